Background: an optimization exercise with open tools, aiming at small area. Do not read the settings as production practice.
In this exercise RTL edits were held to simulation tests only and were not proved equivalent to the original.
Order is by start time. A run may have started before the one above it ended, and the first run may already hold edits.
Not every run is shown, and edits may drop behaviour that the tests do not exercise.
Power figures rest on the tool's default switching activity, not on a simulated workload.

$ cat flow/flow/run.sh
#!/bin/bash
# Own layout flow: the standard flow (standard.sh) with three changes that
# only cut cell area:
#  - synthesis maps the logic with an area-oriented ABC script (flow/area.abc)
#    and without Yosys's full-adder extraction; the registers are mapped before
#    either step, so they are the standard synthesis's (checked below, falling
#    back to the standard netlist if they are not);
#  - ports are buffered with buf_1 instead of a delay buffer;
#  - CTS adds no dummy loads.
# Each step's full output goes to a log file in this folder.
set -euo pipefail
W=$PWD
R=orfs/results/sky130hd/flappybird_top/base
mkdir -p own

# 1. the standard synthesis, kept for reference
bash standard.sh synth > 1_synth_standard.log 2>&1
cp $R/1_2_yosys.v own/standard_1_2_yosys.v

# 2. own synthesis: synth.tcl with the ABC script swapped and no extract_fa
sed -e 's#^\( *\)log_cmd abc {\*}\$abc_args#\1lset abc_args 1 '"$W"'/flow/area.abc\n&#' \
    -e 's#^\( *\)extract_fa {\*}\[dont_use_extract_fa_args\]#\1\# extract_fa left out#' \
    "$FLOW_HOME/scripts/synth.tcl" > own/synth.tcl
grep -q "flow/area.abc" own/synth.tcl
grep -q "extract_fa left out" own/synth.tcl
sed -e 's#\$::env(SCRIPTS_DIR)/synth.tcl#'"$W"'/own/synth.tcl#' synth_recipe.tcl > own/synth_recipe.tcl
grep -q "own/synth.tcl" own/synth_recipe.tcl
rm -f $R/1_2_yosys.v $R/1_synth.odb $R/1_synth.sdc
if bash standard.sh "SYNTH_SCRIPT=$W/own/synth_recipe.tcl" synth > 1_synth_own.log 2>&1 &&
   python3 flow/regs.py own/standard_1_2_yosys.v $R/1_2_yosys.v > regs.log 2>&1; then
  echo "own synthesis used" >> regs.log
else
  echo "own synthesis not used: back to the standard netlist" >> regs.log
  rm -f $R/1_synth.odb $R/1_synth.sdc
  cp own/standard_1_2_yosys.v $R/1_2_yosys.v
  touch $R/1_2_yosys.v
  bash standard.sh synth > 1_synth_fallback.log 2>&1
fi

# 3. floorplan to final layout
bash standard.sh \
  "BUFFER_PORTS_ARGS=-buffer_cell sky130_fd_sc_hd__buf_1" \
  "CTS_ARGS=-sink_clustering_enable -repair_clock_nets -dont_use_dummy_load" \
  finish > 2_finish.log 2>&1
test -s out/final.def
$ cat flow/flow/area.abc
strash
dc2
balance; resub -K 6; rewrite; resub -K 6 -N 2; refactor; resub -K 8; balance; resub -K 8 -N 2; rewrite; resub -K 10; rewrite -z; resub -K 10 -N 2; balance; resub -K 12; refactor -z; resub -K 12 -N 2; rewrite -z; balance
dch
amap
topo
$ cat flow/flow/regs.py
#!/usr/bin/env python3
"""regs.py A.v B.v: exit 0 if the two netlists hold the same flip-flops: the same
instance names, each with the same cell type (drive strength aside)."""
import re
import sys


def regs(path):
    text = open(path).read()
    out = {}
    for m in re.finditer(r"^\s*(sky130_fd_sc_hd__(?:df|edf|sdf|dl)\w*?)(?:_\d+)?\s+(\\\S+|\S+)\s*\(", text, re.M):
        out[m.group(2)] = m.group(1)
    return out


a, b = regs(sys.argv[1]), regs(sys.argv[2])
print(f"{len(a)} registers in {sys.argv[1]}, {len(b)} in {sys.argv[2]}")
if not a or a != b:
    for k in sorted(set(a) | set(b)):
        if a.get(k) != b.get(k):
            print("differs:", k, a.get(k), b.get(k))
    sys.exit(1)
$ cat flow/standard.sh
#!/bin/bash
# synth_recipe.tcl (not shown) runs the flow's synth.tcl, then flattens the netlist and writes it again
# the make line also repeats each setting of config.mk as NAME=value (left out here)
make -C /OpenROAD-flow-scripts/flow DESIGN_CONFIG=/design/flow/config.mk WORK_HOME=/design/flow/orfs CLKGATE_MAP_FILE= SYNTH_SCRIPT=/design/flow/synth_recipe.tcl "${@:-finish}"
$ cat flow/config.mk
export PLATFORM = sky130hd
export DESIGN_NAME = flappybird_top
export DESIGN_NICKNAME = flappybird_top
export VERILOG_FILES = /design/flow/design.v
export SDC_FILE = /design/flow/constraint.sdc
export NUM_CORES = 4
export LEC_CHECK = 0
export CAP_MARGIN = 20
export CORE_MARGIN = 2
export CORE_UTILIZATION = 30
export GPL_TIMING_DRIVEN = 0
export PLACE_DENSITY = 0.4
export SLEW_MARGIN = 20
$ cat flow/constraint.sdc
create_clock -name core_clock -period 10.0 [get_ports {ClkPort}]
set_input_delay 2.0000 -clock core_clock [delete_from_list [all_inputs] [get_ports {ClkPort}]]
set_output_delay 2.0000 -clock core_clock [all_outputs]
set_load 0.01 [all_outputs]
$ cat flow/design.v
module flappy30by30_12_bit_rom(input wire [4:0] row, input wire [4:0] col, output wire [11:0] color_data);
  wire [9:0] a = {row, col};
  wire new_n23, new_n24, new_n25, new_n26, new_n27, new_n28, new_n29,
    new_n30, new_n31, new_n32, new_n33, new_n34, new_n35, new_n36, new_n37,
    new_n38, new_n39, new_n40, new_n41, new_n42, new_n43, new_n44, new_n45,
    new_n46, new_n47, new_n48, new_n49, new_n50, new_n51, new_n52, new_n53,
    new_n54, new_n55, new_n56, new_n57, new_n58, new_n59, new_n60, new_n61,
    new_n62, new_n63, new_n64, new_n65, new_n66, new_n67, new_n68, new_n69,
    new_n70, new_n71, new_n72, new_n73, new_n74, new_n75, new_n76, new_n77,
    new_n78, new_n79, new_n80, new_n81, new_n82, new_n83, new_n84, new_n85,
    new_n86, new_n87, new_n88, new_n89, new_n90, new_n91, new_n92, new_n93,
    new_n94, new_n95, new_n96, new_n97, new_n98, new_n99, new_n100,
    new_n101, new_n102, new_n103, new_n104, new_n105, new_n106, new_n107,
    new_n108, new_n109, new_n110, new_n111, new_n112, new_n113, new_n114,
    new_n115, new_n116, new_n117, new_n118, new_n119, new_n120, new_n121,
    new_n122, new_n123, new_n124, new_n125, new_n126, new_n127, new_n128,
    new_n129, new_n130, new_n131, new_n132, new_n133, new_n134, new_n135,
    new_n136, new_n137, new_n138, new_n139, new_n140, new_n141, new_n142,
    new_n143, new_n144, new_n145, new_n146, new_n147, new_n148, new_n149,
    new_n150, new_n151, new_n152, new_n153, new_n154, new_n155, new_n156,
    new_n157, new_n158, new_n159, new_n160, new_n161, new_n162, new_n163,
    new_n164, new_n165, new_n166, new_n167, new_n168, new_n169, new_n170,
    new_n171, new_n172, new_n173, new_n174, new_n175, new_n176, new_n177,
    new_n178, new_n179, new_n180, new_n181, new_n182, new_n183, new_n184,
    new_n185, new_n186, new_n187, new_n188, new_n189, new_n190, new_n191,
    new_n192, new_n193, new_n194, new_n195, new_n196, new_n197, new_n198,
    new_n199, new_n200, new_n201, new_n202, new_n203, new_n204, new_n205,
    new_n206, new_n207, new_n208, new_n209, new_n210, new_n212, new_n213,
    new_n214, new_n215, new_n216, new_n217, new_n218, new_n219, new_n220,
    new_n221, new_n222, new_n223, new_n224, new_n225, new_n226, new_n227,
    new_n228, new_n229, new_n230, new_n231, new_n232, new_n233, new_n234,
    new_n235, new_n236, new_n237, new_n238, new_n240, new_n241, new_n242,
    new_n243, new_n244, new_n245, new_n246, new_n247, new_n248, new_n249,
    new_n250, new_n251, new_n252, new_n253, new_n254, new_n256, new_n257,
    new_n258, new_n259, new_n260, new_n261, new_n262, new_n263, new_n264,
    new_n265, new_n266, new_n267, new_n268, new_n269, new_n270, new_n271,
    new_n272, new_n273, new_n274, new_n275, new_n276, new_n277, new_n278,
    new_n279, new_n280, new_n281, new_n282, new_n283, new_n284, new_n285,
    new_n286, new_n287, new_n288, new_n289, new_n290, new_n291, new_n292,
    new_n293, new_n294, new_n295, new_n296, new_n297, new_n298, new_n299,
    new_n300, new_n301, new_n302, new_n303, new_n304, new_n305, new_n306,
    new_n307, new_n308, new_n309, new_n310, new_n311, new_n312, new_n313,
    new_n314, new_n315, new_n316, new_n317, new_n318, new_n319, new_n320,
    new_n321, new_n322, new_n323, new_n324, new_n325, new_n326, new_n327,
    new_n328, new_n329, new_n330, new_n331, new_n332, new_n333, new_n334,
    new_n335, new_n337, new_n338, new_n339, new_n340, new_n341, new_n342,
    new_n343, new_n344, new_n345, new_n346, new_n347, new_n348, new_n349,
    new_n350, new_n351, new_n352, new_n353, new_n354, new_n355, new_n356,
    new_n357, new_n358, new_n359, new_n360, new_n361, new_n362, new_n363,
    new_n364, new_n365, new_n366, new_n367, new_n368, new_n369, new_n370,
    new_n371, new_n372, new_n373, new_n374, new_n375, new_n376, new_n377,
    new_n378, new_n379, new_n380, new_n381, new_n382, new_n383, new_n384,
    new_n385, new_n386, new_n387, new_n388, new_n389, new_n390, new_n391,
    new_n392, new_n393, new_n394, new_n395, new_n396, new_n397, new_n398,
    new_n399, new_n400, new_n401, new_n402, new_n403, new_n404, new_n405,
    new_n406, new_n407, new_n408, new_n409, new_n410, new_n411, new_n412,
    new_n413, new_n414, new_n415, new_n416, new_n417, new_n418, new_n419,
    new_n420, new_n421, new_n422, new_n423, new_n424, new_n425, new_n427,
    new_n428, new_n429, new_n430, new_n431, new_n432, new_n433, new_n434,
    new_n435, new_n436, new_n437, new_n438, new_n439, new_n440, new_n441,
    new_n442, new_n443, new_n444, new_n445, new_n446, new_n447, new_n448,
    new_n449, new_n450, new_n451, new_n452, new_n453, new_n454, new_n455,
    new_n456, new_n457, new_n458, new_n459, new_n460, new_n461, new_n462,
    new_n463, new_n464, new_n465, new_n466, new_n467, new_n468, new_n469,
    new_n470, new_n471, new_n472, new_n473, new_n474, new_n475, new_n477,
    new_n478, new_n479, new_n480, new_n481, new_n482, new_n483, new_n484,
    new_n485, new_n486, new_n487, new_n488, new_n489, new_n490, new_n491,
    new_n492, new_n493, new_n494, new_n495, new_n496, new_n497, new_n498,
    new_n499, new_n500, new_n501, new_n502, new_n503, new_n504, new_n505,
    new_n506, new_n507, new_n508, new_n509, new_n510, new_n511, new_n512,
    new_n513, new_n514, new_n515, new_n516, new_n517, new_n519, new_n520,
    new_n521, new_n522, new_n523, new_n524, new_n525, new_n526, new_n527,
    new_n528, new_n529, new_n530, new_n531, new_n532, new_n533, new_n534,
    new_n535, new_n536, new_n537, new_n538, new_n539, new_n540, new_n541,
    new_n542, new_n543, new_n544, new_n545, new_n546, new_n547, new_n548,
    new_n549, new_n550, new_n551, new_n552, new_n553, new_n554, new_n555,
    new_n557, new_n558, new_n559, new_n560, new_n561, new_n562, new_n563,
    new_n564, new_n565, new_n566, new_n567, new_n568, new_n569, new_n570,
    new_n571, new_n572, new_n573, new_n575, new_n576, new_n577, new_n578,
    new_n579, new_n580, new_n581, new_n582, new_n583, new_n584, new_n585,
    new_n586, new_n587, new_n588, new_n589, new_n590, new_n591, new_n592,
    new_n593, new_n594, new_n595, new_n596, new_n597, new_n598, new_n599,
    new_n600, new_n601, new_n602, new_n603, new_n604, new_n605, new_n606,
    new_n607, new_n608, new_n609, new_n610, new_n611, new_n612, new_n613,
    new_n614, new_n615, new_n616, new_n617, new_n618, new_n619, new_n620,
    new_n621, new_n622, new_n623, new_n624, new_n625, new_n626, new_n627,
    new_n628, new_n629, new_n630, new_n631, new_n632, new_n633, new_n634,
    new_n635, new_n636, new_n637, new_n638, new_n639, new_n640, new_n641,
    new_n642, new_n643, new_n644, new_n645, new_n646, new_n647, new_n648,
    new_n649, new_n651, new_n652, new_n653, new_n654, new_n655, new_n656,
    new_n657, new_n658, new_n659, new_n660, new_n661, new_n662, new_n663,
    new_n664, new_n665, new_n666, new_n667, new_n668, new_n669, new_n670,
    new_n671, new_n672, new_n673, new_n674, new_n675, new_n676, new_n677,
    new_n678, new_n679, new_n680, new_n681, new_n682, new_n683, new_n684,
    new_n685, new_n686, new_n687, new_n688, new_n689, new_n690, new_n691,
    new_n692, new_n693, new_n694, new_n696, new_n697, new_n698, new_n699,
    new_n700, new_n701, new_n702, new_n703, new_n704, new_n705, new_n706,
    new_n707, new_n708, new_n709, new_n710, new_n711, new_n712, new_n713,
    new_n714, new_n715, new_n716, new_n717, new_n718, new_n719, new_n720,
    new_n721, new_n722, new_n723, new_n724, new_n725, new_n726, new_n727,
    new_n728, new_n729, new_n730, new_n731, new_n732;
  assign new_n23 = a[6] & a[1];
  assign new_n24 = ~a[9] & a[8];
  assign new_n25 = a[7] & new_n24;
  assign new_n26 = ~a[4] & new_n25;
  assign new_n27 = a[6] & ~a[1];
  assign new_n28 = ~a[2] & new_n27;
  assign new_n29 = a[5] & a[0];
  assign new_n30 = ~a[6] & ~a[3];
  assign new_n31 = a[6] & a[3];
  assign new_n32 = ~new_n30 & ~new_n31;
  assign new_n33 = new_n29 & ~new_n32;
  assign new_n34 = ~new_n28 & ~new_n33;
  assign new_n35 = new_n26 & ~new_n34;
  assign new_n36 = a[4] & ~a[3];
  assign new_n37 = a[9] & ~a[8];
  assign new_n38 = ~a[7] & new_n37;
  assign new_n39 = new_n36 & new_n38;
  assign new_n40 = a[1] & ~a[0];
  assign new_n41 = a[6] & a[2];
  assign new_n42 = ~new_n40 & ~new_n41;
  assign new_n43 = new_n39 & new_n42;
  assign new_n44 = ~new_n35 & ~new_n43;
  assign new_n45 = new_n23 & ~new_n44;
  assign new_n46 = ~a[6] & ~a[5];
  assign new_n47 = a[1] & new_n46;
  assign new_n48 = ~a[6] & a[0];
  assign new_n49 = ~new_n47 & ~new_n48;
  assign new_n50 = a[1] & a[0];
  assign new_n51 = ~a[5] & new_n50;
  assign new_n52 = a[5] & ~a[2];
  assign new_n53 = ~new_n50 & new_n52;
  assign new_n54 = ~new_n51 & ~new_n53;
  assign new_n55 = new_n49 & new_n54;
  assign new_n56 = ~a[1] & ~a[0];
  assign new_n57 = a[2] & ~new_n56;
  assign new_n58 = new_n39 & ~new_n57;
  assign new_n59 = new_n55 & new_n58;
  assign new_n60 = a[6] & ~a[5];
  assign new_n61 = ~a[5] & a[2];
  assign new_n62 = a[3] & new_n50;
  assign new_n63 = ~new_n61 & new_n62;
  assign new_n64 = ~new_n60 & new_n63;
  assign new_n65 = new_n41 & ~new_n56;
  assign new_n66 = ~a[6] & ~a[2];
  assign new_n67 = a[5] & new_n66;
  assign new_n68 = a[3] & ~a[1];
  assign new_n69 = ~new_n67 & new_n68;
  assign new_n70 = ~new_n65 & ~new_n69;
  assign new_n71 = ~new_n64 & new_n70;
  assign new_n72 = ~a[1] & a[0];
  assign new_n73 = ~a[5] & new_n72;
  assign new_n74 = a[2] & new_n73;
  assign new_n75 = new_n38 & new_n74;
  assign new_n76 = new_n71 & new_n75;
  assign new_n77 = ~new_n36 & new_n76;
  assign new_n78 = ~new_n59 & ~new_n77;
  assign new_n79 = a[1] & ~new_n24;
  assign new_n80 = a[4] & new_n30;
  assign new_n81 = ~a[0] & new_n80;
  assign new_n82 = ~a[4] & a[3];
  assign new_n83 = a[6] & new_n82;
  assign new_n84 = ~a[7] & new_n83;
  assign new_n85 = ~new_n81 & ~new_n84;
  assign new_n86 = ~new_n79 & ~new_n85;
  assign new_n87 = ~new_n55 & new_n86;
  assign new_n88 = ~a[3] & ~a[2];
  assign new_n89 = a[4] & new_n88;
  assign new_n90 = new_n25 & new_n89;
  assign new_n91 = ~new_n87 & ~new_n90;
  assign new_n92 = a[6] & a[5];
  assign new_n93 = ~new_n46 & ~new_n92;
  assign new_n94 = a[0] & new_n93;
  assign new_n95 = ~new_n91 & new_n94;
  assign new_n96 = ~a[4] & new_n37;
  assign new_n97 = a[2] & new_n96;
  assign new_n98 = ~a[6] & new_n97;
  assign new_n99 = new_n24 & new_n89;
  assign new_n100 = ~new_n98 & ~new_n99;
  assign new_n101 = ~new_n25 & ~new_n100;
  assign new_n102 = a[7] & new_n82;
  assign new_n103 = ~a[5] & new_n36;
  assign new_n104 = ~new_n102 & ~new_n103;
  assign new_n105 = new_n56 & ~new_n104;
  assign new_n106 = ~new_n63 & ~new_n105;
  assign new_n107 = ~new_n30 & ~new_n106;
  assign new_n108 = new_n101 & new_n107;
  assign new_n109 = ~new_n95 & ~new_n108;
  assign new_n110 = new_n78 & new_n109;
  assign new_n111 = ~a[2] & new_n82;
  assign new_n112 = ~a[5] & new_n37;
  assign new_n113 = ~new_n25 & ~new_n38;
  assign new_n114 = new_n82 & ~new_n113;
  assign new_n115 = ~a[6] & new_n114;
  assign new_n116 = ~new_n112 & new_n115;
  assign new_n117 = new_n111 & new_n116;
  assign new_n118 = a[7] & a[1];
  assign new_n119 = ~a[7] & ~a[1];
  assign new_n120 = ~new_n118 & ~new_n119;
  assign new_n121 = ~new_n50 & new_n120;
  assign new_n122 = new_n117 & new_n121;
  assign new_n123 = ~new_n41 & ~new_n66;
  assign new_n124 = new_n37 & new_n123;
  assign new_n125 = new_n80 & new_n124;
  assign new_n126 = ~a[2] & new_n83;
  assign new_n127 = a[6] & ~a[2];
  assign new_n128 = ~new_n37 & ~new_n127;
  assign new_n129 = ~a[3] & ~a[1];
  assign new_n130 = a[4] & new_n129;
  assign new_n131 = ~new_n128 & new_n130;
  assign new_n132 = ~new_n126 & ~new_n131;
  assign new_n133 = ~new_n125 & new_n132;
  assign new_n134 = ~new_n40 & ~new_n72;
  assign new_n135 = a[5] & new_n24;
  assign new_n136 = ~new_n134 & new_n135;
  assign new_n137 = ~new_n133 & new_n136;
  assign new_n138 = ~a[7] & new_n137;
  assign new_n139 = ~new_n50 & new_n57;
  assign new_n140 = new_n26 & new_n139;
  assign new_n141 = ~a[3] & a[2];
  assign new_n142 = new_n25 & new_n141;
  assign new_n143 = a[6] & new_n142;
  assign new_n144 = new_n140 & new_n143;
  assign new_n145 = ~new_n138 & ~new_n144;
  assign new_n146 = ~new_n122 & new_n145;
  assign new_n147 = new_n110 & new_n146;
  assign new_n148 = ~new_n45 & new_n147;
  assign new_n149 = a[7] & ~a[2];
  assign new_n150 = ~a[6] & new_n82;
  assign new_n151 = new_n112 & new_n150;
  assign new_n152 = new_n149 & new_n151;
  assign new_n153 = ~a[6] & a[5];
  assign new_n154 = ~a[4] & new_n141;
  assign new_n155 = a[1] & new_n25;
  assign new_n156 = new_n154 & new_n155;
  assign new_n157 = new_n153 & new_n156;
  assign new_n158 = ~new_n152 & ~new_n157;
  assign new_n159 = a[1] & ~new_n158;
  assign new_n160 = a[7] & new_n37;
  assign new_n161 = new_n153 & new_n160;
  assign new_n162 = ~new_n66 & new_n82;
  assign new_n163 = new_n161 & new_n162;
  assign new_n164 = ~a[2] & new_n80;
  assign new_n165 = ~new_n56 & new_n112;
  assign new_n166 = new_n164 & new_n165;
  assign new_n167 = ~new_n163 & ~new_n166;
  assign new_n168 = ~new_n159 & new_n167;
  assign new_n169 = ~new_n92 & new_n162;
  assign new_n170 = a[5] & ~a[1];
  assign new_n171 = ~a[5] & a[1];
  assign new_n172 = ~new_n170 & ~new_n171;
  assign new_n173 = ~a[2] & ~new_n172;
  assign new_n174 = new_n81 & new_n173;
  assign new_n175 = ~new_n169 & ~new_n174;
  assign new_n176 = new_n40 & ~new_n175;
  assign new_n177 = new_n25 & new_n176;
  assign new_n178 = new_n168 & ~new_n177;
  assign new_n179 = new_n24 & new_n82;
  assign new_n180 = a[2] & new_n179;
  assign new_n181 = ~new_n112 & ~new_n180;
  assign new_n182 = new_n86 & ~new_n181;
  assign new_n183 = new_n111 & new_n112;
  assign new_n184 = a[6] & new_n180;
  assign new_n185 = ~new_n183 & ~new_n184;
  assign new_n186 = ~new_n93 & ~new_n185;
  assign new_n187 = ~new_n97 & ~new_n186;
  assign new_n188 = new_n182 & new_n187;
  assign new_n189 = new_n50 & new_n90;
  assign new_n190 = a[5] & new_n189;
  assign new_n191 = new_n30 & new_n40;
  assign new_n192 = new_n97 & new_n191;
  assign new_n193 = ~a[7] & new_n192;
  assign new_n194 = ~new_n190 & ~new_n193;
  assign new_n195 = ~new_n188 & new_n194;
  assign new_n196 = new_n178 & new_n195;
  assign new_n197 = new_n38 & new_n150;
  assign new_n198 = new_n38 & new_n93;
  assign new_n199 = new_n141 & new_n198;
  assign new_n200 = ~new_n197 & ~new_n199;
  assign new_n201 = new_n154 & ~new_n200;
  assign new_n202 = ~new_n186 & ~new_n201;
  assign new_n203 = new_n50 & ~new_n202;
  assign new_n204 = ~a[1] & new_n29;
  assign new_n205 = ~new_n80 & ~new_n111;
  assign new_n206 = new_n204 & ~new_n205;
  assign new_n207 = new_n124 & new_n206;
  assign new_n208 = ~a[7] & new_n207;
  assign new_n209 = ~new_n203 & ~new_n208;
  assign new_n210 = new_n196 & new_n209;
  assign color_data[11] = new_n148 & new_n210;
  assign new_n212 = ~a[7] & ~new_n96;
  assign new_n213 = a[3] & new_n119;
  assign new_n214 = new_n210 & ~new_n213;
  assign new_n215 = a[2] & ~new_n214;
  assign new_n216 = ~a[7] & new_n97;
  assign new_n217 = new_n31 & new_n216;
  assign new_n218 = ~new_n29 & new_n217;
  assign new_n219 = a[5] & new_n218;
  assign new_n220 = ~new_n215 & ~new_n219;
  assign new_n221 = ~new_n212 & ~new_n220;
  assign new_n222 = new_n56 & new_n90;
  assign new_n223 = ~new_n137 & ~new_n222;
  assign new_n224 = new_n26 & ~new_n71;
  assign new_n225 = new_n38 & new_n50;
  assign new_n226 = ~new_n111 & ~new_n154;
  assign new_n227 = new_n225 & ~new_n226;
  assign new_n228 = new_n71 & new_n227;
  assign new_n229 = ~new_n208 & ~new_n228;
  assign new_n230 = ~new_n224 & new_n229;
  assign new_n231 = new_n223 & new_n230;
  assign new_n232 = new_n178 & new_n231;
  assign new_n233 = ~new_n221 & new_n232;
  assign new_n234 = ~a[5] & ~a[0];
  assign new_n235 = ~new_n111 & ~new_n234;
  assign new_n236 = ~new_n29 & new_n197;
  assign new_n237 = ~new_n235 & new_n236;
  assign new_n238 = new_n110 & ~new_n237;
  assign color_data[10] = ~new_n233 | ~new_n238;
  assign new_n240 = new_n24 & new_n50;
  assign new_n241 = new_n83 & new_n240;
  assign new_n242 = ~new_n115 & ~new_n241;
  assign new_n243 = a[6] & new_n36;
  assign new_n244 = ~a[2] & new_n24;
  assign new_n245 = ~new_n72 & ~new_n120;
  assign new_n246 = new_n244 & new_n245;
  assign new_n247 = new_n243 & new_n246;
  assign new_n248 = ~a[6] & new_n90;
  assign new_n249 = ~new_n40 & ~new_n73;
  assign new_n250 = new_n248 & ~new_n249;
  assign new_n251 = ~new_n247 & ~new_n250;
  assign new_n252 = ~new_n182 & new_n251;
  assign new_n253 = new_n242 & new_n252;
  assign new_n254 = new_n233 & new_n253;
  assign color_data[7] = color_data[11] & ~new_n254;
  assign new_n256 = new_n217 & ~color_data[7];
  assign new_n257 = ~a[5] & new_n127;
  assign new_n258 = ~a[1] & new_n257;
  assign new_n259 = color_data[7] & new_n258;
  assign new_n260 = ~a[7] & new_n24;
  assign new_n261 = ~a[5] & new_n260;
  assign new_n262 = new_n83 & new_n261;
  assign new_n263 = ~a[6] & ~new_n200;
  assign new_n264 = ~new_n262 & ~new_n263;
  assign new_n265 = new_n56 & ~new_n264;
  assign new_n266 = ~new_n112 & ~new_n265;
  assign new_n267 = new_n139 & new_n150;
  assign new_n268 = a[2] & new_n243;
  assign new_n269 = new_n134 & new_n268;
  assign new_n270 = ~new_n267 & ~new_n269;
  assign new_n271 = ~new_n266 & new_n270;
  assign new_n272 = ~a[7] & a[5];
  assign new_n273 = ~new_n242 & new_n272;
  assign new_n274 = ~a[7] & ~a[0];
  assign new_n275 = ~new_n24 & ~new_n37;
  assign new_n276 = new_n274 & ~new_n275;
  assign new_n277 = ~new_n112 & ~new_n276;
  assign new_n278 = ~new_n273 & new_n277;
  assign new_n279 = ~new_n271 & ~new_n278;
  assign new_n280 = a[7] & ~a[5];
  assign new_n281 = ~a[0] & ~new_n280;
  assign new_n282 = new_n164 & new_n281;
  assign new_n283 = ~new_n279 & ~new_n282;
  assign new_n284 = ~new_n133 & ~new_n283;
  assign new_n285 = new_n61 & new_n160;
  assign new_n286 = new_n243 & new_n285;
  assign new_n287 = ~a[6] & ~new_n226;
  assign new_n288 = ~new_n243 & ~new_n287;
  assign new_n289 = new_n73 & ~new_n288;
  assign new_n290 = new_n260 & new_n289;
  assign new_n291 = ~new_n286 & ~new_n290;
  assign new_n292 = ~a[0] & new_n37;
  assign new_n293 = new_n118 & new_n292;
  assign new_n294 = new_n183 & new_n293;
  assign new_n295 = new_n291 & ~new_n294;
  assign new_n296 = new_n127 & ~new_n295;
  assign new_n297 = new_n39 & new_n73;
  assign new_n298 = ~a[0] & new_n23;
  assign new_n299 = new_n89 & new_n298;
  assign new_n300 = new_n135 & new_n299;
  assign new_n301 = ~new_n297 & ~new_n300;
  assign new_n302 = ~new_n296 & new_n301;
  assign new_n303 = new_n56 & new_n117;
  assign new_n304 = new_n113 & ~new_n244;
  assign new_n305 = ~new_n52 & ~new_n61;
  assign new_n306 = ~new_n304 & ~new_n305;
  assign new_n307 = new_n265 & new_n306;
  assign new_n308 = ~new_n303 & ~new_n307;
  assign new_n309 = new_n302 & new_n308;
  assign new_n310 = new_n185 & ~new_n248;
  assign new_n311 = new_n200 & new_n310;
  assign new_n312 = ~new_n96 & ~new_n311;
  assign new_n313 = ~new_n36 & ~new_n150;
  assign new_n314 = ~new_n41 & new_n160;
  assign new_n315 = ~new_n313 & new_n314;
  assign new_n316 = ~new_n312 & ~new_n315;
  assign new_n317 = new_n51 & ~new_n316;
  assign new_n318 = new_n60 & new_n97;
  assign new_n319 = ~new_n186 & ~new_n318;
  assign new_n320 = new_n78 & new_n319;
  assign new_n321 = ~new_n119 & new_n281;
  assign new_n322 = ~new_n320 & new_n321;
  assign new_n323 = ~a[1] & new_n201;
  assign new_n324 = ~new_n90 & ~new_n156;
  assign new_n325 = ~new_n323 & new_n324;
  assign new_n326 = ~new_n55 & ~new_n325;
  assign new_n327 = a[5] & ~new_n270;
  assign new_n328 = new_n25 & new_n327;
  assign new_n329 = new_n167 & ~new_n328;
  assign new_n330 = ~new_n326 & new_n329;
  assign new_n331 = ~new_n322 & new_n330;
  assign new_n332 = ~new_n317 & new_n331;
  assign new_n333 = new_n309 & new_n332;
  assign new_n334 = ~new_n284 & new_n333;
  assign new_n335 = ~new_n259 & new_n334;
  assign color_data[9] = ~new_n256 & new_n335;
  assign new_n337 = ~new_n82 & ~new_n243;
  assign new_n338 = a[1] & ~new_n337;
  assign new_n339 = ~a[6] & new_n280;
  assign new_n340 = new_n36 & new_n339;
  assign new_n341 = ~new_n338 & ~new_n340;
  assign new_n342 = new_n225 & ~new_n341;
  assign new_n343 = ~new_n317 & ~new_n342;
  assign new_n344 = new_n257 & new_n343;
  assign new_n345 = a[1] & ~new_n257;
  assign new_n346 = ~new_n108 & new_n345;
  assign new_n347 = ~new_n344 & ~new_n346;
  assign new_n348 = ~a[0] & ~new_n264;
  assign new_n349 = new_n46 & new_n90;
  assign new_n350 = ~new_n348 & ~new_n349;
  assign new_n351 = ~new_n347 & new_n350;
  assign new_n352 = ~a[1] & ~new_n286;
  assign new_n353 = new_n114 & new_n272;
  assign new_n354 = ~new_n161 & ~new_n292;
  assign new_n355 = ~new_n115 & new_n354;
  assign new_n356 = ~new_n353 & new_n355;
  assign new_n357 = a[7] & a[5];
  assign new_n358 = new_n83 & new_n357;
  assign new_n359 = ~new_n89 & ~new_n358;
  assign new_n360 = ~new_n354 & new_n359;
  assign new_n361 = ~new_n356 & ~new_n360;
  assign new_n362 = ~new_n352 & ~new_n361;
  assign new_n363 = new_n352 & new_n361;
  assign new_n364 = ~new_n362 & ~new_n363;
  assign new_n365 = ~new_n351 & ~new_n364;
  assign new_n366 = new_n141 & ~new_n343;
  assign new_n367 = ~new_n29 & ~new_n119;
  assign new_n368 = new_n184 & ~new_n367;
  assign new_n369 = a[3] & new_n26;
  assign new_n370 = new_n204 & new_n369;
  assign new_n371 = ~new_n368 & ~new_n370;
  assign new_n372 = ~a[7] & a[6];
  assign new_n373 = ~new_n339 & ~new_n372;
  assign new_n374 = ~new_n242 & ~new_n373;
  assign new_n375 = new_n31 & new_n56;
  assign new_n376 = ~a[4] & new_n375;
  assign new_n377 = ~new_n156 & ~new_n376;
  assign new_n378 = ~new_n374 & new_n377;
  assign new_n379 = new_n306 & ~new_n378;
  assign new_n380 = new_n371 & ~new_n379;
  assign new_n381 = ~new_n39 & ~new_n114;
  assign new_n382 = ~a[2] & ~new_n381;
  assign new_n383 = ~new_n52 & new_n134;
  assign new_n384 = ~new_n127 & ~new_n383;
  assign new_n385 = new_n369 & new_n384;
  assign new_n386 = new_n116 & ~new_n385;
  assign new_n387 = ~new_n382 & ~new_n386;
  assign new_n388 = ~new_n46 & ~new_n280;
  assign new_n389 = new_n382 & new_n388;
  assign new_n390 = ~new_n50 & ~new_n389;
  assign new_n391 = ~new_n387 & new_n390;
  assign new_n392 = ~new_n76 & new_n194;
  assign new_n393 = ~a[7] & ~new_n72;
  assign new_n394 = new_n135 & ~new_n393;
  assign new_n395 = ~new_n225 & ~new_n293;
  assign new_n396 = ~new_n394 & new_n395;
  assign new_n397 = new_n93 & new_n111;
  assign new_n398 = ~new_n396 & new_n397;
  assign new_n399 = new_n94 & new_n129;
  assign new_n400 = a[5] & ~a[3];
  assign new_n401 = new_n23 & new_n400;
  assign new_n402 = new_n24 & new_n127;
  assign new_n403 = ~new_n375 & ~new_n402;
  assign new_n404 = ~new_n401 & new_n403;
  assign new_n405 = ~new_n399 & new_n404;
  assign new_n406 = new_n143 & ~new_n405;
  assign new_n407 = ~new_n398 & ~new_n406;
  assign new_n408 = new_n392 & new_n407;
  assign new_n409 = new_n80 & ~new_n234;
  assign new_n410 = new_n29 & new_n30;
  assign new_n411 = ~new_n409 & ~new_n410;
  assign new_n412 = a[7] & ~a[1];
  assign new_n413 = new_n244 & new_n412;
  assign new_n414 = new_n200 & ~new_n413;
  assign new_n415 = ~new_n411 & ~new_n414;
  assign new_n416 = ~new_n105 & ~new_n298;
  assign new_n417 = new_n101 & ~new_n416;
  assign new_n418 = ~new_n56 & new_n201;
  assign new_n419 = ~new_n417 & ~new_n418;
  assign new_n420 = ~new_n415 & new_n419;
  assign new_n421 = new_n408 & new_n420;
  assign new_n422 = ~new_n391 & new_n421;
  assign new_n423 = new_n380 & new_n422;
  assign new_n424 = new_n302 & new_n423;
  assign new_n425 = ~new_n366 & new_n424;
  assign color_data[8] = new_n365 | ~new_n425;
  assign new_n427 = ~color_data[10] & ~new_n242;
  assign new_n428 = new_n201 & new_n365;
  assign new_n429 = a[0] & ~new_n145;
  assign new_n430 = new_n246 & new_n410;
  assign new_n431 = ~a[5] & ~a[2];
  assign new_n432 = new_n241 & new_n431;
  assign new_n433 = ~new_n207 & ~new_n432;
  assign new_n434 = ~new_n430 & new_n433;
  assign new_n435 = ~new_n76 & new_n434;
  assign new_n436 = ~new_n219 & new_n435;
  assign new_n437 = ~new_n429 & new_n436;
  assign new_n438 = ~new_n428 & new_n437;
  assign new_n439 = new_n37 & new_n327;
  assign new_n440 = new_n46 & new_n142;
  assign new_n441 = ~new_n186 & ~new_n440;
  assign new_n442 = new_n226 & ~new_n441;
  assign new_n443 = ~new_n439 & ~new_n442;
  assign new_n444 = new_n56 & ~new_n443;
  assign new_n445 = new_n58 & ~new_n206;
  assign new_n446 = new_n168 & ~new_n445;
  assign new_n447 = new_n272 & new_n292;
  assign new_n448 = new_n243 & new_n447;
  assign new_n449 = ~a[6] & ~new_n172;
  assign new_n450 = new_n135 & new_n449;
  assign new_n451 = new_n111 & new_n274;
  assign new_n452 = a[7] & a[0];
  assign new_n453 = new_n36 & new_n452;
  assign new_n454 = ~new_n451 & ~new_n453;
  assign new_n455 = new_n450 & ~new_n454;
  assign new_n456 = ~new_n88 & new_n455;
  assign new_n457 = ~new_n448 & ~new_n456;
  assign new_n458 = new_n225 & new_n318;
  assign new_n459 = new_n252 & ~new_n458;
  assign new_n460 = new_n457 & new_n459;
  assign new_n461 = ~a[7] & new_n135;
  assign new_n462 = ~a[0] & ~new_n461;
  assign new_n463 = new_n123 & ~new_n462;
  assign new_n464 = a[1] & ~new_n431;
  assign new_n465 = ~new_n113 & ~new_n464;
  assign new_n466 = ~new_n463 & ~new_n465;
  assign new_n467 = a[0] & ~new_n197;
  assign new_n468 = ~new_n341 & ~new_n467;
  assign new_n469 = ~new_n466 & new_n468;
  assign new_n470 = a[5] & new_n469;
  assign new_n471 = ~new_n303 & ~new_n470;
  assign new_n472 = new_n460 & new_n471;
  assign new_n473 = new_n446 & new_n472;
  assign new_n474 = ~new_n444 & new_n473;
  assign new_n475 = new_n438 & new_n474;
  assign color_data[6] = ~new_n427 & new_n475;
  assign new_n477 = ~new_n149 & ~new_n412;
  assign new_n478 = ~new_n327 & new_n477;
  assign new_n479 = ~new_n374 & new_n478;
  assign new_n480 = ~a[0] & new_n82;
  assign new_n481 = new_n36 & new_n431;
  assign new_n482 = ~new_n480 & ~new_n481;
  assign new_n483 = new_n24 & ~new_n482;
  assign new_n484 = ~new_n479 & new_n483;
  assign new_n485 = ~new_n444 & ~new_n484;
  assign new_n486 = new_n335 & ~new_n485;
  assign new_n487 = new_n444 & new_n484;
  assign new_n488 = new_n99 & new_n469;
  assign new_n489 = a[5] & new_n156;
  assign new_n490 = ~new_n43 & ~new_n489;
  assign new_n491 = ~new_n48 & ~new_n490;
  assign new_n492 = ~new_n488 & ~new_n491;
  assign new_n493 = ~new_n72 & ~new_n492;
  assign new_n494 = ~a[5] & new_n100;
  assign new_n495 = a[0] & ~new_n32;
  assign new_n496 = new_n96 & new_n495;
  assign new_n497 = new_n494 & new_n496;
  assign new_n498 = ~new_n227 & ~new_n497;
  assign new_n499 = new_n306 & ~new_n498;
  assign new_n500 = new_n182 & new_n292;
  assign new_n501 = ~new_n108 & ~new_n386;
  assign new_n502 = ~new_n500 & new_n501;
  assign new_n503 = ~new_n31 & ~new_n60;
  assign new_n504 = ~new_n449 & new_n503;
  assign new_n505 = ~new_n176 & ~new_n504;
  assign new_n506 = new_n382 & ~new_n505;
  assign new_n507 = ~new_n118 & ~new_n139;
  assign new_n508 = ~new_n151 & ~new_n448;
  assign new_n509 = ~new_n507 & ~new_n508;
  assign new_n510 = new_n371 & ~new_n455;
  assign new_n511 = ~new_n509 & new_n510;
  assign new_n512 = ~new_n506 & new_n511;
  assign new_n513 = new_n502 & new_n512;
  assign new_n514 = ~new_n499 & new_n513;
  assign new_n515 = ~new_n493 & new_n514;
  assign new_n516 = ~new_n487 & new_n515;
  assign new_n517 = new_n438 & new_n516;
  assign color_data[5] = new_n486 | ~new_n517;
  assign new_n519 = new_n196 & ~new_n353;
  assign new_n520 = a[6] & ~new_n519;
  assign new_n521 = a[1] & ~new_n520;
  assign new_n522 = ~new_n169 & new_n373;
  assign new_n523 = new_n114 & new_n522;
  assign new_n524 = ~new_n349 & new_n352;
  assign new_n525 = ~new_n523 & new_n524;
  assign new_n526 = ~new_n521 & ~new_n525;
  assign new_n527 = ~new_n168 & new_n445;
  assign new_n528 = new_n164 & ~new_n446;
  assign new_n529 = ~new_n527 & new_n528;
  assign new_n530 = ~new_n40 & new_n374;
  assign new_n531 = new_n93 & new_n225;
  assign new_n532 = new_n96 & new_n531;
  assign new_n533 = ~new_n530 & ~new_n532;
  assign new_n534 = a[2] & ~new_n533;
  assign new_n535 = ~new_n206 & new_n270;
  assign new_n536 = new_n160 & ~new_n535;
  assign new_n537 = ~new_n189 & ~new_n297;
  assign new_n538 = ~new_n536 & new_n537;
  assign new_n539 = new_n123 & ~new_n538;
  assign new_n540 = new_n35 & ~new_n129;
  assign new_n541 = ~new_n29 & ~new_n93;
  assign new_n542 = new_n156 & ~new_n541;
  assign new_n543 = ~new_n193 & ~new_n542;
  assign new_n544 = ~new_n218 & new_n543;
  assign new_n545 = ~new_n540 & new_n544;
  assign new_n546 = ~new_n37 & ~new_n261;
  assign new_n547 = new_n268 & ~new_n546;
  assign new_n548 = ~new_n248 & ~new_n547;
  assign new_n549 = new_n56 & ~new_n548;
  assign new_n550 = new_n457 & ~new_n469;
  assign new_n551 = ~new_n549 & new_n550;
  assign new_n552 = new_n545 & new_n551;
  assign new_n553 = ~new_n539 & new_n552;
  assign new_n554 = ~new_n534 & new_n553;
  assign new_n555 = ~new_n529 & new_n554;
  assign color_data[4] = new_n526 | ~new_n555;
  assign new_n557 = ~new_n74 & ~color_data[11];
  assign new_n558 = ~new_n38 & ~new_n98;
  assign new_n559 = ~new_n82 & new_n382;
  assign new_n560 = a[1] & new_n111;
  assign new_n561 = a[2] & ~new_n93;
  assign new_n562 = ~new_n198 & ~new_n561;
  assign new_n563 = new_n82 & ~new_n562;
  assign new_n564 = ~new_n560 & ~new_n563;
  assign new_n565 = ~new_n559 & new_n564;
  assign new_n566 = ~new_n558 & ~new_n565;
  assign new_n567 = new_n184 & ~new_n241;
  assign new_n568 = ~a[1] & ~new_n180;
  assign new_n569 = a[1] & new_n180;
  assign new_n570 = ~new_n568 & ~new_n569;
  assign new_n571 = ~new_n242 & new_n570;
  assign new_n572 = ~new_n567 & ~new_n571;
  assign new_n573 = ~new_n566 & new_n572;
  assign color_data[3] = ~new_n557 & new_n573;
  assign new_n575 = ~color_data[7] & new_n265;
  assign new_n576 = color_data[11] & ~new_n252;
  assign new_n577 = new_n141 & new_n450;
  assign new_n578 = ~new_n23 & ~new_n172;
  assign new_n579 = new_n180 & new_n578;
  assign new_n580 = ~new_n577 & ~new_n579;
  assign new_n581 = ~new_n278 & ~new_n580;
  assign new_n582 = new_n36 & ~new_n93;
  assign new_n583 = a[2] & new_n240;
  assign new_n584 = new_n582 & new_n583;
  assign new_n585 = ~new_n40 & ~new_n149;
  assign new_n586 = ~a[4] & ~new_n585;
  assign new_n587 = ~new_n546 & new_n586;
  assign new_n588 = ~new_n405 & new_n587;
  assign new_n589 = ~new_n584 & ~new_n588;
  assign new_n590 = new_n291 & new_n589;
  assign new_n591 = ~new_n581 & new_n590;
  assign new_n592 = a[0] & ~new_n118;
  assign new_n593 = ~new_n179 & new_n592;
  assign new_n594 = new_n158 & new_n593;
  assign new_n595 = a[6] & new_n201;
  assign new_n596 = ~new_n27 & ~new_n47;
  assign new_n597 = ~new_n142 & ~new_n180;
  assign new_n598 = ~new_n596 & ~new_n597;
  assign new_n599 = ~new_n289 & ~new_n598;
  assign new_n600 = ~new_n497 & new_n599;
  assign new_n601 = ~new_n595 & new_n600;
  assign new_n602 = ~new_n594 & ~new_n601;
  assign new_n603 = new_n591 & ~new_n602;
  assign new_n604 = new_n301 & ~new_n342;
  assign new_n605 = new_n174 & new_n260;
  assign new_n606 = ~new_n385 & ~new_n605;
  assign new_n607 = new_n88 & new_n531;
  assign new_n608 = new_n94 & new_n140;
  assign new_n609 = new_n48 & new_n216;
  assign new_n610 = ~new_n608 & ~new_n609;
  assign new_n611 = ~new_n607 & new_n610;
  assign new_n612 = new_n606 & new_n611;
  assign new_n613 = new_n604 & new_n612;
  assign new_n614 = ~new_n272 & ~new_n280;
  assign new_n615 = new_n164 & ~new_n614;
  assign new_n616 = ~new_n382 & ~new_n615;
  assign new_n617 = new_n240 & ~new_n616;
  assign new_n618 = new_n48 & new_n246;
  assign new_n619 = ~a[0] & new_n171;
  assign new_n620 = ~new_n618 & ~new_n619;
  assign new_n621 = ~new_n494 & ~new_n620;
  assign new_n622 = ~a[4] & new_n621;
  assign new_n623 = ~new_n617 & ~new_n622;
  assign new_n624 = new_n613 & new_n623;
  assign new_n625 = new_n37 & ~new_n357;
  assign new_n626 = ~new_n186 & new_n625;
  assign new_n627 = ~new_n461 & ~new_n626;
  assign new_n628 = ~new_n565 & ~new_n627;
  assign new_n629 = a[2] & new_n497;
  assign new_n630 = new_n73 & new_n88;
  assign new_n631 = new_n26 & new_n630;
  assign new_n632 = new_n37 & new_n174;
  assign new_n633 = ~new_n631 & ~new_n632;
  assign new_n634 = ~new_n629 & new_n633;
  assign new_n635 = new_n98 & new_n134;
  assign new_n636 = ~new_n140 & ~new_n635;
  assign new_n637 = new_n400 & ~new_n636;
  assign new_n638 = ~a[7] & a[1];
  assign new_n639 = new_n480 & ~new_n638;
  assign new_n640 = ~new_n156 & ~new_n639;
  assign new_n641 = new_n60 & ~new_n304;
  assign new_n642 = ~new_n640 & new_n641;
  assign new_n643 = ~new_n637 & ~new_n642;
  assign new_n644 = new_n97 & ~new_n643;
  assign new_n645 = new_n634 & ~new_n644;
  assign new_n646 = ~new_n628 & new_n645;
  assign new_n647 = new_n624 & new_n646;
  assign new_n648 = new_n603 & new_n647;
  assign new_n649 = ~new_n576 & new_n648;
  assign color_data[2] = ~new_n575 & new_n649;
  assign new_n651 = ~new_n133 & ~new_n148;
  assign new_n652 = new_n492 & new_n634;
  assign new_n653 = ~new_n651 & new_n652;
  assign new_n654 = a[7] & ~new_n653;
  assign new_n655 = ~a[1] & new_n147;
  assign new_n656 = a[5] & ~new_n147;
  assign new_n657 = new_n115 & ~new_n656;
  assign new_n658 = ~new_n655 & new_n657;
  assign new_n659 = ~a[5] & new_n380;
  assign new_n660 = ~new_n99 & ~new_n143;
  assign new_n661 = new_n56 & ~new_n582;
  assign new_n662 = ~new_n660 & new_n661;
  assign new_n663 = a[9] & new_n206;
  assign new_n664 = ~new_n299 & ~new_n663;
  assign new_n665 = ~new_n137 & new_n664;
  assign new_n666 = ~new_n662 & new_n665;
  assign new_n667 = ~a[7] & ~new_n275;
  assign new_n668 = ~new_n666 & new_n667;
  assign new_n669 = ~new_n140 & ~new_n668;
  assign new_n670 = ~new_n659 & ~new_n669;
  assign new_n671 = new_n260 & new_n560;
  assign new_n672 = ~new_n285 & ~new_n671;
  assign new_n673 = ~a[5] & ~new_n86;
  assign new_n674 = ~new_n672 & ~new_n673;
  assign new_n675 = ~new_n617 & ~new_n674;
  assign new_n676 = new_n357 & new_n635;
  assign new_n677 = ~new_n294 & ~new_n676;
  assign new_n678 = ~new_n265 & new_n677;
  assign new_n679 = new_n30 & new_n621;
  assign new_n680 = new_n141 & ~new_n604;
  assign new_n681 = ~new_n679 & ~new_n680;
  assign new_n682 = new_n678 & new_n681;
  assign new_n683 = new_n675 & new_n682;
  assign new_n684 = new_n603 & new_n683;
  assign new_n685 = a[5] & new_n120;
  assign new_n686 = ~new_n380 & new_n685;
  assign new_n687 = ~new_n98 & ~new_n500;
  assign new_n688 = ~new_n311 & ~new_n687;
  assign new_n689 = ~new_n532 & ~new_n688;
  assign new_n690 = new_n604 & ~new_n689;
  assign new_n691 = ~new_n686 & ~new_n690;
  assign new_n692 = new_n684 & new_n691;
  assign new_n693 = ~new_n670 & new_n692;
  assign new_n694 = ~new_n658 & new_n693;
  assign color_data[1] = new_n654 | ~new_n694;
  assign new_n696 = a[1] & new_n160;
  assign new_n697 = ~new_n260 & ~new_n696;
  assign new_n698 = new_n29 & ~new_n697;
  assign new_n699 = ~new_n180 & ~new_n447;
  assign new_n700 = ~new_n698 & new_n699;
  assign new_n701 = ~new_n81 & ~new_n150;
  assign new_n702 = ~a[2] & ~new_n701;
  assign new_n703 = a[0] & new_n46;
  assign new_n704 = ~new_n702 & ~new_n703;
  assign new_n705 = ~new_n700 & ~new_n704;
  assign new_n706 = ~new_n215 & new_n705;
  assign new_n707 = ~new_n309 & new_n357;
  assign new_n708 = ~new_n441 & ~new_n614;
  assign new_n709 = new_n101 & new_n614;
  assign new_n710 = ~a[0] & ~new_n709;
  assign new_n711 = ~new_n708 & new_n710;
  assign new_n712 = ~new_n72 & ~new_n108;
  assign new_n713 = ~new_n311 & ~new_n712;
  assign new_n714 = ~new_n40 & ~new_n631;
  assign new_n715 = ~new_n439 & new_n714;
  assign new_n716 = ~new_n713 & new_n715;
  assign new_n717 = ~new_n711 & ~new_n716;
  assign new_n718 = ~new_n192 & ~new_n632;
  assign new_n719 = ~new_n607 & new_n718;
  assign new_n720 = ~new_n201 & ~new_n540;
  assign new_n721 = ~new_n662 & new_n720;
  assign new_n722 = new_n719 & new_n721;
  assign new_n723 = ~a[7] & ~new_n111;
  assign new_n724 = new_n497 & ~new_n723;
  assign new_n725 = new_n643 & ~new_n724;
  assign new_n726 = new_n722 & new_n725;
  assign new_n727 = new_n43 & new_n506;
  assign new_n728 = new_n675 & ~new_n727;
  assign new_n729 = new_n726 & new_n728;
  assign new_n730 = new_n591 & new_n729;
  assign new_n731 = ~new_n717 & new_n730;
  assign new_n732 = ~new_n707 & new_n731;
  assign color_data[0] = new_n706 | ~new_n732;
endmodule
`timescale 1ns / 1ps
module flappybird_top (
    input        ClkPort,
    input        BtnC,
    input        BtnL,
    input        BtnU,
    output       Hsync,
    output       Vsync,
    output [3:0] vgaRed,
    output [3:0] vgaGreen,
    output [3:0] vgaBlue
);
    function automatic ge10(input [9:0] x, input [9:0] k);
        integer i;
        reg r;
        begin
            r = 1'b1;
            for (i = 0; i < 10; i = i + 1)
                r = k[i] ? (x[i] & r) : (x[i] | r);
            ge10 = r;
        end
    endfunction
    function automatic [11:0] inc12(input [11:0] a);
        integer i;
        reg c;
        begin
            c = 1'b1;
            for (i = 0; i < 12; i = i + 1) begin
                inc12[i] = a[i] ^ c;
                c = a[i] & c;
            end
        end
    endfunction
    function automatic [9:0] sub10(input [9:0] a, input [9:0] b);
        integer i;
        reg br;
        begin
            br = 1'b0;
            for (i = 0; i < 10; i = i + 1) begin
                sub10[i] = a[i] ^ b[i] ^ br;
                br = (~a[i] & b[i]) | (~(a[i] ^ b[i]) & br);
            end
        end
    endfunction
    function automatic [9:0] add10(input [9:0] a, input [9:0] b, input c);
        integer i;
        reg cy;
        begin
            cy = c;
            for (i = 0; i < 10; i = i + 1) begin
                add10[i] = a[i] ^ b[i] ^ cy;
                cy = (a[i] & b[i]) | ((a[i] ^ b[i]) & cy);
            end
        end
    endfunction
    reg [11:0] t;
    reg [4:0]  hs;
    reg [9:0]  vCount;
    wire [9:0] hCount = {hs, t[6:2]};
    wire [11:0] t_inc  = inc12(t);
    wire [11:0] hs_inc = inc12({7'd0, hs});
    wire [11:0] v_inc  = inc12({2'd0, vCount});
    wire line_end  = &t[6:0];
    wire hs_last   = hs[4] & hs[3];                       
    wire v_last    = vCount[9] & vCount[3] & vCount[2];   
    always @(posedge ClkPort or posedge BtnC) begin
        if (BtnC) begin
            t <= 12'd0;
            hs <= 5'd0;
            vCount <= 10'd0;
        end else begin
            t <= t_inc;
            if (line_end) begin
                if (hs_last) begin
                    hs <= 5'd0;
                    vCount <= v_last ? 10'd0 : v_inc[9:0];
                end else begin
                    hs <= hs_inc[4:0];
                end
            end
        end
    end
    wire tick = ~|t;
    assign Hsync = hs[4] | hs[3] | hs[2] | (hs[1] & hs[0]);    
    assign Vsync = |vCount[9:1];                              
    wire bright = ge10(hCount, 10'd145) & ~(hs_last & ge10({5'd0, t[6:2]}, 10'd17)) &
                  ge10(vCount, 10'd35) & ~ge10(vCount, 10'd516);
    localparam [1:0] S_I = 2'd0, S_FLAP = 2'd1, S_HITREST = 2'd2, S_HIT = 2'd3;
    reg [1:0] st;
    reg       hit;
    reg [9:0] bird_y;
    reg [8:0] px;                   
    wire [9:0] px10 = {1'b0, px};
    wire p1_col = ge10(px10, 10'd140) & ~ge10(px10, 10'd171);
    wire p2_col = ge10(px10, 10'd502) | ~ge10(px10, 10'd21);
    wire hit1 = p1_col & ~(ge10(bird_y, 10'd150) & ~ge10(bird_y, 10'd251));
    wire hit2 = p2_col & ~(ge10(bird_y, 10'd180) & ~ge10(bird_y, 10'd281));
    wire ground = ge10(bird_y, 10'd440);
    wire s_flap = (st == S_FLAP);
    wire s_hr   = (st == S_HITREST);
    wire up     = s_flap & BtnU;
    wire [9:0] by_step = add10(bird_y, {up, up, up, up, up, 1'b0, up, up, ~up, 1'b0}, s_hr);
    wire [11:0] px_dec = inc12({3'd0, ~px});    
    always @(posedge ClkPort or posedge BtnC) begin
        if (BtnC) begin
            st <= S_I;
            hit <= 1'b0;
            bird_y <= 10'd240;
            px <= 9'd250;
        end else if (tick) begin
            hit <= s_flap & (hit1 | hit2 | ground);
            case (st)
                S_I: begin
                    if (BtnL) st <= S_FLAP;
                end
                S_FLAP: begin
                    bird_y <= by_step;
                    px <= ~px_dec[8:0];
                    if (hit) st <= S_HITREST;
                end
                S_HITREST: begin
                    if (ground) begin
                        bird_y <= 10'd440;
                        st <= S_HIT;
                    end else begin
                        bird_y <= by_step;
                    end
                end
                S_HIT: begin
                    if (BtnL) begin
                        st <= S_I;
                        bird_y <= 10'd240;
                        px <= 9'd250;
                    end
                end
            endcase
        end
    end
    wire [9:0] dy = sub10(vCount, bird_y);
    wire [9:0] tm1 = sub10({3'd0, t[6:0]}, 10'd1);
    wire [4:0] col = tm1[6:2];
    wire [4:0] row = dy[4:0];
    wire in_rows = ~|dy[9:5] & ~&dy[4:1];                        
    wire in_cols = ~hs[0] & hs[1] & ~hs[2] & hs[3] & ~&t[6:3];    
    wire bird_region = in_rows & in_cols;
    reg c0_b, c0_r;
    always @(posedge ClkPort) begin
        c0_b <= (row == 5'd9) || (row == 5'd15) || (row == 5'd17) ||
                (row == 5'd18) || (row == 5'd21);
        c0_r <= (row == 5'd16);
    end
    wire [11:0] rom_color;
    flappy30by30_12_bit_rom bird_rom (.row(row), .col(col), .color_data(rom_color));
    wire col0 = ~|col;
    wire [11:0] bird_color = col0 ? {3'b101, c0_r, 4'h4, 1'b1, ~c0_b, c0_b, c0_b} : rom_color;
    wire [9:0] e_hi = sub10({1'b0, hCount[9:1]}, px10);
    wire [9:0] e = {e_hi[8:0], hCount[0]};
    wire horiz1 = ~ge10(e, 10'd40);
    wire horiz2 = ge10(e, 10'd300) & ~ge10(e, 10'd340);
    wire pipe1 = horiz1 & (~ge10(vCount, 10'd150) | ge10(vCount, 10'd270));
    wire pipe2 = horiz2 & (~ge10(vCount, 10'd180) | ge10(vCount, 10'd300));
    reg [11:0] rgb;
    always @* begin
        if (!bright)
            rgb = 12'h000;
        else if (bird_region)
            rgb = bird_color;
        else if (pipe1 | pipe2)
            rgb = 12'h0f0;
        else if (ge10(vCount, 10'd460))
            rgb = 12'h840;
        else
            rgb = 12'h2cf;
    end
    assign vgaRed   = rgb[11:8];
    assign vgaGreen = rgb[7:4];
    assign vgaBlue  = rgb[3:0];
endmodule
==> results of run 1 <==
-- layer usage --
layer | track usage (%) | part of all wire [%] | up-vias
met3 | 9.388 | 9.7 | 159
li1 | - | - | 3522
met2 | 54.38 | 45 | 504
met4 | 20.22 | 7.6 | 0
met1 | 39.33 | 38 | 3571
met5 | 0 | 0 | -
-- cell families after synthesis --
| family | count (synthesis) | share of synthesized area (%) |
|---|---|---|
| DFF | 51 | 22.23 |
| buffers and inverters | 139 | 9.069 |
| and+or+nand+nor | 467 | 34.25 |
| AOI/OAI and AO/OA | 306 | 34.45 |
-- worst max-delay path by stage --
stage	endpoint
6_report	vgaGreen[1]
5_1_grt	vgaGreen[1]
4_1_cts	vgaGreen[1]
3_5_place_dp	vgaGreen[1]
3_3_place_gp	vgaGreen[1]
2_1_floorplan	vgaGreen[1]
-- worst register-to-register path, cell delays in order, from the launching register on --
cell and delay, ps:
dfrtp_1 450, clkinv_1 260, nor2_1 310, clkinv_1 220, o22ai_1 250, nand2_1 110
o21ai_0 120, nand2_1 90, o21ai_0 100, nand2_1 90, o21ai_0 160, clkinv_1 230
nor2_4 270, clkinvlp_4 140, buf_4 160, nor2_2 330, clkinv_1 370, nor2_1 290
clkinv_1 220, o211ai_1 270
-- area by class of cell --
type | count | area, µm²
Clock buffer | 5 | 125.1
Fill cell | 2130 | 12320
Inverter | 139 | 526.8
Multi-Input combinational cell | 773 | 4043
Sequential cell | 51 | 1279
Tap cell | 234 | 292.8
Timing Repair Buffer | 25 | 182.7
-- synth_stat cells, types with 4 or more instances --
| cell | number | area [µm²] |
|---|---|---|
| a2111oi_0 | 6 | 52.55 |
| a211oi_1 | 19 | 142.6 |
| a21oi_1 | 58 | 290.3 |
| a22oi_1 | 22 | 165.2 |
| a311oi_1 | 4 | 35.03 |
| a31oi_1 | 15 | 93.84 |
| clkinv_1 | 139 | 521.8 |
| dfrtp_1 | 39 | 975.9 |
| dfstp_2 | 10 | 262.8 |
| nand2_1 | 101 | 379.1 |
| nand3_1 | 16 | 80.08 |
| nor2_1 | 250 | 938.4 |
| nor3_1 | 58 | 290.3 |
| nor4_1 | 15 | 93.84 |
| o2111ai_1 | 6 | 52.55 |
| o211ai_1 | 6 | 45.04 |
| o21a_1 | 23 | 172.7 |
| o21ai_0 | 84 | 420.4 |
| o221ai_1 | 7 | 61.31 |
| o22ai_1 | 20 | 125.1 |
| o31ai_1 | 4 | 30.03 |
| o32ai_1 | 4 | 35.03 |
| or3_1 | 8 | 50.05 |
| or4_1 | 5 | 37.54 |
-- repair_timing --
item                       4_1_cts  5_1_grt
setup endpoints to repair        1        9
setup buffers                    0        2
gates resized for setup          1       10
gates cloned                     0        0
-- power by group --
| part | internal, µW | total (µW) | switching (µW) |
|---|---|---|---|
| combinational | 55.9 | 214 | 158 |
| clock | 89.3 | 177 | 87.4 |
| sequential | 213 | 219 | 6.61 |
-- placed cells by master (no fill, tap or decap), drive strengths merged, types with 3 or more instances in the layout --
cell type / n
buf: 25
dfstp: 10
dfrtp: 39
o211ai: 6
clkinv: 138
clkbuf: 5
o221ai: 7
a211o: 3
o2111ai: 6
a221oi: 3
a311oi: 4
nor4: 15
o311ai: 3
nand3: 16
or3: 8
o21ai: 84
or4: 5
a2111oi: 6
o31ai: 4
o32ai: 4
nand2: 101
a211oi: 19
o22ai: 20
a22oi: 22
nor3: 58
or2: 3
o21a: 23
a31oi: 15
nand4: 3
nor2: 250
a21oi: 58
-- stage by stage --
| stage | hold slack, ps | cell area (µm²) | utilization (%) |
|---|---|---|---|
| 4_1_cts | 468.3 | 6391 | 34.05 |
| 6_report | 461.8 | 6449 | 34.36 |
| 5_1_grt | 494.1 | 6449 | 34.36 |
| 2_1_floorplan | 431.4 | 5753 | - |
| 3_5_place_dp | 458.4 | 6261 | 33.36 |
| 3_3_place_gp | 445.8 | 6110 | 32.55 |
==> metrics.md, run 1 <==
| Metric | Value |
|---|---|
| Status | complete, no violations |
| Setup ws final | 416.0 ps |
| Syn Nets | 967 |
| Critical path peak fanout | 8 |
| Register area share after synthesis | 22.23% |
| WP depth | 24 |
| CTS tree | built |
| Rows | 50 |
| Vias per inst | 6.321 |
| Min-Delay Path Depth | 1 |
| Placement Setup Slack | 262.4 ps |
| Hold Crit Endpoint | t[11] |
| Hold Crit Class | reg -> reg |
| Final Critical Period | 9584 ps |
| Cell Chain, Critical Path | nor2_1 -> nand2_1 -> nor2_1 -> nand2_1 -> a21oi_1 -> clkinv_1 -> nor2_1 -> clkinv_1 -> nor2_1 -> nand2_1 -> nor3_1 -> o21ai_0 -> o21ai_0 -> a311o_1 -> nor3_1 -> a21oi_1 -> nor2_1 -> o221ai_1 -> o31ai_1 -> clkinv_1 -> a31oi_1 -> a21boi_0 -> o31a_1 -> buf_1 |
| Pwr/cell area | 94.51 nW/µm² |
| Fin cells | 1,227 |
| CP Class | reg -> out |
| Via count | 7,756 |
| Overall power | 609.5 µW |
| Total Routed Length | 33.56 mm |
| CP startpoint | t[0] |
| Total CTS buffers | 5 |
| Top_reg_cell synth | dfrtp_1 |
| Hold Crit Start | t[11] |
| First-pass GRT wire length | 49.27 mm |
| Synthesized flop and latch total | 51 |
| Fmax | 0.1043 GHz |
| DRT Pass-1 Iters | 8 |
| RePlAce Congestion | 1.025 |
| CP Launch Type | flop |
| Worst-margin pin slew | 1124 ps |
| Die H | 142.5 µm |
| DPL Wire Length | 25.15 mm |
| Required time worst endpoint | 8000 ps |
| Grt ovf | 0 |
| Syn-to-layout area delta | 12.09% |
| DRC violations left | 0 |
| Largest net degree at the start of global routing | 34 |
| Clk sinks | 51 |
| MaxCap Viol Count | 0 |
| Gr usage total | 33.52% |
| Unique masters post-synth | 54 |
| Starting DRT DRC Count | 1,034 |
| Hold Vio Cnt, Final | 0 |
| RR Endpoint | c0_b |
| Ys async rst share | 96.08% |
| Initial antenna violation count | 0 |
| N_diodes | 0 |
| Antenna-violating nets left | 0 |
| Initial Util | 30.65% |
| Worst skew pair latency | 310 ps |
| Layout cells sized above 1 | 4.028% |
| Flop-to-flop setup slack | 5450 ps |
| Wire per inst | 27.35 µm |
| Final Cycle Share | 95.84% |
| H-tree Lvls | 2 |
| Yosys warning count | 1 |
| CP delay by family, top | compound AO/OA/AOI/OAI gates |
| Vias in the first global route | 7,359 |
| R2R cell count | 19 |
| CP max-delay cell | a21oi_1 |
| Largest register by flop count | t |
| CP endpoint kind | output port |
| Placed cell count | 1,220 |
| Leakage power total | 0.002232 µW |
| Post-Syn Area per Cell | 5.974 µm² |
| Io pins | 18 |
| Reg2reg start | bird_y[0] |
| Setup TNS | 0 ps |
| CP bufs+invs | 4 |
| Max FFs per register | 12 |
| Final Max Tran Viols | 0 |
| Layout Nets | 999 |
| Hold_buf cts | 0 |
| Worst path most repeated cell | nor2_1 |
| Core area | 18,770 µm² |
| Die width | 142.5 µm |
| Skew final | 14.23 ps |
| RSZ-0062 raised after global routing | false |
| Final setup fails | 0 |
| Peak supply drop | 0.00007056 V |
| Critical path arrival | 7580 ps |
| Cell Area, Synth | 5753 µm² |
| Longest Clk Path Bufs | 2 |
| Slew margin rel. | 24.74% |
| Largest registers | t x12, bird_y x10, vCount x10 |
| Crit path largest cell delay | 780 ps |
| CTS root buffer | clkbuf_16 |
| Mapped Cells | 963 |
| Die ar. | 20,300 µm² |
| Number of flops mapped to enable cells by yosys | 0 |
| Port-buffer cells | 17 |
| Clk slew on worst S/H paths | 80 ps |
==> inputs of run 2 (changes only) <==
--- a/flow/flow/run.sh
+++ b/flow/flow/run.sh
@@ -6,7 +6,7 @@
 #    either step, so they are the standard synthesis's (checked below, falling
 #    back to the standard netlist if they are not);
 #  - ports are buffered with buf_1 instead of a delay buffer;
-#  - CTS adds no dummy loads.
+#  - CTS adds no dummy loads and builds the tree from clkbuf_4/clkbuf_8.
 # Each step's full output goes to a log file in this folder.
 set -euo pipefail
 W=$PWD
@@ -40,6 +40,6 @@
 # 3. floorplan to final layout
 bash standard.sh \
   "BUFFER_PORTS_ARGS=-buffer_cell sky130_fd_sc_hd__buf_1" \
-  "CTS_ARGS=-sink_clustering_enable -repair_clock_nets -dont_use_dummy_load" \
+  "CTS_ARGS=-sink_clustering_enable -repair_clock_nets -dont_use_dummy_load -buf_list {sky130_fd_sc_hd__clkbuf_4 sky130_fd_sc_hd__clkbuf_8}" \
   finish > 2_finish.log 2>&1
 test -s out/final.def
==> flow/flow/area.abc (replaced) <==
strash
dc2
balance; resub -K 6; rewrite; resub -K 6 -N 2; refactor; resub -K 8; balance; resub -K 8 -N 2; rewrite; resub -K 10; rewrite -z; resub -K 10 -N 2; balance; resub -K 12; refactor -z; resub -K 12 -N 2; rewrite -z; balance
dch -f
amap -F 20 -A 30
topo
--- a/flow/config.mk
+++ b/flow/config.mk
@@ -5,9 +5,9 @@
 export SDC_FILE = /design/flow/constraint.sdc
 export NUM_CORES = 4
 export LEC_CHECK = 0
-export CAP_MARGIN = 20
+export CAP_MARGIN = 10
 export CORE_MARGIN = 2
 export CORE_UTILIZATION = 30
 export GPL_TIMING_DRIVEN = 0
 export PLACE_DENSITY = 0.4
-export SLEW_MARGIN = 20
+export SLEW_MARGIN = 10
==> run 2 against run 1 <==
Effect of this change:
- synthesized area fell by 2.8%
- largest cell class unchanged
- clock-buffer cell count is the same
- flip-flop and latch count unchanged
==> metrics.md, run 2 <==
| Metric | Value |
|---|---|
| Status | complete, no violations |
| CP Class | reg -> out |
| Leakage power total | 0.002168 µW (-2.9%) |
| Longest Clk Path Bufs | 2 (unchanged) |
| Most common cell in the synthesized netlist | nor2_1 |
| Die H | 140.6 µm (-1.4%) |
| Wire per inst | 28.40 µm (+3.8%) |
| Cell Area, Synth | 5594 µm² (-2.8%) |
| Register area share after synthesis | 22.86% (+0.63 points) |
| Worst skew pair latency | 320 ps (about the same) |
| Final Max Tran Viols | 0 (unchanged) |
| CTS tree | built |
| Vias in the first global route | 7,227 (-1.8%) |
| Grt ovf | 0 (unchanged) |
| Largest register by flop count | t |
| Required time worst endpoint | 8000 ps (about the same) |
| Clk slew on worst S/H paths | 100 ps (+20 ps) |
| RePlAce Congestion | 1.016 (-0.80%) |
| CP delay by family, top | compound AO/OA/AOI/OAI gates |
| Unique masters post-synth | 47 (-13%) |
| Number of flops mapped to enable cells by yosys | 0 (unchanged) |
| DP Area | 6062 µm² (-3.2%) |
| Clk sinks | 51 (unchanged) |
| Layout Nets | 950 (-4.9%) |
| Critical path peak fanout | 11 (+3) |
| Via count | 7,679 (-0.99%) |
| DRC violations left | 0 (unchanged) |
| Core area | 18,150 µm² (-3.3%) |
| CP bufs+invs | 6 (+2) |
| Rows | 49 (-2.0%) |
| CP startpoint | t[0] |
| Crit path largest cell delay | 590 ps (-190 ps) |
| Vias per inst | 6.546 (+3.6%) |
| H-tree Lvls | 2 (unchanged) |
| Initial antenna violation count | 0 (unchanged) |
| First-pass GRT wire length | 48.29 mm (-2.0%) |
| Final Cycle Share | 96.66% (+0.82 points) |
| Most frequent cells in the layout | nor2_1, clkinv_1, a21oi_1, o21ai_0, nand2_1 |
| DPL Wire Length | 25.56 mm (+1.6%) |
| Gr usage total | 33.36% (-0.16 points) |
| Worst path most repeated cell | clkinv_1 |
| Largest registers | t x12, bird_y x10, vCount x10 |
| Total CTS buffers | 5 (unchanged) |
| Port-buffer cells | 17 (unchanged) |
| N_diodes | 0 (unchanged) |
| Post-route cell area | 6222 µm² (-3.5%) |
| Min-Delay Path Depth | 1 (unchanged) |
| Syn-to-layout area delta | 11.23% |
| Starting DRT DRC Count | 1,010 (-2.3%) |
| WP depth | 25 (+4.2%) |
| Io pins | 18 (unchanged) |
| Total Routed Length | 33.32 mm (-0.73%) |
| RSZ-0062 raised after global routing | false |
| DRT Pass-1 Iters | 8 (unchanged) |
| Antenna-violating nets left | 0 (unchanged) |
| Yosys warning count | 1 (unchanged) |
| CP Launch Type | flop |
| Top_reg_cell synth | dfrtp_1 |
| Fmax | 0.1035 GHz (-0.85%) |
| Post-Syn Area per Cell | 6.141 µm² (+2.8%) |
| Synthesized flop and latch total | 51 (unchanged) |
| Hold_buf cts | 0 (unchanged) |
| Critical path capture point | vgaGreen[1] |
| Hold Vio Cnt, Final | 0 (unchanged) |
| Layout cells sized above 1 | 4.555% (+0.53 points) |
| Final setup fails | 0 (unchanged) |
| Most common cell after layout, fill and taps aside | nor2_1 |
| Slew margin rel. | 20.83% (-3.9 points) |
| Critical path arrival | 7670 ps (+90 ps) |
| Worst hold slack | 470.0 ps (+8.146 ps) |
| Ys async rst share | 96.08% (unchanged) |
| Skew final | 21.34 ps (+7.111 ps) |
| Synth top area cells | dfrtp_1, nor2_1, clkinv_1, a21oi_1, o21ai_0 |
| RR Endpoint | vCount[9] |
| Worst-margin pin slew | 1177 ps (+52.97 ps) |
| Pwr/cell area | 80.75 nW/µm² (-15%) |
| Yosys top cell by area | dfrtp_1 |
| Die ar. | 19,760 µm² (-2.7%) |
| Reg2reg start | t[3] |
| Mapped Cells | 911 (-5.4%) |
| Area share of the largest cell type after synthesis | 17.45% (+0.48 points) |
| Syn Nets | 915 (-5.4%) |
| CP endpoint kind | output port |
| MaxCap Viol Count | 0 (unchanged) |
| CTS root buffer | clkbuf_8 |
| Die width | 140.6 µm (-1.4%) |
| Max FFs per register | 12 (unchanged) |
| R2R cell count | 22 (+3) |
| CP max-delay cell | nor2_2 |
| Flop-to-flop setup slack | 4870 ps (-580 ps) |
| Hold Crit Class | reg -> reg |
| Initial Util | 30.83% (+0.17 points) |
| Final Critical Period | 9666 ps (+81.84 ps) |
| Largest net degree at the start of global routing | 34 (unchanged) |
| Peak supply drop | 0.00007009 V (-0.66%) |
| Top cells by count, synth | nor2_1, clkinv_1, a21oi_1 |
[run 2: cell count changes in the layout (fill, tap and decap cells not counted), moves of 10 or more]
cell / previous run / this run
a21oi_1: 57 / 85
a22oi_1: 22 / 9
nand2_1: 101 / 70
nor2_1: 245 / 208
nor3_1: 56 / 44
o21a_1: 23 / 13
o22ai_1: 19 / 40
[run 2: area by class of cell]
class | instances | area, µm²
tap | 229 | 286.5
sequential | 51 | 1279
inverter | 133 | 509.2
fill | 2079 | 11930
multi-input combinational | 727 | 3882
clock buffer | 5 | 68.82
timing repair buffer | 28 | 196.4
[run 2: metal layers]
metal  part of all wire, %  vias up  global-route usage [%]
met5                     0        -                       0
met4                   8.4        0                   23.11
met3                   8.6      147                   6.803
met2                    45      475                   54.75
met1                    38     3624                   39.15
li1                      -     3433                       -
[run 2: logic make-up (layout without fill, tap and decap cells)]
family                 count (synthesis)  in the layout  synth area share, %
and+or+nand+nor                      389            389                29.68
AOI/OAI and AO/OA                    338            338                38.54
buffers and inverters                133            166                8.924
DFF                                   51             51                22.86
[run 2: how the worst min path moves through the flow]
| stage | from | to | slack [ps] |
|---|---|---|---|
| final | t[11] | t[11] | 470 |
| after global routing | t[11] | t[11] | 500 |
| after CTS | t[11] | t[11] | 470 |
| after detailed placement | t[0] | t[0] | 450 |
| after global placement | t[11] | t[11] | 450 |
| after floorplan | t[11] | t[11] | 430 |
[run 2: what timing repair did]
item / in CTS / in global routing
setup endpoints to repair: 3 / 10
setup buffers: 0 / 4
resized for setup: 3 / 10
[run 2: power by group]
group	internal, µW	switching (µW)	total (µW)
registers	211	5.55	216
logic	45.9	124	170
clock network	45.5	70.2	116
total	302	200	502
[run 2: through the flow]
stage / setup TNS [ps] / worst slack, ps / util, % / cells / total power, µW
after floorplan: 0 / 2918 / - / 911 / 312.0
after global placement: -10750 / -1783 / 32.76 / 1157 / 375.7
final: 0 / 334.1 / 34.29 / 1173 / 502.4
after CTS: -14.94 / -14.94 / 33.82 / 1168 / 491.4
after global routing: 0 / 14.93 / 34.29 / 1173 / 519.8
after detailed placement: 0 / 75.98 / 33.40 / 1163 / 372.6
==> inputs of run 3 (changes only) <==
==> flow/design.v (replaced) <==
module flappy_logic (
    input         BtnL,
    input         BtnU,
    input  [11:0] t,
    input  [4:0]  hs,
    input  [9:0]  vCount,
    input  [1:0]  st,
    input         hit,
    input  [9:0]  bird_y,
    input  [8:0]  px,
    input  [4:0]  row_reg,
    output [11:0] t_n,
    output [4:0]  hs_n,
    output [9:0]  vCount_n,
    output [1:0]  st_n,
    output        hit_n,
    output [9:0]  bird_y_n,
    output [8:0]  px_n,
    output [4:0]  row_n,
    output        Hsync,
    output        Vsync,
    output [11:0] rgb
);
wire new_n125, new_n126, new_n128, new_n129, new_n131, new_n132, new_n134,
    new_n135, new_n137, new_n138, new_n139, new_n141, new_n142, new_n143,
    new_n144, new_n146, new_n147, new_n149, new_n150, new_n152, new_n153,
    new_n155, new_n156, new_n158, new_n159, new_n161, new_n162, new_n163,
    new_n164, new_n165, new_n166, new_n167, new_n168, new_n169, new_n170,
    new_n172, new_n173, new_n174, new_n175, new_n177, new_n178, new_n179,
    new_n181, new_n182, new_n184, new_n186, new_n187, new_n188, new_n189,
    new_n190, new_n191, new_n193, new_n194, new_n195, new_n196, new_n198,
    new_n199, new_n200, new_n202, new_n203, new_n204, new_n206, new_n207,
    new_n208, new_n210, new_n211, new_n212, new_n213, new_n215, new_n216,
    new_n217, new_n219, new_n220, new_n221, new_n223, new_n224, new_n225,
    new_n227, new_n229, new_n230, new_n231, new_n232, new_n233, new_n234,
    new_n235, new_n236, new_n237, new_n238, new_n239, new_n240, new_n241,
    new_n242, new_n243, new_n244, new_n245, new_n246, new_n247, new_n248,
    new_n249, new_n250, new_n251, new_n252, new_n253, new_n254, new_n255,
    new_n256, new_n257, new_n258, new_n259, new_n260, new_n261, new_n262,
    new_n263, new_n264, new_n265, new_n266, new_n267, new_n269, new_n270,
    new_n272, new_n273, new_n274, new_n275, new_n276, new_n277, new_n278,
    new_n279, new_n280, new_n281, new_n282, new_n283, new_n284, new_n285,
    new_n286, new_n287, new_n288, new_n289, new_n290, new_n291, new_n292,
    new_n293, new_n294, new_n295, new_n296, new_n297, new_n298, new_n299,
    new_n300, new_n301, new_n302, new_n303, new_n304, new_n305, new_n306,
    new_n307, new_n308, new_n309, new_n310, new_n311, new_n312, new_n313,
    new_n314, new_n315, new_n316, new_n317, new_n318, new_n319, new_n320,
    new_n321, new_n322, new_n323, new_n324, new_n326, new_n327, new_n328,
    new_n329, new_n331, new_n332, new_n333, new_n334, new_n335, new_n337,
    new_n338, new_n339, new_n340, new_n341, new_n342, new_n343, new_n345,
    new_n346, new_n347, new_n348, new_n349, new_n350, new_n351, new_n352,
    new_n354, new_n355, new_n356, new_n357, new_n359, new_n360, new_n361,
    new_n362, new_n363, new_n364, new_n365, new_n367, new_n368, new_n369,
    new_n370, new_n371, new_n372, new_n373, new_n375, new_n376, new_n377,
    new_n378, new_n380, new_n381, new_n382, new_n383, new_n384, new_n385,
    new_n386, new_n387, new_n389, new_n390, new_n391, new_n392, new_n393,
    new_n395, new_n396, new_n397, new_n399, new_n400, new_n401, new_n403,
    new_n404, new_n405, new_n407, new_n408, new_n409, new_n411, new_n412,
    new_n413, new_n415, new_n416, new_n417, new_n419, new_n420, new_n421,
    new_n423, new_n424, new_n425, new_n427, new_n428, new_n430, new_n431,
    new_n433, new_n434, new_n435, new_n436, new_n437, new_n439, new_n440,
    new_n441, new_n442, new_n443, new_n444, new_n446, new_n447, new_n448,
    new_n449, new_n450, new_n451, new_n453, new_n454, new_n455, new_n456,
    new_n457, new_n458, new_n460, new_n461, new_n463, new_n464, new_n465,
    new_n466, new_n467, new_n468, new_n469, new_n470, new_n472, new_n473,
    new_n474, new_n475, new_n476, new_n477, new_n478, new_n479, new_n480,
    new_n481, new_n482, new_n483, new_n484, new_n485, new_n486, new_n487,
    new_n488, new_n489, new_n490, new_n491, new_n492, new_n493, new_n494,
    new_n495, new_n496, new_n497, new_n498, new_n499, new_n500, new_n501,
    new_n502, new_n503, new_n504, new_n505, new_n506, new_n507, new_n508,
    new_n509, new_n510, new_n511, new_n512, new_n513, new_n514, new_n515,
    new_n516, new_n517, new_n518, new_n519, new_n520, new_n521, new_n522,
    new_n523, new_n524, new_n525, new_n526, new_n527, new_n528, new_n529,
    new_n530, new_n531, new_n532, new_n533, new_n534, new_n535, new_n536,
    new_n537, new_n538, new_n539, new_n540, new_n541, new_n542, new_n543,
    new_n544, new_n545, new_n546, new_n547, new_n548, new_n549, new_n550,
    new_n551, new_n552, new_n553, new_n554, new_n555, new_n556, new_n557,
    new_n558, new_n559, new_n560, new_n561, new_n562, new_n563, new_n564,
    new_n565, new_n566, new_n567, new_n568, new_n569, new_n570, new_n571,
    new_n572, new_n573, new_n574, new_n575, new_n576, new_n577, new_n578,
    new_n579, new_n580, new_n581, new_n582, new_n583, new_n584, new_n585,
    new_n586, new_n587, new_n588, new_n589, new_n590, new_n591, new_n592,
    new_n593, new_n594, new_n595, new_n596, new_n597, new_n598, new_n599,
    new_n600, new_n601, new_n602, new_n603, new_n604, new_n605, new_n606,
    new_n607, new_n608, new_n609, new_n610, new_n611, new_n612, new_n613,
    new_n614, new_n615, new_n616, new_n617, new_n618, new_n619, new_n620,
    new_n621, new_n622, new_n623, new_n624, new_n625, new_n626, new_n627,
    new_n628, new_n629, new_n630, new_n631, new_n632, new_n633, new_n634,
    new_n635, new_n636, new_n637, new_n638, new_n639, new_n640, new_n641,
    new_n642, new_n643, new_n644, new_n645, new_n646, new_n647, new_n648,
    new_n649, new_n650, new_n651, new_n652, new_n653, new_n654, new_n655,
    new_n656, new_n657, new_n658, new_n659, new_n660, new_n661, new_n662,
    new_n663, new_n664, new_n665, new_n666, new_n667, new_n668, new_n669,
    new_n670, new_n671, new_n672, new_n673, new_n674, new_n675, new_n676,
    new_n677, new_n678, new_n679, new_n680, new_n681, new_n682, new_n683,
    new_n684, new_n685, new_n686, new_n687, new_n688, new_n689, new_n690,
    new_n691, new_n692, new_n693, new_n694, new_n695, new_n696, new_n697,
    new_n698, new_n699, new_n700, new_n701, new_n702, new_n703, new_n704,
    new_n705, new_n706, new_n707, new_n708, new_n709, new_n710, new_n711,
    new_n712, new_n713, new_n714, new_n715, new_n716, new_n717, new_n718,
    new_n719, new_n720, new_n721, new_n722, new_n723, new_n724, new_n725,
    new_n726, new_n727, new_n728, new_n729, new_n730, new_n731, new_n732,
    new_n733, new_n734, new_n735, new_n736, new_n737, new_n738, new_n739,
    new_n740, new_n741, new_n742, new_n743, new_n744, new_n745, new_n746,
    new_n747, new_n748, new_n749, new_n750, new_n751, new_n752, new_n753,
    new_n754, new_n755, new_n756, new_n757, new_n758, new_n759, new_n760,
    new_n761, new_n762, new_n763, new_n764, new_n765, new_n766, new_n767,
    new_n768, new_n769, new_n770, new_n771, new_n772, new_n773, new_n774,
    new_n775, new_n776, new_n777, new_n778, new_n779, new_n780, new_n781,
    new_n782, new_n783, new_n784, new_n785, new_n786, new_n787, new_n788,
    new_n789, new_n790, new_n791, new_n792, new_n793, new_n794, new_n795,
    new_n796, new_n797, new_n798, new_n799, new_n800, new_n801, new_n802,
    new_n803, new_n804, new_n805, new_n806, new_n807, new_n808, new_n809,
    new_n810, new_n811, new_n812, new_n813, new_n814, new_n815, new_n816,
    new_n817, new_n818, new_n819, new_n820, new_n821, new_n822, new_n823,
    new_n824, new_n825, new_n826, new_n827, new_n828, new_n829, new_n830,
    new_n831, new_n832, new_n833, new_n834, new_n835, new_n836, new_n837,
    new_n838, new_n839, new_n840, new_n841, new_n842, new_n843, new_n844,
    new_n845, new_n846, new_n847, new_n848, new_n849, new_n850, new_n851,
    new_n852, new_n853, new_n854, new_n855, new_n856, new_n857, new_n858,
    new_n859, new_n860, new_n861, new_n862, new_n863, new_n864, new_n865,
    new_n866, new_n867, new_n868, new_n869, new_n870, new_n871, new_n872,
    new_n873, new_n874, new_n875, new_n876, new_n877, new_n878, new_n879,
    new_n880, new_n881, new_n882, new_n883, new_n884, new_n885, new_n886,
    new_n887, new_n888, new_n889, new_n890, new_n891, new_n892, new_n893,
    new_n894, new_n895, new_n896, new_n897, new_n898, new_n899, new_n900,
    new_n901, new_n902, new_n903, new_n904, new_n905, new_n906, new_n907,
    new_n908, new_n909, new_n910, new_n911, new_n912, new_n913, new_n914,
    new_n915, new_n916, new_n917, new_n918, new_n919, new_n920, new_n921,
    new_n922, new_n923, new_n924, new_n925, new_n926, new_n927, new_n928,
    new_n929, new_n930, new_n931, new_n932, new_n933, new_n935, new_n936,
    new_n937, new_n938, new_n939, new_n940, new_n941, new_n942, new_n943,
    new_n944, new_n945, new_n946, new_n947, new_n948, new_n949, new_n950,
    new_n951, new_n952, new_n953, new_n954, new_n955, new_n956, new_n957,
    new_n958, new_n959, new_n960, new_n961, new_n962, new_n963, new_n964,
    new_n965, new_n966, new_n967, new_n968, new_n969, new_n970, new_n971,
    new_n972, new_n973, new_n974, new_n975, new_n976, new_n977, new_n978,
    new_n979, new_n980, new_n981, new_n982, new_n983, new_n984, new_n985,
    new_n986, new_n987, new_n988, new_n989, new_n990, new_n991, new_n992,
    new_n993, new_n994, new_n995, new_n996, new_n997, new_n998, new_n999,
    new_n1000, new_n1001, new_n1002, new_n1003, new_n1004, new_n1005,
    new_n1006, new_n1007, new_n1008, new_n1009, new_n1010, new_n1011,
    new_n1012, new_n1013, new_n1014, new_n1015, new_n1016, new_n1017,
    new_n1018, new_n1019, new_n1020, new_n1021, new_n1022, new_n1023,
    new_n1024, new_n1025, new_n1026, new_n1027, new_n1028, new_n1029,
    new_n1030, new_n1031, new_n1032, new_n1033, new_n1034, new_n1035,
    new_n1036, new_n1037, new_n1038, new_n1039, new_n1040, new_n1041,
    new_n1042, new_n1043, new_n1044, new_n1045, new_n1046, new_n1047,
    new_n1048, new_n1049, new_n1050, new_n1051, new_n1052, new_n1053,
    new_n1054, new_n1055, new_n1056, new_n1057, new_n1058, new_n1059,
    new_n1060, new_n1061, new_n1062, new_n1063, new_n1064, new_n1065,
    new_n1066, new_n1067, new_n1068, new_n1069, new_n1070, new_n1071,
    new_n1073, new_n1074, new_n1075, new_n1076, new_n1077, new_n1078,
    new_n1079, new_n1080, new_n1081, new_n1082, new_n1083, new_n1084,
    new_n1085, new_n1086, new_n1087, new_n1088, new_n1089, new_n1090,
    new_n1091, new_n1092, new_n1093, new_n1094, new_n1095, new_n1096,
    new_n1097, new_n1098, new_n1099, new_n1100, new_n1101, new_n1102,
    new_n1103, new_n1104, new_n1105, new_n1106, new_n1107, new_n1108,
    new_n1109, new_n1110, new_n1111, new_n1112, new_n1113, new_n1114,
    new_n1115, new_n1116, new_n1117, new_n1118, new_n1119, new_n1120,
    new_n1121, new_n1122, new_n1123, new_n1124, new_n1125, new_n1126,
    new_n1127, new_n1128, new_n1129, new_n1130, new_n1131, new_n1132,
    new_n1133, new_n1134, new_n1135, new_n1136, new_n1137, new_n1138,
    new_n1139, new_n1140, new_n1141, new_n1142, new_n1143, new_n1144,
    new_n1145, new_n1146, new_n1147, new_n1148, new_n1149, new_n1150,
    new_n1151, new_n1152, new_n1153, new_n1154, new_n1155, new_n1156,
    new_n1157, new_n1158, new_n1159, new_n1160, new_n1162, new_n1163,
    new_n1164, new_n1165, new_n1166, new_n1167, new_n1168, new_n1169,
    new_n1170, new_n1171, new_n1172, new_n1173, new_n1174, new_n1175,
    new_n1177, new_n1178, new_n1179, new_n1180, new_n1181, new_n1182,
    new_n1183, new_n1184, new_n1185, new_n1186, new_n1187, new_n1188,
    new_n1189, new_n1190, new_n1191, new_n1192, new_n1193, new_n1194,
    new_n1195, new_n1196, new_n1197, new_n1198, new_n1199, new_n1200,
    new_n1201, new_n1202, new_n1203, new_n1204, new_n1205, new_n1206,
    new_n1207, new_n1208, new_n1209, new_n1210, new_n1211, new_n1212,
    new_n1213, new_n1214, new_n1215, new_n1216, new_n1217, new_n1218,
    new_n1219, new_n1220, new_n1221, new_n1222, new_n1223, new_n1224,
    new_n1225, new_n1226, new_n1227, new_n1228, new_n1229, new_n1231,
    new_n1232, new_n1233, new_n1234, new_n1235, new_n1236, new_n1237,
    new_n1238, new_n1239, new_n1240, new_n1241, new_n1242, new_n1243,
    new_n1244, new_n1245, new_n1246, new_n1247, new_n1248, new_n1249,
    new_n1250, new_n1251, new_n1252, new_n1253, new_n1254, new_n1255,
    new_n1256, new_n1257, new_n1258, new_n1259, new_n1260, new_n1261,
    new_n1262, new_n1263, new_n1264, new_n1265, new_n1266, new_n1267,
    new_n1268, new_n1269, new_n1270, new_n1271, new_n1272, new_n1273,
    new_n1274, new_n1275, new_n1276, new_n1277, new_n1278, new_n1279,
    new_n1280, new_n1281, new_n1282, new_n1283, new_n1284, new_n1285,
    new_n1286, new_n1287, new_n1288, new_n1289, new_n1290, new_n1291,
    new_n1292, new_n1293, new_n1294, new_n1295, new_n1296, new_n1297,
    new_n1298, new_n1299, new_n1300, new_n1301, new_n1302, new_n1303,
    new_n1304, new_n1305, new_n1306, new_n1307, new_n1308, new_n1309,
    new_n1310, new_n1311, new_n1312, new_n1313, new_n1314, new_n1315,
    new_n1316, new_n1317, new_n1318, new_n1319, new_n1320, new_n1321,
    new_n1322, new_n1323, new_n1324, new_n1326, new_n1327, new_n1328,
    new_n1329, new_n1330, new_n1331, new_n1332, new_n1333, new_n1334,
    new_n1335, new_n1336, new_n1337, new_n1338, new_n1339, new_n1340,
    new_n1341, new_n1342, new_n1344, new_n1345, new_n1347, new_n1348,
    new_n1349, new_n1350, new_n1351, new_n1352, new_n1353, new_n1354,
    new_n1355, new_n1356, new_n1357, new_n1358, new_n1359, new_n1360,
    new_n1361, new_n1362, new_n1363, new_n1364, new_n1365, new_n1366,
    new_n1367, new_n1368, new_n1370, new_n1371, new_n1372, new_n1373;
  assign new_n125 = ~t[0] & ~t[1];
  assign new_n126 = t[0] & t[1];
  assign t_n[1] = ~new_n125 & ~new_n126;
  assign new_n128 = t[2] & new_n126;
  assign new_n129 = ~t[2] & ~new_n126;
  assign t_n[2] = ~new_n128 & ~new_n129;
  assign new_n131 = t[3] & new_n128;
  assign new_n132 = ~t[3] & ~new_n128;
  assign t_n[3] = ~new_n131 & ~new_n132;
  assign new_n134 = ~t[4] & ~new_n131;
  assign new_n135 = t[4] & new_n131;
  assign t_n[4] = ~new_n134 & ~new_n135;
  assign new_n137 = ~t[5] & ~new_n135;
  assign new_n138 = t[4] & t[5];
  assign new_n139 = new_n131 & new_n138;
  assign t_n[5] = ~new_n137 & ~new_n139;
  assign new_n141 = ~t[6] & ~new_n139;
  assign new_n142 = t[3] & t[6];
  assign new_n143 = new_n138 & new_n142;
  assign new_n144 = new_n128 & new_n143;
  assign t_n[6] = ~new_n141 & ~new_n144;
  assign new_n146 = ~t[7] & ~new_n144;
  assign new_n147 = t[7] & new_n144;
  assign t_n[7] = ~new_n146 & ~new_n147;
  assign new_n149 = t[8] & new_n147;
  assign new_n150 = ~t[8] & ~new_n147;
  assign t_n[8] = ~new_n149 & ~new_n150;
  assign new_n152 = t[9] & new_n149;
  assign new_n153 = ~t[9] & ~new_n149;
  assign t_n[9] = ~new_n152 & ~new_n153;
  assign new_n155 = ~t[10] & ~new_n152;
  assign new_n156 = t[10] & new_n152;
  assign t_n[10] = ~new_n155 & ~new_n156;
  assign new_n158 = ~t[11] & ~new_n156;
  assign new_n159 = t[11] & new_n156;
  assign t_n[11] = ~new_n158 & ~new_n159;
  assign new_n161 = ~t[4] & ~t[5];
  assign new_n162 = ~t[3] & new_n161;
  assign new_n163 = ~t[2] & new_n162;
  assign new_n164 = t[6] & ~new_n163;
  assign new_n165 = hs[3] & hs[4];
  assign new_n166 = new_n164 & new_n165;
  assign new_n167 = new_n139 & new_n166;
  assign new_n168 = ~hs[0] & ~new_n144;
  assign new_n169 = hs[0] & new_n144;
  assign new_n170 = ~new_n168 & ~new_n169;
  assign hs_n[0] = ~new_n167 & new_n170;
  assign new_n172 = ~hs[1] & ~new_n169;
  assign new_n173 = hs[0] & hs[1];
  assign new_n174 = new_n144 & new_n173;
  assign new_n175 = ~new_n172 & ~new_n174;
  assign hs_n[1] = ~new_n167 & new_n175;
  assign new_n177 = ~hs[2] & ~new_n174;
  assign new_n178 = hs[2] & new_n174;
  assign new_n179 = ~new_n167 & ~new_n178;
  assign hs_n[2] = ~new_n177 & new_n179;
  assign new_n181 = ~hs[3] & ~new_n178;
  assign new_n182 = hs[3] & ~new_n179;
  assign hs_n[3] = ~new_n181 & ~new_n182;
  assign new_n184 = ~hs[4] & ~new_n182;
  assign hs_n[4] = ~new_n167 & ~new_n184;
  assign new_n186 = vCount[2] & vCount[3];
  assign new_n187 = vCount[9] & new_n186;
  assign new_n188 = new_n167 & new_n187;
  assign new_n189 = vCount[0] & new_n167;
  assign new_n190 = ~vCount[0] & ~new_n167;
  assign new_n191 = ~new_n189 & ~new_n190;
  assign vCount_n[0] = ~new_n188 & new_n191;
  assign new_n193 = ~vCount[1] & ~new_n189;
  assign new_n194 = vCount[0] & vCount[1];
  assign new_n195 = new_n167 & new_n194;
  assign new_n196 = ~new_n188 & ~new_n195;
  assign vCount_n[1] = ~new_n193 & new_n196;
  assign new_n198 = vCount[2] & new_n195;
  assign new_n199 = ~vCount[2] & ~new_n195;
  assign new_n200 = ~new_n188 & ~new_n199;
  assign vCount_n[2] = ~new_n198 & new_n200;
  assign new_n202 = ~vCount[3] & ~new_n198;
  assign new_n203 = new_n186 & new_n195;
  assign new_n204 = ~new_n188 & ~new_n203;
  assign vCount_n[3] = ~new_n202 & new_n204;
  assign new_n206 = ~vCount[4] & ~new_n203;
  assign new_n207 = vCount[4] & new_n203;
  assign new_n208 = ~new_n188 & ~new_n207;
  assign vCount_n[4] = ~new_n206 & new_n208;
  assign new_n210 = ~vCount[5] & ~new_n207;
  assign new_n211 = vCount[4] & vCount[5];
  assign new_n212 = new_n203 & new_n211;
  assign new_n213 = ~new_n188 & ~new_n212;
  assign vCount_n[5] = ~new_n210 & new_n213;
  assign new_n215 = vCount[6] & new_n212;
  assign new_n216 = ~vCount[6] & ~new_n212;
  assign new_n217 = ~new_n188 & ~new_n216;
  assign vCount_n[6] = ~new_n215 & new_n217;
  assign new_n219 = vCount[7] & new_n215;
  assign new_n220 = ~vCount[7] & ~new_n215;
  assign new_n221 = ~new_n188 & ~new_n220;
  assign vCount_n[7] = ~new_n219 & new_n221;
  assign new_n223 = vCount[8] & new_n219;
  assign new_n224 = ~vCount[8] & ~new_n219;
  assign new_n225 = ~new_n188 & ~new_n224;
  assign vCount_n[8] = ~new_n223 & new_n225;
  assign new_n227 = ~vCount[9] & ~new_n223;
  assign vCount_n[9] = ~new_n188 & ~new_n227;
  assign new_n229 = ~t[2] & new_n125;
  assign new_n230 = ~t[3] & new_n229;
  assign new_n231 = t[4] & ~new_n230;
  assign new_n232 = ~t[4] & new_n230;
  assign new_n233 = ~new_n231 & ~new_n232;
  assign new_n234 = ~t_n[5] & new_n233;
  assign new_n235 = ~new_n138 & ~new_n161;
  assign new_n236 = ~new_n233 & new_n235;
  assign new_n237 = ~new_n234 & ~new_n236;
  assign new_n238 = t[5] & ~t[6];
  assign new_n239 = ~t[5] & t[6];
  assign new_n240 = ~new_n238 & ~new_n239;
  assign new_n241 = new_n237 & ~new_n240;
  assign new_n242 = t[3] & ~new_n229;
  assign new_n243 = ~new_n230 & ~new_n242;
  assign new_n244 = ~new_n241 & ~new_n243;
  assign new_n245 = new_n162 & new_n244;
  assign new_n246 = ~t[7] & ~t[8];
  assign new_n247 = ~t[9] & ~t[10];
  assign new_n248 = ~t[11] & new_n247;
  assign new_n249 = new_n246 & new_n248;
  assign new_n250 = new_n245 & new_n249;
  assign new_n251 = ~st[0] & st[1];
  assign new_n252 = new_n250 & new_n251;
  assign new_n253 = bird_y[3] & bird_y[4];
  assign new_n254 = bird_y[5] & new_n253;
  assign new_n255 = ~bird_y[6] & ~new_n254;
  assign new_n256 = bird_y[7] & bird_y[8];
  assign new_n257 = ~new_n255 & new_n256;
  assign new_n258 = ~bird_y[9] & ~new_n257;
  assign new_n259 = new_n252 & ~new_n258;
  assign new_n260 = BtnL & new_n250;
  assign new_n261 = ~st[0] & ~new_n260;
  assign new_n262 = st[0] & ~st[1];
  assign new_n263 = new_n250 & new_n262;
  assign new_n264 = hit & new_n263;
  assign new_n265 = st[1] & new_n260;
  assign new_n266 = ~new_n264 & ~new_n265;
  assign new_n267 = ~new_n261 & new_n266;
  assign st_n[0] = new_n259 | new_n267;
  assign new_n269 = st[0] & new_n265;
  assign new_n270 = ~st[1] & ~new_n264;
  assign st_n[1] = ~new_n269 & ~new_n270;
  assign new_n272 = bird_y[2] & bird_y[4];
  assign new_n273 = bird_y[5] & ~bird_y[8];
  assign new_n274 = new_n272 & new_n273;
  assign new_n275 = new_n255 & ~new_n274;
  assign new_n276 = bird_y[7] & ~new_n275;
  assign new_n277 = ~bird_y[0] & ~bird_y[1];
  assign new_n278 = ~bird_y[2] & new_n277;
  assign new_n279 = new_n253 & ~new_n278;
  assign new_n280 = ~bird_y[5] & ~bird_y[6];
  assign new_n281 = ~bird_y[7] & bird_y[8];
  assign new_n282 = new_n280 & new_n281;
  assign new_n283 = ~new_n279 & new_n282;
  assign new_n284 = ~new_n276 & ~new_n283;
  assign new_n285 = px[1] & px[2];
  assign new_n286 = ~px[3] & ~new_n285;
  assign new_n287 = px[4] & ~new_n286;
  assign new_n288 = px[0] & px[2];
  assign new_n289 = px[4] & new_n288;
  assign new_n290 = ~new_n287 & ~new_n289;
  assign new_n291 = new_n284 & new_n290;
  assign new_n292 = ~px[7] & ~new_n291;
  assign new_n293 = bird_y[0] & bird_y[1];
  assign new_n294 = ~bird_y[2] & ~new_n293;
  assign new_n295 = bird_y[6] & new_n254;
  assign new_n296 = ~new_n294 & new_n295;
  assign new_n297 = bird_y[1] & new_n272;
  assign new_n298 = ~new_n253 & new_n280;
  assign new_n299 = ~new_n297 & new_n298;
  assign new_n300 = ~new_n296 & ~new_n299;
  assign new_n301 = bird_y[7] & ~bird_y[8];
  assign new_n302 = px[7] & new_n301;
  assign new_n303 = new_n300 & new_n302;
  assign new_n304 = px[2] & px[3];
  assign new_n305 = ~px[4] & px[7];
  assign new_n306 = ~new_n304 & new_n305;
  assign new_n307 = px[0] & px[1];
  assign new_n308 = px[3] & new_n307;
  assign new_n309 = px[5] & ~new_n308;
  assign new_n310 = new_n306 & ~new_n309;
  assign new_n311 = px[5] & ~new_n306;
  assign new_n312 = ~px[6] & ~px[8];
  assign new_n313 = ~new_n311 & new_n312;
  assign new_n314 = ~new_n310 & new_n313;
  assign new_n315 = ~new_n303 & new_n314;
  assign new_n316 = px[5] & px[6];
  assign new_n317 = px[8] & new_n316;
  assign new_n318 = new_n287 & new_n317;
  assign new_n319 = new_n284 & new_n318;
  assign new_n320 = ~new_n315 & ~new_n319;
  assign new_n321 = ~new_n292 & ~new_n320;
  assign new_n322 = new_n258 & ~new_n321;
  assign new_n323 = new_n263 & ~new_n322;
  assign new_n324 = hit & ~new_n250;
  assign hit_n = new_n323 | new_n324;
  assign new_n326 = ~new_n259 & ~new_n269;
  assign new_n327 = ~bird_y[0] & new_n252;
  assign new_n328 = bird_y[0] & ~new_n252;
  assign new_n329 = ~new_n327 & ~new_n328;
  assign bird_y_n[0] = new_n326 & ~new_n329;
  assign new_n331 = ~BtnU & new_n263;
  assign new_n332 = ~new_n327 & ~new_n331;
  assign new_n333 = ~bird_y[1] & new_n332;
  assign new_n334 = bird_y[1] & ~new_n332;
  assign new_n335 = new_n326 & ~new_n334;
  assign bird_y_n[1] = ~new_n333 & new_n335;
  assign new_n337 = new_n252 & ~new_n277;
  assign new_n338 = ~BtnU & ~bird_y[1];
  assign new_n339 = new_n263 & ~new_n338;
  assign new_n340 = ~new_n337 & ~new_n339;
  assign new_n341 = ~bird_y[2] & new_n340;
  assign new_n342 = bird_y[2] & ~new_n340;
  assign new_n343 = new_n326 & ~new_n342;
  assign bird_y_n[2] = ~new_n341 & new_n343;
  assign new_n345 = BtnU & new_n263;
  assign new_n346 = ~bird_y[3] & ~new_n345;
  assign new_n347 = bird_y[3] & new_n345;
  assign new_n348 = ~new_n346 & ~new_n347;
  assign new_n349 = new_n342 & ~new_n348;
  assign new_n350 = ~new_n342 & new_n348;
  assign new_n351 = ~new_n259 & ~new_n350;
  assign new_n352 = ~new_n349 & new_n351;
  assign bird_y_n[3] = ~new_n269 & ~new_n352;
  assign new_n354 = ~new_n346 & ~new_n350;
  assign new_n355 = ~bird_y[4] & ~new_n354;
  assign new_n356 = bird_y[4] & new_n354;
  assign new_n357 = ~new_n355 & ~new_n356;
  assign bird_y_n[4] = ~new_n326 | new_n357;
  assign new_n359 = new_n345 & ~new_n356;
  assign new_n360 = new_n253 & ~new_n345;
  assign new_n361 = new_n342 & new_n360;
  assign new_n362 = ~new_n359 & ~new_n361;
  assign new_n363 = bird_y[5] & new_n362;
  assign new_n364 = ~bird_y[5] & ~new_n362;
  assign new_n365 = new_n326 & ~new_n364;
  assign bird_y_n[5] = new_n363 | ~new_n365;
  assign new_n367 = ~bird_y[5] & ~new_n359;
  assign new_n368 = bird_y[5] & ~new_n361;
  assign new_n369 = ~new_n367 & ~new_n368;
  assign new_n370 = bird_y[6] & ~new_n369;
  assign new_n371 = ~bird_y[6] & new_n369;
  assign new_n372 = ~new_n269 & ~new_n371;
  assign new_n373 = ~new_n370 & new_n372;
  assign bird_y_n[6] = ~new_n259 & ~new_n373;
  assign new_n375 = ~new_n300 & ~new_n362;
  assign new_n376 = ~bird_y[7] & new_n375;
  assign new_n377 = bird_y[7] & ~new_n375;
  assign new_n378 = new_n326 & ~new_n377;
  assign bird_y_n[7] = new_n376 | ~new_n378;
  assign new_n380 = bird_y[8] & ~new_n269;
  assign new_n381 = ~bird_y[6] & ~bird_y[7];
  assign new_n382 = bird_y[6] & bird_y[7];
  assign new_n383 = ~new_n381 & ~new_n382;
  assign new_n384 = new_n375 & ~new_n383;
  assign new_n385 = ~new_n380 & new_n384;
  assign new_n386 = new_n380 & ~new_n384;
  assign new_n387 = ~new_n259 & ~new_n386;
  assign bird_y_n[8] = new_n385 | ~new_n387;
  assign new_n389 = ~new_n281 & ~new_n301;
  assign new_n390 = new_n384 & new_n389;
  assign new_n391 = ~bird_y[9] & ~new_n390;
  assign new_n392 = bird_y[9] & new_n390;
  assign new_n393 = new_n326 & ~new_n392;
  assign bird_y_n[9] = ~new_n391 & new_n393;
  assign new_n395 = ~px[0] & new_n263;
  assign new_n396 = px[0] & ~new_n263;
  assign new_n397 = ~new_n269 & new_n396;
  assign px_n[0] = new_n395 | new_n397;
  assign new_n399 = ~px[1] & ~new_n269;
  assign new_n400 = ~new_n395 & ~new_n399;
  assign new_n401 = ~px[1] & new_n395;
  assign px_n[1] = new_n400 | new_n401;
  assign new_n403 = ~px[2] & new_n401;
  assign new_n404 = px[2] & ~new_n269;
  assign new_n405 = ~new_n401 & new_n404;
  assign px_n[2] = new_n403 | new_n405;
  assign new_n407 = px[3] & ~new_n403;
  assign new_n408 = ~px[3] & new_n403;
  assign new_n409 = ~new_n269 & ~new_n408;
  assign px_n[3] = new_n407 | ~new_n409;
  assign new_n411 = px[4] & ~new_n408;
  assign new_n412 = ~px[4] & new_n408;
  assign new_n413 = ~new_n269 & ~new_n412;
  assign px_n[4] = new_n411 | ~new_n413;
  assign new_n415 = ~px[5] & new_n412;
  assign new_n416 = ~px[5] & ~new_n269;
  assign new_n417 = ~new_n412 & ~new_n416;
  assign px_n[5] = new_n415 | new_n417;
  assign new_n419 = px[6] & ~new_n415;
  assign new_n420 = ~px[6] & new_n415;
  assign new_n421 = ~new_n269 & ~new_n420;
  assign px_n[6] = new_n419 | ~new_n421;
  assign new_n423 = px[7] & ~new_n420;
  assign new_n424 = ~px[7] & new_n420;
  assign new_n425 = ~new_n269 & ~new_n424;
  assign px_n[7] = new_n423 | ~new_n425;
  assign new_n427 = ~px[8] & ~new_n424;
  assign new_n428 = px[8] & ~new_n425;
  assign px_n[8] = ~new_n427 & ~new_n428;
  assign new_n430 = ~vCount[0] & bird_y[0];
  assign new_n431 = vCount[0] & ~bird_y[0];
  assign row_n[0] = new_n430 | new_n431;
  assign new_n433 = vCount[1] & ~bird_y[1];
  assign new_n434 = ~vCount[1] & bird_y[1];
  assign new_n435 = ~new_n433 & ~new_n434;
  assign new_n436 = new_n430 & new_n435;
  assign new_n437 = ~new_n430 & ~new_n435;
  assign row_n[1] = new_n436 | new_n437;
  assign new_n439 = ~new_n434 & ~new_n436;
  assign new_n440 = vCount[2] & ~bird_y[2];
  assign new_n441 = ~vCount[2] & bird_y[2];
  assign new_n442 = ~new_n440 & ~new_n441;
  assign new_n443 = new_n439 & ~new_n442;
  assign new_n444 = ~new_n439 & new_n442;
  assign row_n[2] = new_n443 | new_n444;
  assign new_n446 = ~new_n441 & ~new_n444;
  assign new_n447 = vCount[3] & ~bird_y[3];
  assign new_n448 = ~vCount[3] & bird_y[3];
  assign new_n449 = ~new_n447 & ~new_n448;
  assign new_n450 = new_n446 & ~new_n449;
  assign new_n451 = ~new_n446 & new_n449;
  assign row_n[3] = new_n450 | new_n451;
  assign new_n453 = ~new_n448 & ~new_n451;
  assign new_n454 = vCount[4] & ~bird_y[4];
  assign new_n455 = ~vCount[4] & bird_y[4];
  assign new_n456 = ~new_n454 & ~new_n455;
  assign new_n457 = new_n453 & ~new_n456;
  assign new_n458 = ~new_n453 & new_n456;
  assign row_n[4] = new_n457 | new_n458;
  assign new_n460 = ~hs[3] & ~hs[4];
  assign new_n461 = ~hs[2] & ~new_n173;
  assign Hsync = ~new_n460 | ~new_n461;
  assign new_n463 = ~vCount[2] & ~vCount[3];
  assign new_n464 = ~vCount[6] & ~vCount[7];
  assign new_n465 = ~vCount[8] & new_n464;
  assign new_n466 = ~vCount[4] & ~new_n186;
  assign new_n467 = ~vCount[5] & new_n466;
  assign new_n468 = new_n465 & new_n467;
  assign new_n469 = new_n463 & new_n468;
  assign new_n470 = ~vCount[1] & ~vCount[9];
  assign Vsync = ~new_n469 | ~new_n470;
  assign new_n472 = vCount[6] & vCount[7];
  assign new_n473 = vCount[8] & new_n472;
  assign new_n474 = ~new_n467 & new_n473;
  assign new_n475 = ~new_n468 & ~new_n474;
  assign new_n476 = ~hs[0] & ~hs[1];
  assign new_n477 = ~new_n164 & new_n476;
  assign new_n478 = hs[2] & ~new_n477;
  assign new_n479 = new_n460 & ~new_n478;
  assign new_n480 = vCount[9] & ~new_n469;
  assign new_n481 = ~new_n194 & new_n463;
  assign new_n482 = vCount[5] & ~new_n481;
  assign new_n483 = ~vCount[9] & ~new_n211;
  assign new_n484 = new_n465 & new_n483;
  assign new_n485 = ~new_n482 & new_n484;
  assign new_n486 = ~new_n166 & ~new_n485;
  assign new_n487 = ~new_n480 & new_n486;
  assign new_n488 = ~new_n479 & new_n487;
  assign new_n489 = ~new_n455 & ~new_n458;
  assign new_n490 = ~vCount[5] & bird_y[5];
  assign new_n491 = vCount[5] & ~bird_y[5];
  assign new_n492 = ~new_n490 & ~new_n491;
  assign new_n493 = new_n489 & ~new_n492;
  assign new_n494 = vCount[8] & bird_y[8];
  assign new_n495 = ~vCount[7] & bird_y[7];
  assign new_n496 = ~vCount[8] & ~bird_y[8];
  assign new_n497 = new_n495 & ~new_n496;
  assign new_n498 = ~new_n494 & new_n497;
  assign new_n499 = ~vCount[9] & ~bird_y[8];
  assign new_n500 = ~bird_y[9] & ~new_n499;
  assign new_n501 = ~vCount[8] & new_n500;
  assign new_n502 = vCount[6] & ~bird_y[6];
  assign new_n503 = vCount[7] & ~bird_y[7];
  assign new_n504 = new_n490 & ~new_n503;
  assign new_n505 = ~new_n502 & new_n504;
  assign new_n506 = vCount[8] & ~new_n500;
  assign new_n507 = ~new_n505 & ~new_n506;
  assign new_n508 = ~new_n501 & new_n507;
  assign new_n509 = ~new_n498 & ~new_n508;
  assign new_n510 = hs[1] & hs[3];
  assign new_n511 = ~new_n143 & new_n510;
  assign new_n512 = vCount[9] & ~bird_y[8];
  assign new_n513 = bird_y[9] & ~new_n512;
  assign new_n514 = new_n461 & ~new_n513;
  assign new_n515 = new_n511 & new_n514;
  assign new_n516 = ~new_n495 & ~new_n503;
  assign new_n517 = ~vCount[6] & bird_y[6];
  assign new_n518 = ~new_n516 & ~new_n517;
  assign new_n519 = ~new_n502 & ~new_n517;
  assign new_n520 = ~new_n490 & ~new_n519;
  assign new_n521 = ~new_n518 & ~new_n520;
  assign new_n522 = new_n515 & new_n521;
  assign new_n523 = ~new_n509 & new_n522;
  assign new_n524 = ~new_n493 & new_n523;
  assign new_n525 = ~new_n489 & new_n492;
  assign new_n526 = row_n[1] & row_n[2];
  assign new_n527 = row_n[3] & new_n526;
  assign new_n528 = row_n[4] & new_n527;
  assign new_n529 = ~new_n525 & ~new_n528;
  assign new_n530 = new_n524 & new_n529;
  assign new_n531 = new_n488 & ~new_n530;
  assign new_n532 = ~hs[0] & px[4];
  assign new_n533 = hs[0] & ~px[4];
  assign new_n534 = ~new_n532 & ~new_n533;
  assign new_n535 = ~t[6] & px[3];
  assign new_n536 = new_n534 & new_n535;
  assign new_n537 = ~new_n532 & ~new_n536;
  assign new_n538 = hs[1] & ~px[5];
  assign new_n539 = ~hs[1] & px[5];
  assign new_n540 = ~new_n538 & ~new_n539;
  assign new_n541 = ~new_n537 & new_n540;
  assign new_n542 = new_n537 & ~new_n540;
  assign new_n543 = ~new_n541 & ~new_n542;
  assign new_n544 = t[6] & ~px[3];
  assign new_n545 = ~new_n534 & new_n544;
  assign new_n546 = ~new_n536 & ~new_n545;
  assign new_n547 = t[5] & ~px[2];
  assign new_n548 = ~new_n534 & ~new_n535;
  assign new_n549 = new_n547 & new_n548;
  assign new_n550 = new_n546 & ~new_n549;
  assign new_n551 = ~t[5] & px[2];
  assign new_n552 = ~new_n535 & ~new_n544;
  assign new_n553 = ~new_n551 & ~new_n552;
  assign new_n554 = ~t[3] & px[0];
  assign new_n555 = ~px[1] & ~new_n554;
  assign new_n556 = t[4] & new_n555;
  assign new_n557 = ~new_n553 & ~new_n556;
  assign new_n558 = px[1] & new_n554;
  assign new_n559 = ~t[4] & new_n558;
  assign new_n560 = ~new_n547 & new_n559;
  assign new_n561 = ~new_n557 & ~new_n560;
  assign new_n562 = ~new_n550 & new_n561;
  assign new_n563 = new_n543 & new_n562;
  assign new_n564 = new_n547 & ~new_n559;
  assign new_n565 = ~new_n551 & new_n556;
  assign new_n566 = ~new_n564 & ~new_n565;
  assign new_n567 = ~new_n552 & ~new_n566;
  assign new_n568 = new_n551 & new_n559;
  assign new_n569 = new_n548 & ~new_n568;
  assign new_n570 = new_n546 & ~new_n569;
  assign new_n571 = ~new_n543 & new_n570;
  assign new_n572 = ~new_n567 & new_n571;
  assign new_n573 = ~new_n563 & ~new_n572;
  assign new_n574 = ~hs[2] & px[6];
  assign new_n575 = ~hs[3] & px[7];
  assign new_n576 = hs[3] & ~px[7];
  assign new_n577 = ~new_n575 & ~new_n576;
  assign new_n578 = new_n574 & new_n577;
  assign new_n579 = ~new_n574 & ~new_n577;
  assign new_n580 = ~new_n578 & ~new_n579;
  assign new_n581 = vCount[8] & new_n464;
  assign new_n582 = vCount[5] & ~new_n466;
  assign new_n583 = new_n581 & ~new_n582;
  assign new_n584 = ~new_n580 & ~new_n583;
  assign new_n585 = ~new_n573 & new_n584;
  assign new_n586 = new_n543 & new_n580;
  assign new_n587 = t[4] & ~new_n558;
  assign new_n588 = ~new_n555 & ~new_n587;
  assign new_n589 = ~new_n551 & ~new_n588;
  assign new_n590 = new_n534 & ~new_n547;
  assign new_n591 = new_n552 & new_n590;
  assign new_n592 = ~new_n589 & new_n591;
  assign new_n593 = ~new_n553 & new_n588;
  assign new_n594 = ~new_n550 & ~new_n593;
  assign new_n595 = ~new_n592 & ~new_n594;
  assign new_n596 = new_n586 & new_n595;
  assign new_n597 = ~new_n585 & ~new_n596;
  assign new_n598 = vCount[1] & vCount[2];
  assign new_n599 = ~vCount[3] & ~new_n598;
  assign new_n600 = vCount[4] & ~new_n599;
  assign new_n601 = ~vCount[5] & ~new_n600;
  assign new_n602 = new_n580 & ~new_n601;
  assign new_n603 = new_n211 & ~new_n463;
  assign new_n604 = ~vCount[6] & ~new_n603;
  assign new_n605 = ~new_n602 & new_n604;
  assign new_n606 = vCount[7] & ~vCount[8];
  assign new_n607 = ~new_n605 & new_n606;
  assign new_n608 = hs[2] & ~px[6];
  assign new_n609 = ~new_n574 & ~new_n608;
  assign new_n610 = ~new_n532 & ~new_n539;
  assign new_n611 = ~new_n538 & ~new_n610;
  assign new_n612 = new_n609 & ~new_n611;
  assign new_n613 = ~new_n609 & new_n611;
  assign new_n614 = ~new_n612 & ~new_n613;
  assign new_n615 = vCount[1] & new_n186;
  assign new_n616 = ~vCount[4] & ~vCount[5];
  assign new_n617 = new_n581 & new_n616;
  assign new_n618 = ~new_n615 & new_n617;
  assign new_n619 = ~new_n614 & ~new_n618;
  assign new_n620 = ~new_n575 & ~new_n578;
  assign new_n621 = ~hs[4] & ~px[8];
  assign new_n622 = hs[4] & px[8];
  assign new_n623 = ~new_n621 & ~new_n622;
  assign new_n624 = ~new_n620 & ~new_n623;
  assign new_n625 = new_n620 & new_n623;
  assign new_n626 = ~new_n624 & ~new_n625;
  assign new_n627 = new_n619 & new_n626;
  assign new_n628 = ~new_n607 & new_n627;
  assign new_n629 = ~new_n597 & new_n628;
  assign new_n630 = new_n531 & ~new_n629;
  assign new_n631 = new_n475 & new_n630;
  assign new_n632 = new_n488 & new_n530;
  assign new_n633 = ~row_reg[3] & row_reg[4];
  assign new_n634 = ~row_reg[2] & new_n633;
  assign new_n635 = row_reg[3] & ~row_reg[4];
  assign new_n636 = row_reg[2] & new_n635;
  assign new_n637 = ~new_n634 & ~new_n636;
  assign new_n638 = ~row_reg[0] & ~new_n233;
  assign new_n639 = ~new_n637 & new_n638;
  assign new_n640 = ~new_n633 & ~new_n635;
  assign new_n641 = row_reg[0] & ~new_n640;
  assign new_n642 = new_n233 & new_n641;
  assign new_n643 = ~new_n639 & ~new_n642;
  assign new_n644 = row_reg[1] & row_reg[2];
  assign new_n645 = ~row_reg[1] & ~row_reg[2];
  assign new_n646 = ~new_n644 & ~new_n645;
  assign new_n647 = new_n635 & new_n646;
  assign new_n648 = row_reg[1] & ~new_n635;
  assign new_n649 = ~new_n647 & ~new_n648;
  assign new_n650 = ~new_n643 & new_n649;
  assign new_n651 = t[2] & ~new_n125;
  assign new_n652 = ~new_n229 & ~new_n651;
  assign new_n653 = row_reg[0] & ~new_n652;
  assign new_n654 = ~t[6] & ~new_n653;
  assign new_n655 = ~row_reg[0] & new_n652;
  assign new_n656 = new_n636 & ~new_n655;
  assign new_n657 = ~new_n654 & new_n656;
  assign new_n658 = new_n634 & new_n655;
  assign new_n659 = ~new_n657 & ~new_n658;
  assign new_n660 = ~t[3] & new_n652;
  assign new_n661 = new_n161 & new_n660;
  assign new_n662 = ~t[6] & new_n661;
  assign new_n663 = new_n659 & new_n662;
  assign new_n664 = ~new_n650 & new_n663;
  assign new_n665 = new_n632 & ~new_n664;
  assign new_n666 = ~new_n243 & ~new_n652;
  assign new_n667 = ~new_n660 & ~new_n666;
  assign new_n668 = t[4] & new_n667;
  assign new_n669 = t[6] & ~new_n237;
  assign new_n670 = ~new_n164 & ~new_n669;
  assign new_n671 = ~new_n245 & new_n670;
  assign new_n672 = new_n633 & new_n671;
  assign new_n673 = ~new_n233 & new_n672;
  assign new_n674 = ~row_reg[1] & new_n673;
  assign new_n675 = ~new_n668 & ~new_n674;
  assign new_n676 = new_n636 & new_n671;
  assign new_n677 = new_n668 & ~new_n676;
  assign new_n678 = row_reg[0] & ~new_n677;
  assign new_n679 = ~new_n675 & new_n678;
  assign new_n680 = ~new_n237 & new_n679;
  assign new_n681 = row_reg[1] & new_n241;
  assign new_n682 = new_n660 & new_n681;
  assign new_n683 = new_n236 & new_n636;
  assign new_n684 = ~t[6] & ~new_n243;
  assign new_n685 = new_n683 & new_n684;
  assign new_n686 = ~new_n682 & ~new_n685;
  assign new_n687 = t[3] & new_n652;
  assign new_n688 = ~row_reg[1] & new_n239;
  assign new_n689 = ~row_reg[0] & new_n233;
  assign new_n690 = new_n688 & new_n689;
  assign new_n691 = new_n239 & new_n243;
  assign new_n692 = ~new_n238 & ~new_n691;
  assign new_n693 = row_reg[0] & row_reg[1];
  assign new_n694 = ~row_reg[1] & new_n233;
  assign new_n695 = ~new_n693 & ~new_n694;
  assign new_n696 = ~new_n692 & new_n695;
  assign new_n697 = ~new_n690 & ~new_n696;
  assign new_n698 = new_n687 & ~new_n697;
  assign new_n699 = row_reg[2] & new_n698;
  assign new_n700 = new_n686 & ~new_n699;
  assign new_n701 = ~row_reg[0] & row_reg[1];
  assign new_n702 = new_n233 & new_n635;
  assign new_n703 = new_n637 & ~new_n702;
  assign new_n704 = new_n701 & ~new_n703;
  assign new_n705 = ~new_n700 & new_n704;
  assign new_n706 = ~new_n680 & ~new_n705;
  assign new_n707 = ~row_reg[2] & new_n652;
  assign new_n708 = ~new_n640 & new_n707;
  assign new_n709 = new_n241 & new_n635;
  assign new_n710 = ~new_n233 & new_n709;
  assign new_n711 = row_reg[1] & ~new_n243;
  assign new_n712 = ~row_reg[0] & ~new_n243;
  assign new_n713 = row_reg[0] & new_n243;
  assign new_n714 = ~new_n712 & ~new_n713;
  assign new_n715 = ~new_n711 & ~new_n714;
  assign new_n716 = new_n710 & new_n715;
  assign new_n717 = ~t[5] & new_n243;
  assign new_n718 = row_reg[0] & ~row_reg[1];
  assign new_n719 = ~new_n633 & new_n718;
  assign new_n720 = new_n717 & new_n719;
  assign new_n721 = ~new_n716 & ~new_n720;
  assign new_n722 = new_n708 & ~new_n721;
  assign new_n723 = row_reg[2] & new_n633;
  assign new_n724 = new_n233 & new_n723;
  assign new_n725 = ~row_reg[0] & ~row_reg[2];
  assign new_n726 = new_n635 & new_n725;
  assign new_n727 = ~new_n633 & ~new_n726;
  assign new_n728 = new_n687 & ~new_n727;
  assign new_n729 = ~new_n661 & ~new_n728;
  assign new_n730 = ~new_n724 & new_n729;
  assign new_n731 = row_reg[1] & new_n233;
  assign new_n732 = row_reg[4] & ~new_n660;
  assign new_n733 = new_n731 & ~new_n732;
  assign new_n734 = ~row_reg[0] & ~row_reg[1];
  assign new_n735 = ~new_n693 & ~new_n734;
  assign new_n736 = new_n243 & new_n735;
  assign new_n737 = row_reg[0] & new_n711;
  assign new_n738 = ~new_n736 & ~new_n737;
  assign new_n739 = ~t[5] & ~new_n738;
  assign new_n740 = ~new_n733 & ~new_n739;
  assign new_n741 = ~new_n730 & ~new_n740;
  assign new_n742 = new_n671 & new_n741;
  assign new_n743 = new_n635 & new_n666;
  assign new_n744 = new_n236 & new_n735;
  assign new_n745 = ~row_reg[2] & new_n718;
  assign new_n746 = ~new_n236 & ~new_n745;
  assign new_n747 = ~new_n744 & ~new_n746;
  assign new_n748 = row_reg[2] & new_n734;
  assign new_n749 = ~new_n747 & ~new_n748;
  assign new_n750 = new_n669 & ~new_n749;
  assign new_n751 = new_n233 & new_n241;
  assign new_n752 = ~new_n637 & new_n751;
  assign new_n753 = ~new_n750 & ~new_n752;
  assign new_n754 = new_n743 & ~new_n753;
  assign new_n755 = new_n638 & new_n723;
  assign new_n756 = row_reg[1] & ~new_n233;
  assign new_n757 = new_n669 & new_n756;
  assign new_n758 = new_n755 & new_n757;
  assign new_n759 = new_n243 & ~new_n652;
  assign new_n760 = ~t[6] & new_n235;
  assign new_n761 = ~row_reg[1] & ~new_n760;
  assign new_n762 = row_reg[1] & ~new_n239;
  assign new_n763 = new_n726 & ~new_n762;
  assign new_n764 = ~new_n761 & new_n763;
  assign new_n765 = new_n759 & new_n764;
  assign new_n766 = ~new_n758 & ~new_n765;
  assign new_n767 = ~new_n754 & new_n766;
  assign new_n768 = ~new_n742 & new_n767;
  assign new_n769 = ~new_n722 & new_n768;
  assign new_n770 = ~new_n241 & new_n687;
  assign new_n771 = new_n674 & new_n770;
  assign new_n772 = ~new_n243 & new_n751;
  assign new_n773 = ~new_n755 & ~new_n772;
  assign new_n774 = new_n652 & new_n688;
  assign new_n775 = ~row_reg[2] & new_n681;
  assign new_n776 = ~new_n774 & ~new_n775;
  assign new_n777 = ~new_n243 & ~new_n635;
  assign new_n778 = ~new_n776 & ~new_n777;
  assign new_n779 = row_reg[0] & new_n635;
  assign new_n780 = ~row_reg[2] & new_n779;
  assign new_n781 = ~new_n778 & ~new_n780;
  assign new_n782 = ~new_n773 & ~new_n781;
  assign new_n783 = ~new_n771 & ~new_n782;
  assign new_n784 = new_n769 & new_n783;
  assign new_n785 = new_n706 & new_n784;
  assign new_n786 = row_reg[0] & row_reg[2];
  assign new_n787 = ~new_n725 & ~new_n786;
  assign new_n788 = new_n233 & new_n239;
  assign new_n789 = new_n635 & new_n788;
  assign new_n790 = ~row_reg[2] & new_n789;
  assign new_n791 = ~new_n674 & ~new_n790;
  assign new_n792 = ~new_n787 & ~new_n791;
  assign new_n793 = new_n693 & new_n710;
  assign new_n794 = ~row_reg[0] & new_n633;
  assign new_n795 = new_n751 & new_n794;
  assign new_n796 = ~row_reg[1] & new_n795;
  assign new_n797 = ~new_n793 & ~new_n796;
  assign new_n798 = new_n637 & ~new_n797;
  assign new_n799 = new_n683 & new_n734;
  assign new_n800 = new_n652 & ~new_n799;
  assign new_n801 = ~new_n798 & new_n800;
  assign new_n802 = ~new_n792 & new_n801;
  assign new_n803 = ~row_reg[1] & new_n241;
  assign new_n804 = new_n634 & new_n803;
  assign new_n805 = new_n634 & new_n744;
  assign new_n806 = ~new_n795 & ~new_n805;
  assign new_n807 = ~new_n804 & new_n806;
  assign new_n808 = ~new_n694 & ~new_n756;
  assign new_n809 = row_reg[2] & new_n789;
  assign new_n810 = ~new_n710 & ~new_n809;
  assign new_n811 = ~new_n808 & ~new_n810;
  assign new_n812 = new_n807 & ~new_n811;
  assign new_n813 = ~new_n235 & new_n674;
  assign new_n814 = ~new_n243 & new_n653;
  assign new_n815 = new_n813 & new_n814;
  assign new_n816 = ~new_n673 & ~new_n790;
  assign new_n817 = ~new_n669 & ~new_n803;
  assign new_n818 = new_n723 & ~new_n756;
  assign new_n819 = ~new_n817 & new_n818;
  assign new_n820 = ~new_n689 & ~new_n819;
  assign new_n821 = new_n660 & ~new_n820;
  assign new_n822 = ~new_n816 & new_n821;
  assign new_n823 = ~new_n694 & new_n822;
  assign new_n824 = ~new_n815 & ~new_n823;
  assign new_n825 = ~new_n759 & new_n824;
  assign new_n826 = ~new_n812 & ~new_n825;
  assign new_n827 = ~new_n660 & new_n794;
  assign new_n828 = new_n239 & new_n827;
  assign new_n829 = new_n694 & new_n828;
  assign new_n830 = new_n233 & new_n718;
  assign new_n831 = ~new_n712 & ~new_n830;
  assign new_n832 = row_reg[2] & ~new_n243;
  assign new_n833 = ~new_n667 & ~new_n832;
  assign new_n834 = ~new_n831 & new_n833;
  assign new_n835 = ~new_n829 & ~new_n834;
  assign new_n836 = ~row_reg[1] & ~new_n652;
  assign new_n837 = ~row_reg[0] & new_n836;
  assign new_n838 = new_n633 & ~new_n837;
  assign new_n839 = new_n234 & new_n838;
  assign new_n840 = ~new_n835 & new_n839;
  assign new_n841 = new_n689 & new_n717;
  assign new_n842 = new_n676 & new_n841;
  assign new_n843 = ~new_n840 & ~new_n842;
  assign new_n844 = ~new_n667 & new_n757;
  assign new_n845 = new_n668 & new_n803;
  assign new_n846 = ~new_n844 & ~new_n845;
  assign new_n847 = row_reg[0] & ~new_n846;
  assign new_n848 = new_n633 & new_n847;
  assign new_n849 = ~new_n687 & ~new_n848;
  assign new_n850 = new_n843 & new_n849;
  assign new_n851 = ~new_n826 & new_n850;
  assign new_n852 = ~new_n802 & ~new_n851;
  assign new_n853 = new_n645 & ~new_n807;
  assign new_n854 = new_n681 & new_n726;
  assign new_n855 = ~new_n853 & ~new_n854;
  assign new_n856 = new_n652 & ~new_n855;
  assign new_n857 = ~t[3] & new_n856;
  assign new_n858 = ~new_n643 & new_n857;
  assign new_n859 = ~new_n637 & new_n803;
  assign new_n860 = ~new_n794 & new_n859;
  assign new_n861 = ~t[4] & new_n660;
  assign new_n862 = new_n860 & new_n861;
  assign new_n863 = new_n687 & new_n723;
  assign new_n864 = new_n795 & new_n863;
  assign new_n865 = new_n766 & ~new_n864;
  assign new_n866 = new_n731 & ~new_n865;
  assign new_n867 = ~row_reg[2] & new_n243;
  assign new_n868 = new_n828 & new_n867;
  assign new_n869 = new_n687 & new_n693;
  assign new_n870 = new_n789 & new_n869;
  assign new_n871 = ~new_n868 & ~new_n870;
  assign new_n872 = ~new_n866 & new_n871;
  assign new_n873 = ~new_n862 & new_n872;
  assign new_n874 = ~new_n858 & new_n873;
  assign new_n875 = new_n786 & ~new_n874;
  assign new_n876 = new_n666 & new_n694;
  assign new_n877 = ~new_n831 & ~new_n876;
  assign new_n878 = new_n237 & ~new_n877;
  assign new_n879 = row_reg[1] & ~new_n878;
  assign new_n880 = new_n653 & ~new_n879;
  assign new_n881 = row_reg[2] & new_n243;
  assign new_n882 = ~row_reg[2] & new_n687;
  assign new_n883 = ~new_n881 & ~new_n882;
  assign new_n884 = ~t[4] & ~new_n883;
  assign new_n885 = ~new_n880 & ~new_n884;
  assign new_n886 = new_n676 & ~new_n885;
  assign new_n887 = ~new_n244 & ~new_n681;
  assign new_n888 = new_n886 & ~new_n887;
  assign new_n889 = new_n634 & new_n669;
  assign new_n890 = ~new_n687 & new_n889;
  assign new_n891 = new_n689 & new_n698;
  assign new_n892 = new_n234 & new_n693;
  assign new_n893 = new_n694 & new_n714;
  assign new_n894 = ~new_n892 & ~new_n893;
  assign new_n895 = ~new_n891 & new_n894;
  assign new_n896 = new_n890 & ~new_n895;
  assign new_n897 = new_n241 & ~new_n637;
  assign new_n898 = ~new_n889 & ~new_n897;
  assign new_n899 = ~new_n723 & ~new_n779;
  assign new_n900 = ~new_n881 & ~new_n899;
  assign new_n901 = new_n652 & new_n830;
  assign new_n902 = ~new_n900 & new_n901;
  assign new_n903 = ~new_n898 & new_n902;
  assign new_n904 = row_reg[1] & new_n683;
  assign new_n905 = ~new_n789 & ~new_n904;
  assign new_n906 = new_n660 & ~new_n905;
  assign new_n907 = new_n669 & ~new_n735;
  assign new_n908 = new_n906 & ~new_n907;
  assign new_n909 = ~t[6] & new_n805;
  assign new_n910 = ~new_n840 & ~new_n909;
  assign new_n911 = ~new_n908 & new_n910;
  assign new_n912 = ~new_n903 & new_n911;
  assign new_n913 = ~new_n896 & new_n912;
  assign new_n914 = ~t[6] & new_n694;
  assign new_n915 = ~new_n241 & ~new_n914;
  assign new_n916 = new_n794 & ~new_n803;
  assign new_n917 = ~new_n915 & new_n916;
  assign new_n918 = ~new_n652 & new_n917;
  assign new_n919 = ~row_reg[2] & ~new_n731;
  assign new_n920 = new_n918 & ~new_n919;
  assign new_n921 = new_n735 & new_n751;
  assign new_n922 = ~new_n652 & new_n900;
  assign new_n923 = new_n921 & new_n922;
  assign new_n924 = new_n837 & ~new_n867;
  assign new_n925 = new_n710 & new_n924;
  assign new_n926 = ~new_n923 & ~new_n925;
  assign new_n927 = ~new_n920 & new_n926;
  assign new_n928 = new_n913 & new_n927;
  assign new_n929 = ~new_n888 & new_n928;
  assign new_n930 = ~new_n875 & new_n929;
  assign new_n931 = ~new_n852 & new_n930;
  assign new_n932 = new_n785 & new_n931;
  assign new_n933 = new_n665 & ~new_n932;
  assign rgb[0] = new_n631 | new_n933;
  assign new_n935 = ~new_n692 & new_n731;
  assign new_n936 = new_n667 & new_n779;
  assign new_n937 = new_n935 & new_n936;
  assign new_n938 = ~row_reg[2] & ~new_n937;
  assign new_n939 = t[4] & new_n688;
  assign new_n940 = ~new_n691 & ~new_n939;
  assign new_n941 = ~row_reg[3] & ~new_n940;
  assign new_n942 = ~new_n935 & ~new_n941;
  assign new_n943 = new_n681 & new_n743;
  assign new_n944 = ~new_n859 & ~new_n943;
  assign new_n945 = new_n646 & ~new_n944;
  assign new_n946 = new_n686 & ~new_n945;
  assign new_n947 = ~new_n643 & ~new_n946;
  assign new_n948 = new_n812 & ~new_n881;
  assign new_n949 = ~new_n653 & ~new_n867;
  assign new_n950 = new_n709 & ~new_n949;
  assign new_n951 = ~new_n948 & new_n950;
  assign new_n952 = ~new_n947 & ~new_n951;
  assign new_n953 = ~new_n756 & new_n890;
  assign new_n954 = ~new_n886 & ~new_n953;
  assign new_n955 = new_n711 & ~new_n954;
  assign new_n956 = new_n687 & new_n734;
  assign new_n957 = ~t[4] & row_reg[0];
  assign new_n958 = new_n652 & ~new_n957;
  assign new_n959 = row_reg[1] & ~new_n652;
  assign new_n960 = new_n714 & new_n959;
  assign new_n961 = ~new_n958 & ~new_n960;
  assign new_n962 = ~new_n956 & ~new_n961;
  assign new_n963 = new_n778 & ~new_n962;
  assign new_n964 = ~new_n809 & ~new_n963;
  assign new_n965 = ~new_n652 & new_n735;
  assign new_n966 = ~new_n964 & new_n965;
  assign new_n967 = ~new_n646 & new_n759;
  assign new_n968 = ~new_n643 & new_n967;
  assign new_n969 = new_n236 & new_n968;
  assign new_n970 = ~row_reg[2] & new_n969;
  assign new_n971 = ~new_n889 & new_n970;
  assign new_n972 = ~new_n233 & ~new_n660;
  assign new_n973 = new_n889 & ~new_n972;
  assign new_n974 = new_n962 & new_n973;
  assign new_n975 = ~new_n971 & ~new_n974;
  assign new_n976 = ~new_n966 & new_n975;
  assign new_n977 = new_n824 & new_n976;
  assign new_n978 = new_n860 & new_n884;
  assign new_n979 = new_n780 & new_n935;
  assign new_n980 = ~t[6] & new_n904;
  assign new_n981 = ~new_n979 & ~new_n980;
  assign new_n982 = new_n667 & ~new_n981;
  assign new_n983 = ~new_n978 & ~new_n982;
  assign new_n984 = new_n977 & new_n983;
  assign new_n985 = ~new_n955 & new_n984;
  assign new_n986 = new_n952 & new_n985;
  assign new_n987 = ~new_n942 & ~new_n986;
  assign new_n988 = new_n676 & new_n736;
  assign new_n989 = ~new_n917 & ~new_n988;
  assign new_n990 = ~new_n233 & ~new_n652;
  assign new_n991 = ~new_n989 & new_n990;
  assign new_n992 = new_n843 & ~new_n991;
  assign new_n993 = new_n985 & ~new_n992;
  assign new_n994 = row_reg[0] & new_n685;
  assign new_n995 = ~new_n953 & ~new_n994;
  assign new_n996 = ~new_n836 & ~new_n995;
  assign new_n997 = ~new_n652 & ~new_n804;
  assign new_n998 = new_n241 & ~new_n243;
  assign new_n999 = ~new_n711 & ~new_n748;
  assign new_n1000 = new_n669 & ~new_n999;
  assign new_n1001 = ~new_n998 & ~new_n1000;
  assign new_n1002 = new_n652 & ~new_n780;
  assign new_n1003 = new_n808 & ~new_n1002;
  assign new_n1004 = ~new_n243 & ~new_n689;
  assign new_n1005 = ~new_n637 & ~new_n1004;
  assign new_n1006 = ~new_n1003 & ~new_n1005;
  assign new_n1007 = ~new_n1001 & ~new_n1006;
  assign new_n1008 = ~new_n997 & new_n1007;
  assign new_n1009 = new_n789 & new_n1008;
  assign new_n1010 = ~new_n996 & ~new_n1009;
  assign new_n1011 = ~new_n679 & new_n1010;
  assign new_n1012 = ~new_n993 & new_n1011;
  assign new_n1013 = ~new_n987 & new_n1012;
  assign new_n1014 = ~new_n938 & ~new_n1013;
  assign new_n1015 = ~row_reg[1] & ~new_n243;
  assign new_n1016 = new_n984 & ~new_n1015;
  assign new_n1017 = new_n897 & ~new_n1016;
  assign new_n1018 = new_n931 & new_n1017;
  assign new_n1019 = ~new_n816 & new_n956;
  assign new_n1020 = new_n634 & new_n666;
  assign new_n1021 = ~new_n1001 & new_n1020;
  assign new_n1022 = new_n871 & ~new_n1021;
  assign new_n1023 = ~new_n1019 & new_n1022;
  assign new_n1024 = ~new_n236 & ~new_n707;
  assign new_n1025 = ~new_n1023 & new_n1024;
  assign new_n1026 = ~new_n674 & new_n686;
  assign new_n1027 = ~new_n812 & ~new_n1026;
  assign new_n1028 = new_n671 & new_n1020;
  assign new_n1029 = new_n735 & new_n1028;
  assign new_n1030 = new_n1023 & ~new_n1029;
  assign new_n1031 = ~new_n1027 & new_n1030;
  assign new_n1032 = ~new_n1025 & ~new_n1031;
  assign new_n1033 = new_n652 & new_n693;
  assign new_n1034 = new_n889 & new_n1033;
  assign new_n1035 = ~t[4] & new_n1034;
  assign new_n1036 = new_n952 & ~new_n1035;
  assign new_n1037 = ~row_reg[2] & ~new_n652;
  assign new_n1038 = ~new_n667 & ~new_n1037;
  assign new_n1039 = ~new_n1036 & ~new_n1038;
  assign new_n1040 = new_n832 & new_n918;
  assign new_n1041 = ~row_reg[1] & ~new_n712;
  assign new_n1042 = ~new_n683 & ~new_n710;
  assign new_n1043 = ~new_n711 & ~new_n1042;
  assign new_n1044 = ~new_n909 & ~new_n1043;
  assign new_n1045 = ~new_n1041 & ~new_n1044;
  assign new_n1046 = ~new_n1040 & ~new_n1045;
  assign new_n1047 = ~new_n241 & new_n959;
  assign new_n1048 = ~new_n1046 & ~new_n1047;
  assign new_n1049 = row_reg[2] & new_n759;
  assign new_n1050 = ~new_n797 & new_n1049;
  assign new_n1051 = new_n769 & ~new_n1050;
  assign new_n1052 = ~new_n1048 & new_n1051;
  assign new_n1053 = ~new_n688 & ~new_n751;
  assign new_n1054 = row_reg[0] & new_n759;
  assign new_n1055 = ~new_n1053 & new_n1054;
  assign new_n1056 = new_n634 & new_n1055;
  assign new_n1057 = new_n667 & ~new_n731;
  assign new_n1058 = ~new_n830 & ~new_n1057;
  assign new_n1059 = row_reg[2] & ~new_n1058;
  assign new_n1060 = ~t[5] & new_n743;
  assign new_n1061 = new_n1059 & new_n1060;
  assign new_n1062 = ~new_n864 & ~new_n1061;
  assign new_n1063 = ~new_n1056 & new_n1062;
  assign new_n1064 = ~new_n782 & new_n1063;
  assign new_n1065 = ~new_n857 & new_n1064;
  assign new_n1066 = new_n1052 & new_n1065;
  assign new_n1067 = ~new_n1039 & new_n1066;
  assign new_n1068 = ~new_n1032 & new_n1067;
  assign new_n1069 = ~new_n1018 & new_n1068;
  assign new_n1070 = ~new_n1014 & new_n1069;
  assign new_n1071 = new_n665 & ~new_n1070;
  assign rgb[1] = new_n631 | new_n1071;
  assign new_n1073 = new_n632 & ~new_n857;
  assign new_n1074 = new_n786 & new_n813;
  assign new_n1075 = ~new_n829 & ~new_n1074;
  assign new_n1076 = new_n794 & new_n803;
  assign new_n1077 = ~new_n1034 & ~new_n1076;
  assign new_n1078 = ~new_n668 & ~new_n832;
  assign new_n1079 = ~new_n1077 & ~new_n1078;
  assign new_n1080 = ~new_n718 & ~new_n1079;
  assign new_n1081 = ~new_n685 & new_n797;
  assign new_n1082 = ~new_n1080 & ~new_n1081;
  assign new_n1083 = new_n1075 & ~new_n1082;
  assign new_n1084 = new_n636 & new_n698;
  assign new_n1085 = ~new_n694 & new_n1056;
  assign new_n1086 = ~new_n1084 & ~new_n1085;
  assign new_n1087 = new_n1083 & new_n1086;
  assign new_n1088 = ~new_n710 & ~new_n794;
  assign new_n1089 = new_n778 & ~new_n1088;
  assign new_n1090 = ~row_reg[0] & ~new_n673;
  assign new_n1091 = new_n1089 & new_n1090;
  assign new_n1092 = new_n797 & ~new_n909;
  assign new_n1093 = new_n666 & ~new_n1092;
  assign new_n1094 = new_n674 & new_n882;
  assign new_n1095 = new_n666 & new_n809;
  assign new_n1096 = row_reg[0] & new_n1095;
  assign new_n1097 = ~new_n1094 & ~new_n1096;
  assign new_n1098 = ~t[5] & ~new_n1097;
  assign new_n1099 = ~new_n1093 & ~new_n1098;
  assign new_n1100 = ~new_n1091 & new_n1099;
  assign new_n1101 = new_n1087 & new_n1100;
  assign new_n1102 = new_n632 & new_n985;
  assign new_n1103 = new_n1101 & new_n1102;
  assign new_n1104 = ~new_n1089 & new_n1099;
  assign new_n1105 = new_n236 & ~new_n1104;
  assign new_n1106 = ~new_n243 & ~new_n1033;
  assign new_n1107 = new_n673 & new_n897;
  assign new_n1108 = ~new_n1106 & new_n1107;
  assign new_n1109 = ~new_n236 & ~new_n751;
  assign new_n1110 = new_n1028 & ~new_n1109;
  assign new_n1111 = ~new_n660 & new_n756;
  assign new_n1112 = ~new_n878 & ~new_n1111;
  assign new_n1113 = new_n1110 & new_n1112;
  assign new_n1114 = new_n676 & ~new_n1112;
  assign new_n1115 = new_n660 & new_n809;
  assign new_n1116 = ~new_n937 & ~new_n1115;
  assign new_n1117 = ~new_n1114 & new_n1116;
  assign new_n1118 = ~new_n1113 & new_n1117;
  assign new_n1119 = ~new_n1108 & new_n1118;
  assign new_n1120 = new_n1087 & new_n1119;
  assign new_n1121 = ~new_n1105 & new_n1120;
  assign new_n1122 = new_n243 & ~new_n734;
  assign new_n1123 = ~new_n667 & new_n734;
  assign new_n1124 = ~new_n1122 & ~new_n1123;
  assign new_n1125 = new_n809 & new_n1124;
  assign new_n1126 = row_reg[1] & ~row_reg[2];
  assign new_n1127 = new_n906 & new_n1126;
  assign new_n1128 = ~new_n1125 & ~new_n1127;
  assign new_n1129 = ~new_n1089 & new_n1128;
  assign new_n1130 = new_n944 & new_n1129;
  assign new_n1131 = new_n1121 & new_n1130;
  assign new_n1132 = new_n1103 & ~new_n1131;
  assign new_n1133 = ~new_n1073 & ~new_n1132;
  assign new_n1134 = new_n1103 & ~new_n1129;
  assign new_n1135 = new_n673 & ~new_n706;
  assign new_n1136 = new_n794 & ~new_n796;
  assign new_n1137 = ~row_reg[2] & new_n641;
  assign new_n1138 = ~new_n1136 & ~new_n1137;
  assign new_n1139 = new_n233 & new_n889;
  assign new_n1140 = new_n233 & ~new_n735;
  assign new_n1141 = ~row_reg[4] & new_n645;
  assign new_n1142 = row_reg[4] & new_n644;
  assign new_n1143 = ~new_n1141 & ~new_n1142;
  assign new_n1144 = ~new_n1140 & new_n1143;
  assign new_n1145 = new_n241 & new_n1144;
  assign new_n1146 = ~new_n772 & ~new_n1145;
  assign new_n1147 = ~new_n1139 & new_n1146;
  assign new_n1148 = ~new_n1138 & ~new_n1147;
  assign new_n1149 = new_n674 & new_n1037;
  assign new_n1150 = ~new_n1148 & ~new_n1149;
  assign new_n1151 = new_n1023 & new_n1150;
  assign new_n1152 = ~new_n709 & ~new_n888;
  assign new_n1153 = new_n1059 & ~new_n1152;
  assign new_n1154 = new_n992 & ~new_n1153;
  assign new_n1155 = new_n1151 & new_n1154;
  assign new_n1156 = new_n1052 & new_n1155;
  assign new_n1157 = ~new_n1135 & new_n1156;
  assign new_n1158 = ~new_n1134 & new_n1157;
  assign new_n1159 = ~new_n664 & ~new_n1158;
  assign new_n1160 = ~new_n1133 & ~new_n1159;
  assign rgb[2] = new_n631 | new_n1160;
  assign new_n1162 = ~new_n921 & ~new_n969;
  assign new_n1163 = ~new_n863 & ~new_n1020;
  assign new_n1164 = ~new_n968 & new_n1163;
  assign new_n1165 = ~new_n1162 & ~new_n1164;
  assign new_n1166 = new_n632 & new_n1165;
  assign new_n1167 = ~new_n1103 & ~new_n1166;
  assign new_n1168 = ~new_n634 & new_n944;
  assign new_n1169 = ~new_n673 & new_n1168;
  assign new_n1170 = ~new_n243 & new_n710;
  assign new_n1171 = ~new_n1169 & new_n1170;
  assign new_n1172 = ~new_n710 & new_n1169;
  assign new_n1173 = ~new_n1147 & ~new_n1172;
  assign new_n1174 = ~new_n1171 & new_n1173;
  assign new_n1175 = ~new_n1167 & ~new_n1174;
  assign rgb[3] = new_n631 | new_n1175;
  assign new_n1177 = new_n488 & ~new_n630;
  assign new_n1178 = new_n652 & ~new_n725;
  assign new_n1179 = new_n709 & new_n1178;
  assign new_n1180 = new_n785 & new_n1179;
  assign new_n1181 = ~new_n636 & ~new_n1180;
  assign new_n1182 = new_n636 & ~new_n1055;
  assign new_n1183 = ~row_reg[1] & ~new_n1182;
  assign new_n1184 = ~new_n1181 & new_n1183;
  assign new_n1185 = ~new_n789 & new_n1184;
  assign new_n1186 = ~new_n1034 & ~new_n1185;
  assign new_n1187 = new_n711 & ~new_n1101;
  assign new_n1188 = new_n241 & new_n807;
  assign new_n1189 = ~new_n771 & ~new_n1188;
  assign new_n1190 = new_n964 & ~new_n1189;
  assign new_n1191 = ~new_n862 & ~new_n973;
  assign new_n1192 = ~new_n1055 & ~new_n1191;
  assign new_n1193 = new_n694 & ~new_n827;
  assign new_n1194 = new_n1192 & new_n1193;
  assign new_n1195 = ~new_n1190 & ~new_n1194;
  assign new_n1196 = new_n634 & ~new_n1195;
  assign new_n1197 = ~new_n233 & new_n1029;
  assign new_n1198 = ~new_n734 & ~new_n1033;
  assign new_n1199 = new_n685 & new_n1198;
  assign new_n1200 = new_n239 & ~new_n727;
  assign new_n1201 = new_n660 & new_n1200;
  assign new_n1202 = new_n756 & new_n1201;
  assign new_n1203 = row_reg[2] & new_n829;
  assign new_n1204 = ~new_n1202 & ~new_n1203;
  assign new_n1205 = ~new_n1199 & new_n1204;
  assign new_n1206 = new_n530 & new_n1205;
  assign new_n1207 = new_n638 & ~new_n687;
  assign new_n1208 = new_n860 & new_n1207;
  assign new_n1209 = ~new_n1008 & ~new_n1208;
  assign new_n1210 = new_n1206 & new_n1209;
  assign new_n1211 = ~new_n888 & new_n1210;
  assign new_n1212 = ~new_n1197 & new_n1211;
  assign new_n1213 = new_n846 & ~new_n1055;
  assign new_n1214 = new_n723 & ~new_n1213;
  assign new_n1215 = ~new_n868 & ~new_n1095;
  assign new_n1216 = ~new_n1214 & new_n1215;
  assign new_n1217 = new_n808 & ~new_n1216;
  assign new_n1218 = new_n709 & new_n786;
  assign new_n1219 = ~new_n653 & new_n809;
  assign new_n1220 = ~new_n804 & ~new_n1219;
  assign new_n1221 = ~new_n1218 & new_n1220;
  assign new_n1222 = ~new_n808 & ~new_n1221;
  assign new_n1223 = ~new_n758 & ~new_n1222;
  assign new_n1224 = new_n243 & ~new_n1223;
  assign new_n1225 = ~new_n1217 & ~new_n1224;
  assign new_n1226 = new_n1212 & new_n1225;
  assign new_n1227 = ~new_n1196 & new_n1226;
  assign new_n1228 = ~new_n1187 & new_n1227;
  assign new_n1229 = new_n1186 & new_n1228;
  assign rgb[4] = new_n1177 & ~new_n1229;
  assign new_n1231 = ~new_n882 & ~new_n1180;
  assign new_n1232 = new_n673 & new_n701;
  assign new_n1233 = new_n797 & new_n975;
  assign new_n1234 = ~new_n1232 & new_n1233;
  assign new_n1235 = ~new_n1231 & ~new_n1234;
  assign new_n1236 = new_n652 & ~new_n913;
  assign new_n1237 = ~new_n794 & ~new_n857;
  assign new_n1238 = new_n846 & ~new_n1237;
  assign new_n1239 = ~new_n243 & new_n780;
  assign new_n1240 = ~new_n708 & ~new_n794;
  assign new_n1241 = ~new_n1239 & new_n1240;
  assign new_n1242 = ~new_n1238 & ~new_n1241;
  assign new_n1243 = ~new_n1236 & ~new_n1242;
  assign new_n1244 = ~new_n942 & ~new_n1243;
  assign new_n1245 = new_n1027 & ~new_n1118;
  assign new_n1246 = ~new_n237 & new_n1027;
  assign new_n1247 = ~new_n809 & ~new_n1246;
  assign new_n1248 = ~new_n1245 & ~new_n1247;
  assign new_n1249 = ~new_n685 & ~new_n1248;
  assign new_n1250 = ~new_n962 & ~new_n1249;
  assign new_n1251 = ~new_n672 & ~new_n812;
  assign new_n1252 = ~new_n819 & ~new_n1251;
  assign new_n1253 = new_n666 & ~new_n1252;
  assign new_n1254 = ~new_n888 & ~new_n1253;
  assign new_n1255 = ~row_reg[0] & ~new_n1254;
  assign new_n1256 = new_n636 & new_n847;
  assign new_n1257 = new_n1075 & ~new_n1256;
  assign new_n1258 = new_n874 & new_n1257;
  assign new_n1259 = ~new_n1255 & new_n1258;
  assign new_n1260 = ~new_n1250 & new_n1259;
  assign new_n1261 = ~new_n1244 & new_n1260;
  assign new_n1262 = ~new_n1235 & new_n1261;
  assign new_n1263 = t[6] & new_n799;
  assign new_n1264 = ~new_n793 & ~new_n1263;
  assign new_n1265 = ~new_n848 & new_n1264;
  assign new_n1266 = new_n660 & ~new_n1265;
  assign new_n1267 = ~new_n966 & ~new_n1266;
  assign new_n1268 = ~new_n1180 & new_n1267;
  assign new_n1269 = new_n1262 & ~new_n1268;
  assign new_n1270 = new_n243 & ~new_n758;
  assign new_n1271 = new_n681 & new_n786;
  assign new_n1272 = ~new_n788 & ~new_n1271;
  assign new_n1273 = ~new_n959 & ~new_n1037;
  assign new_n1274 = new_n838 & new_n1273;
  assign new_n1275 = ~new_n1272 & new_n1274;
  assign new_n1276 = new_n897 & ~new_n1274;
  assign new_n1277 = new_n1272 & new_n1276;
  assign new_n1278 = new_n992 & new_n1277;
  assign new_n1279 = ~new_n1275 & ~new_n1278;
  assign new_n1280 = new_n1270 & new_n1279;
  assign new_n1281 = row_reg[2] & new_n1001;
  assign new_n1282 = new_n1253 & ~new_n1281;
  assign new_n1283 = new_n735 & new_n808;
  assign new_n1284 = new_n1282 & new_n1283;
  assign new_n1285 = ~new_n243 & ~new_n809;
  assign new_n1286 = new_n233 & new_n701;
  assign new_n1287 = ~new_n1004 & ~new_n1286;
  assign new_n1288 = ~new_n1285 & new_n1287;
  assign new_n1289 = ~new_n856 & ~new_n1288;
  assign new_n1290 = ~new_n1284 & new_n1289;
  assign new_n1291 = ~new_n1270 & ~new_n1279;
  assign new_n1292 = ~new_n1290 & ~new_n1291;
  assign new_n1293 = ~new_n1280 & new_n1292;
  assign new_n1294 = new_n909 & new_n1293;
  assign new_n1295 = new_n1033 & new_n1107;
  assign new_n1296 = new_n633 & ~new_n694;
  assign new_n1297 = new_n1055 & new_n1296;
  assign new_n1298 = new_n689 & new_n943;
  assign new_n1299 = new_n759 & ~new_n981;
  assign new_n1300 = ~new_n970 & ~new_n1061;
  assign new_n1301 = ~new_n1299 & new_n1300;
  assign new_n1302 = ~new_n1298 & new_n1301;
  assign new_n1303 = ~new_n1297 & new_n1302;
  assign new_n1304 = ~new_n1295 & new_n1303;
  assign new_n1305 = ~new_n1294 & new_n1304;
  assign new_n1306 = ~new_n633 & new_n1027;
  assign new_n1307 = new_n660 & new_n1089;
  assign new_n1308 = new_n530 & ~new_n1079;
  assign new_n1309 = ~new_n895 & ~new_n898;
  assign new_n1310 = new_n860 & ~new_n1059;
  assign new_n1311 = ~new_n1309 & ~new_n1310;
  assign new_n1312 = new_n1308 & new_n1311;
  assign new_n1313 = ~new_n1307 & new_n1312;
  assign new_n1314 = ~new_n951 & new_n1313;
  assign new_n1315 = ~new_n918 & ~new_n1110;
  assign new_n1316 = ~new_n643 & ~new_n1315;
  assign new_n1317 = ~new_n759 & ~new_n1010;
  assign new_n1318 = ~new_n1316 & ~new_n1317;
  assign new_n1319 = new_n1314 & new_n1318;
  assign new_n1320 = new_n824 & new_n1319;
  assign new_n1321 = ~new_n1306 & new_n1320;
  assign new_n1322 = ~new_n1184 & new_n1321;
  assign new_n1323 = new_n1305 & new_n1322;
  assign new_n1324 = ~new_n1269 & new_n1323;
  assign rgb[5] = new_n1177 & ~new_n1324;
  assign new_n1326 = ~new_n233 & ~new_n655;
  assign new_n1327 = ~new_n653 & ~new_n1326;
  assign new_n1328 = new_n804 & new_n1327;
  assign new_n1329 = new_n977 & ~new_n1328;
  assign new_n1330 = new_n1121 & new_n1329;
  assign new_n1331 = ~new_n944 & new_n1330;
  assign new_n1332 = new_n488 & new_n1129;
  assign new_n1333 = ~new_n1192 & new_n1332;
  assign new_n1334 = ~row_reg[0] & ~new_n1029;
  assign new_n1335 = ~new_n638 & ~new_n1008;
  assign new_n1336 = ~new_n1334 & ~new_n1335;
  assign new_n1337 = ~new_n1266 & ~new_n1336;
  assign new_n1338 = new_n1333 & new_n1337;
  assign new_n1339 = new_n1083 & new_n1338;
  assign new_n1340 = new_n1305 & new_n1339;
  assign new_n1341 = ~new_n1331 & new_n1340;
  assign new_n1342 = new_n1186 & new_n1341;
  assign rgb[6] = new_n531 | new_n1342;
  assign new_n1344 = ~new_n475 & new_n630;
  assign new_n1345 = new_n531 & ~new_n1344;
  assign rgb[7] = new_n1132 | new_n1345;
  assign new_n1347 = t[6] & new_n1126;
  assign new_n1348 = new_n852 & new_n1347;
  assign new_n1349 = new_n236 & new_n1282;
  assign new_n1350 = ~new_n786 & ~new_n1126;
  assign new_n1351 = ~new_n666 & new_n1350;
  assign new_n1352 = new_n643 & new_n1351;
  assign new_n1353 = ~new_n898 & new_n1352;
  assign new_n1354 = new_n683 & new_n737;
  assign new_n1355 = ~new_n909 & ~new_n1354;
  assign new_n1356 = ~new_n660 & ~new_n1355;
  assign new_n1357 = new_n694 & new_n717;
  assign new_n1358 = ~new_n659 & new_n1357;
  assign new_n1359 = ~new_n1356 & ~new_n1358;
  assign new_n1360 = ~new_n1353 & new_n1359;
  assign new_n1361 = ~new_n1165 & new_n1360;
  assign new_n1362 = new_n872 & new_n1361;
  assign new_n1363 = ~new_n822 & new_n1362;
  assign new_n1364 = new_n952 & new_n1363;
  assign new_n1365 = new_n1097 & new_n1364;
  assign new_n1366 = ~new_n1349 & new_n1365;
  assign new_n1367 = ~new_n1293 & new_n1366;
  assign new_n1368 = ~new_n1348 & new_n1367;
  assign rgb[8] = new_n632 & ~new_n1368;
  assign new_n1370 = new_n673 & new_n775;
  assign new_n1371 = new_n632 & ~new_n1370;
  assign new_n1372 = ~new_n1132 & ~new_n1371;
  assign new_n1373 = new_n1262 & ~new_n1372;
  assign rgb[9] = new_n631 | new_n1373;
  assign rgb[10] = new_n632 & ~new_n1330;
  assign rgb[11] = new_n1103 | new_n1344;
  assign t_n[0] = ~t[0];
endmodule
`timescale 1ns / 1ps
module flappybird_top (
    input        ClkPort,
    input        BtnC,
    input        BtnL,
    input        BtnU,
    output       Hsync,
    output       Vsync,
    output [3:0] vgaRed,
    output [3:0] vgaGreen,
    output [3:0] vgaBlue
);
    reg [11:0] t;
    reg [4:0]  hs;
    reg [9:0]  vCount;
    reg [1:0]  st;         
    reg        hit;
    reg [9:0]  bird_y;
    reg [8:0]  px;         
    reg [4:0]  row_reg;    
    wire [11:0] t_n;
    wire [4:0]  hs_n;
    wire [9:0]  vCount_n;
    wire [1:0]  st_n;
    wire        hit_n;
    wire [9:0]  bird_y_n;
    wire [8:0]  px_n;
    wire [4:0]  row_n;
    wire [11:0] rgb;
    flappy_logic u_logic (
        .BtnL(BtnL), .BtnU(BtnU),
        .t(t), .hs(hs), .vCount(vCount), .st(st), .hit(hit), .bird_y(bird_y), .px(px),
        .row_reg(row_reg),
        .t_n(t_n), .hs_n(hs_n), .vCount_n(vCount_n), .st_n(st_n), .hit_n(hit_n),
        .bird_y_n(bird_y_n), .px_n(px_n), .row_n(row_n),
        .Hsync(Hsync), .Vsync(Vsync), .rgb(rgb)
    );
    always @(posedge ClkPort or posedge BtnC) begin
        if (BtnC) begin
            t <= 12'd0;
            hs <= 5'd0;
            vCount <= 10'd0;
            st <= 2'd0;
            hit <= 1'b0;
            bird_y <= 10'd240;
            px <= 9'd250;
        end else begin
            t <= t_n;
            hs <= hs_n;
            vCount <= vCount_n;
            st <= st_n;
            hit <= hit_n;
            bird_y <= bird_y_n;
            px <= px_n;
        end
    end
    always @(posedge ClkPort)
        row_reg <= row_n;
    assign vgaRed   = rgb[11:8];
    assign vgaGreen = rgb[7:4];
    assign vgaBlue  = rgb[3:0];
endmodule
==> flow/flow/area.abc (replaced) <==
strash
dch -f
amap -F 20 -A 30
topo
--- a/flow/config.mk
+++ b/flow/config.mk
@@ -10,4 +10,5 @@
 export CORE_UTILIZATION = 30
 export GPL_TIMING_DRIVEN = 0
 export PLACE_DENSITY = 0.4
+export SETUP_SLACK_MARGIN = 0.3
 export SLEW_MARGIN = 10
==> run 3 against run 2 <==
Effect of this change:
- register-to-register slack worse by 1500 ps
- clock-buffer cell count did not move
- worst setup slack worse by 44 ps
- critical path type unchanged
- die area shrank 1.7%
- sequential share of layout area rose by 1.8 points
- sequential power rose by 11%
- hold slack worse by 5.3 ps
- synthesized cell count down 4.8%
- clock power about the same
- global-route usage shrank 0.87 points
- still clean on timing, DRC and antenna
- largest cell class unchanged
- highest routed layer unchanged
==> metrics.md, run 3 <==
| Metric | Value |
|---|---|
| Syn Nets | 871 (-4.8%) |
| Layout Nets | 899 (-5.4%) |
| Critical path arrival | 7710 ps (+40 ps) |
| CTS tree | built |
| Reg2reg start | t[0] |
| Total Routed Length | 31.96 mm (-4.1%) |
| Worst skew pair latency | 310 ps (about the same) |
| Register area share after synthesis | 24.35% (+1.5 points) |
| Vias per inst | 6.631 (+1.3%) |
| Hold_buf cts | 0 (unchanged) |
| Rows | 49 (unchanged) |
| Initial Util | 30.61% (-0.22 points) |
| Leakage power total | 0.001997 µW (-7.9%) |
| Gr usage total | 32.49% (-0.87 points) |
| Final Critical Period | 9710 ps (+44.06 ps) |
| Slew margin rel. | 13.52% (-7.3 points) |
| Number of flops mapped to enable cells by yosys | 0 (unchanged) |
| Antenna-violating nets left | 0 (unchanged) |
| Hold Vio Cnt, Final | 0 (unchanged) |
| Final Max Tran Viols | 0 (unchanged) |
| Placement Setup Slack | 274.1 ps (+198.1 ps) |
| CP endpoint kind | output port |
| Via count | 7,440 (-3.1%) |
| Yosys warning count | 1 (unchanged) |
| Most common cell in the synthesized netlist | nor2_1 |
| Io pins | 18 (unchanged) |
| Largest net degree at the start of global routing | 39 (+15%) |
| First-pass GRT wire length | 47.09 mm (-2.5%) |
| Placed cell count | 1,117 (-4.0%) |
| Clk sinks | 54 (+5.9%) |
| Top_reg_cell synth | dfrtp_1 |
| M1 WL | 11.42 mm (-8.7%) |
| Layout cells sized above 1 | 3.247% (-1.3 points) |
| Largest registers | t x12, bird_y x10, vCount x10 |
| Fmax | 0.1030 GHz (-0.45%) |
| DRC violations left | 0 (unchanged) |
| Ys async rst share | 90.74% (-5.3 points) |
| Final Cycle Share | 97.10% (+0.44 points) |
| Status | complete, no violations |
| Final core occ | 33.41% (-0.88 points) |
| Fill cells | 2,049 (-1.4%) |
| Top cells by count, synth | nor2_1, clkinv_1, o21ai_0 |
| Longest Clk Path Bufs | 2 (unchanged) |
| Area share of the largest cell type after synthesis | 17.75% (+0.31 points) |
| Final setup fails | 0 (unchanged) |
| Cell Area, Synth | 5498 µm² (-1.7%) |
| CTS root buffer | clkbuf_8 |
| Peak supply drop | 0.0001042 V (+49%) |
| Fin cells | 1,122 (-4.3%) |
| H-tree Lvls | 2 (unchanged) |
| Total CTS buffers | 5 (unchanged) |
| Worst-margin pin slew | 1295 ps (+118.7 ps) |
| Min-Delay Path Depth | 1 (unchanged) |
| Core area | 17,960 µm² (-1.0%) |
| Synthesized flop and latch total | 54 (+5.9%) |
| Die ar. | 19,430 µm² (-1.7%) |
| CP Class | reg -> out |
| Met3 wire len | 2.923 mm (+1.8%) |
| Vias in the first global route | 7,196 (-0.43%) |
| DPL Wire Length | 24.63 mm (-3.6%) |
| Yosys top cell by area | dfrtp_1 |
| Wire per inst | 28.48 µm (+0.28%) |
| Hold Crit Endpoint | t[11] |
| DRT Pass-1 Iters | 19 (+11) |
| Die width | 139.4 µm (-0.84%) |
| Unique masters post-synth | 49 (+4.3%) |
| Top sig layer | met4 |
| Flop-to-flop setup slack | 3420 ps (-1450 ps) |
| Grt ovf | 0 (unchanged) |
| RePlAce Congestion | 1.029 (+1.3%) |
| Largest register by flop count | t |
| RSZ-0062 raised after global routing | false |
| Die H | 139.4 µm (-0.84%) |
| Hold Crit Start | t[11] |
| Hold Crit Class | reg -> reg |
| Syn-to-layout area delta | 9.149% |
| RR Endpoint | bird_y[9] |
| Mapped Cells | 867 (-4.8%) |
| Initial antenna violation count | 1 (+1) |
| Post-Syn Area per Cell | 6.341 µm² (+3.3%) |
| Met2 WL | 14.77 mm (-2.4%) |
| Clk slew on worst S/H paths | 90 ps (about the same) |
| Port-buffer cells | 17 (unchanged) |
| Setup ws final | 290.1 ps (-44.05 ps) |
| Most common cell after layout, fill and taps aside | nor2_1 |
| Synth top area cells | dfrtp_1, nor2_1, clkinv_1, o21ai_0, a21oi_1 |
| Critical path peak fanout | 11 (unchanged) |
| R2R cell count | 27 (+23%) |
| N_diodes | 0 (unchanged) |
| Starting DRT DRC Count | 981 (-2.9%) |
| CP Launch Type | flop |
| Max FFs per register | 12 (unchanged) |
| Pwr/cell area | 83.55 nW/µm² (+3.5%) |
| MaxCap Viol Count | 0 (unchanged) |
| Required time worst endpoint | 8000 ps (about the same) |
| Skew final | 13.49 ps (-7.845 ps) |
| Most frequent cells in the layout | nor2_1, clkinv_1, o21ai_0, a21oi_1, nor3_1 |
[run 3: changes by cell type after synthesis, moves of 7 or more]
cell	delta
a2111oi_0	+7
a21oi_1	-30
nand2_1	-22
nor2_1	-21
nor3_1	+9
o21a_1	+11
o21ai_0	+15
o22ai_1	-18
or4_1	+7
[run 3: cell families after synthesis]
family,Yosys count,synth area share [%]
compound gates,321,38.14
buf+inv,136,9.285
flops,54,24.35
simple gates,356,28.22
[run 3: layout make-up]
cell class                      instances  area [µm²]  area share, %
Clock buffer                            5       68.82          1.147
Inverter                              136       513.0          8.549
Multi-Input combinational cell        677        3680          61.32
Sequential cell                        54        1339          22.31
Tap cell                              229       286.5          4.775
Timing Repair Buffer                   21       113.9          1.897
[run 3: metrics by stage]
| stage | cell area [µm²] | power [µW] | hold WS [ps] | setup TNS, ps |
|---|---|---|---|---|
| floorplan | 5498 | 320.9 | 433.5 | 0 |
| CTS | 5986 | 497.1 | 471.2 | 0 |
| finish | 6001 | 501.4 | 464.6 | 0 |
| global placement | 5848 | 386.1 | 451.5 | -11030 |
| detailed placement | 5909 | 380.2 | 457.8 | 0 |
| global route | 6001 | 521.1 | 500.0 | 0 |
[run 3: metal layers]
layer	GRT usage (%)	up-vias
met4	23.39	0
met2	54.41	523
li1	-	3255
met5	0	-
met1	37.08	3481
met3	6.160	181
[run 3: critical path, stage by stage (launching register included)]
cell and delay [ps]:
dfrtp_1 630, clkinv_1 500, o22ai_1 620, nor2_2 150, nor2_1 740, o21ai_2 320, clkinv_2 260, nor3_1 120
nor3_1 410, clkinv_1 380, nor2_1 230, nand2_1 350, nor2_2 550, nand2_1 190, o32ai_1 570, nor3_1 190
o221a_1 200, o31ai_1 140, o21ai_0 170, o2111ai_1 140, o21a_1 160, nor4_1 50, o21ai_0 140, buf_1 170
[run 3: how the worst max path moves through the flow]
stage,from,to,slack (ps),depth (start not counted)
3_5_place_dp,t[0],vgaBlue[1],270,24
4_1_cts,t[0],vgaBlue[1],280,27
2_1_floorplan,t[0],vgaBlue[2],2720,25
6_report,t[4],vgaBlue[1],290,23
3_3_place_gp,t[0],vgaBlue[1],-1350,23
5_1_grt,t[0],vgaBlue[1],400,28
[run 3: timing repair]
action,4_1_cts,5_1_grt
resized for setup,2,5
buffers inserted,0,0
endpoints found under the setup margin,7,12
[run 3: report_power, final]
part	switching, µW	total, µW	internal (µW)
combinational	113	149	36.0
sequential	14.8	239	224
clock	67.4	113	45.4
total	196	501	306
==> inputs of run 4 (changes only) <==
--- a/flow/config.mk
+++ b/flow/config.mk
@@ -7,8 +7,8 @@
 export LEC_CHECK = 0
 export CAP_MARGIN = 10
 export CORE_MARGIN = 2
-export CORE_UTILIZATION = 30
+export CORE_UTILIZATION = 35
 export GPL_TIMING_DRIVEN = 0
-export PLACE_DENSITY = 0.4
+export PLACE_DENSITY = 0.5
 export SETUP_SLACK_MARGIN = 0.3
 export SLEW_MARGIN = 10
==> run 4 against run 3 <==
Effect of this change:
- still clean
- sequential share of layout area about the same
- critical endpoint unchanged
- hold slack hardly changed
- clock power barely moved
- global-route usage up 4.7 points
- clock skew fell by 0.82 ps
- synthesized cell count did not move
==> metrics.md, run 4 <==
| Metric | Value |
|---|---|
| CP endpoint kind | output port |
| Fin cells | 1,106 (-1.4%) |
| Post-synthesis compound-gate area fraction | 38.14% (unchanged) |
| Syn-to-layout area delta | 8.990% |
| Final Critical Period | 9468 ps (-242.4 ps) |
| Status | complete, no violations |
| R2R cell count | 27 (unchanged) |
| Post-synthesis adder-cell area fraction | 0% (unchanged) |
| Max FFs per register | 12 (unchanged) |
| Synth top area cells | dfrtp_1, nor2_1, clkinv_1, o21ai_0, a21oi_1 |
| Final setup fails | 0 (unchanged) |
| DRC violations left | 0 (unchanged) |
| Worst skew pair latency | 310 ps (about the same) |
| Die H | 129.3 µm (-7.2%) |
| Critical path arrival | 7470 ps (-240 ps) |
| Register area share after synthesis | 24.35% (unchanged) |
| Via count | 7,348 (-1.2%) |
| Top cells by count, synth | nor2_1, clkinv_1, o21ai_0 |
| Layout cells sized above 1 | 3.240% (-0.0073 points) |
| Clock power frac | 22.5% (about the same) |
| Post-Synth Simple-Gate Area | 28.22% (unchanged) |
| Most common cell after layout, fill and taps aside | nor2_1 |
| Cell Area, Synth | 5498 µm² (unchanged) |
| Fmax | 0.1056 GHz (+2.6%) |
| Synthesized flop and latch total | 54 (unchanged) |
| Final Max Tran Viols | 0 (unchanged) |
| RR Endpoint | bird_y[9] |
| Die ar. | 16,730 µm² (-14%) |
| Yosys warning count | 1 (unchanged) |
| Core area | 15,260 µm² (-15%) |
| Gr usage total | 37.14% (+4.7 points) |
| Switch share | 38.73% (-0.28 points) |
| Sw power | 193.2 µW (-1.3%) |
| Longest Clk Path Bufs | 2 (unchanged) |
| Most common cell in the synthesized netlist | nor2_1 |
| Hold Vio Cnt, Final | 0 (unchanged) |
| RSZ-0062 raised after global routing | true |
| Most frequent cells in the layout | nor2_1, clkinv_1, o21ai_0, a21oi_1, nor3_1 |
| Hold Crit Endpoint | t[11] |
| Top_reg_cell synth | dfrtp_1 |
| Leakage power total | 0.002004 µW (+0.33%) |
| Slew margin rel. | 6.726% (-6.8 points) |
| Seq pwr share | 47.7% (about the same) |
| Ys async rst share | 90.74% (unchanged) |
| Clk sinks | 54 (unchanged) |
| Unique masters post-synth | 49 (unchanged) |
| Hold Crit Class | reg -> reg |
| Largest register by flop count | t |
| Antenna-violating nets left | 0 (unchanged) |
| Grt ovf | 0 (unchanged) |
| CTS root buffer | clkbuf_8 |
| Internal power | 305.6 µW (about the same) |
| Total Routed Length | 30.23 mm (-5.4%) |
| Reg2reg start | t[0] |
| DPL Wire Length | 22.72 mm (-7.8%) |
| Syn Nets | 871 (unchanged) |
| RePlAce Congestion | 1.106 (+7.5%) |
| Pwr/cell area | 83.23 nW/µm² (-0.39%) |
| Final Cycle Share | 94.68% (-2.4 points) |
| Hold Crit Start | t[11] |
| Initial Util | 36.03% (+5.4 points) |
| Largest net degree at the start of global routing | 36 (-7.7%) |
| Yosys top cell by area | dfrtp_1 |
| Required time worst endpoint | 8000 ps (about the same) |
| XOR/XNOR share of the synthesized area | 0% (unchanged) |
| Overall power | 498.7 µW (-0.53%) |
| N_diodes | 0 (unchanged) |
| Largest registers | t x12, bird_y x10, vCount x10 |
| Critical path peak fanout | 10 (-1) |
| Vias in the first global route | 6,980 (-3.0%) |
| Worst hold slack | 464.2 ps (-0.4420 ps) |
| CP Class | reg -> out |
| Flop-to-flop setup slack | 3490 ps (+70 ps) |
| H-tree Lvls | 2 (unchanged) |
| Area share of the largest cell type after synthesis | 17.75% (unchanged) |
| Rows | 45 (-8.2%) |
| Initial antenna violation count | 0 (-1) |
| Min-Delay Path Depth | 1 (unchanged) |
| Io pins | 18 (unchanged) |
| MaxCap Viol Count | 0 (unchanged) |
| Worst-margin pin slew | 1399 ps (+103.7 ps) |
| Post-synthesis mux area share | 0% (unchanged) |
| Peak supply drop | 0.00009031 V (-13%) |
| CP Launch Type | flop |
| Skew final | 12.68 ps (-0.8156 ps) |
| Layout Nets | 901 (+0.22%) |
| Logic pwr share | 29.8% (about the same) |
| Postcts setup bufs | 0 (unchanged) |
| Total CTS buffers | 5 (unchanged) |
| Die width | 129.3 µm (-7.2%) |
| Port-buffer cells | 17 (unchanged) |
| Clk slew on worst S/H paths | 90 ps (about the same) |
| Starting DRT DRC Count | 973 (-0.82%) |
| Post-Syn Area per Cell | 6.341 µm² (unchanged) |
| Placed cell count | 1,100 (-1.5%) |
| Main combinational cell family by area after synthesis | compound AO/OA/AOI/OAI gates |
| Mapped Cells | 867 (unchanged) |
| Number of flops mapped to enable cells by yosys | 0 (unchanged) |
| Wire per inst | 27.33 µm (-4.0%) |
| First-pass GRT wire length | 44.99 mm (-4.5%) |
| DRT Pass-1 Iters | 12 (-7) |
| Vias per inst | 6.644 (+0.19%) |
| CTS tree | built |
## run 4: stage by stage
stage / setup slack (ps) / util, % / area (µm²) / setup TNS [ps]
3_3_place_gp: -867.3 / 38.18 / 5826 / -6055
4_1_cts: 557.1 / 39.17 / 5977 / 0
2_1_floorplan: 2719 / - / 5498 / 0
3_5_place_dp: 931.9 / 38.72 / 5908 / 0
6_report: 532.5 / 39.27 / 5992 / 0
5_1_grt: 306.3 / 39.27 / 5992 / 0
## run 4: critical path, stage by stage, from the launching register on
cell and delay [ps]:
dfrtp_1 690, clkinv_1 410, o22ai_1 470, nor2_2 160, nor2_1 490, o21ai_0 530
inv_2 340, nor3_1 130, nor3_1 320, clkinv_1 290, nor2_1 210, nand2_1 310
nor2_1 590, nand2_1 260, o32ai_1 560, nor3_1 150, o221a_1 190, o31ai_1 170
o21ai_0 190, o2111ai_1 130, o21a_1 150, nor4_1 60, o21ai_0 170, buf_1 180
## run 4: logic make-up after synthesis
family	after synthesis
simple gates	356
compound gates	321
buf+inv	136
flops	54
## run 4: area by class of cell
cell class | instances | area [µm²]
Clock buffer | 5 | 68.82
Fill cell | 1675 | 9266
Inverter | 136 | 511.7
Multi-Input combinational cell | 677 | 3676
Sequential cell | 54 | 1339
Tap cell | 211 | 264.0
Timing Repair Buffer | 23 | 132.6
## run 4: timing repair
item	in CTS	in global routing
hold endpoints to repair	0	0
setup endpoints to repair	0	10
resized for setup	0	3
hold buffers	0	0
## run 4: routing by layer
| layer | global-route usage [%] | wire length [µm] |
|---|---|---|
| met4 | 30.75 | 3209 |
| met5 | 0 | 0 |
| met2 | 58.67 | 13290 |
| met3 | 13.34 | 3481 |
| met1 | 39.87 | 10250 |
## run 4: worst max path at each step
stage	startpoint	to	slack (ps)	cells after the start
6_report	t[5]	vgaBlue[1]	530	23
5_1_grt	t[0]	vgaBlue[1]	310	27
4_1_cts	t[0]	vgaBlue[1]	560	24
3_5_place_dp	t[0]	vgaBlue[1]	930	24
3_3_place_gp	t[0]	vgaBlue[1]	-870	23
2_1_floorplan	t[0]	vgaBlue[2]	2720	25
## run 4: power by group through the flow
stage / registers (µW) / logic, µW / clock network, µW
global placement: 242 / 141 / 0
floorplan: 236 / 84.6 / 0
finish: 238 / 149 / 112
CTS: 237 / 135 / 118
detailed placement: 241 / 134 / 0
global route: 238 / 157 / 123
==> inputs of run 5 (changes only) <==
--- a/flow/flow/run.sh
+++ b/flow/flow/run.sh
@@ -6,7 +6,7 @@
 #    either step, so they are the standard synthesis's (checked below, falling
 #    back to the standard netlist if they are not);
 #  - ports are buffered with buf_1 instead of a delay buffer;
-#  - CTS adds no dummy loads and builds the tree from clkbuf_4/clkbuf_8.
+#  - CTS adds no dummy loads and builds the tree from clkbuf_8 with clusters of up to 30 sinks.
 # Each step's full output goes to a log file in this folder.
 set -euo pipefail
 W=$PWD
@@ -40,6 +40,6 @@
 # 3. floorplan to final layout
 bash standard.sh \
   "BUFFER_PORTS_ARGS=-buffer_cell sky130_fd_sc_hd__buf_1" \
-  "CTS_ARGS=-sink_clustering_enable -repair_clock_nets -dont_use_dummy_load -buf_list {sky130_fd_sc_hd__clkbuf_4 sky130_fd_sc_hd__clkbuf_8}" \
+  "CTS_ARGS=-sink_clustering_enable -sink_clustering_size 30 -repair_clock_nets -dont_use_dummy_load -buf_list {sky130_fd_sc_hd__clkbuf_8}" \
   finish > 2_finish.log 2>&1
 test -s out/final.def
--- a/flow/config.mk
+++ b/flow/config.mk
@@ -7,8 +7,8 @@
 export LEC_CHECK = 0
 export CAP_MARGIN = 10
 export CORE_MARGIN = 2
-export CORE_UTILIZATION = 35
+export CORE_UTILIZATION = 30
 export GPL_TIMING_DRIVEN = 0
-export PLACE_DENSITY = 0.5
-export SETUP_SLACK_MARGIN = 0.3
+export PLACE_DENSITY = 0.4
+export SETUP_SLACK_MARGIN = 0.5
 export SLEW_MARGIN = 10
==> run 5 against run 4 <==
Effect of this change:
- power increased by 0.67%
- clock power hardly changed
- sequential share of layout area decreased by 0.056 points
- cell count grew 1.4%
- via count rose by 1.5%
- wire length up 5.6%
- synthesized area unchanged
- final area up 0.25%
- combinational power barely moved
- largest cell class unchanged
- highest routed layer unchanged
==> metrics.md, run 5 <==
| Metric | Value |
|---|---|
| Hold Crit Class | reg -> reg |
| RSZ-0062 raised after global routing | false |
| CP Class | reg -> out |
| Die ar. | 19,430 µm² (+16%) |
| Layout Nets | 899 (-0.22%) |
| Io pins | 18 (unchanged) |
| Top cells by count, synth | nor2_1, clkinv_1, o21ai_0 |
| Final Max Tran Viols | 0 (unchanged) |
| MaxCap Viol Count | 0 (unchanged) |
| Skew final | 11.71 ps (-0.9703 ps) |
| Slew margin rel. | 7.482% (+0.76 points) |
| Worst skew pair latency | 310 ps (about the same) |
| Synthesized flop and latch total | 54 (unchanged) |
| Leakage power total | 0.001996 µW (-0.41%) |
| Register area share after synthesis | 24.35% (unchanged) |
| CP endpoint kind | output port |
| CP max-delay cell | dfrtp_1 |
| DPL Wire Length | 24.63 mm (+8.4%) |
| CTS root buffer | clkbuf_8 |
| Area share of the largest cell type after synthesis | 17.75% (unchanged) |
| Hold Vio Cnt, Final | 0 (unchanged) |
| Largest net degree at the start of global routing | 39 (+8.3%) |
| Most common cell after layout, fill and taps aside | nor2_1 |
| Gr usage total | 32.46% (-4.7 points) |
| Unique masters post-synth | 49 (unchanged) |
| Critical path arrival | 7360 ps (-110 ps) |
| Logic pwr share | 29.8% (about the same) |
| Total CTS buffers | 5 (unchanged) |
| Clk sinks | 54 (unchanged) |
| Die H | 139.4 µm (+7.8%) |
| Number of flops mapped to enable cells by yosys | 0 (unchanged) |
| R2R cell count | 27 (unchanged) |
| DRC violations left | 0 (unchanged) |
| Seq pwr share | 47.6% (about the same) |
| N_diodes | 0 (unchanged) |
| Layout cells sized above 1 | 3.471% (+0.23 points) |
| Switch share | 39.09% (+0.36 points) |
| Clock power frac | 22.6% (about the same) |
| DRT Pass-1 Iters | 8 (-4) |
| Port-buffer cells | 17 (unchanged) |
| Initial antenna violation count | 1 (+1) |
| H-tree Lvls | 2 (unchanged) |
| RePlAce Congestion | 1.029 (-7.0%) |
| Sw power | 196.3 µW (+1.6%) |
| Cell Chain, Critical Path | clkinv_1 -> o22ai_1 -> nor2_2 -> nor2_2 -> o21ai_2 -> clkinv_2 -> nor3_1 -> nor3_1 -> clkinv_1 -> nor2_1 -> nand2_1 -> nor2_2 -> nand2_1 -> o32ai_1 -> nor3_1 -> o221a_1 -> o31ai_1 -> o21ai_0 -> o2111ai_1 -> o21a_1 -> nor4_1 -> o21ai_0 -> buf_1 |
| Fmax | 0.1068 GHz (+1.1%) |
| Core area | 17,960 µm² (+18%) |
| Postcts setup bufs | 0 (unchanged) |
| Top_reg_cell synth | dfrtp_1 |
| Final setup fails | 0 (unchanged) |
| Largest register by flop count | t |
| Internal power | 305.8 µW (about the same) |
| CP Launch Type | flop |
| Most common cell in the synthesized netlist | nor2_1 |
| Starting DRT DRC Count | 979 (+0.62%) |
| Post-Syn Area per Cell | 6.341 µm² (unchanged) |
| Most frequent cells in the layout | nor2_1, clkinv_1, o21ai_0, a21oi_1, nor3_1 |
| Hold Crit Start | t[11] |
| Antenna-violating nets left | 0 (unchanged) |
| Via count | 7,457 (+1.5%) |
| Max FFs per register | 12 (unchanged) |
| Hold Crit Endpoint | t[11] |
| Syn-to-layout area delta | 9.263% |
| Peak supply drop | 0.0001043 V (+15%) |
| RR Endpoint | bird_y[9] |
| Vias per inst | 6.646 (about the same) |
| Yosys warning count | 1 (unchanged) |
| Final core occ | 33.44% (-5.8 points) |
| First-pass GRT wire length | 47.13 mm (+4.8%) |
| Wire per inst | 28.46 µm (+4.1%) |
| Rows | 49 (+8.9%) |
| CTS tree | built |
| Fill cells | 2,048 (+22%) |
| Synth top area cells | dfrtp_1, nor2_1, clkinv_1, o21ai_0, a21oi_1 |
| Worst-margin pin slew | 1373 ps (-25.86 ps) |
| Crit path largest cell delay | 630 ps (-60 ps) |
| Total Routed Length | 31.93 mm (+5.6%) |
| Die width | 139.4 µm (+7.8%) |
| Longest Clk Path Bufs | 2 (unchanged) |
| Status | complete, no violations |
| Min-Delay Path Depth | 1 (unchanged) |
| Cell Area, Synth | 5498 µm² (unchanged) |
| Final Critical Period | 9362 ps (-105.3 ps) |
| Ys async rst share | 90.74% (unchanged) |
| Yosys top cell by area | dfrtp_1 |
| Vias in the first global route | 7,207 (+3.3%) |
| Initial Util | 30.61% (-5.4 points) |
| Grt ovf | 0 (unchanged) |
| Largest registers | t x12, bird_y x10, vCount x10 |
| Pwr/cell area | 83.58 nW/µm² (+0.42%) |
| Worst hold slack | 464.6 ps (+0.4230 ps) |
| Final Cycle Share | 93.62% (-1.1 points) |
| Flop-to-flop setup slack | 3660 ps (+170 ps) |
| Critical path peak fanout | 11 (+1) |
| Mapped Cells | 867 (unchanged) |
| Syn Nets | 871 (unchanged) |
| Clk slew on worst S/H paths | 90 ps (about the same) |
| Required time worst endpoint | 8000 ps (about the same) |
| Reg2reg start | t[0] |
run 5: cell counts after synthesis:
Identical to the previous run, type by type.
run 5: cell families after synthesis:
logic type | count (synthesis) | share of synthesized area [%]
simple gates | 356 | 28.22
flops | 54 | 24.35
buf+inv | 136 | 9.285
compound gates | 321 | 38.14
run 5: repair_timing:
item,CTS,global route
endpoints found under the setup margin,11,9
hold buffers,0,0
gates resized for setup,5,4
cloned,0,0
run 5: per-stage QoR:
step / power [µW] / cell area, µm² / instances / setup TNS, ps / setup WS, ps
after detailed placement: 380.2 / 5909 / 1117 / 0 / 274.1
after floorplan: 320.9 / 5498 / 867 / 0 / 2719
after global routing: 521.0 / 6007 / 1122 / 0 / 670.9
after global placement: 386.1 / 5848 / 1113 / -11030 / -1352
final: 502.1 / 6007 / 1122 / 0 / 637.8
after CTS: 497.4 / 5992 / 1122 / 0 / 732.1
run 5: critical path: cells and delay by family, from the launching register on:
kind / cells / cell delay, ps
AND/OR/NAND/NOR: 10 / 2740
AO/OA/AOI/OAI: 9 / 2380
buffers and inverters: 4 / 1270
flip-flops: 1 / 630
run 5: worst max path at each step:
| stage | depth (start not counted) | endpoint | slack (ps) | start |
|---|---|---|---|---|
| 2_1_floorplan | 25 | vgaBlue[2] | 2720 | t[0] |
| 3_3_place_gp | 23 | vgaBlue[1] | -1350 | t[0] |
| 3_5_place_dp | 24 | vgaBlue[1] | 270 | t[0] |
| 4_1_cts | 27 | vgaBlue[1] | 730 | t[0] |
| 5_1_grt | 28 | vgaBlue[1] | 670 | t[0] |
| 6_report | 23 | vgaBlue[1] | 640 | t[4] |
run 5: layout make-up:
| class | instances | area (µm²) | share of cell area, % |
|---|---|---|---|
| Multi-Input combinational cell | 677 | 3682 | 61.30 |
| Inverter | 136 | 516.7 | 8.602 |
| Timing Repair Buffer | 21 | 113.9 | 1.895 |
| Clock buffer | 5 | 68.82 | 1.146 |
| Sequential cell | 54 | 1339 | 22.29 |
| Tap cell | 229 | 286.5 | 4.770 |
run 5: power groups by stage:
stage / combinational (µW) / sequential [µW] / clock (µW)
2_1_floorplan: 84.6 / 236 / 0
3_3_place_gp: 144 / 243 / 0
3_5_place_dp: 138 / 242 / 0
4_1_cts: 139 / 238 / 120
5_1_grt: 156 / 240 / 126
6_report: 149 / 239 / 113
run 5: metal layers:
metal	track usage, %	routed length [µm]
met1	37.13	11580
met2	54.54	14650
met3	5.988	2747
met4	23.07	2956
met5	0	0

separate check: timing with driven ports:
No port has a modelled driver above. Below, the same layouts with a new extraction and two added sets of constraints. Step 1 (the two cells are an assumption about what drives the block):
set clk [get_ports {ClkPort}]
set_driving_cell -lib_cell sky130_fd_sc_hd__clkbuf_16 $clk
set_driving_cell -lib_cell sky130_fd_sc_hd__buf_2 [delete_from_list [all_inputs] $clk]
Step 2 moves the port delays by t, midway between the first and last clock arrival at a register: inputs arrive t later, outputs are due t later. That takes back most of the time a late clock gives input paths. Slacks: no drivers / after step 1 / after step 2; pairs: no drivers / after step 1.
| run | shift t [ns] | slack for setup (ns) | worst register clock-pin slew, ns | worst slew at a driven data input, ns | pins driven straight from the clock port |
|---|---|---|---|---|---|
| run 1 | 0.349 | 0.416 / 0.371 / 0.720 | 0.08 / 0.08 | 0.03 | 1 |
| run 2 | 0.347 | 0.334 / 0.299 / 0.646 | 0.10 / 0.10 | 0.05 | 1 |
| run 3 | 0.340 | 0.290 / 0.257 / 0.596 | 0.09 / 0.09 | 0.04 | 1 |
| run 4 | 0.338 | 0.532 / 0.502 / 0.840 | 0.09 / 0.09 | 0.03 | 1 |
| run 5 | 0.341 | 0.638 / 0.604 / 0.945 | 0.09 / 0.09 | 0.04 | 1 |
After both steps every run listed still meets setup and hold.
